From an optimization exercise on the open Yosys and OpenROAD flow, aimed at small area; shortcuts taken in it are not production practice. Where RTL was checked, it was by simulation tests only, not by an equivalence proof against the original. Runs are listed by start time; runs that overlapped did not see each other's results, and the first one shown may already differ from the original design. Some runs may be left out. An edit can pass the tests and still lose a function that they never use. Only the layout flow was run in runs 5 and 6; the RTL was not checked for function there. Power figures rest on the tool's default switching activity, not on a simulated workload.

--- design/flow/run.sh ---
#!/bin/bash
# synth_recipe.tcl (not shown) runs the flow's synth.tcl, then flattens the netlist and writes it again
# the make line also repeats each setting of config.mk as NAME=value (left out here)
make -C /OpenROAD-flow-scripts/flow DESIGN_CONFIG=/design/flow/config.mk WORK_HOME=/design/flow/orfs CLKGATE_MAP_FILE= SYNTH_SCRIPT=/design/flow/synth_recipe.tcl finish
--- design/flow/config.mk ---
export PLATFORM = sky130hd
export DESIGN_NAME = alu
export DESIGN_NICKNAME = alu
export VERILOG_FILES = /design/flow/design.v
export SDC_FILE = /design/flow/constraint.sdc
export NUM_CORES = 4
export LEC_CHECK = 0
export CAP_MARGIN = 20
export CORE_MARGIN = 2
export CORE_UTILIZATION = 40
export SLEW_MARGIN = 20
--- design/flow/constraint.sdc ---
create_clock -name core_clock -period 9.0 [get_ports {i_clk}]
set_input_delay 1.8000 -clock core_clock [delete_from_list [all_inputs] [get_ports {i_clk}]]
set_output_delay 1.8000 -clock core_clock [all_outputs]
set_load 0.01 [all_outputs]
--- design/flow/design.v ---
module alu (
    input               i_clk,
    input               i_rst_n,
    input               i_valid,
    input signed [11:0] i_data_a,
    input signed [11:0] i_data_b,
    input        [2:0]  i_inst,
    output              o_valid,
    output       [11:0] o_data,
    output              o_overflow
);
reg  [11:0] o_data_w, o_data_r;
reg         o_valid_w, o_valid_r;
reg         o_overflow_w, o_overflow_r;
wire signed  [23:0]result[0:7];
wire signed  [11:0]result2;
reg [2:0]last_inst_w,last_inst_r;
reg mac_overflow_w,mac_overflow_r;
wire [11:0]abs_i_data_a,abs_i_data_b;
wire signed  [23:0] invert_result2;
assign o_valid = o_valid_r;
assign o_data = o_data_r;
assign o_overflow = o_overflow_r;
assign result[0] = i_data_a + i_data_b;
assign result[1] = i_data_a - i_data_b;
assign result[2] = i_data_a*i_data_b;
assign result2 = (result[2][4])?result[2][16:5]+1:result[2][16:5];   
assign invert_result2 = ~result[2]+1;  
assign result[3] =o_data_r + result2;
assign result[4] = (i_data_a~^i_data_b);
assign result[5] = (!i_data_a[11])?i_data_a:0;
assign result[6] = i_data_a + i_data_b;
assign abs_i_data_a = (~i_data_a[11])?i_data_a:-i_data_a;
assign abs_i_data_b = (~i_data_b[11])?i_data_b:-i_data_b;
always@(*) begin   
    o_overflow_w = 1'b0;
    o_valid_w = o_valid_r;
    last_inst_w = i_inst;
    mac_overflow_w = 1'b0;
    if(i_valid)begin
        o_data_w = 0;
        o_valid_w = 1'b1;
        case (i_inst)
            3'b000:begin 
                if((result[0][11]^i_data_a[11]) & (result[0][11]^i_data_b[11]))begin 
                    o_overflow_w = 1;
                end
                else begin
                    o_data_w = result[0][11:0];
                    o_overflow_w = 0;
                end
            end 
            3'b001:begin 
                if((result[1][11]^i_data_a[11]) & (result[1][11]^(!i_data_b[11])))begin 
                    o_overflow_w = 1;
                end
                else begin
                    o_data_w = result[1][11:0];
                    o_overflow_w = 0;
                end
            end
            3'b010:begin 
                if (result[2][23:5] > 2047 & !i_data_a[11] &!i_data_b[11]) begin     
                    o_overflow_w = 1; 
                end
                else if (result[2][23:5] > 2047 & i_data_a[11] &i_data_b[11])begin  
                    o_overflow_w = 1; 
                end
                else if (invert_result2[23:5] > 2048 & i_data_a[11] & !i_data_b[11])begin 
                    o_overflow_w = 1;
                end
                else if (invert_result2[23:5] > 2048 & !i_data_a[11] & i_data_b[11])begin 
                    o_overflow_w = 1;
                end
                else begin
                    o_data_w = result2;
                end
            end
            3'b011:begin  
                mac_overflow_w = mac_overflow_r;
                if(mac_overflow_r)begin              
                    o_overflow_w = 1'b1;
                    mac_overflow_w = 1'b1;
                end
                else if(last_inst_r == 3'b011)begin  
                    if (result[2][23:5] > 2047 & !i_data_a[11] &!i_data_b[11]) begin     
                        o_overflow_w = 1; 
                        mac_overflow_w = 1;
                    end
                    else if (result[2][23:5] > 2047 & i_data_a[11] &i_data_b[11])begin  
                        o_overflow_w = 1; 
                        mac_overflow_w = 1;
                    end
                    else if (invert_result2[23:5] > 2048 & i_data_a[11] &!i_data_b[11])begin 
                        o_overflow_w = 1;
                        mac_overflow_w = 1;
                    end
                    else if (invert_result2[23:5] > 2048 & !i_data_a[11] &i_data_b[11])begin 
                        o_overflow_w = 1;
                        mac_overflow_w = 1;
                    end
                    else if((result[3][11]^o_data_r[11]) & (result[3][11]^result[2][16]))begin
                        o_overflow_w = 1;
                        mac_overflow_w = 1;
                    end
                    else begin
                        o_data_w = result[3];
                    end
                end
                else begin                           
                    if (result[2][23:5] > 2047 & !i_data_a[11] &!i_data_b[11]) begin     
                        o_overflow_w = 1; 
                        mac_overflow_w = 1;
                    end
                    else if (result[2][23:5] > 2047 & i_data_a[11] &i_data_b[11])begin  
                        o_overflow_w = 1; 
                        mac_overflow_w = 1;
                    end
                    else if (invert_result2[23:5] > 2048 & i_data_a[11] &!i_data_b[11])begin 
                        o_overflow_w = 1;
                        mac_overflow_w = 1;
                    end
                    else if (invert_result2[23:5] > 2048 & !i_data_a[11] &i_data_b[11])begin 
                        o_overflow_w = 1;
                        mac_overflow_w = 1;
                    end
                    else begin
                        o_data_w = result2;
                    end
                end
            end
            3'b100:begin 
                o_data_w = result[4];
            end
            3'b101:begin 
                o_data_w = result[5];
            end
            3'b110:begin 
                o_data_w = result[6][12:1];
            end
            3'b111:begin 
                if(abs_i_data_a>=abs_i_data_b)begin
                    o_data_w = abs_i_data_a;      
                end
                else begin
                    o_data_w = abs_i_data_b;
                end
            end
            default: begin
            end
        endcase
    end
    else begin
        o_valid_w = 1'b0;
        o_data_w = o_data_r;
        o_overflow_w = o_overflow_r;
        mac_overflow_w = mac_overflow_r;
    end
end
always@(posedge i_clk or negedge i_rst_n) begin
    if(!i_rst_n) begin
        o_data_r <= 0;
        o_overflow_r <= 0;
        o_valid_r <= 0;
        last_inst_r <= 0;
        mac_overflow_r <= 0;
    end else begin
        o_data_r <= o_data_w;
        o_overflow_r <= o_overflow_w;
        o_valid_r <= o_valid_w;
        last_inst_r <= last_inst_w;
        mac_overflow_r <= mac_overflow_w ;
    end
end
endmodule
==> results of run 1 <==
flip-flops by register name, summed over array words and instances (netlist names):
signal,cells
last_inst_r,3
mac_overflow_r,1
o_data_r,12
o_overflow_r,1
o_valid_r,1
layout make-up:
class,count,area (µm²),share of cell area
tap,330,413,0.0341
sequential,18,450,0.0372
multi-input combinational,1002,8850,0.730
inverter,223,837,0.0691
clock buffer,4,88.8,0.00733
timing repair buffer,173,1480,0.122
cells in the final DEF, fill, tap and decap left out, types with 8 or more instances in the layout:
master,n
nand3_1,24
mux2i_1,8
o211ai_1,17
nor3_1,26
nand2b_1,19
nor2b_1,10
o21ai_0,31
a21oi_1,60
a221oi_1,9
inv_1,219
dfrtp_1,18
dlymetal6s2s_1,13
nand2_1,134
ha_1,98
xnor2_1,46
nand4_1,11
and2_1,49
buf_4,123
a21o_1,18
clkdlybuf4s50_1,30
nor2_1,92
xor2_1,12
a31oi_1,19
a22oi_1,15
fa_1,141
worst max-delay path by stage:
stage,start,to,slack [ps],cells after the start
CTS,i_data_b[5],o_data_r[0],150,31
global placement,i_data_b[5],o_data_r[0],-6,28
floorplan,i_data_a[7],o_data_r[0],320,32
detailed placement,i_data_b[5],o_data_r[0],-90,31
global route,i_data_a[5],o_overflow_r,-130,31
finish,i_data_a[5],o_overflow_r,180,31
metrics by stage:
| step | TNS (ps) | hold WS (ps) | area, µm² | utilization | std cells |
|---|---|---|---|---|---|
| after floorplan | 0 | 567 | 10200 | - | 1304 |
| after global placement | -6.14 | 544 | 11800 | 0.471 | 1744 |
| after detailed placement | -566 | 554 | 11800 | 0.471 | 1744 |
| after CTS | 0 | 566 | 11900 | 0.474 | 1748 |
| after global routing | -1000 | 597 | 12100 | 0.482 | 1750 |
| final | 0 | 556 | 12100 | 0.482 | 1750 |
logic make-up after synthesis:
logic type,Yosys count,synth area share
compound gates,264,0.182
buf+inv,284,0.105
mux,10,0.0100
simple gates,423,0.204
xor+xnor,62,0.0532
flops,18,0.0441
fa+ha+maj,243,0.401
routing by layer:
layer | GRT usage | wire length [µm]
met5 | 0 | 0
met4 | 0.0622 | 949
met3 | 0.00758 | 1200
met2 | 0.434 | 15500
met1 | 0.333 | 14100
critical path: cells and delay by family:
| kind | cells | cell delay [ps] |
|---|---|---|
| compound gates | 10 | 1740 |
| fa+ha+maj | 7 | 3080 |
| simple gates | 7 | 1120 |
| buf+inv | 6 | 1050 |
| xor+xnor | 1 | 170 |
repair_timing:
action / in CTS / in global routing
resized for setup: 0 / 50
setup buffers: 0 / 1
hold buffers: 0 / 0
endpoints found under the setup margin: 0 / 14
==> run summary, run 1 <==
outcome=complete, no violations; CP Capture Type=flip-flop; Post-synth ARST share=1.00; pre-CTS WS=-87.9 ps; min-delay worst type=flip-flop to flip-flop; Worst Hold End=o_data_r[2]; Die Width=164 µm; yosys warns=1; Routed WL per cell=about 18 µm; Critical Path AT=8960 ps; Worst path max stage delay=620 ps; flop2flop setup slack=approximately 6000 ps; largest net degree at the start of global routing=33; via count=just under 10,000; ratio of cells with drive above 1 in the final layout=0.134; final WL=31.7 mm; Reg2Reg Depth=14; Initial Utilization=0.407; RePlAce Congestion=0.932; worst skew pair latency=roughly 250 ps; vias in the first global route=roughly 9,700; type of the worst setup path=primary input to flip-flop; first-pass GRT wire length=52.1 mm; n_diodes=0; Synth Flop Type=dfrtp_1; cells after synthesis=about 1,300; number of I/O pins=44; Pre-Repair DR Iteration Count=5; initial DRC count=slightly below 700; crit path max fanout=12; Slew Viols, Final=0; max frequency=0.113 GHz; Final nets=1,694; cell with the most instances after synthesis=inv_1; clk slew on worst S/H paths=50 ps; worst hold stages=2; CTS tree=done; Syn Std Cell Area=10,200 µm²; FP Rows=between 50 and 60; Sink Count=18; number of synthesized flops with an enable pin=0; initial antenna violation count=0; Slowest-stage cell, CP=fa_1; vias per inst=5.49; Final Cycle Share=0.980; TritonCTS Buffers=3; Die ar.=26,800 µm²; Distinct cells, synth=between 70 and 80; synthesized flop and latch total=18; Die Height=164 µm; Yosys top cell by area=fa_1; share of the synthesized area in the top cell type=0.276; Slew @ Worst Pin=around 1000 ps; max_cap viols=0; grt total ovfl=0; Most common cell on crit path=fa_1; DPL Wire Length=26.8 mm; max_slew headroom=0.300; minimum clock period=8820 ps; # fillers=2,531; synth top area cells=fa_1 (28%), ha_1 (12%), inv_1 (8.0%); core area=25,100 µm²; synth cell count leaders=inv_1 (219), fa_1 (141), nand2_1 (134); number of remaining DRC errors=0; CTS Buffer Depth=2; CP required=9140 ps; r2r endpoint=o_data_r[10]; critical path startpoint category=primary input; Root Buffer=clkbuf_16; htree depth=1; final worst slack=178 ps; Hold Startpoint=o_data_r[2]; P&R area growth vs syn=18.6%; GRT Util Overall=0.246; reg2reg start=o_data_r[0]; Final setup viols=0; syn_area_per_cell=7.83 µm²; Clock Skews=about 1.8 ps; Fin. Hold Viols=0; IO buf count=43; antenna-violating nets left=0; post-synthesis sequential area ratio=0.0441
Power of run 1 is not shown: default switching activity piles up to over one toggle a cycle in this logic, so the estimate is an artifact.
==> inputs of run 2 (changes only) <==
==> design/flow/design.v (replaced) <==
module alu (
    input               i_clk,
    input               i_rst_n,
    input               i_valid,
    input signed [11:0] i_data_a,
    input signed [11:0] i_data_b,
    input        [2:0]  i_inst,
    output              o_valid,
    output       [11:0] o_data,
    output              o_overflow
);
wire [11:0] a = i_data_a;
wire [11:0] b = i_data_b;
wire        v = i_valid;
wire        sa = a[11];
wire        sb = b[11];
reg  [11:0] data_r;      
reg         ovf_r;
reg         valid_r;
reg         last3_r;     
reg         sticky_r;    
reg         av_r;        
assign o_valid    = valid_r;
assign o_data     = data_r;
assign o_overflow = ovf_r;
wire is_add  = (i_inst == 3'd0);
wire is_sub  = (i_inst == 3'd1);
wire is_mul  = (i_inst == 3'd2);
wire is_mac  = (i_inst == 3'd3);
wire is_xn   = (i_inst == 3'd4);
wire is_relu = (i_inst == 3'd5);
wire is_mean = (i_inst == 3'd6);
wire is_abs  = (i_inst == 3'd7);
wire        k = ~(sa ^ sb);
wire [10:0] bk = b[10:0] ^ {11{k}};
wire        cc11;
wire sel_a = sa ^ cc11;
wire abs_b = v & is_abs & ~sel_a;
wire ua    = ~(is_add | is_sub | is_mean);
wire ub    = v & (is_add | is_sub | is_mul | is_mac | is_mean);
wire kb    = v & is_abs;
wire [11:0] pa, pb;
assign pa[3:0]  = a[3:0] & {4{ua}};
assign pa[4]    = ua ? a[4] : is_mean;
assign pa[5]    = ua ? a[5] : ~is_mean;
assign pa[11:6] = ua ? a[11:6] : {6{is_sub}};
assign pb[4:0]  = b[4:0] & {5{ub}};
assign pb[5]    = (b[5] & ub) | kb;
assign pb[11:6] = (b[11:6] & {6{ub}}) | {6{kb & sa}};
wire [22:0] P;
wire [11:0] T;
wire        tc12;
wire s_acc = ~v | (is_mac & last3_r & av_r);
wire s_a   = v & (is_add | is_sub | (is_relu & ~sa));
wire s_m   = v & is_mean;
wire s_x   = v & is_xn;
wire [11:0] bab = b ^ {12{sb}};
wire [11:0] am = {a[11], a[11:1]};
wire [11:0] xn = ~(a ^ b);
wire [11:0] accp = (data_r & {12{s_acc}}) | (a & {12{s_a}}) |
                   (am & {12{s_m}}) | (xn & {12{s_x}}) |
                   (bab & {12{abs_b}});
wire [11:0] R = P[16:5] & {12{~abs_b}};
wire cin = (P[4] & (~is_mean | a[0])) | (abs_b & sb);
wire pp_0_0;
assign pp_0_0 = pa[0] & pb[0];
wire pp_0_1;
assign pp_0_1 = pa[0] & pb[1];
wire pp_0_2;
assign pp_0_2 = pa[0] & pb[2];
wire pp_0_3;
assign pp_0_3 = pa[0] & pb[3];
wire pp_0_4;
assign pp_0_4 = pa[0] & pb[4];
wire pp_0_5;
assign pp_0_5 = pa[0] & pb[5];
wire pp_0_6;
assign pp_0_6 = pa[0] & pb[6];
wire pp_0_7;
assign pp_0_7 = pa[0] & pb[7];
wire pp_0_8;
assign pp_0_8 = pa[0] & pb[8];
wire pp_0_9;
assign pp_0_9 = pa[0] & pb[9];
wire pp_0_10;
assign pp_0_10 = pa[0] & pb[10];
wire pp_0_11;
assign pp_0_11 = ~(pa[0] & pb[11]);
wire pp_1_0;
assign pp_1_0 = pa[1] & pb[0];
wire pp_1_1;
assign pp_1_1 = pa[1] & pb[1];
wire pp_1_2;
assign pp_1_2 = pa[1] & pb[2];
wire pp_1_3;
assign pp_1_3 = pa[1] & pb[3];
wire pp_1_4;
assign pp_1_4 = pa[1] & pb[4];
wire pp_1_5;
assign pp_1_5 = pa[1] & pb[5];
wire pp_1_6;
assign pp_1_6 = pa[1] & pb[6];
wire pp_1_7;
assign pp_1_7 = pa[1] & pb[7];
wire pp_1_8;
assign pp_1_8 = pa[1] & pb[8];
wire pp_1_9;
assign pp_1_9 = pa[1] & pb[9];
wire pp_1_10;
assign pp_1_10 = pa[1] & pb[10];
wire pp_1_11;
assign pp_1_11 = ~(pa[1] & pb[11]);
wire pp_2_0;
assign pp_2_0 = pa[2] & pb[0];
wire pp_2_1;
assign pp_2_1 = pa[2] & pb[1];
wire pp_2_2;
assign pp_2_2 = pa[2] & pb[2];
wire pp_2_3;
assign pp_2_3 = pa[2] & pb[3];
wire pp_2_4;
assign pp_2_4 = pa[2] & pb[4];
wire pp_2_5;
assign pp_2_5 = pa[2] & pb[5];
wire pp_2_6;
assign pp_2_6 = pa[2] & pb[6];
wire pp_2_7;
assign pp_2_7 = pa[2] & pb[7];
wire pp_2_8;
assign pp_2_8 = pa[2] & pb[8];
wire pp_2_9;
assign pp_2_9 = pa[2] & pb[9];
wire pp_2_10;
assign pp_2_10 = pa[2] & pb[10];
wire pp_2_11;
assign pp_2_11 = ~(pa[2] & pb[11]);
wire pp_3_0;
assign pp_3_0 = pa[3] & pb[0];
wire pp_3_1;
assign pp_3_1 = pa[3] & pb[1];
wire pp_3_2;
assign pp_3_2 = pa[3] & pb[2];
wire pp_3_3;
assign pp_3_3 = pa[3] & pb[3];
wire pp_3_4;
assign pp_3_4 = pa[3] & pb[4];
wire pp_3_5;
assign pp_3_5 = pa[3] & pb[5];
wire pp_3_6;
assign pp_3_6 = pa[3] & pb[6];
wire pp_3_7;
assign pp_3_7 = pa[3] & pb[7];
wire pp_3_8;
assign pp_3_8 = pa[3] & pb[8];
wire pp_3_9;
assign pp_3_9 = pa[3] & pb[9];
wire pp_3_10;
assign pp_3_10 = pa[3] & pb[10];
wire pp_3_11;
assign pp_3_11 = ~(pa[3] & pb[11]);
wire pp_4_0;
assign pp_4_0 = pa[4] & pb[0];
wire pp_4_1;
assign pp_4_1 = pa[4] & pb[1];
wire pp_4_2;
assign pp_4_2 = pa[4] & pb[2];
wire pp_4_3;
assign pp_4_3 = pa[4] & pb[3];
wire pp_4_4;
assign pp_4_4 = pa[4] & pb[4];
wire pp_4_5;
assign pp_4_5 = pa[4] & pb[5];
wire pp_4_6;
assign pp_4_6 = pa[4] & pb[6];
wire pp_4_7;
assign pp_4_7 = pa[4] & pb[7];
wire pp_4_8;
assign pp_4_8 = pa[4] & pb[8];
wire pp_4_9;
assign pp_4_9 = pa[4] & pb[9];
wire pp_4_10;
assign pp_4_10 = pa[4] & pb[10];
wire pp_4_11;
assign pp_4_11 = ~(pa[4] & pb[11]);
wire pp_5_0;
assign pp_5_0 = pa[5] & pb[0];
wire pp_5_1;
assign pp_5_1 = pa[5] & pb[1];
wire pp_5_2;
assign pp_5_2 = pa[5] & pb[2];
wire pp_5_3;
assign pp_5_3 = pa[5] & pb[3];
wire pp_5_4;
assign pp_5_4 = pa[5] & pb[4];
wire pp_5_5;
assign pp_5_5 = pa[5] & pb[5];
wire pp_5_6;
assign pp_5_6 = pa[5] & pb[6];
wire pp_5_7;
assign pp_5_7 = pa[5] & pb[7];
wire pp_5_8;
assign pp_5_8 = pa[5] & pb[8];
wire pp_5_9;
assign pp_5_9 = pa[5] & pb[9];
wire pp_5_10;
assign pp_5_10 = pa[5] & pb[10];
wire pp_5_11;
assign pp_5_11 = ~(pa[5] & pb[11]);
wire pp_6_0;
assign pp_6_0 = pa[6] & pb[0];
wire pp_6_1;
assign pp_6_1 = pa[6] & pb[1];
wire pp_6_2;
assign pp_6_2 = pa[6] & pb[2];
wire pp_6_3;
assign pp_6_3 = pa[6] & pb[3];
wire pp_6_4;
assign pp_6_4 = pa[6] & pb[4];
wire pp_6_5;
assign pp_6_5 = pa[6] & pb[5];
wire pp_6_6;
assign pp_6_6 = pa[6] & pb[6];
wire pp_6_7;
assign pp_6_7 = pa[6] & pb[7];
wire pp_6_8;
assign pp_6_8 = pa[6] & pb[8];
wire pp_6_9;
assign pp_6_9 = pa[6] & pb[9];
wire pp_6_10;
assign pp_6_10 = pa[6] & pb[10];
wire pp_6_11;
assign pp_6_11 = ~(pa[6] & pb[11]);
wire pp_7_0;
assign pp_7_0 = pa[7] & pb[0];
wire pp_7_1;
assign pp_7_1 = pa[7] & pb[1];
wire pp_7_2;
assign pp_7_2 = pa[7] & pb[2];
wire pp_7_3;
assign pp_7_3 = pa[7] & pb[3];
wire pp_7_4;
assign pp_7_4 = pa[7] & pb[4];
wire pp_7_5;
assign pp_7_5 = pa[7] & pb[5];
wire pp_7_6;
assign pp_7_6 = pa[7] & pb[6];
wire pp_7_7;
assign pp_7_7 = pa[7] & pb[7];
wire pp_7_8;
assign pp_7_8 = pa[7] & pb[8];
wire pp_7_9;
assign pp_7_9 = pa[7] & pb[9];
wire pp_7_10;
assign pp_7_10 = pa[7] & pb[10];
wire pp_7_11;
assign pp_7_11 = ~(pa[7] & pb[11]);
wire pp_8_0;
assign pp_8_0 = pa[8] & pb[0];
wire pp_8_1;
assign pp_8_1 = pa[8] & pb[1];
wire pp_8_2;
assign pp_8_2 = pa[8] & pb[2];
wire pp_8_3;
assign pp_8_3 = pa[8] & pb[3];
wire pp_8_4;
assign pp_8_4 = pa[8] & pb[4];
wire pp_8_5;
assign pp_8_5 = pa[8] & pb[5];
wire pp_8_6;
assign pp_8_6 = pa[8] & pb[6];
wire pp_8_7;
assign pp_8_7 = pa[8] & pb[7];
wire pp_8_8;
assign pp_8_8 = pa[8] & pb[8];
wire pp_8_9;
assign pp_8_9 = pa[8] & pb[9];
wire pp_8_10;
assign pp_8_10 = pa[8] & pb[10];
wire pp_8_11;
assign pp_8_11 = ~(pa[8] & pb[11]);
wire pp_9_0;
assign pp_9_0 = pa[9] & pb[0];
wire pp_9_1;
assign pp_9_1 = pa[9] & pb[1];
wire pp_9_2;
assign pp_9_2 = pa[9] & pb[2];
wire pp_9_3;
assign pp_9_3 = pa[9] & pb[3];
wire pp_9_4;
assign pp_9_4 = pa[9] & pb[4];
wire pp_9_5;
assign pp_9_5 = pa[9] & pb[5];
wire pp_9_6;
assign pp_9_6 = pa[9] & pb[6];
wire pp_9_7;
assign pp_9_7 = pa[9] & pb[7];
wire pp_9_8;
assign pp_9_8 = pa[9] & pb[8];
wire pp_9_9;
assign pp_9_9 = pa[9] & pb[9];
wire pp_9_10;
assign pp_9_10 = pa[9] & pb[10];
wire pp_9_11;
assign pp_9_11 = ~(pa[9] & pb[11]);
wire pp_10_0;
assign pp_10_0 = pa[10] & pb[0];
wire pp_10_1;
assign pp_10_1 = pa[10] & pb[1];
wire pp_10_2;
assign pp_10_2 = pa[10] & pb[2];
wire pp_10_3;
assign pp_10_3 = pa[10] & pb[3];
wire pp_10_4;
assign pp_10_4 = pa[10] & pb[4];
wire pp_10_5;
assign pp_10_5 = pa[10] & pb[5];
wire pp_10_6;
assign pp_10_6 = pa[10] & pb[6];
wire pp_10_7;
assign pp_10_7 = pa[10] & pb[7];
wire pp_10_8;
assign pp_10_8 = pa[10] & pb[8];
wire pp_10_9;
assign pp_10_9 = pa[10] & pb[9];
wire pp_10_10;
assign pp_10_10 = pa[10] & pb[10];
wire pp_10_11;
assign pp_10_11 = ~(pa[10] & pb[11]);
wire pp_11_0;
assign pp_11_0 = ~(pa[11] & pb[0]);
wire pp_11_1;
assign pp_11_1 = ~(pa[11] & pb[1]);
wire pp_11_2;
assign pp_11_2 = ~(pa[11] & pb[2]);
wire pp_11_3;
assign pp_11_3 = ~(pa[11] & pb[3]);
wire pp_11_4;
assign pp_11_4 = ~(pa[11] & pb[4]);
wire pp_11_5;
assign pp_11_5 = ~(pa[11] & pb[5]);
wire pp_11_6;
assign pp_11_6 = ~(pa[11] & pb[6]);
wire pp_11_7;
assign pp_11_7 = ~(pa[11] & pb[7]);
wire pp_11_8;
assign pp_11_8 = ~(pa[11] & pb[8]);
wire pp_11_9;
assign pp_11_9 = ~(pa[11] & pb[9]);
wire pp_11_10;
assign pp_11_10 = ~(pa[11] & pb[10]);
wire pp_11_11;
assign pp_11_11 = pa[11] & pb[11];
wire s1;
wire c2;
alu_ha u_ha3 (.a(pp_0_9), .b(pp_1_8), .s(s1), .co(c2));
wire s4;
wire c5;
alu_fa u_fa6 (.a(pp_0_10), .b(pp_10_0), .c(pp_1_9), .s(s4), .co(c5));
wire s7;
wire c8;
alu_ha u_ha9 (.a(pp_2_8), .b(pp_3_7), .s(s7), .co(c8));
wire s10;
wire c11;
alu_fa u_fa12 (.a(pp_0_11), .b(pp_10_1), .c(pp_11_0), .s(s10), .co(c11));
wire s13;
wire c14;
alu_fa u_fa15 (.a(pp_1_10), .b(pp_2_9), .c(pp_3_8), .s(s13), .co(c14));
wire s16;
wire c17;
alu_ha u_ha18 (.a(pp_4_7), .b(pp_5_6), .s(s16), .co(c17));
wire s19;
wire c20;
alu_fa u_fa21 (.a(1'b1), .b(pp_10_2), .c(pp_11_1), .s(s19), .co(c20));
wire s22;
wire c23;
alu_fa u_fa24 (.a(pp_1_11), .b(pp_2_10), .c(pp_3_9), .s(s22), .co(c23));
wire s25;
wire c26;
alu_fa u_fa27 (.a(pp_4_8), .b(pp_5_7), .c(pp_6_6), .s(s25), .co(c26));
wire s28;
wire c29;
alu_fa u_fa30 (.a(pp_10_3), .b(pp_11_2), .c(pp_2_11), .s(s28), .co(c29));
wire s31;
wire c32;
alu_fa u_fa33 (.a(pp_3_10), .b(pp_4_9), .c(pp_5_8), .s(s31), .co(c32));
wire s34;
wire c35;
alu_fa u_fa36 (.a(pp_10_4), .b(pp_11_3), .c(pp_3_11), .s(s34), .co(c35));
wire s37;
wire c38;
alu_ha u_ha39 (.a(pp_0_6), .b(pp_1_5), .s(s37), .co(c38));
wire s40;
wire c41;
alu_fa u_fa42 (.a(pp_0_7), .b(pp_1_6), .c(pp_2_5), .s(s40), .co(c41));
wire s43;
wire c44;
alu_ha u_ha45 (.a(pp_3_4), .b(pp_4_3), .s(s43), .co(c44));
wire s46;
wire c47;
alu_fa u_fa48 (.a(pp_0_8), .b(pp_1_7), .c(pp_2_6), .s(s46), .co(c47));
wire s49;
wire c50;
alu_fa u_fa51 (.a(pp_3_5), .b(pp_4_4), .c(pp_5_3), .s(s49), .co(c50));
wire s52;
wire c53;
alu_ha u_ha54 (.a(pp_6_2), .b(pp_7_1), .s(s52), .co(c53));
wire s55;
wire c56;
alu_fa u_fa57 (.a(pp_2_7), .b(pp_3_6), .c(pp_4_5), .s(s55), .co(c56));
wire s58;
wire c59;
alu_fa u_fa60 (.a(pp_5_4), .b(pp_6_3), .c(pp_7_2), .s(s58), .co(c59));
wire s61;
wire c62;
alu_fa u_fa63 (.a(pp_8_1), .b(pp_9_0), .c(s1), .s(s61), .co(c62));
wire s64;
wire c65;
alu_fa u_fa66 (.a(pp_4_6), .b(pp_5_5), .c(pp_6_4), .s(s64), .co(c65));
wire s67;
wire c68;
alu_fa u_fa69 (.a(pp_7_3), .b(pp_8_2), .c(pp_9_1), .s(s67), .co(c68));
wire s70;
wire c71;
alu_fa u_fa72 (.a(c2), .b(s7), .c(s4), .s(s70), .co(c71));
wire s73;
wire c74;
alu_fa u_fa75 (.a(pp_6_5), .b(pp_7_4), .c(pp_8_3), .s(s73), .co(c74));
wire s76;
wire c77;
alu_fa u_fa78 (.a(pp_9_2), .b(c8), .c(s16), .s(s76), .co(c77));
wire s79;
wire c80;
alu_fa u_fa81 (.a(c5), .b(s10), .c(s13), .s(s79), .co(c80));
wire s82;
wire c83;
alu_fa u_fa84 (.a(pp_7_5), .b(pp_8_4), .c(pp_9_3), .s(s82), .co(c83));
wire s85;
wire c86;
alu_fa u_fa87 (.a(c17), .b(c11), .c(c14), .s(s85), .co(c86));
wire s88;
wire c89;
alu_fa u_fa90 (.a(s19), .b(s22), .c(s25), .s(s88), .co(c89));
wire s91;
wire c92;
alu_fa u_fa93 (.a(pp_6_7), .b(pp_7_6), .c(pp_8_5), .s(s91), .co(c92));
wire s94;
wire c95;
alu_fa u_fa96 (.a(pp_9_4), .b(c20), .c(c23), .s(s94), .co(c95));
wire s97;
wire c98;
alu_fa u_fa99 (.a(c26), .b(s28), .c(s31), .s(s97), .co(c98));
wire s100;
wire c101;
alu_fa u_fa102 (.a(pp_4_10), .b(pp_5_9), .c(pp_6_8), .s(s100), .co(c101));
wire s103;
wire c104;
alu_fa u_fa105 (.a(pp_7_7), .b(pp_8_6), .c(pp_9_5), .s(s103), .co(c104));
wire s106;
wire c107;
alu_fa u_fa108 (.a(c29), .b(c32), .c(s34), .s(s106), .co(c107));
wire s109;
wire c110;
alu_fa u_fa111 (.a(pp_10_5), .b(pp_11_4), .c(pp_4_11), .s(s109), .co(c110));
wire s112;
wire c113;
alu_fa u_fa114 (.a(pp_5_10), .b(pp_6_9), .c(pp_7_8), .s(s112), .co(c113));
wire s115;
wire c116;
alu_fa u_fa117 (.a(pp_8_7), .b(pp_9_6), .c(c35), .s(s115), .co(c116));
wire s118;
wire c119;
alu_fa u_fa120 (.a(pp_10_6), .b(pp_11_5), .c(pp_5_11), .s(s118), .co(c119));
wire s121;
wire c122;
alu_fa u_fa123 (.a(pp_6_10), .b(pp_7_9), .c(pp_8_8), .s(s121), .co(c122));
wire s124;
wire c125;
alu_fa u_fa126 (.a(pp_10_7), .b(pp_11_6), .c(pp_6_11), .s(s124), .co(c125));
wire s127;
wire c128;
alu_ha u_ha129 (.a(pp_0_4), .b(pp_1_3), .s(s127), .co(c128));
wire s130;
wire c131;
alu_fa u_fa132 (.a(pp_0_5), .b(pp_1_4), .c(pp_2_3), .s(s130), .co(c131));
wire s133;
wire c134;
alu_ha u_ha135 (.a(pp_3_2), .b(pp_4_1), .s(s133), .co(c134));
wire s136;
wire c137;
alu_fa u_fa138 (.a(pp_2_4), .b(pp_3_3), .c(pp_4_2), .s(s136), .co(c137));
wire s139;
wire c140;
alu_fa u_fa141 (.a(pp_5_1), .b(pp_6_0), .c(s37), .s(s139), .co(c140));
wire s142;
wire c143;
alu_fa u_fa144 (.a(pp_5_2), .b(pp_6_1), .c(pp_7_0), .s(s142), .co(c143));
wire s145;
wire c146;
alu_fa u_fa147 (.a(c38), .b(s43), .c(s40), .s(s145), .co(c146));
wire s148;
wire c149;
alu_fa u_fa150 (.a(pp_8_0), .b(c44), .c(s52), .s(s148), .co(c149));
wire s151;
wire c152;
alu_fa u_fa153 (.a(c41), .b(s46), .c(s49), .s(s151), .co(c152));
wire s154;
wire c155;
alu_fa u_fa156 (.a(c53), .b(c47), .c(c50), .s(s154), .co(c155));
wire s157;
wire c158;
alu_fa u_fa159 (.a(s55), .b(s58), .c(s61), .s(s157), .co(c158));
wire s160;
wire c161;
alu_fa u_fa162 (.a(c56), .b(c59), .c(s64), .s(s160), .co(c161));
wire s163;
wire c164;
alu_fa u_fa165 (.a(s67), .b(c62), .c(s70), .s(s163), .co(c164));
wire s166;
wire c167;
alu_fa u_fa168 (.a(c65), .b(c68), .c(s73), .s(s166), .co(c167));
wire s169;
wire c170;
alu_fa u_fa171 (.a(s76), .b(c71), .c(s79), .s(s169), .co(c170));
wire s172;
wire c173;
alu_fa u_fa174 (.a(c74), .b(s82), .c(c77), .s(s172), .co(c173));
wire s175;
wire c176;
alu_fa u_fa177 (.a(c80), .b(s85), .c(s88), .s(s175), .co(c176));
wire s178;
wire c179;
alu_fa u_fa180 (.a(c83), .b(s91), .c(c86), .s(s178), .co(c179));
wire s181;
wire c182;
alu_fa u_fa183 (.a(c89), .b(s94), .c(s97), .s(s181), .co(c182));
wire s184;
wire c185;
alu_fa u_fa186 (.a(c92), .b(s100), .c(s103), .s(s184), .co(c185));
wire s187;
wire c188;
alu_fa u_fa189 (.a(c95), .b(c98), .c(s106), .s(s187), .co(c188));
wire s190;
wire c191;
alu_fa u_fa192 (.a(c101), .b(c104), .c(s109), .s(s190), .co(c191));
wire s193;
wire c194;
alu_fa u_fa195 (.a(s112), .b(c107), .c(s115), .s(s193), .co(c194));
wire s196;
wire c197;
alu_fa u_fa198 (.a(pp_9_7), .b(c110), .c(c113), .s(s196), .co(c197));
wire s199;
wire c200;
alu_fa u_fa201 (.a(s118), .b(s121), .c(c116), .s(s199), .co(c200));
wire s202;
wire c203;
alu_fa u_fa204 (.a(pp_7_10), .b(pp_8_9), .c(pp_9_8), .s(s202), .co(c203));
wire s205;
wire c206;
alu_fa u_fa207 (.a(c119), .b(c122), .c(s124), .s(s205), .co(c206));
wire s208;
wire c209;
alu_fa u_fa210 (.a(pp_10_8), .b(pp_11_7), .c(pp_7_11), .s(s208), .co(c209));
wire s211;
wire c212;
alu_fa u_fa213 (.a(pp_8_10), .b(pp_9_9), .c(c125), .s(s211), .co(c212));
wire s214;
wire c215;
alu_fa u_fa216 (.a(pp_10_9), .b(pp_11_8), .c(pp_8_11), .s(s214), .co(c215));
wire s217;
wire c218;
alu_ha u_ha219 (.a(pp_0_3), .b(pp_1_2), .s(s217), .co(c218));
wire s220;
wire c221;
alu_fa u_fa222 (.a(pp_2_2), .b(pp_3_1), .c(pp_4_0), .s(s220), .co(c221));
wire s223;
wire c224;
alu_fa u_fa225 (.a(pp_5_0), .b(c128), .c(s133), .s(s223), .co(c224));
wire s226;
wire c227;
alu_fa u_fa228 (.a(c134), .b(c131), .c(s136), .s(s226), .co(c227));
wire s229;
wire c230;
alu_fa u_fa231 (.a(c137), .b(s142), .c(c140), .s(s229), .co(c230));
wire s232;
wire c233;
alu_fa u_fa234 (.a(c143), .b(s148), .c(c146), .s(s232), .co(c233));
wire s235;
wire c236;
alu_fa u_fa237 (.a(c149), .b(c152), .c(s154), .s(s235), .co(c236));
wire s238;
wire c239;
alu_fa u_fa240 (.a(c155), .b(s160), .c(c158), .s(s238), .co(c239));
wire s241;
wire c242;
alu_fa u_fa243 (.a(c161), .b(s166), .c(c164), .s(s241), .co(c242));
wire s244;
wire c245;
alu_fa u_fa246 (.a(c167), .b(s172), .c(c170), .s(s244), .co(c245));
wire s247;
wire c248;
alu_fa u_fa249 (.a(c173), .b(s178), .c(c176), .s(s247), .co(c248));
wire s250;
wire c251;
alu_fa u_fa252 (.a(s184), .b(c179), .c(c182), .s(s250), .co(c251));
wire s253;
wire c254;
alu_fa u_fa255 (.a(c185), .b(s190), .c(c188), .s(s253), .co(c254));
wire s256;
wire c257;
alu_fa u_fa258 (.a(c191), .b(s196), .c(s199), .s(s256), .co(c257));
wire s259;
wire c260;
alu_fa u_fa261 (.a(s202), .b(c197), .c(s205), .s(s259), .co(c260));
wire s262;
wire c263;
alu_fa u_fa264 (.a(c203), .b(s208), .c(c206), .s(s262), .co(c263));
wire s265;
wire c266;
alu_fa u_fa267 (.a(pp_9_10), .b(c209), .c(s214), .s(s265), .co(c266));
wire s268;
wire c269;
alu_fa u_fa270 (.a(pp_10_10), .b(pp_11_9), .c(pp_9_11), .s(s268), .co(c269));
wire s271;
wire c272;
alu_ha u_ha273 (.a(pp_0_2), .b(pp_1_1), .s(s271), .co(c272));
wire s274;
wire c275;
alu_fa u_fa276 (.a(pp_2_1), .b(pp_3_0), .c(s217), .s(s274), .co(c275));
wire s277;
wire c278;
alu_fa u_fa279 (.a(c218), .b(s127), .c(s220), .s(s277), .co(c278));
wire s280;
wire c281;
alu_fa u_fa282 (.a(c221), .b(s130), .c(s223), .s(s280), .co(c281));
wire s283;
wire c284;
alu_fa u_fa285 (.a(c224), .b(s139), .c(s226), .s(s283), .co(c284));
wire s286;
wire c287;
alu_fa u_fa288 (.a(c227), .b(s145), .c(s229), .s(s286), .co(c287));
wire s289;
wire c290;
alu_fa u_fa291 (.a(s151), .b(c230), .c(s232), .s(s289), .co(c290));
wire s292;
wire c293;
alu_fa u_fa294 (.a(s157), .b(c233), .c(s235), .s(s292), .co(c293));
wire s295;
wire c296;
alu_fa u_fa297 (.a(c236), .b(s163), .c(s238), .s(s295), .co(c296));
wire s298;
wire c299;
alu_fa u_fa300 (.a(s169), .b(c239), .c(s241), .s(s298), .co(c299));
wire s301;
wire c302;
alu_fa u_fa303 (.a(s175), .b(c242), .c(s244), .s(s301), .co(c302));
wire s304;
wire c305;
alu_fa u_fa306 (.a(s181), .b(c245), .c(s247), .s(s304), .co(c305));
wire s307;
wire c308;
alu_fa u_fa309 (.a(s187), .b(c248), .c(s250), .s(s307), .co(c308));
wire s310;
wire c311;
alu_fa u_fa312 (.a(s193), .b(c251), .c(s253), .s(s310), .co(c311));
wire s313;
wire c314;
alu_fa u_fa315 (.a(c194), .b(c254), .c(s256), .s(s313), .co(c314));
wire s316;
wire c317;
alu_fa u_fa318 (.a(c200), .b(s259), .c(c257), .s(s316), .co(c317));
wire s319;
wire c320;
alu_fa u_fa321 (.a(s211), .b(c260), .c(s262), .s(s319), .co(c320));
wire s322;
wire c323;
alu_fa u_fa324 (.a(c212), .b(s265), .c(c263), .s(s322), .co(c323));
wire s325;
wire c326;
alu_fa u_fa327 (.a(c215), .b(s268), .c(c266), .s(s325), .co(c326));
wire s328;
wire c329;
alu_fa u_fa330 (.a(pp_10_11), .b(pp_11_10), .c(c269), .s(s328), .co(c329));
wire SA0;
wire SB0;
assign SA0 = pp_0_0;
assign SB0 = 1'b0;
wire SA1;
wire SB1;
assign SA1 = pp_0_1;
assign SB1 = pp_1_0;
wire SA2;
wire SB2;
assign SA2 = pp_2_0;
assign SB2 = s271;
wire SA3;
wire SB3;
assign SA3 = c272;
assign SB3 = s274;
wire SA4;
wire SB4;
assign SA4 = c275;
assign SB4 = s277;
wire SA5;
wire SB5;
assign SA5 = c278;
assign SB5 = s280;
wire SA6;
wire SB6;
assign SA6 = c281;
assign SB6 = s283;
wire SA7;
wire SB7;
assign SA7 = c284;
assign SB7 = s286;
wire SA8;
wire SB8;
assign SA8 = c287;
assign SB8 = s289;
wire SA9;
wire SB9;
assign SA9 = c290;
assign SB9 = s292;
wire SA10;
wire SB10;
assign SA10 = c293;
assign SB10 = s295;
wire SA11;
wire SB11;
assign SA11 = c296;
assign SB11 = s298;
wire SA12;
wire SB12;
assign SA12 = c299;
assign SB12 = s301;
wire SA13;
wire SB13;
assign SA13 = c302;
assign SB13 = s304;
wire SA14;
wire SB14;
assign SA14 = c305;
assign SB14 = s307;
wire SA15;
wire SB15;
assign SA15 = c308;
assign SB15 = s310;
wire SA16;
wire SB16;
assign SA16 = c311;
assign SB16 = s313;
wire SA17;
wire SB17;
assign SA17 = c314;
assign SB17 = s316;
wire SA18;
wire SB18;
assign SA18 = s319;
assign SB18 = c317;
wire SA19;
wire SB19;
assign SA19 = c320;
assign SB19 = s322;
wire SA20;
wire SB20;
assign SA20 = s325;
assign SB20 = c323;
wire SA21;
wire SB21;
assign SA21 = s328;
assign SB21 = c326;
wire SA22;
wire SB22;
assign SA22 = pp_11_11;
assign SB22 = c329;
wire g0;
wire p0;
assign g0 = SA0 & SB0;
assign p0 = SA0 ^ SB0;
wire g1;
wire p1;
assign g1 = SA1 & SB1;
assign p1 = SA1 ^ SB1;
wire g2;
wire p2;
assign g2 = SA2 & SB2;
assign p2 = SA2 ^ SB2;
wire g3;
wire p3;
assign g3 = SA3 & SB3;
assign p3 = SA3 ^ SB3;
wire g4;
wire p4;
assign g4 = SA4 & SB4;
assign p4 = SA4 ^ SB4;
wire g5;
wire p5;
assign g5 = SA5 & SB5;
assign p5 = SA5 ^ SB5;
wire g6;
wire p6;
assign g6 = SA6 & SB6;
assign p6 = SA6 ^ SB6;
wire g7;
wire p7;
assign g7 = SA7 & SB7;
assign p7 = SA7 ^ SB7;
wire g8;
wire p8;
assign g8 = SA8 & SB8;
assign p8 = SA8 ^ SB8;
wire g9;
wire p9;
assign g9 = SA9 & SB9;
assign p9 = SA9 ^ SB9;
wire g10;
wire p10;
assign g10 = SA10 & SB10;
assign p10 = SA10 ^ SB10;
wire g11;
wire p11;
assign g11 = SA11 & SB11;
assign p11 = SA11 ^ SB11;
wire g12;
wire p12;
assign g12 = SA12 & SB12;
assign p12 = SA12 ^ SB12;
wire g13;
wire p13;
assign g13 = SA13 & SB13;
assign p13 = SA13 ^ SB13;
wire g14;
wire p14;
assign g14 = SA14 & SB14;
assign p14 = SA14 ^ SB14;
wire g15;
wire p15;
assign g15 = SA15 & SB15;
assign p15 = SA15 ^ SB15;
wire g16;
wire p16;
assign g16 = SA16 & SB16;
assign p16 = SA16 ^ SB16;
wire g17;
wire p17;
assign g17 = SA17 & SB17;
assign p17 = SA17 ^ SB17;
wire g18;
wire p18;
assign g18 = SA18 & SB18;
assign p18 = SA18 ^ SB18;
wire g19;
wire p19;
assign g19 = SA19 & SB19;
assign p19 = SA19 ^ SB19;
wire g20;
wire p20;
assign g20 = SA20 & SB20;
assign p20 = SA20 ^ SB20;
wire g21;
wire p21;
assign g21 = SA21 & SB21;
assign p21 = SA21 ^ SB21;
wire g22;
wire p22;
assign g22 = SA22 & SB22;
assign p22 = SA22 ^ SB22;
wire G1_ci;
assign G1_ci = g1 | (p1 & g0);
wire P1_ci;
assign P1_ci = 1'b0;
wire pg331;
wire pp332;
assign pg331 = g2 | (p2 & G1_ci);
assign pp332 = p2 & P1_ci;
wire pg333;
wire pp334;
assign pg333 = g4 | (p4 & g3);
assign pp334 = p4 & p3;
wire pg335;
wire pp336;
assign pg335 = g6 | (p6 & g5);
assign pp336 = p6 & p5;
wire pg337;
wire pp338;
assign pg337 = g8 | (p8 & g7);
assign pp338 = p8 & p7;
wire pg339;
wire pp340;
assign pg339 = g10 | (p10 & g9);
assign pp340 = p10 & p9;
wire pg341;
wire pp342;
assign pg341 = g12 | (p12 & g11);
assign pp342 = p12 & p11;
wire pg343;
wire pp344;
assign pg343 = g14 | (p14 & g13);
assign pp344 = p14 & p13;
wire pg345;
wire pp346;
assign pg345 = g16 | (p16 & g15);
assign pp346 = p16 & p15;
wire pg347;
wire pp348;
assign pg347 = g18 | (p18 & g17);
assign pp348 = p18 & p17;
wire pg349;
wire pp350;
assign pg349 = g20 | (p20 & g19);
assign pp350 = p20 & p19;
wire pg351;
wire pp352;
assign pg351 = g22 | (p22 & g21);
assign pp352 = p22 & p21;
wire pg353;
wire pp354;
assign pg353 = pg333 | (pp334 & pg331);
assign pp354 = pp334 & pp332;
wire pg355;
wire pp356;
assign pg355 = pg337 | (pp338 & pg335);
assign pp356 = pp338 & pp336;
wire pg357;
wire pp358;
assign pg357 = pg341 | (pp342 & pg339);
assign pp358 = pp342 & pp340;
wire pg359;
wire pp360;
assign pg359 = pg345 | (pp346 & pg343);
assign pp360 = pp346 & pp344;
wire pg361;
wire pp362;
assign pg361 = pg349 | (pp350 & pg347);
assign pp362 = pp350 & pp348;
wire pg363;
wire pp364;
assign pg363 = pg355 | (pp356 & pg353);
assign pp364 = pp356 & pp354;
wire pg365;
wire pp366;
assign pg365 = pg359 | (pp360 & pg357);
assign pp366 = pp360 & pp358;
wire pg367;
wire pp368;
assign pg367 = pg365 | (pp366 & pg363);
assign pp368 = pp366 & pp364;
wire pg369;
wire pp370;
assign pg369 = pg357 | (pp358 & pg363);
assign pp370 = pp358 & pp364;
wire pg371;
wire pp372;
assign pg371 = pg361 | (pp362 & pg367);
assign pp372 = pp362 & pp368;
wire pg373;
wire pp374;
assign pg373 = pg335 | (pp336 & pg353);
assign pp374 = pp336 & pp354;
wire pg375;
wire pp376;
assign pg375 = pg339 | (pp340 & pg363);
assign pp376 = pp340 & pp364;
wire pg377;
wire pp378;
assign pg377 = pg343 | (pp344 & pg369);
assign pp378 = pp344 & pp370;
wire pg379;
wire pp380;
assign pg379 = pg347 | (pp348 & pg367);
assign pp380 = pp348 & pp368;
wire pg381;
wire pp382;
assign pg381 = pg351 | (pp352 & pg371);
assign pp382 = pp352 & pp372;
wire pg383;
wire pp384;
assign pg383 = g3 | (p3 & pg331);
assign pp384 = p3 & pp332;
wire pg385;
wire pp386;
assign pg385 = g5 | (p5 & pg353);
assign pp386 = p5 & pp354;
wire pg387;
wire pp388;
assign pg387 = g7 | (p7 & pg373);
assign pp388 = p7 & pp374;
wire pg389;
wire pp390;
assign pg389 = g9 | (p9 & pg363);
assign pp390 = p9 & pp364;
wire pg391;
wire pp392;
assign pg391 = g11 | (p11 & pg375);
assign pp392 = p11 & pp376;
wire pg393;
wire pp394;
assign pg393 = g13 | (p13 & pg369);
assign pp394 = p13 & pp370;
wire pg395;
wire pp396;
assign pg395 = g15 | (p15 & pg377);
assign pp396 = p15 & pp378;
wire pg397;
wire pp398;
assign pg397 = g17 | (p17 & pg367);
assign pp398 = p17 & pp368;
wire pg399;
wire pp400;
assign pg399 = g19 | (p19 & pg379);
assign pp400 = p19 & pp380;
wire pg401;
wire pp402;
assign pg401 = g21 | (p21 & pg371);
assign pp402 = p21 & pp372;
assign P[0] = p0;
assign P[1] = p1 ^ g0;
assign P[2] = p2 ^ G1_ci;
assign P[3] = p3 ^ pg331;
assign P[4] = p4 ^ pg383;
assign P[5] = p5 ^ pg353;
assign P[6] = p6 ^ pg385;
assign P[7] = p7 ^ pg373;
assign P[8] = p8 ^ pg387;
assign P[9] = p9 ^ pg363;
assign P[10] = p10 ^ pg389;
assign P[11] = p11 ^ pg375;
assign P[12] = p12 ^ pg391;
assign P[13] = p13 ^ pg369;
assign P[14] = p14 ^ pg393;
assign P[15] = p15 ^ pg377;
assign P[16] = p16 ^ pg395;
assign P[17] = p17 ^ pg367;
assign P[18] = p18 ^ pg397;
assign P[19] = p19 ^ pg379;
assign P[20] = p20 ^ pg399;
assign P[21] = p21 ^ pg371;
assign P[22] = p22 ^ pg401;
wire ag403;
wire ap404;
wire ax405;
assign ag403 = a[0] & bk[0];
assign ax405 = a[0] ^ bk[0];
assign ap404 = a[0] | bk[0];
wire ag406;
wire ap407;
wire ax408;
assign ag406 = a[1] & bk[1];
assign ax408 = a[1] ^ bk[1];
assign ap407 = a[1] | bk[1];
wire ag409;
wire ap410;
wire ax411;
assign ag409 = a[2] & bk[2];
assign ax411 = a[2] ^ bk[2];
assign ap410 = a[2] | bk[2];
wire ag412;
wire ap413;
wire ax414;
assign ag412 = a[3] & bk[3];
assign ax414 = a[3] ^ bk[3];
assign ap413 = a[3] | bk[3];
wire ag415;
wire ap416;
wire ax417;
assign ag415 = a[4] & bk[4];
assign ax417 = a[4] ^ bk[4];
assign ap416 = a[4] | bk[4];
wire ag418;
wire ap419;
wire ax420;
assign ag418 = a[5] & bk[5];
assign ax420 = a[5] ^ bk[5];
assign ap419 = a[5] | bk[5];
wire ag421;
wire ap422;
wire ax423;
assign ag421 = a[6] & bk[6];
assign ax423 = a[6] ^ bk[6];
assign ap422 = a[6] | bk[6];
wire ag424;
wire ap425;
wire ax426;
assign ag424 = a[7] & bk[7];
assign ax426 = a[7] ^ bk[7];
assign ap425 = a[7] | bk[7];
wire ag427;
wire ap428;
wire ax429;
assign ag427 = a[8] & bk[8];
assign ax429 = a[8] ^ bk[8];
assign ap428 = a[8] | bk[8];
wire ag430;
wire ap431;
wire ax432;
assign ag430 = a[9] & bk[9];
assign ax432 = a[9] ^ bk[9];
assign ap431 = a[9] | bk[9];
wire ag433;
wire ap434;
wire ax435;
assign ag433 = a[10] & bk[10];
assign ax435 = a[10] ^ bk[10];
assign ap434 = a[10] | bk[10];
wire cg436;
assign cg436 = ag403 | (ap404 & k);
wire rg437;
assign rg437 = ag406 | (ap407 & cg436);
wire rg438;
assign rg438 = ag409 | (ap410 & rg437);
wire rg439;
assign rg439 = ag412 | (ap413 & rg438);
wire rg440;
assign rg440 = ag415 | (ap416 & rg439);
wire rg441;
assign rg441 = ag418 | (ap419 & rg440);
wire rg442;
assign rg442 = ag421 | (ap422 & rg441);
wire rg443;
assign rg443 = ag424 | (ap425 & rg442);
wire rg444;
assign rg444 = ag427 | (ap428 & rg443);
wire rg445;
assign rg445 = ag430 | (ap431 & rg444);
wire rg446;
assign rg446 = ag433 | (ap434 & rg445);
assign cc11 = rg446;
wire ag447;
wire ap448;
wire ax449;
assign ag447 = accp[0] & R[0];
assign ax449 = accp[0] ^ R[0];
assign ap448 = ax449;
wire ag450;
wire ap451;
wire ax452;
assign ag450 = accp[1] & R[1];
assign ax452 = accp[1] ^ R[1];
assign ap451 = ax452;
wire ag453;
wire ap454;
wire ax455;
assign ag453 = accp[2] & R[2];
assign ax455 = accp[2] ^ R[2];
assign ap454 = ax455;
wire ag456;
wire ap457;
wire ax458;
assign ag456 = accp[3] & R[3];
assign ax458 = accp[3] ^ R[3];
assign ap457 = ax458;
wire ag459;
wire ap460;
wire ax461;
assign ag459 = accp[4] & R[4];
assign ax461 = accp[4] ^ R[4];
assign ap460 = ax461;
wire ag462;
wire ap463;
wire ax464;
assign ag462 = accp[5] & R[5];
assign ax464 = accp[5] ^ R[5];
assign ap463 = ax464;
wire ag465;
wire ap466;
wire ax467;
assign ag465 = accp[6] & R[6];
assign ax467 = accp[6] ^ R[6];
assign ap466 = ax467;
wire ag468;
wire ap469;
wire ax470;
assign ag468 = accp[7] & R[7];
assign ax470 = accp[7] ^ R[7];
assign ap469 = ax470;
wire ag471;
wire ap472;
wire ax473;
assign ag471 = accp[8] & R[8];
assign ax473 = accp[8] ^ R[8];
assign ap472 = ax473;
wire ag474;
wire ap475;
wire ax476;
assign ag474 = accp[9] & R[9];
assign ax476 = accp[9] ^ R[9];
assign ap475 = ax476;
wire ag477;
wire ap478;
wire ax479;
assign ag477 = accp[10] & R[10];
assign ax479 = accp[10] ^ R[10];
assign ap478 = ax479;
wire ag480;
wire ap481;
wire ax482;
assign ag480 = accp[11] & R[11];
assign ax482 = accp[11] ^ R[11];
assign ap481 = ax482;
wire cg483;
assign cg483 = ag447 | (ap448 & cin);
wire pg484;
wire pq485;
assign pg484 = ag450 | (ap451 & cg483);
assign pq485 = ap451 & ap448;
wire pg486;
wire pq487;
assign pg486 = ag456 | (ap457 & ag453);
assign pq487 = ap457 & ap454;
wire pg488;
wire pq489;
assign pg488 = ag462 | (ap463 & ag459);
assign pq489 = ap463 & ap460;
wire pg490;
wire pq491;
assign pg490 = ag468 | (ap469 & ag465);
assign pq491 = ap469 & ap466;
wire pg492;
wire pq493;
assign pg492 = ag474 | (ap475 & ag471);
assign pq493 = ap475 & ap472;
wire pg494;
wire pq495;
assign pg494 = ag480 | (ap481 & ag477);
assign pq495 = ap481 & ap478;
wire pg496;
wire pq497;
assign pg496 = pg486 | (pq487 & pg484);
assign pq497 = pq487 & pq485;
wire pg498;
wire pq499;
assign pg498 = pg490 | (pq491 & pg488);
assign pq499 = pq491 & pq489;
wire pg500;
wire pq501;
assign pg500 = pg494 | (pq495 & pg492);
assign pq501 = pq495 & pq493;
wire pg502;
wire pq503;
assign pg502 = pg498 | (pq499 & pg496);
assign pq503 = pq499 & pq497;
wire pg504;
wire pq505;
assign pg504 = pg500 | (pq501 & pg502);
assign pq505 = pq501 & pq503;
wire pg506;
wire pq507;
assign pg506 = pg488 | (pq489 & pg496);
assign pq507 = pq489 & pq497;
wire pg508;
wire pq509;
assign pg508 = pg492 | (pq493 & pg502);
assign pq509 = pq493 & pq503;
wire pg510;
wire pq511;
assign pg510 = ag453 | (ap454 & pg484);
assign pq511 = ap454 & pq485;
wire pg512;
wire pq513;
assign pg512 = ag459 | (ap460 & pg496);
assign pq513 = ap460 & pq497;
wire pg514;
wire pq515;
assign pg514 = ag465 | (ap466 & pg506);
assign pq515 = ap466 & pq507;
wire pg516;
wire pq517;
assign pg516 = ag471 | (ap472 & pg502);
assign pq517 = ap472 & pq503;
wire pg518;
wire pq519;
assign pg518 = ag477 | (ap478 & pg508);
assign pq519 = ap478 & pq509;
wire as520;
assign as520 = ax449 ^ cin;
wire as521;
assign as521 = ax452 ^ cg483;
wire as522;
assign as522 = ax455 ^ pg484;
wire as523;
assign as523 = ax458 ^ pg510;
wire as524;
assign as524 = ax461 ^ pg496;
wire as525;
assign as525 = ax464 ^ pg512;
wire as526;
assign as526 = ax467 ^ pg506;
wire as527;
assign as527 = ax470 ^ pg514;
wire as528;
assign as528 = ax473 ^ pg502;
wire as529;
assign as529 = ax476 ^ pg516;
wire as530;
assign as530 = ax479 ^ pg508;
wire as531;
assign as531 = ax482 ^ pg518;
assign T[0] = as520;
assign T[1] = as521;
assign T[2] = as522;
assign T[3] = as523;
assign T[4] = as524;
assign T[5] = as525;
assign T[6] = as526;
assign T[7] = as527;
assign T[8] = as528;
assign T[9] = as529;
assign T[10] = as530;
assign T[11] = as531;
assign tc12 = pg504;
wire s12     = accp[11] ^ P[17] ^ tc12;
wire ok_mul  = (P[22:16] == 7'h00) | (P[22:16] == 7'h7f) |
               ((P[22:17] == 6'h3f) & ~P[16] & (P[15:5] == 11'h7ff) & (P[4:0] != 5'd0));
wire e_ovf = (is_mul & ~ok_mul) | (is_mac & (sticky_r | ~ok_mul));
wire f_as  = is_add | is_sub;
wire g_acc = is_mac & last3_r;
wire ovf1  = e_ovf | (f_as & ~s12) | (g_acc & ~accp[11] & ~P[16]);
wire ovf0  = e_ovf | (f_as & s12)  | (g_acc & accp[11] & P[16]);
wire ovf   = v & (T[11] ? ovf1 : ovf0);
always @(posedge i_clk) begin
    data_r <= T & {12{~ovf}};
    ovf_r  <= ovf;
end
always @(posedge i_clk or negedge i_rst_n) begin
    if (!i_rst_n) begin
        valid_r  <= 1'b0;
        last3_r  <= 1'b0;
        sticky_r <= 1'b0;
        av_r     <= 1'b0;
    end else begin
        valid_r  <= v;
        last3_r  <= is_mac;
        sticky_r <= v ? (is_mac & ovf) : sticky_r;
        av_r     <= av_r | v;
    end
end
endmodule
module alu_fa (input a, input b, input c, output s, output co);
    assign s  = a ^ b ^ c;
    assign co = (a & b) | (a & c) | (b & c);
endmodule
module alu_ha (input a, input b, output s, output co);
    assign s  = a ^ b;
    assign co = a & b;
endmodule
--- a/design/flow/config.mk
+++ b/design/flow/config.mk
@@ -6,6 +6,9 @@
 export NUM_CORES = 4
 export LEC_CHECK = 0
+export ABC_AREA = 1
 export CAP_MARGIN = 20
 export CORE_MARGIN = 2
-export CORE_UTILIZATION = 40
+export CORE_UTILIZATION = 50
 export SLEW_MARGIN = 20
+export SYNTH_HIERARCHICAL = 1
+export SYNTH_MINIMUM_KEEP_SIZE = 0
==> run 2 against run 1 <==
Effect of this change: still clean on timing, DRC and antenna; via count decreased by 44%; cell count down 43%; global-route usage up 4.6 points; sequential share of layout area up 1.2 points; worst setup slack better by 180 ps; clock skew grew 1.1 ps; routed wire length decreased by 43%; utilization increased by 13 points; non-clock buffer count is 57 lower; critical path type unchanged; largest cell class unchanged.
==> run summary, run 2 <==
M1 GR Usage=0.406 (+0.0727); cell with the most instances after synthesis=nor2_1; min-delay worst type=flip-flop to flip-flop; Synth Area in Simple Gates=0.252 (+0.0481); Initial Utilization=0.510 (+0.103); CP Capture Type=flip-flop; storage element area=360 µm² (-20%); number of remaining DRC errors=0 (unchanged); Sink Count=17 (-1); final WL=18.0 mm (-43%); Syn Std Cell Area=6100 µm² (-40%); RePlAce Congestion=0.911 (-2.2%); Slowest-stage cell, CP=clkdlybuf4s50_1; post-synthesis sequential area ratio=0.0591 (+0.0150); Synth Area in XOR/XNOR=0.0658 (+0.0127); Cells after DPL=987 (-43%); max_slew headroom=0.604 (+0.304); DPL Wire Length=15.7 mm (-41%); Peak VDD IR=approximately 250 µV; type of the worst setup path=primary input to flip-flop; FP Rows=40 (-31%); syn_area_per_cell=8.10 µm² (+3.5%); Static Leak=3.78 nW; Critical Path AT=8800 ps (-160 ps); P per Cell Area=~280 nW/µm²; met3 Use GR=0.0429 (+0.0353); vias per inst=5.42 (-1.3%); GR peak layer=met2; CTS tree=done; commonest non-fill, non-tap cell in the layout=nor2_1; Die Height=114 µm (-30%); number of I/O pins=44 (unchanged); CP required=9160 ps (+20 ps); # fillers=1,119 (-56%); Pre-Repair DR Iteration Count=5 (unchanged); compound-gate portion of the synthesized area=0.0746 (-0.107); Die ar.=13,100 µm² (-51%); Yosys top cell by area=fa_1; minimum clock period=8640 ps (-182 ps); Slew Viols, Final=0 (unchanged); TritonCTS Buffers=3 (unchanged); Synth Area in Adders=0.467 (+0.0658); Synth Flop Type=dfxtp_1; Fin Hold WS=498 ps (-58.4 ps); CTS Buffer Depth=2 (unchanged); Die Width=114 µm (-30%); pre-CTS WS=-308 ps (-220 ps); GRT Util Overall=0.292 (+0.0463); proportion of synthesized area in mux cells=0 (-0.0100); largest net degree at the start of global routing=15 (-55%); Final nets=1,032 (-39%); cells after synthesis=753 (-42%); Routed WL per cell=18.2 µm (+0.42%); synth cell count leaders=nor2_1 (146), fa_1 (118), nand2_1 (109); P&R area growth vs syn=19.5%; area of the multi-input gates=5310 µm² (-40%); Final Cycle Share=0.960 (-0.0202); htree depth=1 (unchanged); max_cap viols=0 (unchanged); Distinct cells, synth=56 (-28%); ratio of cells with drive above 1 in the final layout=0.186 (+0.0522); most frequent cells in the layout=nor2_1 (138), fa_1 (118), nand2_1 (108); crit path max fanout=12 (unchanged); final worst slack=359 ps (+182 ps); IO buf count=43 (unchanged); via count=5,372 (-44%); Slew @ Worst Pin=592 ps (-454 ps); Top reg by flops=data_r; Final Power=2.06 mW; worst skew pair latency=260 ps (about the same); met2 Use GR=0.477 (+0.0428); flip-flop count of the largest register after layout=12 (unchanged); Fin. Hold Viols=0 (unchanged); vias in the first global route=5,633 (-42%); antenna-violating nets left=0 (unchanged); clk slew on worst S/H paths=50 ps (about the same); grt total ovfl=0 (unchanged); yosys warns=7 (+6); number of synthesized flops with an enable pin=0 (unchanged); synthesized flop and latch total=17 (-1); initial antenna violation count=0 (unchanged); critical path startpoint category=primary input; outcome=complete, no violations; Clock Skews=2.95 ps (+1.13 ps); largest family of logic cells by synthesized area=adder cells; synth top area cells=fa_1 (39%), nor2_1 (9.0%), ha_1 (8.0%); max frequency=0.116 GHz (+2.1%); n_diodes=0 (unchanged); Post-CTS Setup Bufs=0 (unchanged); share of the synthesized area in the top cell type=0.387 (+0.111); first-pass GRT wire length=29.2 mm (-44%); Root Buffer=clkbuf_16; Cell Count, Final, Fillers Out=991 (-43%); initial DRC count=286 (-58%); Worst path max stage delay=540 ps (-80 ps); Final setup viols=0 (unchanged); Post-synth ARST share=0.235 (-0.765); core area=12,000 µm² (-52%); CTS Hold Buffers Added=0 (unchanged); RSZ-0062 raised after global routing=no
## run 2: cell count changes in the layout (fill, tap and decap cells not counted), sizes merged, moves of 19 or more
cell,change
buf,-57
nand2b,-19
nor3,-24
and2,-51
o21ai,-29
a21oi,-41
xnor2,-34
nor2,+55
inv,-129
nand3,+21
ha,-63
fa,-23
a31oi,-20
## run 2: metrics by stage
stage	util	TNS (ps)	cell area (µm²)
global placement	0.597	-254	7150
detailed placement	0.597	-3870	7150
finish	0.610	0	7290
global route	0.610	0	7290
CTS	0.605	0	7230
floorplan	-	0	6100
## run 2: final timing paths
path	startpoint	endpoint	slack, ps	cells after the start
min in group asynchronous	i_rst_n	last3_r	1740	1
max	i_data_a[6]	data_r[0]	360	31
max reg2reg	last3_r	data_r[0]	5000	21
min reg2reg	av_r	av_r	500	1
min	av_r	av_r	500	1
max in group asynchronous	i_rst_n	av_r	7100	1
## run 2: report_power, final
group / switching [mW] / total [mW] / internal [mW]
logic: 1.01 / 1.81 / 0.800
registers: 0.0257 / 0.151 / 0.125
clock network: 0.0330 / 0.0927 / 0.0597
total: 1.07 / 2.06 / 0.985
## run 2: layout make-up
cell class,instances,area share
clock inverters,1,0.000686
repair buffers,116,0.137
clock buffers,3,0.0103
multi-input cells,612,0.728
flip-flops and latches,17,0.0494
inverters,95,0.0492
well taps,147,0.0252
## run 2: timing repair
item	4_1_cts	5_1_grt
gates resized for setup	1	25
cloned	0	0
endpoints found under the setup margin	11	14
## run 2: logic make-up after synthesis
group                      after synthesis
AOI/OAI and AO/OA                       65
xor gates and xnor gates                45
adders and majority gates              157
buffers and inverters                  124
DFF                                     17
other                                    1
and+or+nand+nor                        344
## run 2: Yosys stat by module, one instance, submodules excluded
module  flops+latches  cell area, µm²
alu                17            3980
alu_fa              0            20.0
alu_ha              0            12.5
## run 2: worst max-delay path: cells and delay by family
kind	cells	cell delay (ps)
xor gates and xnor gates	2	450
AOI/OAI and AO/OA	5	1110
and+or+nand+nor	9	1000
adders and majority gates	8	3210
buffers and inverters	7	1240
## run 2: routing by layer
metal  part of all wire  up-vias
met4              0.030        0
met2               0.48      175
met3              0.052       43
met1               0.43     2607
li1                   -     2547
met5                  0        -
==> inputs of run 3 (changes only) <==
--- a/design/flow/config.mk
+++ b/design/flow/config.mk
@@ -10,4 +10,6 @@
 export CORE_MARGIN = 2
 export CORE_UTILIZATION = 50
+export GPL_ROUTABILITY_DRIVEN = 0
+export GPL_TIMING_DRIVEN = 0
 export SLEW_MARGIN = 20
 export SYNTH_HIERARCHICAL = 1
==> run 3 against run 2 <==
Effect of this change: fmax down 1.0%; cell count decreased by 4.0%; first-iteration DRC count decreased by 4.5%; critical endpoint is now data_r[6]; largest power group unchanged.
==> run summary, run 3 <==
antenna-violating nets left=0 (unchanged); initial antenna violation count=0 (unchanged); Distinct cells, synth=56 (unchanged); Pre-Repair DR Iteration Count=5 (unchanged); Synth Flop Type=dfxtp_1; max_cap viols=0 (unchanged); Hold Startpoint=av_r; Crit path depth=31 (unchanged); flop2flop setup slack=4710 ps (-290 ps); number of I/O pins=44 (unchanged); syn_area_per_cell=8.10 µm² (unchanged); grt total ovfl=0 (unchanged); Post-synth ARST share=0.235 (unchanged); minimum clock period=8730 ps (+88.8 ps); worst path bufs/invs=9 (+2); Final Cycle Share=0.970 (+0.00987); sw frac=0.518 (-0.00316); CP Capture Type=flip-flop; type of the worst setup path=primary input to flip-flop; worst hold stages=1 (unchanged); Die Height=114 µm (unchanged); synth top area cells=fa_1 (39%), nor2_1 (9.0%), ha_1 (8.0%); Slew @ Worst Pin=538 ps (-54.2 ps); # fillers=1,090 (-2.6%); n_diodes=0 (unchanged); Root Buffer=clkbuf_16; CTS Buffer Depth=2 (unchanged); Peak VDD IR=461 µV (+86%); Final Power=2.23 mW (+8.5%); Yosys top cell by area=fa_1; Worst Hold End=av_r; number of synthesized flops with an enable pin=0 (unchanged); largest net degree at the start of global routing=12 (-3); most frequent cells in the layout=nor2_1 (136), fa_1 (115), nand2_1 (106); Final setup viols=0 (unchanged); CP required=9160 ps (about the same); top cell family by delay on the critical path=adder cells; Top reg by flops=data_r; P per Cell Area=313 nW/µm² (+11%); Initial Utilization=0.510 (unchanged); flip-flop count of the largest register after layout=12 (unchanged); DPL Wire Length=14.3 mm (-8.7%); part of the power in registers=0.067 (-0.006); via count=5,237 (-2.5%); core area=12,000 µm² (unchanged); Syn Std Cell Area=6100 µm² (unchanged); Die Width=114 µm (unchanged); initial DRC count=273 (-4.5%); ratio of cells with drive above 1 in the final layout=0.165 (-0.0206); critical path startpoint category=primary input; Clk pwr share=0.042 (-0.003); reg2reg start=last3_r; Slowest-stage cell, CP=fa_1; yosys warns=7 (unchanged); Util after Layout=0.596 (-0.0138); r2r endpoint=data_r[6]; vias in the first global route=5,504 (-2.3%); commonest non-fill, non-tap cell in the layout=nor2_1; first-pass GRT wire length=28.0 mm (-4.1%); Fin. Hold Viols=0 (unchanged); max_slew headroom=0.642 (+0.0374); Critical Path AT=8890 ps (+90 ps); Slew Viols, Final=0 (unchanged); FP Rows=40 (unchanged); TritonCTS Buffers=3 (unchanged); GRT Util Overall=0.275 (-0.0177); max frequency=0.115 GHz (-1.0%); Int Pwr=1.08 mW (+9.2%); clk slew on worst S/H paths=50 ps (about the same); vias per inst=5.51 (+1.6%); outcome=complete, no violations; synthesized flop and latch total=17 (unchanged); Sink Count=17 (unchanged); post-synthesis sequential area ratio=0.0591 (unchanged); Worst path max stage delay=540 ps (about the same); Net Sw Power=1.16 mW (+7.8%); CTS tree=done; min-delay worst type=flip-flop to flip-flop; synth cell count leaders=nor2_1 (146), fa_1 (118), nand2_1 (109); crit path from=i_data_a[3]; Final nets=992 (-3.9%); final WL=16.6 mm (-7.7%); cells after synthesis=753 (unchanged); htree depth=1 (unchanged); Reg2Reg Depth=22 (+4.8%); Clock Skews=3.46 ps (+0.514 ps); Comb pwr share=0.891 (+0.009); Static Leak=3.62 nW (-4.4%); share of the synthesized area in the top cell type=0.387 (unchanged); crit path max fanout=10 (-2); IO buf count=40 (-7.0%); worst skew pair latency=260 ps (about the same); Die ar.=13,100 µm² (unchanged); P&R area growth vs syn=16.8%; Most common cell on crit path=fa_1; Routed WL per cell=17.5 µm (-3.9%); cell with the most instances after synthesis=nor2_1; number of remaining DRC errors=0 (unchanged)
-- run 3: cell counts after synthesis --
No cell type changed its count.
-- run 3: layout make-up --
type	count	area (µm²)	area share
multi-input combinational	612	5460	0.766
timing repair buffer	53	512	0.0718
inverter	95	372	0.0521
sequential	17	360	0.0505
tap	147	184	0.0258
buffer	23	165	0.0232
clock buffer	4	78.8	0.0111
-- run 3: metrics by stage --
stage               instance area, µm²  hold WS (ps)  TNS (ps)  std cells  worst slack [ps]
detailed placement                6690           457    -22420        940             -1680
global placement                  6690           461    -19620        940             -1470
global route                      7130           506     -57.6        951             -13.6
CTS                               6930           473         0        947             0.239
floorplan                         6100           440         0        753               477
finish                            7130           473         0        951               271
-- run 3: worst max-delay path by stage --
stage	to	slack, ps
2_1_floorplan	data_r[2]	480
3_3_place_gp	data_r[7]	-1470
3_5_place_dp	data_r[6]	-1680
4_1_cts	data_r[6]	0.2
5_1_grt	data_r[10]	-10
6_report	data_r[6]	270
-- run 3: logic make-up after synthesis --
group / synth area share
fa+ha+maj: 0.467
buf+inv: 0.0804
other cells: 0.000615
compound gates: 0.0746
xor+xnor: 0.0658
simple gates: 0.252
flops: 0.0591
-- run 3: power groups by stage --
stage / Combinational (mW) / Clock [mW] / Sequential (mW)
2_1_floorplan: 1.21 / 0 / 0.155
3_3_place_gp: 1.62 / 0 / 0.150
3_5_place_dp: 1.69 / 0 / 0.150
4_1_cts: 1.86 / 0.0948 / 0.148
5_1_grt: 2.22 / 0.0978 / 0.151
6_report: 1.99 / 0.0935 / 0.149
-- run 3: metal layers --
metal / part of all wire / wire (µm) / vias up / global-route usage
li1: - / - / 2466 / -
met1: 0.45 / 7480 / 2609 / 0.390
met2: 0.49 / 8100 / 140 / 0.455
met3: 0.045 / 753 / 22 / 0.0365
met4: 0.018 / 294 / 0 / 0.0512
met5: 0 / 0 / - / 0
-- run 3: per-module statistics from Yosys (local to each module, per instance) --
| module | cells inside | times used | area (µm²) | flops+latches |
|---|---|---|---|---|
| alu | 643 | 1 | 3980 | 17 |
| alu_fa | 1 | 100 | 20.0 | 0 |
| alu_ha | 1 | 10 | 12.5 | 0 |
-- run 3: repair_timing --
item                                    in CTS  in global routing
gates resized for setup                     49                 59
gates cloned                                 0                  0
hold buffers                                 0                  0
pin swaps                                    8                 17
setup buffers                                6                  7
hold endpoints to repair                     0                  0
endpoints found under the setup margin      14                 14
==> inputs of run 4 (changes only) <==
--- a/design/flow/config.mk
+++ b/design/flow/config.mk
@@ -10,5 +10,4 @@
 export CORE_MARGIN = 2
 export CORE_UTILIZATION = 50
-export GPL_ROUTABILITY_DRIVEN = 0
 export GPL_TIMING_DRIVEN = 0
 export SLEW_MARGIN = 20
==> run 4 against run 3 <==
Effect of this change: utilization decreased by 0.81 points; critical path depth is 1 higher; still clean; critical path type unchanged; sequential share of layout area rose by 0.069 points; area after synthesis did not move; register-to-register slack got worse by 80 ps; cell count fell by 0.74%; design area is 1.4% lower; fmax grew 0.19%; sequential power barely moved.
==> run summary, run 4 <==
max frequency=0.115 GHz (+0.19%); Die ar.=13,100 µm² (unchanged); RePlAce Congestion=0.874; Clock Skews=6.47 ps (+3.01 ps); n_diodes=0 (unchanged); htree depth=1 (unchanged); Worst path max stage delay=610 ps (+70 ps); cells after synthesis=753 (unchanged); Post-synth ARST share=0.235 (unchanged); Slowest-stage cell, CP=clkdlybuf4s50_1; most frequent cells in the layout=nor2_1 (135), fa_1 (115), nand2_1 (105); min-delay worst type=flip-flop to flip-flop; CTS Buffer Depth=2 (unchanged); max_cap viols=0 (unchanged); ratio of cells with drive above 1 in the final layout=0.161 (-0.00482); minimum clock period=8710 ps (-16.3 ps); Comb pwr share=0.887 (-0.004); critical path startpoint category=primary input; Util after Layout=0.588 (-0.00805); synth cell count leaders=nor2_1 (146), fa_1 (118), nand2_1 (109); initial antenna violation count=0 (unchanged); TritonCTS Buffers=3 (unchanged); Fin. Hold Viols=0 (unchanged); IO buf count=40 (unchanged); number of I/O pins=44 (unchanged); P&R area growth vs syn=15.3%; Top reg by flops=data_r; Net Sw Power=1.14 mW (-1.5%); Int Pwr=1.01 mW (-5.6%); sw frac=0.529 (+0.0108); crit path max fanout=10 (unchanged); Peak VDD IR=566 µV (+23%); Die Height=114 µm (unchanged); CTS tree=done; yosys warns=7 (unchanged); Slew @ Worst Pin=496 ps (-41.5 ps); Most common cell on crit path=fa_1; Placement Cell Area=6690 µm² (unchanged); Yosys top cell by area=fa_1; P per Cell Area=306 nW/µm² (-2.2%); Final Power=2.15 mW (-3.5%); DPL Wire Length=14.3 mm (-0.33%); Slew Viols, Final=0 (unchanged); Static Leak=3.55 nW (-2.0%); initial DRC count=294 (+7.7%); part of the power in registers=0.069 (+0.002); Synth Flop Type=dfxtp_1; first-pass GRT wire length=27.8 mm (-0.64%); CTS Hold Buffers Added=0 (unchanged); worst skew pair latency=260 ps (about the same); Critical Path AT=8920 ps (+30 ps); type of the worst setup path=primary input to flip-flop; commonest non-fill, non-tap cell in the layout=nor2_1; largest net degree at the start of global routing=12 (unchanged); CP required=9200 ps (+40 ps); grt total ovfl=0 (unchanged); outcome=complete, no violations; CP Capture Type=flip-flop; Clk pwr share=0.043 (about the same); met3 wire length=731 µm (-2.9%); Sink Count=17 (unchanged); Syn Std Cell Area=6100 µm² (unchanged); Pre-Repair DR Iteration Count=5 (unchanged); synthesized flop and latch total=17 (unchanged); Final Cycle Share=0.968 (-0.00181); Metal-1 WL=7.54 mm (+0.83%); Distinct cells, synth=56 (unchanged); Routed WL per cell=17.6 µm (+0.50%); Die Width=114 µm (unchanged); number of remaining DRC errors=0 (unchanged); Setup TNS Final=0 ps (unchanged); Final setup viols=0 (unchanged); max_slew headroom=0.668 (+0.0266); met2 wire len=8.04 mm (-0.74%); clk slew on worst S/H paths=60 ps (about the same); synth top area cells=fa_1 (39%), nor2_1 (9.0%), ha_1 (8.0%); via count=5,185 (-0.99%); top sig layer=met4; final WL=16.6 mm (-0.24%); vias in the first global route=5,405 (-1.8%); FP Rows=40 (unchanged); syn_area_per_cell=8.10 µm² (unchanged); core area=12,000 µm² (unchanged); antenna-violating nets left=0 (unchanged); Root Buffer=clkbuf_16; Initial Utilization=0.510 (unchanged); GRT Util Overall=0.274 (-0.000391); Design Area, Final=7030 µm² (-1.4%); worst path bufs/invs=7 (-2); post-synthesis sequential area ratio=0.0591 (unchanged); flip-flop count of the largest register after layout=12 (unchanged); Final nets=985 (-0.71%); top cell family by delay on the critical path=adder cells; cell with the most instances after synthesis=nor2_1; share of the synthesized area in the top cell type=0.387 (unchanged); vias per inst=5.49 (-0.26%); number of synthesized flops with an enable pin=0 (unchanged)
==> run 4: layout make-up <==
cell class              count  area (µm²)
inverters                  95         372
repair buffers             48         453
fillers                  1110        4930
flip-flops and latches     17         360
plain buffers              21         151
multi-input cells         612        5430
well taps                 147         184
clock buffers               4        78.8
==> run 4: final timing paths <==
check | from | end | slack (ps) | depth (start not counted)
max in group asynchronous | i_rst_n | av_r | 7080 | 1
min in group asynchronous | i_rst_n | valid_r | 1750 | 1
setup / recovery | i_data_b[5] | data_r[3] | 290 | 32
hold reg to reg | av_r | av_r | 480 | 1
setup reg to reg | last3_r | data_r[3] | 4630 | 22
hold / removal | av_r | av_r | 480 | 1
==> run 4: metrics by stage <==
step / hold WS [ps] / worst slack (ps) / cells
after floorplan: 440 / 477 / 753
after global routing: 496 / -8.55 / 944
final: 477 / 287 / 944
after detailed placement: 463 / -1740 / 940
after global placement: 462 / -1510 / 940
after CTS: 480 / 1.35 / 943
==> run 4: per-layer routing <==
metal  vias up  global-route usage
met2       136               0.453
li1       2446                   -
met3        18              0.0312
met4         0              0.0553
met5         -                   0
met1      2585               0.392
==> run 4: power groups by stage <==
stage	Clock [mW]	Combinational, mW	Sequential [mW]
after CTS	0.0983	1.86	0.149
after global placement	0	1.63	0.150
after global routing	0.100	2.15	0.152
final	0.0934	1.91	0.149
after detailed placement	0	1.68	0.150
after floorplan	0	1.21	0.155
==> run 4: what timing repair did <==
action                                  in CTS  in global routing
pin swaps                                    7                 10
resized for setup                           51                 56
setup buffers                                3                  5
endpoints found under the setup margin      14                 14
hold endpoints to repair                     0                  0
==> run 4: Yosys stat by module (local to each module, per instance) <==
module  times used  cells  cell area [µm²]
alu              1    643             3980
alu_ha          10      1             12.5
alu_fa         100      1             20.0
==> run 4: logic make-up (layout without fill, tap and decap cells) <==
family	count (synthesis)	count (layout)	synth area share
other	1	1	0.000615
DFF	17	17	0.0591
AOI/OAI and AO/OA	65	65	0.0746
and+or+nand+nor	344	344	0.252
xor gates and xnor gates	45	45	0.0658
buffers and inverters	124	168	0.0804
adders and majority gates	157	157	0.467
==> inputs of run 5 (changes only) <==
==> design/flow/design.v (replaced) <==
module alu (
    input               i_clk,
    input               i_rst_n,
    input               i_valid,
    input signed [11:0] i_data_a,
    input signed [11:0] i_data_b,
    input        [2:0]  i_inst,
    output              o_valid,
    output       [11:0] o_data,
    output              o_overflow
);
wire [11:0] a = i_data_a;
wire [11:0] b = i_data_b;
wire        v = i_valid;
wire        sa = a[11];
wire        sb = b[11];
reg  [11:0] data_r;      
reg         ovf_r;
reg         valid_r;
reg         last3_r;     
reg         sticky_r;    
reg         av_r;        
assign o_valid    = valid_r;
assign o_data     = data_r & {12{~ovf_r}};    
assign o_overflow = ovf_r;
wire is_add  = (i_inst == 3'd0);
wire is_sub  = (i_inst == 3'd1);
wire is_mul  = (i_inst == 3'd2);
wire is_mac  = (i_inst == 3'd3);
wire is_xn   = (i_inst == 3'd4);
wire is_relu = (i_inst == 3'd5);
wire is_mean = (i_inst == 3'd6);
wire is_abs  = (i_inst == 3'd7);
wire        k = ~(sa ^ sb);
wire [10:0] bk = b[10:0] ^ {11{k}};
wire        cc11;
wire sel_a = sa ^ cc11;
wire abs_b = v & is_abs & ~sel_a;
wire ua    = ~(is_add | is_sub | is_mean);
wire ub    = v & (is_add | is_sub | is_mul | is_mac | is_mean);
wire kb    = v & is_abs;
wire [11:0] pa, pb;
assign pa[3:0]  = a[3:0] & {4{ua}};
assign pa[4]    = ua ? a[4] : is_mean;
assign pa[5]    = ua ? a[5] : ~is_mean;
assign pa[11:6] = ua ? a[11:6] : {6{is_sub}};
assign pb[4:0]  = b[4:0] & {5{ub}};
assign pb[5]    = (b[5] & ub) | kb;
assign pb[11:6] = (b[11:6] & {6{ub}}) | {6{kb & sa}};
wire [22:0] P;
wire [11:0] T;
wire        tc12;
wire s_acc = (~v | (is_mac & last3_r & av_r)) & ~ovf_r;    
wire s_a   = v & (is_add | is_sub | (is_relu & ~sa));
wire s_m   = v & is_mean;
wire s_x   = v & is_xn;
wire [11:0] bab = b ^ {12{sb}};
wire [11:0] am = {a[11], a[11:1]};
wire [11:0] xn = ~(a ^ b);
wire [11:0] accp = (data_r & {12{s_acc}}) | (a & {12{s_a}}) |
                   (am & {12{s_m}}) | (xn & {12{s_x}}) |
                   (bab & {12{abs_b}});
wire [11:0] R = P[16:5] & {12{~abs_b}};
wire cin = (P[4] & (~is_mean | a[0])) | (abs_b & sb);
wire bo0;
wire bt0;
wire bn0;
assign bo0 = pb[0] ^ 1'b0;
assign bt0 = (pb[1] & ~pb[0] & ~1'b0) | (~pb[1] & pb[0] & 1'b0);
assign bn0 = pb[1];
wire bp_0_0;
assign bp_0_0 = ((bo0 & pa[0]) | (bt0 & 1'b0)) ^ bn0;
wire bp_0_1;
assign bp_0_1 = ((bo0 & pa[1]) | (bt0 & pa[0])) ^ bn0;
wire bp_0_2;
assign bp_0_2 = ((bo0 & pa[2]) | (bt0 & pa[1])) ^ bn0;
wire bp_0_3;
assign bp_0_3 = ((bo0 & pa[3]) | (bt0 & pa[2])) ^ bn0;
wire bp_0_4;
assign bp_0_4 = ((bo0 & pa[4]) | (bt0 & pa[3])) ^ bn0;
wire bp_0_5;
assign bp_0_5 = ((bo0 & pa[5]) | (bt0 & pa[4])) ^ bn0;
wire bp_0_6;
assign bp_0_6 = ((bo0 & pa[6]) | (bt0 & pa[5])) ^ bn0;
wire bp_0_7;
assign bp_0_7 = ((bo0 & pa[7]) | (bt0 & pa[6])) ^ bn0;
wire bp_0_8;
assign bp_0_8 = ((bo0 & pa[8]) | (bt0 & pa[7])) ^ bn0;
wire bp_0_9;
assign bp_0_9 = ((bo0 & pa[9]) | (bt0 & pa[8])) ^ bn0;
wire bp_0_10;
assign bp_0_10 = ((bo0 & pa[10]) | (bt0 & pa[9])) ^ bn0;
wire bp_0_11;
assign bp_0_11 = ((bo0 & pa[11]) | (bt0 & pa[10])) ^ bn0;
wire bp_0_12;
assign bp_0_12 = ~(((bo0 & pa[11]) | (bt0 & pa[11])) ^ bn0);
wire bo1;
wire bt1;
wire bn1;
assign bo1 = pb[2] ^ pb[1];
assign bt1 = (pb[3] & ~pb[2] & ~pb[1]) | (~pb[3] & pb[2] & pb[1]);
assign bn1 = pb[3];
wire bp_1_0;
assign bp_1_0 = ((bo1 & pa[0]) | (bt1 & 1'b0)) ^ bn1;
wire bp_1_1;
assign bp_1_1 = ((bo1 & pa[1]) | (bt1 & pa[0])) ^ bn1;
wire bp_1_2;
assign bp_1_2 = ((bo1 & pa[2]) | (bt1 & pa[1])) ^ bn1;
wire bp_1_3;
assign bp_1_3 = ((bo1 & pa[3]) | (bt1 & pa[2])) ^ bn1;
wire bp_1_4;
assign bp_1_4 = ((bo1 & pa[4]) | (bt1 & pa[3])) ^ bn1;
wire bp_1_5;
assign bp_1_5 = ((bo1 & pa[5]) | (bt1 & pa[4])) ^ bn1;
wire bp_1_6;
assign bp_1_6 = ((bo1 & pa[6]) | (bt1 & pa[5])) ^ bn1;
wire bp_1_7;
assign bp_1_7 = ((bo1 & pa[7]) | (bt1 & pa[6])) ^ bn1;
wire bp_1_8;
assign bp_1_8 = ((bo1 & pa[8]) | (bt1 & pa[7])) ^ bn1;
wire bp_1_9;
assign bp_1_9 = ((bo1 & pa[9]) | (bt1 & pa[8])) ^ bn1;
wire bp_1_10;
assign bp_1_10 = ((bo1 & pa[10]) | (bt1 & pa[9])) ^ bn1;
wire bp_1_11;
assign bp_1_11 = ((bo1 & pa[11]) | (bt1 & pa[10])) ^ bn1;
wire bp_1_12;
assign bp_1_12 = ~(((bo1 & pa[11]) | (bt1 & pa[11])) ^ bn1);
wire bo2;
wire bt2;
wire bn2;
assign bo2 = pb[4] ^ pb[3];
assign bt2 = (pb[5] & ~pb[4] & ~pb[3]) | (~pb[5] & pb[4] & pb[3]);
assign bn2 = pb[5];
wire bp_2_0;
assign bp_2_0 = ((bo2 & pa[0]) | (bt2 & 1'b0)) ^ bn2;
wire bp_2_1;
assign bp_2_1 = ((bo2 & pa[1]) | (bt2 & pa[0])) ^ bn2;
wire bp_2_2;
assign bp_2_2 = ((bo2 & pa[2]) | (bt2 & pa[1])) ^ bn2;
wire bp_2_3;
assign bp_2_3 = ((bo2 & pa[3]) | (bt2 & pa[2])) ^ bn2;
wire bp_2_4;
assign bp_2_4 = ((bo2 & pa[4]) | (bt2 & pa[3])) ^ bn2;
wire bp_2_5;
assign bp_2_5 = ((bo2 & pa[5]) | (bt2 & pa[4])) ^ bn2;
wire bp_2_6;
assign bp_2_6 = ((bo2 & pa[6]) | (bt2 & pa[5])) ^ bn2;
wire bp_2_7;
assign bp_2_7 = ((bo2 & pa[7]) | (bt2 & pa[6])) ^ bn2;
wire bp_2_8;
assign bp_2_8 = ((bo2 & pa[8]) | (bt2 & pa[7])) ^ bn2;
wire bp_2_9;
assign bp_2_9 = ((bo2 & pa[9]) | (bt2 & pa[8])) ^ bn2;
wire bp_2_10;
assign bp_2_10 = ((bo2 & pa[10]) | (bt2 & pa[9])) ^ bn2;
wire bp_2_11;
assign bp_2_11 = ((bo2 & pa[11]) | (bt2 & pa[10])) ^ bn2;
wire bp_2_12;
assign bp_2_12 = ~(((bo2 & pa[11]) | (bt2 & pa[11])) ^ bn2);
wire bo3;
wire bt3;
wire bn3;
assign bo3 = pb[6] ^ pb[5];
assign bt3 = (pb[7] & ~pb[6] & ~pb[5]) | (~pb[7] & pb[6] & pb[5]);
assign bn3 = pb[7];
wire bp_3_0;
assign bp_3_0 = ((bo3 & pa[0]) | (bt3 & 1'b0)) ^ bn3;
wire bp_3_1;
assign bp_3_1 = ((bo3 & pa[1]) | (bt3 & pa[0])) ^ bn3;
wire bp_3_2;
assign bp_3_2 = ((bo3 & pa[2]) | (bt3 & pa[1])) ^ bn3;
wire bp_3_3;
assign bp_3_3 = ((bo3 & pa[3]) | (bt3 & pa[2])) ^ bn3;
wire bp_3_4;
assign bp_3_4 = ((bo3 & pa[4]) | (bt3 & pa[3])) ^ bn3;
wire bp_3_5;
assign bp_3_5 = ((bo3 & pa[5]) | (bt3 & pa[4])) ^ bn3;
wire bp_3_6;
assign bp_3_6 = ((bo3 & pa[6]) | (bt3 & pa[5])) ^ bn3;
wire bp_3_7;
assign bp_3_7 = ((bo3 & pa[7]) | (bt3 & pa[6])) ^ bn3;
wire bp_3_8;
assign bp_3_8 = ((bo3 & pa[8]) | (bt3 & pa[7])) ^ bn3;
wire bp_3_9;
assign bp_3_9 = ((bo3 & pa[9]) | (bt3 & pa[8])) ^ bn3;
wire bp_3_10;
assign bp_3_10 = ((bo3 & pa[10]) | (bt3 & pa[9])) ^ bn3;
wire bp_3_11;
assign bp_3_11 = ((bo3 & pa[11]) | (bt3 & pa[10])) ^ bn3;
wire bp_3_12;
assign bp_3_12 = ~(((bo3 & pa[11]) | (bt3 & pa[11])) ^ bn3);
wire bo4;
wire bt4;
wire bn4;
assign bo4 = pb[8] ^ pb[7];
assign bt4 = (pb[9] & ~pb[8] & ~pb[7]) | (~pb[9] & pb[8] & pb[7]);
assign bn4 = pb[9];
wire bp_4_0;
assign bp_4_0 = ((bo4 & pa[0]) | (bt4 & 1'b0)) ^ bn4;
wire bp_4_1;
assign bp_4_1 = ((bo4 & pa[1]) | (bt4 & pa[0])) ^ bn4;
wire bp_4_2;
assign bp_4_2 = ((bo4 & pa[2]) | (bt4 & pa[1])) ^ bn4;
wire bp_4_3;
assign bp_4_3 = ((bo4 & pa[3]) | (bt4 & pa[2])) ^ bn4;
wire bp_4_4;
assign bp_4_4 = ((bo4 & pa[4]) | (bt4 & pa[3])) ^ bn4;
wire bp_4_5;
assign bp_4_5 = ((bo4 & pa[5]) | (bt4 & pa[4])) ^ bn4;
wire bp_4_6;
assign bp_4_6 = ((bo4 & pa[6]) | (bt4 & pa[5])) ^ bn4;
wire bp_4_7;
assign bp_4_7 = ((bo4 & pa[7]) | (bt4 & pa[6])) ^ bn4;
wire bp_4_8;
assign bp_4_8 = ((bo4 & pa[8]) | (bt4 & pa[7])) ^ bn4;
wire bp_4_9;
assign bp_4_9 = ((bo4 & pa[9]) | (bt4 & pa[8])) ^ bn4;
wire bp_4_10;
assign bp_4_10 = ((bo4 & pa[10]) | (bt4 & pa[9])) ^ bn4;
wire bp_4_11;
assign bp_4_11 = ((bo4 & pa[11]) | (bt4 & pa[10])) ^ bn4;
wire bp_4_12;
assign bp_4_12 = ~(((bo4 & pa[11]) | (bt4 & pa[11])) ^ bn4);
wire bo5;
wire bt5;
wire bn5;
assign bo5 = pb[10] ^ pb[9];
assign bt5 = (pb[11] & ~pb[10] & ~pb[9]) | (~pb[11] & pb[10] & pb[9]);
assign bn5 = pb[11];
wire bp_5_0;
assign bp_5_0 = ((bo5 & pa[0]) | (bt5 & 1'b0)) ^ bn5;
wire bp_5_1;
assign bp_5_1 = ((bo5 & pa[1]) | (bt5 & pa[0])) ^ bn5;
wire bp_5_2;
assign bp_5_2 = ((bo5 & pa[2]) | (bt5 & pa[1])) ^ bn5;
wire bp_5_3;
assign bp_5_3 = ((bo5 & pa[3]) | (bt5 & pa[2])) ^ bn5;
wire bp_5_4;
assign bp_5_4 = ((bo5 & pa[4]) | (bt5 & pa[3])) ^ bn5;
wire bp_5_5;
assign bp_5_5 = ((bo5 & pa[5]) | (bt5 & pa[4])) ^ bn5;
wire bp_5_6;
assign bp_5_6 = ((bo5 & pa[6]) | (bt5 & pa[5])) ^ bn5;
wire bp_5_7;
assign bp_5_7 = ((bo5 & pa[7]) | (bt5 & pa[6])) ^ bn5;
wire bp_5_8;
assign bp_5_8 = ((bo5 & pa[8]) | (bt5 & pa[7])) ^ bn5;
wire bp_5_9;
assign bp_5_9 = ((bo5 & pa[9]) | (bt5 & pa[8])) ^ bn5;
wire bp_5_10;
assign bp_5_10 = ((bo5 & pa[10]) | (bt5 & pa[9])) ^ bn5;
wire bp_5_11;
assign bp_5_11 = ((bo5 & pa[11]) | (bt5 & pa[10])) ^ bn5;
wire bp_5_12;
assign bp_5_12 = ~(((bo5 & pa[11]) | (bt5 & pa[11])) ^ bn5);
wire s1;
wire c2;
alu_ha u_ha3 (.a(bn5), .b(bp_0_10), .s(s1), .co(c2));
wire s4;
wire c5;
alu_ha u_ha6 (.a(bp_0_11), .b(bp_1_9), .s(s4), .co(c5));
wire s7;
wire c8;
alu_fa u_fa9 (.a(1'b1), .b(bp_0_12), .c(bp_1_10), .s(s7), .co(c8));
wire s10;
wire c11;
alu_ha u_ha12 (.a(1'b1), .b(bp_1_11), .s(s10), .co(c11));
wire s13;
wire c14;
alu_ha u_ha15 (.a(bn3), .b(bp_0_6), .s(s13), .co(c14));
wire s16;
wire c17;
alu_ha u_ha18 (.a(bp_0_7), .b(bp_1_5), .s(s16), .co(c17));
wire s19;
wire c20;
alu_fa u_fa21 (.a(bn4), .b(bp_0_8), .c(bp_1_6), .s(s19), .co(c20));
wire s22;
wire c23;
alu_ha u_ha24 (.a(bp_2_4), .b(bp_3_2), .s(s22), .co(c23));
wire s25;
wire c26;
alu_fa u_fa27 (.a(bp_0_9), .b(bp_1_7), .c(bp_2_5), .s(s25), .co(c26));
wire s28;
wire c29;
alu_ha u_ha30 (.a(bp_3_3), .b(bp_4_1), .s(s28), .co(c29));
wire s31;
wire c32;
alu_fa u_fa33 (.a(bp_1_8), .b(bp_2_6), .c(bp_3_4), .s(s31), .co(c32));
wire s34;
wire c35;
alu_fa u_fa36 (.a(bp_4_2), .b(bp_5_0), .c(s1), .s(s34), .co(c35));
wire s37;
wire c38;
alu_fa u_fa39 (.a(bp_2_7), .b(bp_3_5), .c(bp_4_3), .s(s37), .co(c38));
wire s40;
wire c41;
alu_fa u_fa42 (.a(bp_5_1), .b(c2), .c(s4), .s(s40), .co(c41));
wire s43;
wire c44;
alu_fa u_fa45 (.a(bp_2_8), .b(bp_3_6), .c(bp_4_4), .s(s43), .co(c44));
wire s46;
wire c47;
alu_fa u_fa48 (.a(bp_5_2), .b(c5), .c(s7), .s(s46), .co(c47));
wire s49;
wire c50;
alu_fa u_fa51 (.a(bp_2_9), .b(bp_3_7), .c(bp_4_5), .s(s49), .co(c50));
wire s52;
wire c53;
alu_fa u_fa54 (.a(bp_5_3), .b(s10), .c(c8), .s(s52), .co(c53));
wire s55;
wire c56;
alu_fa u_fa57 (.a(bp_1_12), .b(bp_2_10), .c(bp_3_8), .s(s55), .co(c56));
wire s58;
wire c59;
alu_fa u_fa60 (.a(bp_4_6), .b(bp_5_4), .c(c11), .s(s58), .co(c59));
wire s61;
wire c62;
alu_fa u_fa63 (.a(1'b1), .b(bp_2_11), .c(bp_3_9), .s(s61), .co(c62));
wire s64;
wire c65;
alu_ha u_ha66 (.a(bp_4_7), .b(bp_5_5), .s(s64), .co(c65));
wire s67;
wire c68;
alu_fa u_fa69 (.a(bp_2_12), .b(bp_3_10), .c(bp_4_8), .s(s67), .co(c68));
wire s70;
wire c71;
alu_ha u_ha72 (.a(1'b1), .b(bp_3_11), .s(s70), .co(c71));
wire s73;
wire c74;
alu_ha u_ha75 (.a(bn2), .b(bp_0_4), .s(s73), .co(c74));
wire s76;
wire c77;
alu_ha u_ha78 (.a(bp_0_5), .b(bp_1_3), .s(s76), .co(c77));
wire s79;
wire c80;
alu_fa u_fa81 (.a(bp_1_4), .b(bp_2_2), .c(bp_3_0), .s(s79), .co(c80));
wire s82;
wire c83;
alu_fa u_fa84 (.a(bp_2_3), .b(bp_3_1), .c(c14), .s(s82), .co(c83));
wire s85;
wire c86;
alu_fa u_fa87 (.a(bp_4_0), .b(c17), .c(s22), .s(s85), .co(c86));
wire s88;
wire c89;
alu_fa u_fa90 (.a(c23), .b(s28), .c(c20), .s(s88), .co(c89));
wire s91;
wire c92;
alu_fa u_fa93 (.a(c29), .b(c26), .c(s31), .s(s91), .co(c92));
wire s94;
wire c95;
alu_fa u_fa96 (.a(c32), .b(s37), .c(c35), .s(s94), .co(c95));
wire s97;
wire c98;
alu_fa u_fa99 (.a(c38), .b(s43), .c(c41), .s(s97), .co(c98));
wire s100;
wire c101;
alu_fa u_fa102 (.a(c44), .b(s49), .c(c47), .s(s100), .co(c101));
wire s103;
wire c104;
alu_fa u_fa105 (.a(c50), .b(s55), .c(s58), .s(s103), .co(c104));
wire s106;
wire c107;
alu_fa u_fa108 (.a(s64), .b(c56), .c(s61), .s(s106), .co(c107));
wire s109;
wire c110;
alu_fa u_fa111 (.a(bp_5_6), .b(c65), .c(c62), .s(s109), .co(c110));
wire s112;
wire c113;
alu_fa u_fa114 (.a(bp_4_9), .b(bp_5_7), .c(s70), .s(s112), .co(c113));
wire s115;
wire c116;
alu_fa u_fa117 (.a(bp_3_12), .b(bp_4_10), .c(bp_5_8), .s(s115), .co(c116));
wire s118;
wire c119;
alu_ha u_ha120 (.a(1'b1), .b(bp_4_11), .s(s118), .co(c119));
wire s121;
wire c122;
alu_ha u_ha123 (.a(bn1), .b(bp_0_2), .s(s121), .co(c122));
wire s124;
wire c125;
alu_ha u_ha126 (.a(bp_0_3), .b(bp_1_1), .s(s124), .co(c125));
wire s127;
wire c128;
alu_fa u_fa129 (.a(bp_1_2), .b(bp_2_0), .c(s73), .s(s127), .co(c128));
wire s130;
wire c131;
alu_fa u_fa132 (.a(bp_2_1), .b(c74), .c(s76), .s(s130), .co(c131));
wire s133;
wire c134;
alu_fa u_fa135 (.a(c77), .b(s13), .c(s79), .s(s133), .co(c134));
wire s136;
wire c137;
alu_fa u_fa138 (.a(s16), .b(c80), .c(s82), .s(s136), .co(c137));
wire s139;
wire c140;
alu_fa u_fa141 (.a(s19), .b(c83), .c(s85), .s(s139), .co(c140));
wire s142;
wire c143;
alu_fa u_fa144 (.a(s25), .b(c86), .c(s88), .s(s142), .co(c143));
wire s145;
wire c146;
alu_fa u_fa147 (.a(s34), .b(c89), .c(s91), .s(s145), .co(c146));
wire s148;
wire c149;
alu_fa u_fa150 (.a(s40), .b(c92), .c(s94), .s(s148), .co(c149));
wire s151;
wire c152;
alu_fa u_fa153 (.a(s46), .b(c95), .c(s97), .s(s151), .co(c152));
wire s154;
wire c155;
alu_fa u_fa156 (.a(s52), .b(c98), .c(s100), .s(s154), .co(c155));
wire s157;
wire c158;
alu_fa u_fa159 (.a(c53), .b(s103), .c(c101), .s(s157), .co(c158));
wire s160;
wire c161;
alu_fa u_fa162 (.a(c59), .b(s106), .c(c104), .s(s160), .co(c161));
wire s163;
wire c164;
alu_fa u_fa165 (.a(s67), .b(c107), .c(s109), .s(s163), .co(c164));
wire s166;
wire c167;
alu_fa u_fa168 (.a(c68), .b(s112), .c(c110), .s(s166), .co(c167));
wire s169;
wire c170;
alu_fa u_fa171 (.a(c71), .b(s115), .c(c113), .s(s169), .co(c170));
wire s172;
wire c173;
alu_fa u_fa174 (.a(bp_5_9), .b(s118), .c(c116), .s(s172), .co(c173));
wire s175;
wire c176;
alu_fa u_fa177 (.a(bp_4_12), .b(bp_5_10), .c(c119), .s(s175), .co(c176));
wire s178;
wire c179;
alu_ha u_ha180 (.a(1'b1), .b(bp_5_11), .s(s178), .co(c179));
wire SA0;
wire SB0;
assign SA0 = bn0;
assign SB0 = bp_0_0;
wire SA1;
wire SB1;
assign SA1 = bp_0_1;
assign SB1 = 1'b0;
wire SA2;
wire SB2;
assign SA2 = bp_1_0;
assign SB2 = s121;
wire SA3;
wire SB3;
assign SA3 = c122;
assign SB3 = s124;
wire SA4;
wire SB4;
assign SA4 = c125;
assign SB4 = s127;
wire SA5;
wire SB5;
assign SA5 = c128;
assign SB5 = s130;
wire SA6;
wire SB6;
assign SA6 = c131;
assign SB6 = s133;
wire SA7;
wire SB7;
assign SA7 = c134;
assign SB7 = s136;
wire SA8;
wire SB8;
assign SA8 = c137;
assign SB8 = s139;
wire SA9;
wire SB9;
assign SA9 = c140;
assign SB9 = s142;
wire SA10;
wire SB10;
assign SA10 = c143;
assign SB10 = s145;
wire SA11;
wire SB11;
assign SA11 = c146;
assign SB11 = s148;
wire SA12;
wire SB12;
assign SA12 = c149;
assign SB12 = s151;
wire SA13;
wire SB13;
assign SA13 = c152;
assign SB13 = s154;
wire SA14;
wire SB14;
assign SA14 = c155;
assign SB14 = s157;
wire SA15;
wire SB15;
assign SA15 = s160;
assign SB15 = c158;
wire SA16;
wire SB16;
assign SA16 = s163;
assign SB16 = c161;
wire SA17;
wire SB17;
assign SA17 = c164;
assign SB17 = s166;
wire SA18;
wire SB18;
assign SA18 = s169;
assign SB18 = c167;
wire SA19;
wire SB19;
assign SA19 = s172;
assign SB19 = c170;
wire SA20;
wire SB20;
assign SA20 = s175;
assign SB20 = c173;
wire SA21;
wire SB21;
assign SA21 = s178;
assign SB21 = c176;
wire SA22;
wire SB22;
assign SA22 = bp_5_12;
assign SB22 = c179;
wire g0;
wire p0;
assign g0 = SA0 & SB0;
assign p0 = SA0 ^ SB0;
wire g1;
wire p1;
assign g1 = SA1 & SB1;
assign p1 = SA1 ^ SB1;
wire g2;
wire p2;
assign g2 = SA2 & SB2;
assign p2 = SA2 ^ SB2;
wire g3;
wire p3;
assign g3 = SA3 & SB3;
assign p3 = SA3 ^ SB3;
wire g4;
wire p4;
assign g4 = SA4 & SB4;
assign p4 = SA4 ^ SB4;
wire g5;
wire p5;
assign g5 = SA5 & SB5;
assign p5 = SA5 ^ SB5;
wire g6;
wire p6;
assign g6 = SA6 & SB6;
assign p6 = SA6 ^ SB6;
wire g7;
wire p7;
assign g7 = SA7 & SB7;
assign p7 = SA7 ^ SB7;
wire g8;
wire p8;
assign g8 = SA8 & SB8;
assign p8 = SA8 ^ SB8;
wire g9;
wire p9;
assign g9 = SA9 & SB9;
assign p9 = SA9 ^ SB9;
wire g10;
wire p10;
assign g10 = SA10 & SB10;
assign p10 = SA10 ^ SB10;
wire g11;
wire p11;
assign g11 = SA11 & SB11;
assign p11 = SA11 ^ SB11;
wire g12;
wire p12;
assign g12 = SA12 & SB12;
assign p12 = SA12 ^ SB12;
wire g13;
wire p13;
assign g13 = SA13 & SB13;
assign p13 = SA13 ^ SB13;
wire g14;
wire p14;
assign g14 = SA14 & SB14;
assign p14 = SA14 ^ SB14;
wire g15;
wire p15;
assign g15 = SA15 & SB15;
assign p15 = SA15 ^ SB15;
wire g16;
wire p16;
assign g16 = SA16 & SB16;
assign p16 = SA16 ^ SB16;
wire g17;
wire p17;
assign g17 = SA17 & SB17;
assign p17 = SA17 ^ SB17;
wire g18;
wire p18;
assign g18 = SA18 & SB18;
assign p18 = SA18 ^ SB18;
wire g19;
wire p19;
assign g19 = SA19 & SB19;
assign p19 = SA19 ^ SB19;
wire g20;
wire p20;
assign g20 = SA20 & SB20;
assign p20 = SA20 ^ SB20;
wire g21;
wire p21;
assign g21 = SA21 & SB21;
assign p21 = SA21 ^ SB21;
wire g22;
wire p22;
assign g22 = SA22 & SB22;
assign p22 = SA22 ^ SB22;
wire G1_ci;
assign G1_ci = g1 | (p1 & g0);
wire P1_ci;
assign P1_ci = 1'b0;
wire pg181;
wire pp182;
assign pg181 = g2 | (p2 & G1_ci);
assign pp182 = p2 & P1_ci;
wire pg183;
wire pp184;
assign pg183 = g4 | (p4 & g3);
assign pp184 = p4 & p3;
wire pg185;
wire pp186;
assign pg185 = g6 | (p6 & g5);
assign pp186 = p6 & p5;
wire pg187;
wire pp188;
assign pg187 = g8 | (p8 & g7);
assign pp188 = p8 & p7;
wire pg189;
wire pp190;
assign pg189 = g10 | (p10 & g9);
assign pp190 = p10 & p9;
wire pg191;
wire pp192;
assign pg191 = g12 | (p12 & g11);
assign pp192 = p12 & p11;
wire pg193;
wire pp194;
assign pg193 = g14 | (p14 & g13);
assign pp194 = p14 & p13;
wire pg195;
wire pp196;
assign pg195 = g16 | (p16 & g15);
assign pp196 = p16 & p15;
wire pg197;
wire pp198;
assign pg197 = g18 | (p18 & g17);
assign pp198 = p18 & p17;
wire pg199;
wire pp200;
assign pg199 = g20 | (p20 & g19);
assign pp200 = p20 & p19;
wire pg201;
wire pp202;
assign pg201 = g22 | (p22 & g21);
assign pp202 = p22 & p21;
wire pg203;
wire pp204;
assign pg203 = g3 | (p3 & pg181);
assign pp204 = p3 & pp182;
wire pg205;
wire pp206;
assign pg205 = pg183 | (pp184 & pg181);
assign pp206 = pp184 & pp182;
wire pg207;
wire pp208;
assign pg207 = g7 | (p7 & pg185);
assign pp208 = p7 & pp186;
wire pg209;
wire pp210;
assign pg209 = pg187 | (pp188 & pg185);
assign pp210 = pp188 & pp186;
wire pg211;
wire pp212;
assign pg211 = g11 | (p11 & pg189);
assign pp212 = p11 & pp190;
wire pg213;
wire pp214;
assign pg213 = pg191 | (pp192 & pg189);
assign pp214 = pp192 & pp190;
wire pg215;
wire pp216;
assign pg215 = g15 | (p15 & pg193);
assign pp216 = p15 & pp194;
wire pg217;
wire pp218;
assign pg217 = pg195 | (pp196 & pg193);
assign pp218 = pp196 & pp194;
wire pg219;
wire pp220;
assign pg219 = g19 | (p19 & pg197);
assign pp220 = p19 & pp198;
wire pg221;
wire pp222;
assign pg221 = pg199 | (pp200 & pg197);
assign pp222 = pp200 & pp198;
wire pg223;
wire pp224;
assign pg223 = g5 | (p5 & pg205);
assign pp224 = p5 & pp206;
wire pg225;
wire pp226;
assign pg225 = pg185 | (pp186 & pg205);
assign pp226 = pp186 & pp206;
wire pg227;
wire pp228;
assign pg227 = pg207 | (pp208 & pg205);
assign pp228 = pp208 & pp206;
wire pg229;
wire pp230;
assign pg229 = pg209 | (pp210 & pg205);
assign pp230 = pp210 & pp206;
wire pg231;
wire pp232;
assign pg231 = g13 | (p13 & pg213);
assign pp232 = p13 & pp214;
wire pg233;
wire pp234;
assign pg233 = pg193 | (pp194 & pg213);
assign pp234 = pp194 & pp214;
wire pg235;
wire pp236;
assign pg235 = pg215 | (pp216 & pg213);
assign pp236 = pp216 & pp214;
wire pg237;
wire pp238;
assign pg237 = pg217 | (pp218 & pg213);
assign pp238 = pp218 & pp214;
wire pg239;
wire pp240;
assign pg239 = g21 | (p21 & pg221);
assign pp240 = p21 & pp222;
wire pg241;
wire pp242;
assign pg241 = pg201 | (pp202 & pg221);
assign pp242 = pp202 & pp222;
wire pg243;
wire pp244;
assign pg243 = g9 | (p9 & pg229);
assign pp244 = p9 & pp230;
wire pg245;
wire pp246;
assign pg245 = pg189 | (pp190 & pg229);
assign pp246 = pp190 & pp230;
wire pg247;
wire pp248;
assign pg247 = pg211 | (pp212 & pg229);
assign pp248 = pp212 & pp230;
wire pg249;
wire pp250;
assign pg249 = pg213 | (pp214 & pg229);
assign pp250 = pp214 & pp230;
wire pg251;
wire pp252;
assign pg251 = pg231 | (pp232 & pg229);
assign pp252 = pp232 & pp230;
wire pg253;
wire pp254;
assign pg253 = pg233 | (pp234 & pg229);
assign pp254 = pp234 & pp230;
wire pg255;
wire pp256;
assign pg255 = pg235 | (pp236 & pg229);
assign pp256 = pp236 & pp230;
wire pg257;
wire pp258;
assign pg257 = pg237 | (pp238 & pg229);
assign pp258 = pp238 & pp230;
wire pg259;
wire pp260;
assign pg259 = g17 | (p17 & pg257);
assign pp260 = p17 & pp258;
wire pg261;
wire pp262;
assign pg261 = pg197 | (pp198 & pg257);
assign pp262 = pp198 & pp258;
wire pg263;
wire pp264;
assign pg263 = pg219 | (pp220 & pg257);
assign pp264 = pp220 & pp258;
wire pg265;
wire pp266;
assign pg265 = pg221 | (pp222 & pg257);
assign pp266 = pp222 & pp258;
wire pg267;
wire pp268;
assign pg267 = pg239 | (pp240 & pg257);
assign pp268 = pp240 & pp258;
wire pg269;
wire pp270;
assign pg269 = pg241 | (pp242 & pg257);
assign pp270 = pp242 & pp258;
assign P[0] = p0;
assign P[1] = p1 ^ g0;
assign P[2] = p2 ^ G1_ci;
assign P[3] = p3 ^ pg181;
assign P[4] = p4 ^ pg203;
assign P[5] = p5 ^ pg205;
assign P[6] = p6 ^ pg223;
assign P[7] = p7 ^ pg225;
assign P[8] = p8 ^ pg227;
assign P[9] = p9 ^ pg229;
assign P[10] = p10 ^ pg243;
assign P[11] = p11 ^ pg245;
assign P[12] = p12 ^ pg247;
assign P[13] = p13 ^ pg249;
assign P[14] = p14 ^ pg251;
assign P[15] = p15 ^ pg253;
assign P[16] = p16 ^ pg255;
assign P[17] = p17 ^ pg257;
assign P[18] = p18 ^ pg259;
assign P[19] = p19 ^ pg261;
assign P[20] = p20 ^ pg263;
assign P[21] = p21 ^ pg265;
assign P[22] = p22 ^ pg267;
wire ag271;
wire ap272;
wire ax273;
assign ag271 = a[0] & bk[0];
assign ax273 = a[0] ^ bk[0];
assign ap272 = a[0] | bk[0];
wire ag274;
wire ap275;
wire ax276;
assign ag274 = a[1] & bk[1];
assign ax276 = a[1] ^ bk[1];
assign ap275 = a[1] | bk[1];
wire ag277;
wire ap278;
wire ax279;
assign ag277 = a[2] & bk[2];
assign ax279 = a[2] ^ bk[2];
assign ap278 = a[2] | bk[2];
wire ag280;
wire ap281;
wire ax282;
assign ag280 = a[3] & bk[3];
assign ax282 = a[3] ^ bk[3];
assign ap281 = a[3] | bk[3];
wire ag283;
wire ap284;
wire ax285;
assign ag283 = a[4] & bk[4];
assign ax285 = a[4] ^ bk[4];
assign ap284 = a[4] | bk[4];
wire ag286;
wire ap287;
wire ax288;
assign ag286 = a[5] & bk[5];
assign ax288 = a[5] ^ bk[5];
assign ap287 = a[5] | bk[5];
wire ag289;
wire ap290;
wire ax291;
assign ag289 = a[6] & bk[6];
assign ax291 = a[6] ^ bk[6];
assign ap290 = a[6] | bk[6];
wire ag292;
wire ap293;
wire ax294;
assign ag292 = a[7] & bk[7];
assign ax294 = a[7] ^ bk[7];
assign ap293 = a[7] | bk[7];
wire ag295;
wire ap296;
wire ax297;
assign ag295 = a[8] & bk[8];
assign ax297 = a[8] ^ bk[8];
assign ap296 = a[8] | bk[8];
wire ag298;
wire ap299;
wire ax300;
assign ag298 = a[9] & bk[9];
assign ax300 = a[9] ^ bk[9];
assign ap299 = a[9] | bk[9];
wire ag301;
wire ap302;
wire ax303;
assign ag301 = a[10] & bk[10];
assign ax303 = a[10] ^ bk[10];
assign ap302 = a[10] | bk[10];
wire cg304;
assign cg304 = ag271 | (ap272 & k);
wire rg305;
assign rg305 = ag274 | (ap275 & cg304);
wire rg306;
assign rg306 = ag277 | (ap278 & rg305);
wire rg307;
assign rg307 = ag280 | (ap281 & rg306);
wire rg308;
assign rg308 = ag283 | (ap284 & rg307);
wire rg309;
assign rg309 = ag286 | (ap287 & rg308);
wire rg310;
assign rg310 = ag289 | (ap290 & rg309);
wire rg311;
assign rg311 = ag292 | (ap293 & rg310);
wire rg312;
assign rg312 = ag295 | (ap296 & rg311);
wire rg313;
assign rg313 = ag298 | (ap299 & rg312);
wire rg314;
assign rg314 = ag301 | (ap302 & rg313);
assign cc11 = rg314;
wire ag315;
wire ap316;
wire ax317;
assign ag315 = accp[0] & R[0];
assign ax317 = accp[0] ^ R[0];
assign ap316 = ax317;
wire ag318;
wire ap319;
wire ax320;
assign ag318 = accp[1] & R[1];
assign ax320 = accp[1] ^ R[1];
assign ap319 = ax320;
wire ag321;
wire ap322;
wire ax323;
assign ag321 = accp[2] & R[2];
assign ax323 = accp[2] ^ R[2];
assign ap322 = ax323;
wire ag324;
wire ap325;
wire ax326;
assign ag324 = accp[3] & R[3];
assign ax326 = accp[3] ^ R[3];
assign ap325 = ax326;
wire ag327;
wire ap328;
wire ax329;
assign ag327 = accp[4] & R[4];
assign ax329 = accp[4] ^ R[4];
assign ap328 = ax329;
wire ag330;
wire ap331;
wire ax332;
assign ag330 = accp[5] & R[5];
assign ax332 = accp[5] ^ R[5];
assign ap331 = ax332;
wire ag333;
wire ap334;
wire ax335;
assign ag333 = accp[6] & R[6];
assign ax335 = accp[6] ^ R[6];
assign ap334 = ax335;
wire ag336;
wire ap337;
wire ax338;
assign ag336 = accp[7] & R[7];
assign ax338 = accp[7] ^ R[7];
assign ap337 = ax338;
wire ag339;
wire ap340;
wire ax341;
assign ag339 = accp[8] & R[8];
assign ax341 = accp[8] ^ R[8];
assign ap340 = ax341;
wire ag342;
wire ap343;
wire ax344;
assign ag342 = accp[9] & R[9];
assign ax344 = accp[9] ^ R[9];
assign ap343 = ax344;
wire ag345;
wire ap346;
wire ax347;
assign ag345 = accp[10] & R[10];
assign ax347 = accp[10] ^ R[10];
assign ap346 = ax347;
wire ag348;
wire ap349;
wire ax350;
assign ag348 = accp[11] & R[11];
assign ax350 = accp[11] ^ R[11];
assign ap349 = ax350;
wire cg351;
assign cg351 = ag315 | (ap316 & cin);
wire pg352;
wire pq353;
assign pg352 = ag318 | (ap319 & cg351);
assign pq353 = ap319 & ap316;
wire pg354;
wire pq355;
assign pg354 = ag324 | (ap325 & ag321);
assign pq355 = ap325 & ap322;
wire pg356;
wire pq357;
assign pg356 = ag330 | (ap331 & ag327);
assign pq357 = ap331 & ap328;
wire pg358;
wire pq359;
assign pg358 = ag336 | (ap337 & ag333);
assign pq359 = ap337 & ap334;
wire pg360;
wire pq361;
assign pg360 = ag342 | (ap343 & ag339);
assign pq361 = ap343 & ap340;
wire pg362;
wire pq363;
assign pg362 = ag348 | (ap349 & ag345);
assign pq363 = ap349 & ap346;
wire pg364;
wire pq365;
assign pg364 = ag321 | (ap322 & pg352);
assign pq365 = ap322 & pq353;
wire pg366;
wire pq367;
assign pg366 = pg354 | (pq355 & pg352);
assign pq367 = pq355 & pq353;
wire pg368;
wire pq369;
assign pg368 = ag333 | (ap334 & pg356);
assign pq369 = ap334 & pq357;
wire pg370;
wire pq371;
assign pg370 = pg358 | (pq359 & pg356);
assign pq371 = pq359 & pq357;
wire pg372;
wire pq373;
assign pg372 = ag345 | (ap346 & pg360);
assign pq373 = ap346 & pq361;
wire pg374;
wire pq375;
assign pg374 = pg362 | (pq363 & pg360);
assign pq375 = pq363 & pq361;
wire pg376;
wire pq377;
assign pg376 = ag327 | (ap328 & pg366);
assign pq377 = ap328 & pq367;
wire pg378;
wire pq379;
assign pg378 = pg356 | (pq357 & pg366);
assign pq379 = pq357 & pq367;
wire pg380;
wire pq381;
assign pg380 = pg368 | (pq369 & pg366);
assign pq381 = pq369 & pq367;
wire pg382;
wire pq383;
assign pg382 = pg370 | (pq371 & pg366);
assign pq383 = pq371 & pq367;
wire pg384;
wire pq385;
assign pg384 = ag339 | (ap340 & pg382);
assign pq385 = ap340 & pq383;
wire pg386;
wire pq387;
assign pg386 = pg360 | (pq361 & pg382);
assign pq387 = pq361 & pq383;
wire pg388;
wire pq389;
assign pg388 = pg372 | (pq373 & pg382);
assign pq389 = pq373 & pq383;
wire pg390;
wire pq391;
assign pg390 = pg374 | (pq375 & pg382);
assign pq391 = pq375 & pq383;
wire as392;
assign as392 = ax317 ^ cin;
wire as393;
assign as393 = ax320 ^ cg351;
wire as394;
assign as394 = ax323 ^ pg352;
wire as395;
assign as395 = ax326 ^ pg364;
wire as396;
assign as396 = ax329 ^ pg366;
wire as397;
assign as397 = ax332 ^ pg376;
wire as398;
assign as398 = ax335 ^ pg378;
wire as399;
assign as399 = ax338 ^ pg380;
wire as400;
assign as400 = ax341 ^ pg382;
wire as401;
assign as401 = ax344 ^ pg384;
wire as402;
assign as402 = ax347 ^ pg386;
wire as403;
assign as403 = ax350 ^ pg388;
assign T[0] = as392;
assign T[1] = as393;
assign T[2] = as394;
assign T[3] = as395;
assign T[4] = as396;
assign T[5] = as397;
assign T[6] = as398;
assign T[7] = as399;
assign T[8] = as400;
assign T[9] = as401;
assign T[10] = as402;
assign T[11] = as403;
assign tc12 = pg390;
wire s12     = accp[11] ^ P[17] ^ tc12;
wire ok_mul  = (P[22:16] == 7'h00) | (P[22:16] == 7'h7f) |
               ((P[22:17] == 6'h3f) & ~P[16] & (P[15:5] == 11'h7ff) & (P[4:0] != 5'd0));
wire e_ovf = (is_mul & ~ok_mul) | (is_mac & (sticky_r | ~ok_mul));
wire f_as  = is_add | is_sub;
wire g_acc = is_mac & last3_r;
wire ovf1  = e_ovf | (f_as & ~s12) | (g_acc & ~accp[11] & ~P[16]);
wire ovf0  = e_ovf | (f_as & s12)  | (g_acc & accp[11] & P[16]);
wire ovf   = v & (T[11] ? ovf1 : ovf0);
always @(posedge i_clk) begin
    data_r <= T;
    ovf_r  <= ovf;
end
always @(posedge i_clk or negedge i_rst_n) begin
    if (!i_rst_n) begin
        valid_r  <= 1'b0;
        last3_r  <= 1'b0;
        sticky_r <= 1'b0;
        av_r     <= 1'b0;
    end else begin
        valid_r  <= v;
        last3_r  <= is_mac;
        sticky_r <= v ? (is_mac & ovf) : sticky_r;
        av_r     <= av_r | v;
    end
end
endmodule
module alu_fa (input a, input b, input c, output s, output co);
    assign s  = a ^ b ^ c;
    assign co = (a & b) | (a & c) | (b & c);
endmodule
module alu_ha (input a, input b, output s, output co);
    assign s  = a ^ b;
    assign co = a & b;
endmodule
==> run 5 against run 4 <==
Effect of this change: clock-buffer cell count fell by 1; first-iteration DRC count grew 42%; synthesized cell count rose by 10%; via count rose by 13%; global-route usage up 1.5 points; sequential share of layout area increased by 0.24 points; cell count up 9.4%; fmax rose by 3.0%; register-to-register slack better by 520 ps.
==> run summary, run 5 <==
Root Buffer=clkbuf_16; vias in the first global route=5,924 (+9.6%); flip-flop count of the largest register after layout=12 (unchanged); CP Capture Type=flip-flop; number of synthesized flops with an enable pin=0 (unchanged); post-synthesis sequential area ratio=0.0615 (+0.00245); number of I/O pins=44 (unchanged); syn_area_per_cell=7.04 µm² (-13%); antenna-violating nets left=0 (unchanged); Sink Count=17 (unchanged); Slew @ Worst Pin=808 ps (+312 ps); yosys warns=7 (unchanged); Final setup viols=0 (unchanged); grt total ovfl=0 (unchanged); vias per inst=5.67 (+3.2%); commonest non-fill, non-tap cell in the layout=nand2_1; synth top area cells=fa_1 (19%), xor2_1 (13%), ha_1 (9.8%); first-pass GRT wire length=29.7 mm (+6.5%); Fin Hold WS=476 ps (-0.500 ps); largest net degree at the start of global routing=11 (-1); clk slew on worst S/H paths=60 ps (about the same); Reg2Reg Depth=27 (+23%); P&R area growth vs syn=14.6%; Yosys top cell by area=fa_1; critical path startpoint category=primary input; final WL=17.7 mm (+6.6%); reg2reg start=last3_r; max frequency=0.118 GHz (+3.0%); CTS Buffer Depth=2 (unchanged); worst skew pair latency=260 ps (about the same); IO buf count=41 (+2.5%); type of the worst setup path=primary input to flip-flop; Critical Path AT=8610 ps (-310 ps); outcome=complete, no violations; Synth Flop Type=dfxtp_1; synthesized flop and latch total=17 (unchanged); TritonCTS Buffers=3 (unchanged); initial DRC count=417 (+42%); share of the synthesized area in the top cell type=0.188 (-0.199); via count=5,853 (+13%); synth cell count leaders=nand2_1 (135), inv_1 (107), xor2_1 (85); worst hold stages=1 (unchanged); DPL Wire Length=14.5 mm (+1.3%); Clock Skews=4.95 ps (-1.52 ps); Distinct cells, synth=46 (-18%); Worst path max stage delay=600 ps (about the same); CP required=9150 ps (-50 ps); Fin. Hold Viols=0 (unchanged); Routed WL per cell=17.1 µm (-2.5%); Slew Viols, Final=0 (unchanged); min-delay worst type=flip-flop to flip-flop; RePlAce Congestion=0.878 (+0.42%); Syn Std Cell Area=5860 µm² (-4.0%); GRT Util Overall=0.290 (+0.0154); core area=11,400 µm² (-4.5%); crit path max fanout=10 (unchanged); Most common cell on crit path=nand3_1; htree depth=1 (unchanged); Die Width=112 µm (-1.9%); CTS tree=done; storage element area=360 µm² (unchanged); area of the multi-input gates=5020 µm² (-7.6%); Final nets=1,022 (+3.8%); Hold Startpoint=av_r; max_slew headroom=0.461 (-0.207); Initial Utilization=0.513 (+0.00300); ratio of cells with drive above 1 in the final layout=0.0854 (-0.0752); Die Height=112 µm (-1.9%); Slowest-stage cell, CP=fa_2; cells after synthesis=832 (+10%); FP Rows=39 (-2.5%); r2r endpoint=sticky_r; initial antenna violation count=0 (unchanged); cell with the most instances after synthesis=nand2_1; most frequent cells in the layout=nand2_1 (133), inv_1 (107), xor2_1 (85); # fillers=1,148 (+3.4%); Final Cycle Share=0.940 (-0.0283); n_diodes=0 (unchanged); flop2flop setup slack=5150 ps (+520 ps); number of remaining DRC errors=0 (unchanged); Top reg by flops=data_r; Die ar.=12,600 µm² (-3.8%); Post-synth ARST share=0.235 (unchanged); Pre-Repair DR Iteration Count=5 (unchanged); minimum clock period=8460 ps (-255 ps); Worst Hold End=av_r; RSZ-0062 raised after global routing=no; max_cap viols=0 (unchanged)
run 5: cell count changes after synthesis, sizes merged, moves of 4 or more:
cell,before,now
o21ai,9,35
xor2,31,85
nand2,126,144
clkinv,5,1
ha,39,46
nor3,2,9
buf,6,13
nand3,47,60
nor2,150,71
fa,118,55
xnor2,14,26
o22ai,6,73
inv,90,113
run 5: final cells by class:
| class | instances | share of cell area |
|---|---|---|
| Timing Repair Buffer | 49 | 0.0712 |
| Tap cell | 143 | 0.0267 |
| Clock inverter | 1 | 0.000746 |
| Sequential cell | 17 | 0.0537 |
| Multi-Input combinational cell | 671 | 0.748 |
| Inverter | 114 | 0.0641 |
| Buffer | 35 | 0.0242 |
| Clock buffer | 3 | 0.0112 |
run 5: through the flow:
stage          TNS [ps]   util  setup WS, ps  instance area [µm²]  std cells
2_1_floorplan         0      -          1490                 5880        837
3_3_place_gp       -108  0.566         -95.2                 6470       1021
3_5_place_dp       -575  0.566          -226                 6470       1021
4_1_cts               0  0.573          34.2                 6550       1025
5_1_grt               0  0.588          15.6                 6710       1033
6_report              0  0.588           541                 6710       1033
run 5: cell families (layout without fill, tap and decap cells):
kind of cell / count (synthesis) / count (layout) / share of synthesized area
other: 1 / 6 / 0.000640
AND/OR/NAND/NOR: 301 / 301 / 0.224
buffers and inverters: 149 / 202 / 0.0995
adder cells (fa/ha/maj): 101 / 101 / 0.286
AO/OA/AOI/OAI: 152 / 152 / 0.163
flip-flops: 17 / 17 / 0.0615
XOR/XNOR: 111 / 111 / 0.166
run 5: repair_timing:
action                                  4_1_cts  5_1_grt
endpoints found under the setup margin        0        6
hold buffers                                  0        0
resized for setup                             0       35
setup buffers                                 0        8
run 5: worst max path at each step:
stage,startpoint,depth (start not counted),slack (ps),to
6_report,i_valid,36,540,sticky_r
5_1_grt,i_valid,42,20,sticky_r
4_1_cts,i_inst[1],43,30,sticky_r
3_5_place_dp,i_inst[1],43,-230,sticky_r
3_3_place_gp,i_inst[1],42,-100,sticky_r
2_1_floorplan,i_inst[1],43,1490,sticky_r
run 5: Yosys stat by module (local to each module, per instance):
module  cells  cell area [µm²]  flip-flops and latches  times used
alu       772             4770                      17           1
alu_fa      1             20.0                       0          45
alu_ha      1             12.5                       0          15
run 5: worst max-delay path, delay by kind of cell:
| family | cells | cell delay (ps) |
|---|---|---|
| buffers and inverters | 7 | 1380 |
| XOR/XNOR | 1 | 210 |
| AO/OA/AOI/OAI | 9 | 1740 |
| AND/OR/NAND/NOR | 14 | 1410 |
| adder cells (fa/ha/maj) | 5 | 2090 |
run 5: routing by layer:
layer | global-route usage | vias to the layer above | routed length [µm]
li1 | - | 2850 | -
met1 | 0.403 | 2740 | 7930
met2 | 0.478 | 224 | 8000
met3 | 0.0329 | 39 | 1250
met4 | 0.0837 | 0 | 499
met5 | 0 | - | 0
Power of run 5 is not shown: the default activity estimate is doubtful for this run.
==> inputs of run 6 (changes only) <==
--- a/design/flow/config.mk
+++ b/design/flow/config.mk
@@ -10,4 +10,5 @@
 export CORE_MARGIN = 2
 export CORE_UTILIZATION = 50
+export CTS_BUF_LIST = sky130_fd_sc_hd__clkbuf_4
 export GPL_TIMING_DRIVEN = 0
 export SLEW_MARGIN = 20
==> run 6 against run 5 <==
Effect of this change: die area stayed put; fmax is 1.6% lower; design area is 1.1% lower; routed wire length is 0.23% lower; cell count stayed put; synthesized cell count stayed put; critical path type unchanged.
==> run summary, run 6 <==
number of remaining DRC errors=0 (unchanged); Fin. Hold Viols=0 (unchanged); max_slew headroom=0.434 (-0.0274); Post-synth ARST share=0.235 (unchanged); vias in the first global route=5,929 (+0.084%); yosys warns=7 (unchanged); CP required=9240 ps (+90 ps); cells after synthesis=832 (unchanged); core area=11,400 µm² (unchanged); Syn Std Cell Area=5860 µm² (unchanged); Die Width=112 µm (unchanged); Slew @ Worst Pin=849 ps (+41.1 ps); Pre-Repair DR Iteration Count=5 (unchanged); Routed WL per cell=17.1 µm (-0.23%); Sink Count=17 (unchanged); TritonCTS Buffers=3 (unchanged); grt total ovfl=0 (unchanged); most frequent cells in the layout=nand2_1 (133), inv_1 (107), xor2_1 (85); Final nets=1,022 (unchanged); share of the synthesized area in the top cell type=0.188 (unchanged); Yosys top cell by area=fa_1; Critical Path AT=8830 ps (+220 ps); max frequency=0.116 GHz (-1.6%); via count=5,893 (+0.68%); cell with the most instances after synthesis=nand2_1; Top reg by flops=data_r; RePlAce Congestion=0.878 (unchanged); antenna-violating nets left=0 (unchanged); CTS Buffer Depth=2 (unchanged); synthesized flop and latch total=17 (unchanged); type of the worst setup path=primary input to flip-flop; Setup TNS Final=0 ps (unchanged); Clock Skews=7.84 ps (+2.89 ps); flip-flop count of the largest register after layout=12 (unchanged); initial DRC count=353 (-15%); ratio of cells with drive above 1 in the final layout=0.0831 (-0.00225); min-delay worst type=flip-flop to flip-flop; Distinct cells, synth=46 (unchanged); n_diodes=0 (unchanged); htree depth=1 (unchanged); crit path max fanout=10 (unchanged); final WL=17.6 mm (-0.23%); Root Buffer=clkbuf_4; clk slew on worst S/H paths=120 ps (+60 ps); max_cap viols=0 (unchanged); Final setup viols=0 (unchanged); GRT Util Overall=0.290 (about the same); syn_area_per_cell=7.04 µm² (unchanged); synth cell count leaders=nand2_1 (135), inv_1 (107), xor2_1 (85); number of synthesized flops with an enable pin=0 (unchanged); minimum clock period=8590 ps (+136 ps); IO buf count=41 (unchanged); Die ar.=12,600 µm² (unchanged); post-synthesis sequential area ratio=0.0615 (unchanged); number of I/O pins=44 (unchanged); FP Rows=39 (unchanged); P&R area growth vs syn=13.3%; Slew Viols, Final=0 (unchanged); vias per inst=5.70 (+0.68%); largest net degree at the start of global routing=11 (unchanged); outcome=complete, no violations; CTS tree=done; CP Capture Type=flip-flop; first-pass GRT wire length=29.7 mm (about the same); synth top area cells=fa_1 (19%), xor2_1 (13%), ha_1 (9.8%); Die Height=112 µm (unchanged); Util after Layout=0.581 (-0.00657); Fin Hold WS=493 ps (+16.5 ps); Final Cycle Share=0.955 (+0.0151); commonest non-fill, non-tap cell in the layout=nand2_1; flop2flop setup slack=5130 ps (-20 ps); DPL Wire Length=14.5 mm (unchanged); worst skew pair latency=330 ps (+70 ps); initial antenna violation count=0 (unchanged); Initial Utilization=0.513 (unchanged); Synth Flop Type=dfxtp_1; critical path startpoint category=primary input
run 6: cell types whose count changed in the layout (fill, tap and decap cells not counted), moves of 3 or more:
cell / change
clkbuf_16: -3
clkbuf_4: +3
clkdlybuf4s50_1: +3
dlymetal6s2s_1: -3
run 6: timing repair:
item | 4_1_cts | 5_1_grt
setup endpoints to repair | 0 | 6
endpoints found under the hold margin | 0 | 0
gates resized for setup | 0 | 28
hold buffers | 0 | 0
setup buffers | 0 | 8
run 6: final cells by class:
class | count | area (µm²)
Buffer | 35 | 163
Clock buffer | 3 | 22.5
Clock inverter | 1 | 5.00
Fill cell | 1154 | 4780
Inverter | 114 | 430
Multi-Input combinational cell | 671 | 5010
Sequential cell | 17 | 360
Tap cell | 143 | 179
Timing Repair Buffer | 49 | 470
run 6: path summary, 6_finish.rpt:
check | startpoint | end | cells after the start
max | i_inst[2] | sticky_r | 27
min | av_r | av_r | 1
max in group asynchronous | i_rst_n | av_r | 1
min reg2reg | av_r | av_r | 1
min in group asynchronous | i_rst_n | valid_r | 1
max reg2reg | last3_r | sticky_r | 27
run 6: per-stage QoR:
step / area [µm²] / setup WS (ps) / cells
3_3_place_gp: 6470 / -95.2 / 1021
4_1_cts: 6490 / 125 / 1025
2_1_floorplan: 5880 / 1490 / 837
3_5_place_dp: 6470 / -226 / 1021
5_1_grt: 6640 / -9.02 / 1033
6_report: 6640 / 406 / 1033
run 6: per-layer routing:
layer / global-route usage / vias up / part of all wire
met5: 0 / - / 0
met4: 0.0837 / 0 / 0.025
met3: 0.0340 / 33 / 0.062
met2: 0.479 / 213 / 0.46
met1: 0.402 / 2791 / 0.45
li1: - / 2856 / -
run 6: critical path: stages:
cell	delay, ps
clkdlybuf4s50_1	650
inv_1	100
nand2_1	160
nand2_1	240
o21ai_0	630
clkbuf_1	460
o22ai_1	160
xor2_1	210
fa_1	450
fa_1	410
fa_1	510
fa_1	410
ha_1	380
nand2_1	100
nor3_1	240
nand3_1	130
nand2_1	220
inv_1	90
fa_1	540
xnor2_1	240
nand3_1	130
nand3_1	100
nand3_1	80
a21boi_1	190
nand2_1	80
nand3_1	60
nand2_1	50
run 6: cell families after synthesis:
family,Yosys count,share of synthesized area
simple gates,301,0.224
compound gates,152,0.163
buf+inv,149,0.0995
xor+xnor,111,0.166
fa+ha+maj,101,0.286
flops,17,0.0615
other cells,1,0.000640
run 6: modules after synthesis, one instance, submodules excluded:
module,area (µm²),flops+latches,copies in the design
alu_fa,20.0,0,45
alu,4770,17,1
alu_ha,12.5,0,15
Power of run 6 is not shown: the default activity estimate is doubtful for this run.
==> inputs of run 7 (changes only) <==
==> design/flow/design.v (replaced) <==
module alu (
    input               i_clk,
    input               i_rst_n,
    input               i_valid,
    input signed [11:0] i_data_a,
    input signed [11:0] i_data_b,
    input        [2:0]  i_inst,
    output              o_valid,
    output       [11:0] o_data,
    output              o_overflow
);
wire [11:0] a = i_data_a;
wire [11:0] b = i_data_b;
wire        v = i_valid;
wire        sa = a[11];
wire        sb = b[11];
reg  [11:0] data_r;      
reg         ovf_r;
reg         valid_r;
reg         last3_r;     
reg         sticky_r;    
reg         av_r;        
assign o_valid    = valid_r;
assign o_data     = data_r & {12{~ovf_r}};    
assign o_overflow = ovf_r;
wire is_add  = (i_inst == 3'd0);
wire is_sub  = (i_inst == 3'd1);
wire is_mul  = (i_inst == 3'd2);
wire is_mac  = (i_inst == 3'd3);
wire is_xn   = (i_inst == 3'd4);
wire is_relu = (i_inst == 3'd5);
wire is_mean = (i_inst == 3'd6);
wire is_abs  = (i_inst == 3'd7);
wire        k = ~(sa ^ sb);
wire [10:0] bk = b[10:0] ^ {11{k}};
wire        cc11;
wire sel_a = sa ^ cc11;
wire abs_b = v & is_abs & ~sel_a;
wire ua    = ~(is_add | is_sub | is_mean);
wire ub    = v & (is_add | is_sub | is_mul | is_mac | is_mean);
wire kb    = v & is_abs;
wire [11:0] pa, pb;
assign pa[3:0]  = a[3:0] & {4{ua}};
assign pa[4]    = ua ? a[4] : is_mean;
assign pa[5]    = ua ? a[5] : ~is_mean;
assign pa[11:6] = ua ? a[11:6] : {6{is_sub}};
assign pb[4:0]  = b[4:0] & {5{ub}};
assign pb[5]    = (b[5] & ub) | kb;
assign pb[11:6] = (b[11:6] & {6{ub}}) | {6{kb & sa}};
wire [22:0] P;
wire [11:0] T;
wire        tc12;
wire s_acc = (~v | (is_mac & last3_r & av_r)) & ~ovf_r;    
wire s_a   = v & (is_add | is_sub | (is_relu & ~sa));
wire s_m   = v & is_mean;
wire s_x   = v & is_xn;
wire [11:0] bab = b ^ {12{sb}};
wire [11:0] am = {a[11], a[11:1]};
wire [11:0] xn = ~(a ^ b);
wire [11:0] accp = (data_r & {12{s_acc}}) | (a & {12{s_a}}) |
                   (am & {12{s_m}}) | (xn & {12{s_x}}) |
                   (bab & {12{abs_b}});
wire [11:0] R = P[16:5] & {12{~abs_b}};
wire cin = (P[4] & (~is_mean | a[0])) | (abs_b & sb);
wire bo0;
wire bt0;
wire bn0;
assign bo0 = pb[0] ^ 1'b0;
assign bt0 = (pb[1] & ~pb[0] & ~1'b0) | (~pb[1] & pb[0] & 1'b0);
assign bn0 = pb[1];
wire bp_0_0;
assign bp_0_0 = ((bo0 & pa[0]) | (bt0 & 1'b0)) ^ bn0;
wire bp_0_1;
assign bp_0_1 = ((bo0 & pa[1]) | (bt0 & pa[0])) ^ bn0;
wire bp_0_2;
assign bp_0_2 = ((bo0 & pa[2]) | (bt0 & pa[1])) ^ bn0;
wire bp_0_3;
assign bp_0_3 = ((bo0 & pa[3]) | (bt0 & pa[2])) ^ bn0;
wire bp_0_4;
assign bp_0_4 = ((bo0 & pa[4]) | (bt0 & pa[3])) ^ bn0;
wire bp_0_5;
assign bp_0_5 = ((bo0 & pa[5]) | (bt0 & pa[4])) ^ bn0;
wire bp_0_6;
assign bp_0_6 = ((bo0 & pa[6]) | (bt0 & pa[5])) ^ bn0;
wire bp_0_7;
assign bp_0_7 = ((bo0 & pa[7]) | (bt0 & pa[6])) ^ bn0;
wire bp_0_8;
assign bp_0_8 = ((bo0 & pa[8]) | (bt0 & pa[7])) ^ bn0;
wire bp_0_9;
assign bp_0_9 = ((bo0 & pa[9]) | (bt0 & pa[8])) ^ bn0;
wire bp_0_10;
assign bp_0_10 = ((bo0 & pa[10]) | (bt0 & pa[9])) ^ bn0;
wire bp_0_11;
assign bp_0_11 = ((bo0 & pa[11]) | (bt0 & pa[10])) ^ bn0;
wire bp_0_12;
assign bp_0_12 = ~(((bo0 & pa[11]) | (bt0 & pa[11])) ^ bn0);
wire bo1;
wire bt1;
wire bn1;
assign bo1 = pb[2] ^ pb[1];
assign bt1 = (pb[3] & ~pb[2] & ~pb[1]) | (~pb[3] & pb[2] & pb[1]);
assign bn1 = pb[3];
wire bp_1_0;
assign bp_1_0 = ((bo1 & pa[0]) | (bt1 & 1'b0)) ^ bn1;
wire bp_1_1;
assign bp_1_1 = ((bo1 & pa[1]) | (bt1 & pa[0])) ^ bn1;
wire bp_1_2;
assign bp_1_2 = ((bo1 & pa[2]) | (bt1 & pa[1])) ^ bn1;
wire bp_1_3;
assign bp_1_3 = ((bo1 & pa[3]) | (bt1 & pa[2])) ^ bn1;
wire bp_1_4;
assign bp_1_4 = ((bo1 & pa[4]) | (bt1 & pa[3])) ^ bn1;
wire bp_1_5;
assign bp_1_5 = ((bo1 & pa[5]) | (bt1 & pa[4])) ^ bn1;
wire bp_1_6;
assign bp_1_6 = ((bo1 & pa[6]) | (bt1 & pa[5])) ^ bn1;
wire bp_1_7;
assign bp_1_7 = ((bo1 & pa[7]) | (bt1 & pa[6])) ^ bn1;
wire bp_1_8;
assign bp_1_8 = ((bo1 & pa[8]) | (bt1 & pa[7])) ^ bn1;
wire bp_1_9;
assign bp_1_9 = ((bo1 & pa[9]) | (bt1 & pa[8])) ^ bn1;
wire bp_1_10;
assign bp_1_10 = ((bo1 & pa[10]) | (bt1 & pa[9])) ^ bn1;
wire bp_1_11;
assign bp_1_11 = ((bo1 & pa[11]) | (bt1 & pa[10])) ^ bn1;
wire bp_1_12;
assign bp_1_12 = ~(((bo1 & pa[11]) | (bt1 & pa[11])) ^ bn1);
wire bo2;
wire bt2;
wire bn2;
assign bo2 = pb[4] ^ pb[3];
assign bt2 = (pb[5] & ~pb[4] & ~pb[3]) | (~pb[5] & pb[4] & pb[3]);
assign bn2 = pb[5];
wire bp_2_0;
assign bp_2_0 = ((bo2 & pa[0]) | (bt2 & 1'b0)) ^ bn2;
wire bp_2_1;
assign bp_2_1 = ((bo2 & pa[1]) | (bt2 & pa[0])) ^ bn2;
wire bp_2_2;
assign bp_2_2 = ((bo2 & pa[2]) | (bt2 & pa[1])) ^ bn2;
wire bp_2_3;
assign bp_2_3 = ((bo2 & pa[3]) | (bt2 & pa[2])) ^ bn2;
wire bp_2_4;
assign bp_2_4 = ((bo2 & pa[4]) | (bt2 & pa[3])) ^ bn2;
wire bp_2_5;
assign bp_2_5 = ((bo2 & pa[5]) | (bt2 & pa[4])) ^ bn2;
wire bp_2_6;
assign bp_2_6 = ((bo2 & pa[6]) | (bt2 & pa[5])) ^ bn2;
wire bp_2_7;
assign bp_2_7 = ((bo2 & pa[7]) | (bt2 & pa[6])) ^ bn2;
wire bp_2_8;
assign bp_2_8 = ((bo2 & pa[8]) | (bt2 & pa[7])) ^ bn2;
wire bp_2_9;
assign bp_2_9 = ((bo2 & pa[9]) | (bt2 & pa[8])) ^ bn2;
wire bp_2_10;
assign bp_2_10 = ((bo2 & pa[10]) | (bt2 & pa[9])) ^ bn2;
wire bp_2_11;
assign bp_2_11 = ((bo2 & pa[11]) | (bt2 & pa[10])) ^ bn2;
wire bp_2_12;
assign bp_2_12 = ~(((bo2 & pa[11]) | (bt2 & pa[11])) ^ bn2);
wire bo3;
wire bt3;
wire bn3;
assign bo3 = pb[6] ^ pb[5];
assign bt3 = (pb[7] & ~pb[6] & ~pb[5]) | (~pb[7] & pb[6] & pb[5]);
assign bn3 = pb[7];
wire bp_3_0;
assign bp_3_0 = ((bo3 & pa[0]) | (bt3 & 1'b0)) ^ bn3;
wire bp_3_1;
assign bp_3_1 = ((bo3 & pa[1]) | (bt3 & pa[0])) ^ bn3;
wire bp_3_2;
assign bp_3_2 = ((bo3 & pa[2]) | (bt3 & pa[1])) ^ bn3;
wire bp_3_3;
assign bp_3_3 = ((bo3 & pa[3]) | (bt3 & pa[2])) ^ bn3;
wire bp_3_4;
assign bp_3_4 = ((bo3 & pa[4]) | (bt3 & pa[3])) ^ bn3;
wire bp_3_5;
assign bp_3_5 = ((bo3 & pa[5]) | (bt3 & pa[4])) ^ bn3;
wire bp_3_6;
assign bp_3_6 = ((bo3 & pa[6]) | (bt3 & pa[5])) ^ bn3;
wire bp_3_7;
assign bp_3_7 = ((bo3 & pa[7]) | (bt3 & pa[6])) ^ bn3;
wire bp_3_8;
assign bp_3_8 = ((bo3 & pa[8]) | (bt3 & pa[7])) ^ bn3;
wire bp_3_9;
assign bp_3_9 = ((bo3 & pa[9]) | (bt3 & pa[8])) ^ bn3;
wire bp_3_10;
assign bp_3_10 = ((bo3 & pa[10]) | (bt3 & pa[9])) ^ bn3;
wire bp_3_11;
assign bp_3_11 = ((bo3 & pa[11]) | (bt3 & pa[10])) ^ bn3;
wire bp_3_12;
assign bp_3_12 = ~(((bo3 & pa[11]) | (bt3 & pa[11])) ^ bn3);
wire bo4;
wire bt4;
wire bn4;
assign bo4 = pb[8] ^ pb[7];
assign bt4 = (pb[9] & ~pb[8] & ~pb[7]) | (~pb[9] & pb[8] & pb[7]);
assign bn4 = pb[9];
wire bp_4_0;
assign bp_4_0 = ((bo4 & pa[0]) | (bt4 & 1'b0)) ^ bn4;
wire bp_4_1;
assign bp_4_1 = ((bo4 & pa[1]) | (bt4 & pa[0])) ^ bn4;
wire bp_4_2;
assign bp_4_2 = ((bo4 & pa[2]) | (bt4 & pa[1])) ^ bn4;
wire bp_4_3;
assign bp_4_3 = ((bo4 & pa[3]) | (bt4 & pa[2])) ^ bn4;
wire bp_4_4;
assign bp_4_4 = ((bo4 & pa[4]) | (bt4 & pa[3])) ^ bn4;
wire bp_4_5;
assign bp_4_5 = ((bo4 & pa[5]) | (bt4 & pa[4])) ^ bn4;
wire bp_4_6;
assign bp_4_6 = ((bo4 & pa[6]) | (bt4 & pa[5])) ^ bn4;
wire bp_4_7;
assign bp_4_7 = ((bo4 & pa[7]) | (bt4 & pa[6])) ^ bn4;
wire bp_4_8;
assign bp_4_8 = ((bo4 & pa[8]) | (bt4 & pa[7])) ^ bn4;
wire bp_4_9;
assign bp_4_9 = ((bo4 & pa[9]) | (bt4 & pa[8])) ^ bn4;
wire bp_4_10;
assign bp_4_10 = ((bo4 & pa[10]) | (bt4 & pa[9])) ^ bn4;
wire bp_4_11;
assign bp_4_11 = ((bo4 & pa[11]) | (bt4 & pa[10])) ^ bn4;
wire bp_4_12;
assign bp_4_12 = ~(((bo4 & pa[11]) | (bt4 & pa[11])) ^ bn4);
wire bo5;
wire bt5;
wire bn5;
assign bo5 = pb[10] ^ pb[9];
assign bt5 = (pb[11] & ~pb[10] & ~pb[9]) | (~pb[11] & pb[10] & pb[9]);
assign bn5 = pb[11];
wire bp_5_0;
assign bp_5_0 = ((bo5 & pa[0]) | (bt5 & 1'b0)) ^ bn5;
wire bp_5_1;
assign bp_5_1 = ((bo5 & pa[1]) | (bt5 & pa[0])) ^ bn5;
wire bp_5_2;
assign bp_5_2 = ((bo5 & pa[2]) | (bt5 & pa[1])) ^ bn5;
wire bp_5_3;
assign bp_5_3 = ((bo5 & pa[3]) | (bt5 & pa[2])) ^ bn5;
wire bp_5_4;
assign bp_5_4 = ((bo5 & pa[4]) | (bt5 & pa[3])) ^ bn5;
wire bp_5_5;
assign bp_5_5 = ((bo5 & pa[5]) | (bt5 & pa[4])) ^ bn5;
wire bp_5_6;
assign bp_5_6 = ((bo5 & pa[6]) | (bt5 & pa[5])) ^ bn5;
wire bp_5_7;
assign bp_5_7 = ((bo5 & pa[7]) | (bt5 & pa[6])) ^ bn5;
wire bp_5_8;
assign bp_5_8 = ((bo5 & pa[8]) | (bt5 & pa[7])) ^ bn5;
wire bp_5_9;
assign bp_5_9 = ((bo5 & pa[9]) | (bt5 & pa[8])) ^ bn5;
wire bp_5_10;
assign bp_5_10 = ((bo5 & pa[10]) | (bt5 & pa[9])) ^ bn5;
wire bp_5_11;
assign bp_5_11 = ((bo5 & pa[11]) | (bt5 & pa[10])) ^ bn5;
wire bp_5_12;
assign bp_5_12 = ~(((bo5 & pa[11]) | (bt5 & pa[11])) ^ bn5);
wire s1;
wire c2;
alu_ha u_ha3 (.a(bn5), .b(bp_0_10), .s(s1), .co(c2));
wire s4;
wire c5;
alu_ha u_ha6 (.a(bp_0_11), .b(bp_1_9), .s(s4), .co(c5));
wire s7;
wire c8;
assign s7 = ~(bp_0_12 ^ bp_1_10);
assign c8 = bp_0_12 | bp_1_10;
wire s9;
wire c10;
assign s9 = ~bp_1_11;
assign c10 = bp_1_11;
wire s11;
wire c12;
alu_ha u_ha13 (.a(bn3), .b(bp_0_6), .s(s11), .co(c12));
wire s14;
wire c15;
alu_ha u_ha16 (.a(bp_0_7), .b(bp_1_5), .s(s14), .co(c15));
wire s17;
wire c18;
alu_fa u_fa19 (.a(bn4), .b(bp_0_8), .c(bp_1_6), .s(s17), .co(c18));
wire s20;
wire c21;
alu_ha u_ha22 (.a(bp_2_4), .b(bp_3_2), .s(s20), .co(c21));
wire s23;
wire c24;
alu_fa u_fa25 (.a(bp_0_9), .b(bp_1_7), .c(bp_2_5), .s(s23), .co(c24));
wire s26;
wire c27;
alu_ha u_ha28 (.a(bp_3_3), .b(bp_4_1), .s(s26), .co(c27));
wire s29;
wire c30;
alu_fa u_fa31 (.a(bp_1_8), .b(bp_2_6), .c(bp_3_4), .s(s29), .co(c30));
wire s32;
wire c33;
alu_fa u_fa34 (.a(bp_4_2), .b(bp_5_0), .c(s1), .s(s32), .co(c33));
wire s35;
wire c36;
alu_fa u_fa37 (.a(bp_2_7), .b(bp_3_5), .c(bp_4_3), .s(s35), .co(c36));
wire s38;
wire c39;
alu_fa u_fa40 (.a(bp_5_1), .b(c2), .c(s4), .s(s38), .co(c39));
wire s41;
wire c42;
alu_fa u_fa43 (.a(bp_2_8), .b(bp_3_6), .c(bp_4_4), .s(s41), .co(c42));
wire s44;
wire c45;
alu_fa u_fa46 (.a(bp_5_2), .b(c5), .c(s7), .s(s44), .co(c45));
wire s47;
wire c48;
alu_fa u_fa49 (.a(bp_2_9), .b(bp_3_7), .c(bp_4_5), .s(s47), .co(c48));
wire s50;
wire c51;
alu_fa u_fa52 (.a(bp_5_3), .b(s9), .c(c8), .s(s50), .co(c51));
wire s53;
wire c54;
alu_fa u_fa55 (.a(bp_1_12), .b(bp_2_10), .c(bp_3_8), .s(s53), .co(c54));
wire s56;
wire c57;
alu_fa u_fa58 (.a(bp_4_6), .b(bp_5_4), .c(c10), .s(s56), .co(c57));
wire s59;
wire c60;
assign s59 = ~(bp_2_11 ^ bp_3_9);
assign c60 = bp_2_11 | bp_3_9;
wire s61;
wire c62;
alu_ha u_ha63 (.a(bp_4_7), .b(bp_5_5), .s(s61), .co(c62));
wire s64;
wire c65;
alu_fa u_fa66 (.a(bp_2_12), .b(bp_3_10), .c(bp_4_8), .s(s64), .co(c65));
wire s67;
wire c68;
assign s67 = ~bp_3_11;
assign c68 = bp_3_11;
wire s69;
wire c70;
alu_ha u_ha71 (.a(bn2), .b(bp_0_4), .s(s69), .co(c70));
wire s72;
wire c73;
alu_ha u_ha74 (.a(bp_0_5), .b(bp_1_3), .s(s72), .co(c73));
wire s75;
wire c76;
alu_fa u_fa77 (.a(bp_1_4), .b(bp_2_2), .c(bp_3_0), .s(s75), .co(c76));
wire s78;
wire c79;
alu_fa u_fa80 (.a(bp_2_3), .b(bp_3_1), .c(c12), .s(s78), .co(c79));
wire s81;
wire c82;
alu_fa u_fa83 (.a(bp_4_0), .b(c15), .c(s20), .s(s81), .co(c82));
wire s84;
wire c85;
alu_fa u_fa86 (.a(c21), .b(s26), .c(c18), .s(s84), .co(c85));
wire s87;
wire c88;
alu_fa u_fa89 (.a(c27), .b(c24), .c(s29), .s(s87), .co(c88));
wire s90;
wire c91;
alu_fa u_fa92 (.a(c30), .b(s35), .c(c33), .s(s90), .co(c91));
wire s93;
wire c94;
alu_fa u_fa95 (.a(c36), .b(s41), .c(c39), .s(s93), .co(c94));
wire s96;
wire c97;
alu_fa u_fa98 (.a(c42), .b(s47), .c(s50), .s(s96), .co(c97));
wire s99;
wire c100;
alu_fa u_fa101 (.a(c48), .b(s53), .c(s56), .s(s99), .co(c100));
wire s102;
wire c103;
alu_fa u_fa104 (.a(s59), .b(s61), .c(c54), .s(s102), .co(c103));
wire s105;
wire c106;
alu_fa u_fa107 (.a(bp_5_6), .b(c60), .c(c62), .s(s105), .co(c106));
wire s108;
wire c109;
alu_fa u_fa110 (.a(bp_4_9), .b(bp_5_7), .c(s67), .s(s108), .co(c109));
wire s111;
wire c112;
alu_fa u_fa113 (.a(bp_3_12), .b(bp_4_10), .c(bp_5_8), .s(s111), .co(c112));
wire s114;
wire c115;
assign s114 = ~bp_4_11;
assign c115 = bp_4_11;
wire s116;
wire c117;
alu_ha u_ha118 (.a(bn1), .b(bp_0_2), .s(s116), .co(c117));
wire s119;
wire c120;
alu_ha u_ha121 (.a(bp_0_3), .b(bp_1_1), .s(s119), .co(c120));
wire s122;
wire c123;
alu_fa u_fa124 (.a(bp_1_2), .b(bp_2_0), .c(s69), .s(s122), .co(c123));
wire s125;
wire c126;
alu_fa u_fa127 (.a(bp_2_1), .b(c70), .c(s72), .s(s125), .co(c126));
wire s128;
wire c129;
alu_fa u_fa130 (.a(c73), .b(s11), .c(s75), .s(s128), .co(c129));
wire s131;
wire c132;
alu_fa u_fa133 (.a(s14), .b(c76), .c(s78), .s(s131), .co(c132));
wire s134;
wire c135;
alu_fa u_fa136 (.a(s17), .b(c79), .c(s81), .s(s134), .co(c135));
wire s137;
wire c138;
alu_fa u_fa139 (.a(s23), .b(c82), .c(s84), .s(s137), .co(c138));
wire s140;
wire c141;
alu_fa u_fa142 (.a(s32), .b(c85), .c(s87), .s(s140), .co(c141));
wire s143;
wire c144;
alu_fa u_fa145 (.a(s38), .b(c88), .c(s90), .s(s143), .co(c144));
wire s146;
wire c147;
alu_fa u_fa148 (.a(s44), .b(c91), .c(s93), .s(s146), .co(c147));
wire s149;
wire c150;
alu_fa u_fa151 (.a(c45), .b(c94), .c(s96), .s(s149), .co(c150));
wire s152;
wire c153;
alu_fa u_fa154 (.a(c51), .b(s99), .c(c97), .s(s152), .co(c153));
wire s155;
wire c156;
alu_fa u_fa157 (.a(c57), .b(c100), .c(s102), .s(s155), .co(c156));
wire s158;
wire c159;
alu_fa u_fa160 (.a(s64), .b(s105), .c(c103), .s(s158), .co(c159));
wire s161;
wire c162;
alu_fa u_fa163 (.a(c65), .b(s108), .c(c106), .s(s161), .co(c162));
wire s164;
wire c165;
alu_fa u_fa166 (.a(c68), .b(s111), .c(c109), .s(s164), .co(c165));
wire s167;
wire c168;
alu_fa u_fa169 (.a(bp_5_9), .b(s114), .c(c112), .s(s167), .co(c168));
wire s170;
wire c171;
alu_fa u_fa172 (.a(bp_4_12), .b(bp_5_10), .c(c115), .s(s170), .co(c171));
wire s173;
wire c174;
assign s173 = ~bp_5_11;
assign c174 = bp_5_11;
wire SA0;
wire SB0;
assign SA0 = bn0;
assign SB0 = bp_0_0;
wire SA1;
wire SB1;
assign SA1 = bp_0_1;
assign SB1 = 1'b0;
wire SA2;
wire SB2;
assign SA2 = bp_1_0;
assign SB2 = s116;
wire SA3;
wire SB3;
assign SA3 = c117;
assign SB3 = s119;
wire SA4;
wire SB4;
assign SA4 = c120;
assign SB4 = s122;
wire SA5;
wire SB5;
assign SA5 = c123;
assign SB5 = s125;
wire SA6;
wire SB6;
assign SA6 = c126;
assign SB6 = s128;
wire SA7;
wire SB7;
assign SA7 = c129;
assign SB7 = s131;
wire SA8;
wire SB8;
assign SA8 = c132;
assign SB8 = s134;
wire SA9;
wire SB9;
assign SA9 = c135;
assign SB9 = s137;
wire SA10;
wire SB10;
assign SA10 = c138;
assign SB10 = s140;
wire SA11;
wire SB11;
assign SA11 = c141;
assign SB11 = s143;
wire SA12;
wire SB12;
assign SA12 = c144;
assign SB12 = s146;
wire SA13;
wire SB13;
assign SA13 = c147;
assign SB13 = s149;
wire SA14;
wire SB14;
assign SA14 = s152;
assign SB14 = c150;
wire SA15;
wire SB15;
assign SA15 = s155;
assign SB15 = c153;
wire SA16;
wire SB16;
assign SA16 = c156;
assign SB16 = s158;
wire SA17;
wire SB17;
assign SA17 = s161;
assign SB17 = c159;
wire SA18;
wire SB18;
assign SA18 = s164;
assign SB18 = c162;
wire SA19;
wire SB19;
assign SA19 = c165;
assign SB19 = s167;
wire SA20;
wire SB20;
assign SA20 = s170;
assign SB20 = c168;
wire SA21;
wire SB21;
assign SA21 = s173;
assign SB21 = c171;
wire SA22;
wire SB22;
assign SA22 = bp_5_12;
assign SB22 = c174;
wire g0;
wire p0;
assign g0 = SA0 & SB0;
assign p0 = SA0 ^ SB0;
wire g1;
wire p1;
assign g1 = SA1 & SB1;
assign p1 = SA1 ^ SB1;
wire g2;
wire p2;
assign g2 = SA2 & SB2;
assign p2 = SA2 ^ SB2;
wire g3;
wire p3;
assign g3 = SA3 & SB3;
assign p3 = SA3 ^ SB3;
wire g4;
wire p4;
assign g4 = SA4 & SB4;
assign p4 = SA4 ^ SB4;
wire g5;
wire p5;
assign g5 = SA5 & SB5;
assign p5 = SA5 ^ SB5;
wire g6;
wire p6;
assign g6 = SA6 & SB6;
assign p6 = SA6 ^ SB6;
wire g7;
wire p7;
assign g7 = SA7 & SB7;
assign p7 = SA7 ^ SB7;
wire g8;
wire p8;
assign g8 = SA8 & SB8;
assign p8 = SA8 ^ SB8;
wire g9;
wire p9;
assign g9 = SA9 & SB9;
assign p9 = SA9 ^ SB9;
wire g10;
wire p10;
assign g10 = SA10 & SB10;
assign p10 = SA10 ^ SB10;
wire g11;
wire p11;
assign g11 = SA11 & SB11;
assign p11 = SA11 ^ SB11;
wire g12;
wire p12;
assign g12 = SA12 & SB12;
assign p12 = SA12 ^ SB12;
wire g13;
wire p13;
assign g13 = SA13 & SB13;
assign p13 = SA13 ^ SB13;
wire g14;
wire p14;
assign g14 = SA14 & SB14;
assign p14 = SA14 ^ SB14;
wire g15;
wire p15;
assign g15 = SA15 & SB15;
assign p15 = SA15 ^ SB15;
wire g16;
wire p16;
assign g16 = SA16 & SB16;
assign p16 = SA16 ^ SB16;
wire g17;
wire p17;
assign g17 = SA17 & SB17;
assign p17 = SA17 ^ SB17;
wire g18;
wire p18;
assign g18 = SA18 & SB18;
assign p18 = SA18 ^ SB18;
wire g19;
wire p19;
assign g19 = SA19 & SB19;
assign p19 = SA19 ^ SB19;
wire g20;
wire p20;
assign g20 = SA20 & SB20;
assign p20 = SA20 ^ SB20;
wire g21;
wire p21;
assign g21 = SA21 & SB21;
assign p21 = SA21 ^ SB21;
wire g22;
wire p22;
assign g22 = SA22 & SB22;
assign p22 = SA22 ^ SB22;
wire G1_ci;
assign G1_ci = g1 | (p1 & g0);
wire P1_ci;
assign P1_ci = 1'b0;
wire pg175;
wire pp176;
assign pg175 = g2 | (p2 & G1_ci);
assign pp176 = p2 & P1_ci;
wire pg177;
wire pp178;
assign pg177 = g4 | (p4 & g3);
assign pp178 = p4 & p3;
wire pg179;
wire pp180;
assign pg179 = g6 | (p6 & g5);
assign pp180 = p6 & p5;
wire pg181;
wire pp182;
assign pg181 = g8 | (p8 & g7);
assign pp182 = p8 & p7;
wire pg183;
wire pp184;
assign pg183 = g10 | (p10 & g9);
assign pp184 = p10 & p9;
wire pg185;
wire pp186;
assign pg185 = g12 | (p12 & g11);
assign pp186 = p12 & p11;
wire pg187;
wire pp188;
assign pg187 = g14 | (p14 & g13);
assign pp188 = p14 & p13;
wire pg189;
wire pp190;
assign pg189 = g16 | (p16 & g15);
assign pp190 = p16 & p15;
wire pg191;
wire pp192;
assign pg191 = g18 | (p18 & g17);
assign pp192 = p18 & p17;
wire pg193;
wire pp194;
assign pg193 = g20 | (p20 & g19);
assign pp194 = p20 & p19;
wire pg195;
wire pp196;
assign pg195 = g22 | (p22 & g21);
assign pp196 = p22 & p21;
wire pg197;
wire pp198;
assign pg197 = g3 | (p3 & pg175);
assign pp198 = p3 & pp176;
wire pg199;
wire pp200;
assign pg199 = pg177 | (pp178 & pg175);
assign pp200 = pp178 & pp176;
wire pg201;
wire pp202;
assign pg201 = g7 | (p7 & pg179);
assign pp202 = p7 & pp180;
wire pg203;
wire pp204;
assign pg203 = pg181 | (pp182 & pg179);
assign pp204 = pp182 & pp180;
wire pg205;
wire pp206;
assign pg205 = g11 | (p11 & pg183);
assign pp206 = p11 & pp184;
wire pg207;
wire pp208;
assign pg207 = pg185 | (pp186 & pg183);
assign pp208 = pp186 & pp184;
wire pg209;
wire pp210;
assign pg209 = g15 | (p15 & pg187);
assign pp210 = p15 & pp188;
wire pg211;
wire pp212;
assign pg211 = pg189 | (pp190 & pg187);
assign pp212 = pp190 & pp188;
wire pg213;
wire pp214;
assign pg213 = g19 | (p19 & pg191);
assign pp214 = p19 & pp192;
wire pg215;
wire pp216;
assign pg215 = pg193 | (pp194 & pg191);
assign pp216 = pp194 & pp192;
wire pg217;
wire pp218;
assign pg217 = g5 | (p5 & pg199);
assign pp218 = p5 & pp200;
wire pg219;
wire pp220;
assign pg219 = pg179 | (pp180 & pg199);
assign pp220 = pp180 & pp200;
wire pg221;
wire pp222;
assign pg221 = pg201 | (pp202 & pg199);
assign pp222 = pp202 & pp200;
wire pg223;
wire pp224;
assign pg223 = pg203 | (pp204 & pg199);
assign pp224 = pp204 & pp200;
wire pg225;
wire pp226;
assign pg225 = g13 | (p13 & pg207);
assign pp226 = p13 & pp208;
wire pg227;
wire pp228;
assign pg227 = pg187 | (pp188 & pg207);
assign pp228 = pp188 & pp208;
wire pg229;
wire pp230;
assign pg229 = pg209 | (pp210 & pg207);
assign pp230 = pp210 & pp208;
wire pg231;
wire pp232;
assign pg231 = pg211 | (pp212 & pg207);
assign pp232 = pp212 & pp208;
wire pg233;
wire pp234;
assign pg233 = g21 | (p21 & pg215);
assign pp234 = p21 & pp216;
wire pg235;
wire pp236;
assign pg235 = pg195 | (pp196 & pg215);
assign pp236 = pp196 & pp216;
wire pg237;
wire pp238;
assign pg237 = g9 | (p9 & pg223);
assign pp238 = p9 & pp224;
wire pg239;
wire pp240;
assign pg239 = pg183 | (pp184 & pg223);
assign pp240 = pp184 & pp224;
wire pg241;
wire pp242;
assign pg241 = pg205 | (pp206 & pg223);
assign pp242 = pp206 & pp224;
wire pg243;
wire pp244;
assign pg243 = pg207 | (pp208 & pg223);
assign pp244 = pp208 & pp224;
wire pg245;
wire pp246;
assign pg245 = pg225 | (pp226 & pg223);
assign pp246 = pp226 & pp224;
wire pg247;
wire pp248;
assign pg247 = pg227 | (pp228 & pg223);
assign pp248 = pp228 & pp224;
wire pg249;
wire pp250;
assign pg249 = pg229 | (pp230 & pg223);
assign pp250 = pp230 & pp224;
wire pg251;
wire pp252;
assign pg251 = pg231 | (pp232 & pg223);
assign pp252 = pp232 & pp224;
wire pg253;
wire pp254;
assign pg253 = g17 | (p17 & pg251);
assign pp254 = p17 & pp252;
wire pg255;
wire pp256;
assign pg255 = pg191 | (pp192 & pg251);
assign pp256 = pp192 & pp252;
wire pg257;
wire pp258;
assign pg257 = pg213 | (pp214 & pg251);
assign pp258 = pp214 & pp252;
wire pg259;
wire pp260;
assign pg259 = pg215 | (pp216 & pg251);
assign pp260 = pp216 & pp252;
wire pg261;
wire pp262;
assign pg261 = pg233 | (pp234 & pg251);
assign pp262 = pp234 & pp252;
wire pg263;
wire pp264;
assign pg263 = pg235 | (pp236 & pg251);
assign pp264 = pp236 & pp252;
assign P[0] = p0;
assign P[1] = p1 ^ g0;
assign P[2] = p2 ^ G1_ci;
assign P[3] = p3 ^ pg175;
assign P[4] = p4 ^ pg197;
assign P[5] = p5 ^ pg199;
assign P[6] = p6 ^ pg217;
assign P[7] = p7 ^ pg219;
assign P[8] = p8 ^ pg221;
assign P[9] = p9 ^ pg223;
assign P[10] = p10 ^ pg237;
assign P[11] = p11 ^ pg239;
assign P[12] = p12 ^ pg241;
assign P[13] = p13 ^ pg243;
assign P[14] = p14 ^ pg245;
assign P[15] = p15 ^ pg247;
assign P[16] = p16 ^ pg249;
assign P[17] = p17 ^ pg251;
assign P[18] = p18 ^ pg253;
assign P[19] = p19 ^ pg255;
assign P[20] = p20 ^ pg257;
assign P[21] = p21 ^ pg259;
assign P[22] = p22 ^ pg261;
wire ag265;
wire ap266;
wire ax267;
assign ag265 = a[0] & bk[0];
assign ax267 = a[0] ^ bk[0];
assign ap266 = a[0] | bk[0];
wire ag268;
wire ap269;
wire ax270;
assign ag268 = a[1] & bk[1];
assign ax270 = a[1] ^ bk[1];
assign ap269 = a[1] | bk[1];
wire ag271;
wire ap272;
wire ax273;
assign ag271 = a[2] & bk[2];
assign ax273 = a[2] ^ bk[2];
assign ap272 = a[2] | bk[2];
wire ag274;
wire ap275;
wire ax276;
assign ag274 = a[3] & bk[3];
assign ax276 = a[3] ^ bk[3];
assign ap275 = a[3] | bk[3];
wire ag277;
wire ap278;
wire ax279;
assign ag277 = a[4] & bk[4];
assign ax279 = a[4] ^ bk[4];
assign ap278 = a[4] | bk[4];
wire ag280;
wire ap281;
wire ax282;
assign ag280 = a[5] & bk[5];
assign ax282 = a[5] ^ bk[5];
assign ap281 = a[5] | bk[5];
wire ag283;
wire ap284;
wire ax285;
assign ag283 = a[6] & bk[6];
assign ax285 = a[6] ^ bk[6];
assign ap284 = a[6] | bk[6];
wire ag286;
wire ap287;
wire ax288;
assign ag286 = a[7] & bk[7];
assign ax288 = a[7] ^ bk[7];
assign ap287 = a[7] | bk[7];
wire ag289;
wire ap290;
wire ax291;
assign ag289 = a[8] & bk[8];
assign ax291 = a[8] ^ bk[8];
assign ap290 = a[8] | bk[8];
wire ag292;
wire ap293;
wire ax294;
assign ag292 = a[9] & bk[9];
assign ax294 = a[9] ^ bk[9];
assign ap293 = a[9] | bk[9];
wire ag295;
wire ap296;
wire ax297;
assign ag295 = a[10] & bk[10];
assign ax297 = a[10] ^ bk[10];
assign ap296 = a[10] | bk[10];
wire cg298;
assign cg298 = ag265 | (ap266 & k);
wire rg299;
assign rg299 = ag268 | (ap269 & cg298);
wire rg300;
assign rg300 = ag271 | (ap272 & rg299);
wire rg301;
assign rg301 = ag274 | (ap275 & rg300);
wire rg302;
assign rg302 = ag277 | (ap278 & rg301);
wire rg303;
assign rg303 = ag280 | (ap281 & rg302);
wire rg304;
assign rg304 = ag283 | (ap284 & rg303);
wire rg305;
assign rg305 = ag286 | (ap287 & rg304);
wire rg306;
assign rg306 = ag289 | (ap290 & rg305);
wire rg307;
assign rg307 = ag292 | (ap293 & rg306);
wire rg308;
assign rg308 = ag295 | (ap296 & rg307);
assign cc11 = rg308;
wire ag309;
wire ap310;
wire ax311;
assign ag309 = accp[0] & R[0];
assign ax311 = accp[0] ^ R[0];
assign ap310 = ax311;
wire ag312;
wire ap313;
wire ax314;
assign ag312 = accp[1] & R[1];
assign ax314 = accp[1] ^ R[1];
assign ap313 = ax314;
wire ag315;
wire ap316;
wire ax317;
assign ag315 = accp[2] & R[2];
assign ax317 = accp[2] ^ R[2];
assign ap316 = ax317;
wire ag318;
wire ap319;
wire ax320;
assign ag318 = accp[3] & R[3];
assign ax320 = accp[3] ^ R[3];
assign ap319 = ax320;
wire ag321;
wire ap322;
wire ax323;
assign ag321 = accp[4] & R[4];
assign ax323 = accp[4] ^ R[4];
assign ap322 = ax323;
wire ag324;
wire ap325;
wire ax326;
assign ag324 = accp[5] & R[5];
assign ax326 = accp[5] ^ R[5];
assign ap325 = ax326;
wire ag327;
wire ap328;
wire ax329;
assign ag327 = accp[6] & R[6];
assign ax329 = accp[6] ^ R[6];
assign ap328 = ax329;
wire ag330;
wire ap331;
wire ax332;
assign ag330 = accp[7] & R[7];
assign ax332 = accp[7] ^ R[7];
assign ap331 = ax332;
wire ag333;
wire ap334;
wire ax335;
assign ag333 = accp[8] & R[8];
assign ax335 = accp[8] ^ R[8];
assign ap334 = ax335;
wire ag336;
wire ap337;
wire ax338;
assign ag336 = accp[9] & R[9];
assign ax338 = accp[9] ^ R[9];
assign ap337 = ax338;
wire ag339;
wire ap340;
wire ax341;
assign ag339 = accp[10] & R[10];
assign ax341 = accp[10] ^ R[10];
assign ap340 = ax341;
wire ag342;
wire ap343;
wire ax344;
assign ag342 = accp[11] & R[11];
assign ax344 = accp[11] ^ R[11];
assign ap343 = ax344;
wire cg345;
assign cg345 = ag309 | (ap310 & cin);
wire pg346;
wire pq347;
assign pg346 = ag312 | (ap313 & cg345);
assign pq347 = ap313 & ap310;
wire pg348;
wire pq349;
assign pg348 = ag318 | (ap319 & ag315);
assign pq349 = ap319 & ap316;
wire pg350;
wire pq351;
assign pg350 = ag324 | (ap325 & ag321);
assign pq351 = ap325 & ap322;
wire pg352;
wire pq353;
assign pg352 = ag330 | (ap331 & ag327);
assign pq353 = ap331 & ap328;
wire pg354;
wire pq355;
assign pg354 = ag336 | (ap337 & ag333);
assign pq355 = ap337 & ap334;
wire pg356;
wire pq357;
assign pg356 = ag342 | (ap343 & ag339);
assign pq357 = ap343 & ap340;
wire pg358;
wire pq359;
assign pg358 = ag315 | (ap316 & pg346);
assign pq359 = ap316 & pq347;
wire pg360;
wire pq361;
assign pg360 = pg348 | (pq349 & pg346);
assign pq361 = pq349 & pq347;
wire pg362;
wire pq363;
assign pg362 = ag327 | (ap328 & pg350);
assign pq363 = ap328 & pq351;
wire pg364;
wire pq365;
assign pg364 = pg352 | (pq353 & pg350);
assign pq365 = pq353 & pq351;
wire pg366;
wire pq367;
assign pg366 = ag339 | (ap340 & pg354);
assign pq367 = ap340 & pq355;
wire pg368;
wire pq369;
assign pg368 = pg356 | (pq357 & pg354);
assign pq369 = pq357 & pq355;
wire pg370;
wire pq371;
assign pg370 = ag321 | (ap322 & pg360);
assign pq371 = ap322 & pq361;
wire pg372;
wire pq373;
assign pg372 = pg350 | (pq351 & pg360);
assign pq373 = pq351 & pq361;
wire pg374;
wire pq375;
assign pg374 = pg362 | (pq363 & pg360);
assign pq375 = pq363 & pq361;
wire pg376;
wire pq377;
assign pg376 = pg364 | (pq365 & pg360);
assign pq377 = pq365 & pq361;
wire pg378;
wire pq379;
assign pg378 = ag333 | (ap334 & pg376);
assign pq379 = ap334 & pq377;
wire pg380;
wire pq381;
assign pg380 = pg354 | (pq355 & pg376);
assign pq381 = pq355 & pq377;
wire pg382;
wire pq383;
assign pg382 = pg366 | (pq367 & pg376);
assign pq383 = pq367 & pq377;
wire pg384;
wire pq385;
assign pg384 = pg368 | (pq369 & pg376);
assign pq385 = pq369 & pq377;
wire as386;
assign as386 = ax311 ^ cin;
wire as387;
assign as387 = ax314 ^ cg345;
wire as388;
assign as388 = ax317 ^ pg346;
wire as389;
assign as389 = ax320 ^ pg358;
wire as390;
assign as390 = ax323 ^ pg360;
wire as391;
assign as391 = ax326 ^ pg370;
wire as392;
assign as392 = ax329 ^ pg372;
wire as393;
assign as393 = ax332 ^ pg374;
wire as394;
assign as394 = ax335 ^ pg376;
wire as395;
assign as395 = ax338 ^ pg378;
wire as396;
assign as396 = ax341 ^ pg380;
wire as397;
assign as397 = ax344 ^ pg382;
assign T[0] = as386;
assign T[1] = as387;
assign T[2] = as388;
assign T[3] = as389;
assign T[4] = as390;
assign T[5] = as391;
assign T[6] = as392;
assign T[7] = as393;
assign T[8] = as394;
assign T[9] = as395;
assign T[10] = as396;
assign T[11] = as397;
assign tc12 = pg384;
wire s12     = accp[11] ^ P[17] ^ tc12;
wire ok_mul  = (P[22:16] == 7'h00) | (P[22:16] == 7'h7f) |
               ((P[22:17] == 6'h3f) & ~P[16] & (P[15:5] == 11'h7ff) & (P[4:0] != 5'd0));
wire e_ovf = (is_mul & ~ok_mul) | (is_mac & (sticky_r | ~ok_mul));
wire f_as  = is_add | is_sub;
wire g_acc = is_mac & last3_r;
wire ovf1  = e_ovf | (f_as & ~s12) | (g_acc & ~accp[11] & ~P[16]);
wire ovf0  = e_ovf | (f_as & s12)  | (g_acc & accp[11] & P[16]);
wire ovf   = v & (T[11] ? ovf1 : ovf0);
always @(posedge i_clk) begin
    data_r <= T;
    ovf_r  <= ovf;
end
always @(posedge i_clk or negedge i_rst_n) begin
    if (!i_rst_n) begin
        valid_r  <= 1'b0;
        last3_r  <= 1'b0;
        sticky_r <= 1'b0;
        av_r     <= 1'b0;
    end else begin
        valid_r  <= v;
        last3_r  <= is_mac;
        sticky_r <= v ? (is_mac & ovf) : sticky_r;
        av_r     <= av_r | v;
    end
end
endmodule
module alu_fa (input a, input b, input c, output s, output co);
    assign s  = a ^ b ^ c;
    assign co = (a & b) | (a & c) | (b & c);
endmodule
module alu_ha (input a, input b, output s, output co);
    assign s  = a ^ b;
    assign co = a & b;
endmodule
--- a/design/flow/config.mk
+++ b/design/flow/config.mk
@@ -10,5 +10,5 @@
 export CORE_MARGIN = 2
 export CORE_UTILIZATION = 50
-export CTS_BUF_LIST = sky130_fd_sc_hd__clkbuf_4
+export CTS_BUF_LIST = sky130_fd_sc_hd__clkbuf_8
 export GPL_TIMING_DRIVEN = 0
 export SLEW_MARGIN = 20
==> run 7 against run 6 <==
Effect of this change: still clean; non-clock buffer count rose by 2; critical path depth increased by 13; fmax up 1.8%; clock skew is 1.3 ps lower; die area shrank 0.11%; global-route usage down 1.2 points; hold slack lost 11 ps; worst setup slack gained 150 ps; area after synthesis fell by 0.11%; critical path type unchanged.
==> run summary, run 7 <==
outcome=complete, no violations; share of the synthesized area in the top cell type=0.181 (-0.00664); Most common cell on crit path=nand2_1; synthesized flop and latch total=17 (unchanged); core area=11,400 µm² (unchanged); yosys warns=7 (unchanged); flip-flop count of the largest register after layout=12 (unchanged); grt total ovfl=0 (unchanged); GRT Util Overall=0.278 (-0.0119); critical path startpoint category=primary input; initial DRC count=480 (+36%); max_slew headroom=0.487 (+0.0526); IO buf count=39 (-4.9%); Clock Skews=6.53 ps (-1.31 ps); Cells after DPL=1,017 (-0.39%); first-pass GRT wire length=28.7 mm (-3.4%); CTS Buffer Depth=2 (unchanged); met3 wire length=850 µm (-22%); Synth Area in Adders=0.275 (-0.0108); ratio of cells with drive above 1 in the final layout=0.0981 (+0.0149); top sig layer=met4; compound-gate portion of the synthesized area=0.162 (-0.000895); min-delay worst type=flip-flop to flip-flop; TritonCTS Buffers=3 (unchanged); Die ar.=12,600 µm² (-0.11%); Synth Flop Type=dfxtp_1; CP Capture Type=flip-flop; Final nets=1,015 (-0.68%); antenna-violating nets left=0 (unchanged); largest net degree at the start of global routing=12 (+1); Final setup viols=0 (unchanged); met2 wire len=7.98 mm (-1.6%); cell with the most instances after synthesis=nand2_1; vias per inst=5.60 (-1.8%); CTS tree=done; Root Buffer=clkbuf_8; synth cell count leaders=nand2_1 (136), inv_1 (107), xor2_1 (90); Slew @ Worst Pin=770 ps (-78.9 ps); worst skew pair latency=260 ps (-70 ps); Synth Area in Simple Gates=0.229 (+0.00494); P&R area growth vs syn=14.3%; crit path max fanout=10 (unchanged); final worst slack=554 ps (+149 ps); Pre-Repair DR Iteration Count=5 (unchanged); Routed WL per cell=16.8 µm (-1.8%); number of synthesized flops with an enable pin=0 (unchanged); number of remaining DRC errors=0 (unchanged); Slew Viols, Final=0 (unchanged); max_cap viols=0 (unchanged); vias in the first global route=5,789 (-2.4%); Syn Std Cell Area=5850 µm² (-0.11%); DPL Wire Length=14.3 mm (-0.76%); Die Width=112 µm (about the same); FP Rows=39 (unchanged); max frequency=0.118 GHz (+1.8%); Distinct cells, synth=47 (+2.2%); syn_area_per_cell=7.01 µm² (-0.47%); Metal-1 WL=8.08 mm (+0.91%); htree depth=1 (unchanged); Post-synth ARST share=0.235 (unchanged); minimum clock period=8450 ps (-149 ps); Top reg by flops=data_r; Die Height=112 µm (about the same); final WL=17.3 mm (-2.1%); Worst path max stage delay=500 ps (-150 ps); clk slew on worst S/H paths=80 ps (-40 ps); Yosys top cell by area=fa_1; RePlAce Congestion=0.903 (+2.8%); CP required=9160 ps (-80 ps); RSZ-0062 raised after global routing=no; via count=5,773 (-2.0%); number of I/O pins=44 (unchanged); Cell Count, Final, Fillers Out=1,030 (-0.29%); cells after synthesis=835 (+0.36%); synth top area cells=fa_1 (18%), xor2_1 (13%), ha_1 (9.4%); flop2flop setup slack=4670 ps (-460 ps); most frequent cells in the layout=nand2_1 (135), inv_1 (105), xor2_1 (90); Initial Utilization=0.513 (-0.000548); largest family of logic cells by synthesized area=adder cells; pre-CTS WS=-488 ps (-262 ps); Slowest-stage cell, CP=fa_1; Fin Hold WS=482 ps (-10.9 ps); commonest non-fill, non-tap cell in the layout=nand2_1; Final Cycle Share=0.938 (-0.0165); Synth Area in XOR/XNOR=0.171 (+0.00467); initial antenna violation count=0 (unchanged); proportion of synthesized area in mux cells=0 (unchanged); type of the worst setup path=primary input to flip-flop; post-synthesis sequential area ratio=0.0616 (+0.0000657); n_diodes=0 (unchanged); Critical Path AT=8610 ps (-220 ps); Fin. Hold Viols=0 (unchanged); Sink Count=17 (unchanged)
run 7: path summary, 6_finish.rpt:
path / to / cells past startpoint / startpoint
worst max register to register: sticky_r / 28 / last3_r
worst min register to register: av_r / 1 / av_r
worst min-delay path: av_r / 1 / av_r
worst max-delay path: sticky_r / 40 / i_inst[0]
min in group asynchronous: sticky_r / 1 / i_rst_n
max in group asynchronous: av_r / 1 / i_rst_n
run 7: timing repair:
item,CTS,global route
gates cloned,0,1
hold buffers,0,0
setup buffers,0,11
gates resized for setup,4,54
setup endpoints to repair,2,6
pin swaps,0,9
run 7: kinds of logic after synthesis:
family | Yosys count
compound gates | 150
xor+xnor | 114
fa+ha+maj | 97
buf+inv | 154
flops | 17
simple gates | 303
run 7: metrics by stage:
stage | instance area, µm² | setup TNS, ps | utilization
after floorplan | 5850 | 0 | -
after global placement | 6420 | -596 | 0.562
after detailed placement | 6420 | -1160 | 0.562
after CTS | 6480 | 0 | 0.568
after global routing | 6690 | 0 | 0.586
final | 6690 | 0 | 0.586
run 7: layout make-up:
cell class	count	area [µm²]
multi-input cells	664	5010
fillers	1151	4730
repair buffers	51	487
inverters	116	435
flip-flops and latches	17	360
well taps	143	179
plain buffers	35	171
clock buffers	3	41.3
clock inverters	1	5.00
run 7: metal layers:
metal  track usage  vias to the layer above
met3        0.0146                       20
met5             0                        -
met4        0.0618                        0
met1         0.395                     2733
met2         0.470                      172
li1              -                     2848
run 7: modules after synthesis (local to each module, per instance):
module  times used  flip-flops and latches  cells  cell area (µm²)
alu              1                      17    781             4850
alu_fa          43                       0      1             20.0
alu_ha          11                       0      1             12.5
run 7: worst max-delay path: cells and delay by family:
| kind | cells | cell delay, ps |
|---|---|---|
| buffers and inverters | 8 | 1310 |
| AO/OA/AOI/OAI | 8 | 1420 |
| AND/OR/NAND/NOR | 16 | 1420 |
| adder cells (fa/ha/maj) | 6 | 2320 |
| XOR/XNOR | 2 | 320 |
Power of run 7 is not shown: the default activity estimate is doubtful for this run.

-- what the ideal ports hide --
Ports are ideal in the flow. The routed layouts listed here were re-timed in OpenROAD.
Step 1 sets driving cells, clkbuf_16 on the clock port and buf_2 on the other inputs (assumed; they add their load-dependent delay and slew).
Step 2, shift: input delay + t, output delay - t, t = (earliest + latest rising clock arrival at the registers) / 2. This alone moves slack from input paths to output paths.
a / b / c = no drivers / after step 1 / after step 2; a / b = the first two.
run	shift t [ns]	setup WS [ns]	worst setup path at the end	latest minus earliest clock arrival (ns)	cell pins on the clock port's net
run 1	0.277	0.178 / 0.185 / -0.091	input to register	0.002 / 0.001	1
run 2	0.290	0.359 / 0.368 / 0.077	input to register	0.003 / 0.003	1
run 3	0.287	0.271 / 0.277 / -0.011	input to register	0.004 / 0.003	1
run 4	0.293	0.287 / 0.300 / 0.007	input to register	0.006 / 0.006	1
run 5	0.295	0.541 / 0.555 / 0.260	input to register	0.005 / 0.005	1
run 6	0.357	0.406 / 0.407 / 0.050	input to register	0.008 / 0.008	1
run 7	0.289	0.554 / 0.562 / 0.272	input to register	0.007 / 0.007	1
Met with ideal ports but missed after step 2: setup timing in run 1 and run 3. For run 6, which loses most, drivers alone change the setup slack by +0.001 ns; drivers and shift together by -0.356 ns.
